Context: an optimization exercise on an open-source flow, tuned for small area, a short achievable clock period and few clock cycles. The choices shown serve that exercise and are no tape-out recipe.
In this exercise RTL edits were held to simulation tests only and were not proved equivalent to the original.
The runs stand in the order in which they began. Some may have run side by side, so a run need not build on the results above it, and the first need not be the original design.
The series may have gaps, and a smaller design here may also do less where the tests do not look.
Power is estimated from default activity; no workload was simulated.

===== design/flow/flow/run.sh =====
#!/bin/bash
# Standard synthesis and layout; the layout's timing repair aims for a setup
# slack of SETUP_MARGIN ns at the design's clock period (same SDC), so that
# the achieved period is pushed well below the constraint.
set -euo pipefail
SETUP_MARGIN=10
bash standard.sh synth > synth.log 2>&1
bash standard.sh SETUP_SLACK_MARGIN=$SETUP_MARGIN finish > layout.log 2>&1

===== design/flow/standard.sh =====
#!/bin/bash
# synth_recipe.tcl (not shown) runs the flow's synth.tcl, then flattens the netlist and writes it again
# the make line also repeats each setting of config.mk as NAME=value (left out here)
make -C /OpenROAD-flow-scripts/flow DESIGN_CONFIG=/design/flow/config.mk WORK_HOME=/design/flow/orfs CLKGATE_MAP_FILE= SYNTH_SCRIPT=/design/flow/synth_recipe.tcl "${@:-finish}"

===== design/flow/config.mk =====
export PLATFORM = sky130hd
export DESIGN_NAME = riscv_core
export DESIGN_NICKNAME = riscv_core
export VERILOG_FILES = /design/flow/design.v
export SDC_FILE = /design/flow/constraint.sdc
export NUM_CORES = 4
export LEC_CHECK = 0
export CAP_MARGIN = 20
export CELL_PAD_IN_SITES_DETAIL_PLACEMENT = 1
export CELL_PAD_IN_SITES_GLOBAL_PLACEMENT = 1
export CORE_MARGIN = 2
export CORE_UTILIZATION = 35
export PLACE_DENSITY = 0.45
export SLEW_MARGIN = 20

===== design/flow/constraint.sdc =====
create_clock -name core_clock -period 15.0 [get_ports {clk}]
set_input_delay 3.0000 -clock core_clock [delete_from_list [all_inputs] [get_ports {clk}]]
set_output_delay 3.0000 -clock core_clock [all_outputs]
set_load 0.01 [all_outputs]

===== design/flow/design.v =====
module riscv_mult_csa (
  input  logic [32:0] a_i,    
  input  logic [32:0] b_i,    
  output logic [63:0] s_o,    
  output logic [63:0] c_o     
);
  logic [33:0] bx;
  assign bx = {b_i[32], b_i};
  logic [34:0] ax;   
  assign ax = {a_i[32], a_i, 1'b0};
  logic one0, two0, neg0;
  assign one0 = bx[0] ^ 1'b0;
  assign two0 = (bx[1] & ~bx[0] & ~1'b0) | (~bx[1] & bx[0] & 1'b0);
  assign neg0 = bx[1];
  logic [33:0] pp0;
  assign pp0[0] = ((ax[1] & one0) | (ax[0] & two0)) ^ neg0;
  assign pp0[1] = ((ax[2] & one0) | (ax[1] & two0)) ^ neg0;
  assign pp0[2] = ((ax[3] & one0) | (ax[2] & two0)) ^ neg0;
  assign pp0[3] = ((ax[4] & one0) | (ax[3] & two0)) ^ neg0;
  assign pp0[4] = ((ax[5] & one0) | (ax[4] & two0)) ^ neg0;
  assign pp0[5] = ((ax[6] & one0) | (ax[5] & two0)) ^ neg0;
  assign pp0[6] = ((ax[7] & one0) | (ax[6] & two0)) ^ neg0;
  assign pp0[7] = ((ax[8] & one0) | (ax[7] & two0)) ^ neg0;
  assign pp0[8] = ((ax[9] & one0) | (ax[8] & two0)) ^ neg0;
  assign pp0[9] = ((ax[10] & one0) | (ax[9] & two0)) ^ neg0;
  assign pp0[10] = ((ax[11] & one0) | (ax[10] & two0)) ^ neg0;
  assign pp0[11] = ((ax[12] & one0) | (ax[11] & two0)) ^ neg0;
  assign pp0[12] = ((ax[13] & one0) | (ax[12] & two0)) ^ neg0;
  assign pp0[13] = ((ax[14] & one0) | (ax[13] & two0)) ^ neg0;
  assign pp0[14] = ((ax[15] & one0) | (ax[14] & two0)) ^ neg0;
  assign pp0[15] = ((ax[16] & one0) | (ax[15] & two0)) ^ neg0;
  assign pp0[16] = ((ax[17] & one0) | (ax[16] & two0)) ^ neg0;
  assign pp0[17] = ((ax[18] & one0) | (ax[17] & two0)) ^ neg0;
  assign pp0[18] = ((ax[19] & one0) | (ax[18] & two0)) ^ neg0;
  assign pp0[19] = ((ax[20] & one0) | (ax[19] & two0)) ^ neg0;
  assign pp0[20] = ((ax[21] & one0) | (ax[20] & two0)) ^ neg0;
  assign pp0[21] = ((ax[22] & one0) | (ax[21] & two0)) ^ neg0;
  assign pp0[22] = ((ax[23] & one0) | (ax[22] & two0)) ^ neg0;
  assign pp0[23] = ((ax[24] & one0) | (ax[23] & two0)) ^ neg0;
  assign pp0[24] = ((ax[25] & one0) | (ax[24] & two0)) ^ neg0;
  assign pp0[25] = ((ax[26] & one0) | (ax[25] & two0)) ^ neg0;
  assign pp0[26] = ((ax[27] & one0) | (ax[26] & two0)) ^ neg0;
  assign pp0[27] = ((ax[28] & one0) | (ax[27] & two0)) ^ neg0;
  assign pp0[28] = ((ax[29] & one0) | (ax[28] & two0)) ^ neg0;
  assign pp0[29] = ((ax[30] & one0) | (ax[29] & two0)) ^ neg0;
  assign pp0[30] = ((ax[31] & one0) | (ax[30] & two0)) ^ neg0;
  assign pp0[31] = ((ax[32] & one0) | (ax[31] & two0)) ^ neg0;
  assign pp0[32] = ((ax[33] & one0) | (ax[32] & two0)) ^ neg0;
  assign pp0[33] = ((ax[34] & one0) | (ax[33] & two0)) ^ neg0;
  logic one1, two1, neg1;
  assign one1 = bx[2] ^ bx[1];
  assign two1 = (bx[3] & ~bx[2] & ~bx[1]) | (~bx[3] & bx[2] & bx[1]);
  assign neg1 = bx[3];
  logic [33:0] pp1;
  assign pp1[0] = ((ax[1] & one1) | (ax[0] & two1)) ^ neg1;
  assign pp1[1] = ((ax[2] & one1) | (ax[1] & two1)) ^ neg1;
  assign pp1[2] = ((ax[3] & one1) | (ax[2] & two1)) ^ neg1;
  assign pp1[3] = ((ax[4] & one1) | (ax[3] & two1)) ^ neg1;
  assign pp1[4] = ((ax[5] & one1) | (ax[4] & two1)) ^ neg1;
  assign pp1[5] = ((ax[6] & one1) | (ax[5] & two1)) ^ neg1;
  assign pp1[6] = ((ax[7] & one1) | (ax[6] & two1)) ^ neg1;
  assign pp1[7] = ((ax[8] & one1) | (ax[7] & two1)) ^ neg1;
  assign pp1[8] = ((ax[9] & one1) | (ax[8] & two1)) ^ neg1;
  assign pp1[9] = ((ax[10] & one1) | (ax[9] & two1)) ^ neg1;
  assign pp1[10] = ((ax[11] & one1) | (ax[10] & two1)) ^ neg1;
  assign pp1[11] = ((ax[12] & one1) | (ax[11] & two1)) ^ neg1;
  assign pp1[12] = ((ax[13] & one1) | (ax[12] & two1)) ^ neg1;
  assign pp1[13] = ((ax[14] & one1) | (ax[13] & two1)) ^ neg1;
  assign pp1[14] = ((ax[15] & one1) | (ax[14] & two1)) ^ neg1;
  assign pp1[15] = ((ax[16] & one1) | (ax[15] & two1)) ^ neg1;
  assign pp1[16] = ((ax[17] & one1) | (ax[16] & two1)) ^ neg1;
  assign pp1[17] = ((ax[18] & one1) | (ax[17] & two1)) ^ neg1;
  assign pp1[18] = ((ax[19] & one1) | (ax[18] & two1)) ^ neg1;
  assign pp1[19] = ((ax[20] & one1) | (ax[19] & two1)) ^ neg1;
  assign pp1[20] = ((ax[21] & one1) | (ax[20] & two1)) ^ neg1;
  assign pp1[21] = ((ax[22] & one1) | (ax[21] & two1)) ^ neg1;
  assign pp1[22] = ((ax[23] & one1) | (ax[22] & two1)) ^ neg1;
  assign pp1[23] = ((ax[24] & one1) | (ax[23] & two1)) ^ neg1;
  assign pp1[24] = ((ax[25] & one1) | (ax[24] & two1)) ^ neg1;
  assign pp1[25] = ((ax[26] & one1) | (ax[25] & two1)) ^ neg1;
  assign pp1[26] = ((ax[27] & one1) | (ax[26] & two1)) ^ neg1;
  assign pp1[27] = ((ax[28] & one1) | (ax[27] & two1)) ^ neg1;
  assign pp1[28] = ((ax[29] & one1) | (ax[28] & two1)) ^ neg1;
  assign pp1[29] = ((ax[30] & one1) | (ax[29] & two1)) ^ neg1;
  assign pp1[30] = ((ax[31] & one1) | (ax[30] & two1)) ^ neg1;
  assign pp1[31] = ((ax[32] & one1) | (ax[31] & two1)) ^ neg1;
  assign pp1[32] = ((ax[33] & one1) | (ax[32] & two1)) ^ neg1;
  assign pp1[33] = ((ax[34] & one1) | (ax[33] & two1)) ^ neg1;
  logic one2, two2, neg2;
  assign one2 = bx[4] ^ bx[3];
  assign two2 = (bx[5] & ~bx[4] & ~bx[3]) | (~bx[5] & bx[4] & bx[3]);
  assign neg2 = bx[5];
  logic [33:0] pp2;
  assign pp2[0] = ((ax[1] & one2) | (ax[0] & two2)) ^ neg2;
  assign pp2[1] = ((ax[2] & one2) | (ax[1] & two2)) ^ neg2;
  assign pp2[2] = ((ax[3] & one2) | (ax[2] & two2)) ^ neg2;
  assign pp2[3] = ((ax[4] & one2) | (ax[3] & two2)) ^ neg2;
  assign pp2[4] = ((ax[5] & one2) | (ax[4] & two2)) ^ neg2;
  assign pp2[5] = ((ax[6] & one2) | (ax[5] & two2)) ^ neg2;
  assign pp2[6] = ((ax[7] & one2) | (ax[6] & two2)) ^ neg2;
  assign pp2[7] = ((ax[8] & one2) | (ax[7] & two2)) ^ neg2;
  assign pp2[8] = ((ax[9] & one2) | (ax[8] & two2)) ^ neg2;
  assign pp2[9] = ((ax[10] & one2) | (ax[9] & two2)) ^ neg2;
  assign pp2[10] = ((ax[11] & one2) | (ax[10] & two2)) ^ neg2;
  assign pp2[11] = ((ax[12] & one2) | (ax[11] & two2)) ^ neg2;
  assign pp2[12] = ((ax[13] & one2) | (ax[12] & two2)) ^ neg2;
  assign pp2[13] = ((ax[14] & one2) | (ax[13] & two2)) ^ neg2;
  assign pp2[14] = ((ax[15] & one2) | (ax[14] & two2)) ^ neg2;
  assign pp2[15] = ((ax[16] & one2) | (ax[15] & two2)) ^ neg2;
  assign pp2[16] = ((ax[17] & one2) | (ax[16] & two2)) ^ neg2;
  assign pp2[17] = ((ax[18] & one2) | (ax[17] & two2)) ^ neg2;
  assign pp2[18] = ((ax[19] & one2) | (ax[18] & two2)) ^ neg2;
  assign pp2[19] = ((ax[20] & one2) | (ax[19] & two2)) ^ neg2;
  assign pp2[20] = ((ax[21] & one2) | (ax[20] & two2)) ^ neg2;
  assign pp2[21] = ((ax[22] & one2) | (ax[21] & two2)) ^ neg2;
  assign pp2[22] = ((ax[23] & one2) | (ax[22] & two2)) ^ neg2;
  assign pp2[23] = ((ax[24] & one2) | (ax[23] & two2)) ^ neg2;
  assign pp2[24] = ((ax[25] & one2) | (ax[24] & two2)) ^ neg2;
  assign pp2[25] = ((ax[26] & one2) | (ax[25] & two2)) ^ neg2;
  assign pp2[26] = ((ax[27] & one2) | (ax[26] & two2)) ^ neg2;
  assign pp2[27] = ((ax[28] & one2) | (ax[27] & two2)) ^ neg2;
  assign pp2[28] = ((ax[29] & one2) | (ax[28] & two2)) ^ neg2;
  assign pp2[29] = ((ax[30] & one2) | (ax[29] & two2)) ^ neg2;
  assign pp2[30] = ((ax[31] & one2) | (ax[30] & two2)) ^ neg2;
  assign pp2[31] = ((ax[32] & one2) | (ax[31] & two2)) ^ neg2;
  assign pp2[32] = ((ax[33] & one2) | (ax[32] & two2)) ^ neg2;
  assign pp2[33] = ((ax[34] & one2) | (ax[33] & two2)) ^ neg2;
  logic one3, two3, neg3;
  assign one3 = bx[6] ^ bx[5];
  assign two3 = (bx[7] & ~bx[6] & ~bx[5]) | (~bx[7] & bx[6] & bx[5]);
  assign neg3 = bx[7];
  logic [33:0] pp3;
  assign pp3[0] = ((ax[1] & one3) | (ax[0] & two3)) ^ neg3;
  assign pp3[1] = ((ax[2] & one3) | (ax[1] & two3)) ^ neg3;
  assign pp3[2] = ((ax[3] & one3) | (ax[2] & two3)) ^ neg3;
  assign pp3[3] = ((ax[4] & one3) | (ax[3] & two3)) ^ neg3;
  assign pp3[4] = ((ax[5] & one3) | (ax[4] & two3)) ^ neg3;
  assign pp3[5] = ((ax[6] & one3) | (ax[5] & two3)) ^ neg3;
  assign pp3[6] = ((ax[7] & one3) | (ax[6] & two3)) ^ neg3;
  assign pp3[7] = ((ax[8] & one3) | (ax[7] & two3)) ^ neg3;
  assign pp3[8] = ((ax[9] & one3) | (ax[8] & two3)) ^ neg3;
  assign pp3[9] = ((ax[10] & one3) | (ax[9] & two3)) ^ neg3;
  assign pp3[10] = ((ax[11] & one3) | (ax[10] & two3)) ^ neg3;
  assign pp3[11] = ((ax[12] & one3) | (ax[11] & two3)) ^ neg3;
  assign pp3[12] = ((ax[13] & one3) | (ax[12] & two3)) ^ neg3;
  assign pp3[13] = ((ax[14] & one3) | (ax[13] & two3)) ^ neg3;
  assign pp3[14] = ((ax[15] & one3) | (ax[14] & two3)) ^ neg3;
  assign pp3[15] = ((ax[16] & one3) | (ax[15] & two3)) ^ neg3;
  assign pp3[16] = ((ax[17] & one3) | (ax[16] & two3)) ^ neg3;
  assign pp3[17] = ((ax[18] & one3) | (ax[17] & two3)) ^ neg3;
  assign pp3[18] = ((ax[19] & one3) | (ax[18] & two3)) ^ neg3;
  assign pp3[19] = ((ax[20] & one3) | (ax[19] & two3)) ^ neg3;
  assign pp3[20] = ((ax[21] & one3) | (ax[20] & two3)) ^ neg3;
  assign pp3[21] = ((ax[22] & one3) | (ax[21] & two3)) ^ neg3;
  assign pp3[22] = ((ax[23] & one3) | (ax[22] & two3)) ^ neg3;
  assign pp3[23] = ((ax[24] & one3) | (ax[23] & two3)) ^ neg3;
  assign pp3[24] = ((ax[25] & one3) | (ax[24] & two3)) ^ neg3;
  assign pp3[25] = ((ax[26] & one3) | (ax[25] & two3)) ^ neg3;
  assign pp3[26] = ((ax[27] & one3) | (ax[26] & two3)) ^ neg3;
  assign pp3[27] = ((ax[28] & one3) | (ax[27] & two3)) ^ neg3;
  assign pp3[28] = ((ax[29] & one3) | (ax[28] & two3)) ^ neg3;
  assign pp3[29] = ((ax[30] & one3) | (ax[29] & two3)) ^ neg3;
  assign pp3[30] = ((ax[31] & one3) | (ax[30] & two3)) ^ neg3;
  assign pp3[31] = ((ax[32] & one3) | (ax[31] & two3)) ^ neg3;
  assign pp3[32] = ((ax[33] & one3) | (ax[32] & two3)) ^ neg3;
  assign pp3[33] = ((ax[34] & one3) | (ax[33] & two3)) ^ neg3;
  logic one4, two4, neg4;
  assign one4 = bx[8] ^ bx[7];
  assign two4 = (bx[9] & ~bx[8] & ~bx[7]) | (~bx[9] & bx[8] & bx[7]);
  assign neg4 = bx[9];
  logic [33:0] pp4;
  assign pp4[0] = ((ax[1] & one4) | (ax[0] & two4)) ^ neg4;
  assign pp4[1] = ((ax[2] & one4) | (ax[1] & two4)) ^ neg4;
  assign pp4[2] = ((ax[3] & one4) | (ax[2] & two4)) ^ neg4;
  assign pp4[3] = ((ax[4] & one4) | (ax[3] & two4)) ^ neg4;
  assign pp4[4] = ((ax[5] & one4) | (ax[4] & two4)) ^ neg4;
  assign pp4[5] = ((ax[6] & one4) | (ax[5] & two4)) ^ neg4;
  assign pp4[6] = ((ax[7] & one4) | (ax[6] & two4)) ^ neg4;
  assign pp4[7] = ((ax[8] & one4) | (ax[7] & two4)) ^ neg4;
  assign pp4[8] = ((ax[9] & one4) | (ax[8] & two4)) ^ neg4;
  assign pp4[9] = ((ax[10] & one4) | (ax[9] & two4)) ^ neg4;
  assign pp4[10] = ((ax[11] & one4) | (ax[10] & two4)) ^ neg4;
  assign pp4[11] = ((ax[12] & one4) | (ax[11] & two4)) ^ neg4;
  assign pp4[12] = ((ax[13] & one4) | (ax[12] & two4)) ^ neg4;
  assign pp4[13] = ((ax[14] & one4) | (ax[13] & two4)) ^ neg4;
  assign pp4[14] = ((ax[15] & one4) | (ax[14] & two4)) ^ neg4;
  assign pp4[15] = ((ax[16] & one4) | (ax[15] & two4)) ^ neg4;
  assign pp4[16] = ((ax[17] & one4) | (ax[16] & two4)) ^ neg4;
  assign pp4[17] = ((ax[18] & one4) | (ax[17] & two4)) ^ neg4;
  assign pp4[18] = ((ax[19] & one4) | (ax[18] & two4)) ^ neg4;
  assign pp4[19] = ((ax[20] & one4) | (ax[19] & two4)) ^ neg4;
  assign pp4[20] = ((ax[21] & one4) | (ax[20] & two4)) ^ neg4;
  assign pp4[21] = ((ax[22] & one4) | (ax[21] & two4)) ^ neg4;
  assign pp4[22] = ((ax[23] & one4) | (ax[22] & two4)) ^ neg4;
  assign pp4[23] = ((ax[24] & one4) | (ax[23] & two4)) ^ neg4;
  assign pp4[24] = ((ax[25] & one4) | (ax[24] & two4)) ^ neg4;
  assign pp4[25] = ((ax[26] & one4) | (ax[25] & two4)) ^ neg4;
  assign pp4[26] = ((ax[27] & one4) | (ax[26] & two4)) ^ neg4;
  assign pp4[27] = ((ax[28] & one4) | (ax[27] & two4)) ^ neg4;
  assign pp4[28] = ((ax[29] & one4) | (ax[28] & two4)) ^ neg4;
  assign pp4[29] = ((ax[30] & one4) | (ax[29] & two4)) ^ neg4;
  assign pp4[30] = ((ax[31] & one4) | (ax[30] & two4)) ^ neg4;
  assign pp4[31] = ((ax[32] & one4) | (ax[31] & two4)) ^ neg4;
  assign pp4[32] = ((ax[33] & one4) | (ax[32] & two4)) ^ neg4;
  assign pp4[33] = ((ax[34] & one4) | (ax[33] & two4)) ^ neg4;
  logic one5, two5, neg5;
  assign one5 = bx[10] ^ bx[9];
  assign two5 = (bx[11] & ~bx[10] & ~bx[9]) | (~bx[11] & bx[10] & bx[9]);
  assign neg5 = bx[11];
  logic [33:0] pp5;
  assign pp5[0] = ((ax[1] & one5) | (ax[0] & two5)) ^ neg5;
  assign pp5[1] = ((ax[2] & one5) | (ax[1] & two5)) ^ neg5;
  assign pp5[2] = ((ax[3] & one5) | (ax[2] & two5)) ^ neg5;
  assign pp5[3] = ((ax[4] & one5) | (ax[3] & two5)) ^ neg5;
  assign pp5[4] = ((ax[5] & one5) | (ax[4] & two5)) ^ neg5;
  assign pp5[5] = ((ax[6] & one5) | (ax[5] & two5)) ^ neg5;
  assign pp5[6] = ((ax[7] & one5) | (ax[6] & two5)) ^ neg5;
  assign pp5[7] = ((ax[8] & one5) | (ax[7] & two5)) ^ neg5;
  assign pp5[8] = ((ax[9] & one5) | (ax[8] & two5)) ^ neg5;
  assign pp5[9] = ((ax[10] & one5) | (ax[9] & two5)) ^ neg5;
  assign pp5[10] = ((ax[11] & one5) | (ax[10] & two5)) ^ neg5;
  assign pp5[11] = ((ax[12] & one5) | (ax[11] & two5)) ^ neg5;
  assign pp5[12] = ((ax[13] & one5) | (ax[12] & two5)) ^ neg5;
  assign pp5[13] = ((ax[14] & one5) | (ax[13] & two5)) ^ neg5;
  assign pp5[14] = ((ax[15] & one5) | (ax[14] & two5)) ^ neg5;
  assign pp5[15] = ((ax[16] & one5) | (ax[15] & two5)) ^ neg5;
  assign pp5[16] = ((ax[17] & one5) | (ax[16] & two5)) ^ neg5;
  assign pp5[17] = ((ax[18] & one5) | (ax[17] & two5)) ^ neg5;
  assign pp5[18] = ((ax[19] & one5) | (ax[18] & two5)) ^ neg5;
  assign pp5[19] = ((ax[20] & one5) | (ax[19] & two5)) ^ neg5;
  assign pp5[20] = ((ax[21] & one5) | (ax[20] & two5)) ^ neg5;
  assign pp5[21] = ((ax[22] & one5) | (ax[21] & two5)) ^ neg5;
  assign pp5[22] = ((ax[23] & one5) | (ax[22] & two5)) ^ neg5;
  assign pp5[23] = ((ax[24] & one5) | (ax[23] & two5)) ^ neg5;
  assign pp5[24] = ((ax[25] & one5) | (ax[24] & two5)) ^ neg5;
  assign pp5[25] = ((ax[26] & one5) | (ax[25] & two5)) ^ neg5;
  assign pp5[26] = ((ax[27] & one5) | (ax[26] & two5)) ^ neg5;
  assign pp5[27] = ((ax[28] & one5) | (ax[27] & two5)) ^ neg5;
  assign pp5[28] = ((ax[29] & one5) | (ax[28] & two5)) ^ neg5;
  assign pp5[29] = ((ax[30] & one5) | (ax[29] & two5)) ^ neg5;
  assign pp5[30] = ((ax[31] & one5) | (ax[30] & two5)) ^ neg5;
  assign pp5[31] = ((ax[32] & one5) | (ax[31] & two5)) ^ neg5;
  assign pp5[32] = ((ax[33] & one5) | (ax[32] & two5)) ^ neg5;
  assign pp5[33] = ((ax[34] & one5) | (ax[33] & two5)) ^ neg5;
  logic one6, two6, neg6;
  assign one6 = bx[12] ^ bx[11];
  assign two6 = (bx[13] & ~bx[12] & ~bx[11]) | (~bx[13] & bx[12] & bx[11]);
  assign neg6 = bx[13];
  logic [33:0] pp6;
  assign pp6[0] = ((ax[1] & one6) | (ax[0] & two6)) ^ neg6;
  assign pp6[1] = ((ax[2] & one6) | (ax[1] & two6)) ^ neg6;
  assign pp6[2] = ((ax[3] & one6) | (ax[2] & two6)) ^ neg6;
  assign pp6[3] = ((ax[4] & one6) | (ax[3] & two6)) ^ neg6;
  assign pp6[4] = ((ax[5] & one6) | (ax[4] & two6)) ^ neg6;
  assign pp6[5] = ((ax[6] & one6) | (ax[5] & two6)) ^ neg6;
  assign pp6[6] = ((ax[7] & one6) | (ax[6] & two6)) ^ neg6;
  assign pp6[7] = ((ax[8] & one6) | (ax[7] & two6)) ^ neg6;
  assign pp6[8] = ((ax[9] & one6) | (ax[8] & two6)) ^ neg6;
  assign pp6[9] = ((ax[10] & one6) | (ax[9] & two6)) ^ neg6;
  assign pp6[10] = ((ax[11] & one6) | (ax[10] & two6)) ^ neg6;
  assign pp6[11] = ((ax[12] & one6) | (ax[11] & two6)) ^ neg6;
  assign pp6[12] = ((ax[13] & one6) | (ax[12] & two6)) ^ neg6;
  assign pp6[13] = ((ax[14] & one6) | (ax[13] & two6)) ^ neg6;
  assign pp6[14] = ((ax[15] & one6) | (ax[14] & two6)) ^ neg6;
  assign pp6[15] = ((ax[16] & one6) | (ax[15] & two6)) ^ neg6;
  assign pp6[16] = ((ax[17] & one6) | (ax[16] & two6)) ^ neg6;
  assign pp6[17] = ((ax[18] & one6) | (ax[17] & two6)) ^ neg6;
  assign pp6[18] = ((ax[19] & one6) | (ax[18] & two6)) ^ neg6;
  assign pp6[19] = ((ax[20] & one6) | (ax[19] & two6)) ^ neg6;
  assign pp6[20] = ((ax[21] & one6) | (ax[20] & two6)) ^ neg6;
  assign pp6[21] = ((ax[22] & one6) | (ax[21] & two6)) ^ neg6;
  assign pp6[22] = ((ax[23] & one6) | (ax[22] & two6)) ^ neg6;
  assign pp6[23] = ((ax[24] & one6) | (ax[23] & two6)) ^ neg6;
  assign pp6[24] = ((ax[25] & one6) | (ax[24] & two6)) ^ neg6;
  assign pp6[25] = ((ax[26] & one6) | (ax[25] & two6)) ^ neg6;
  assign pp6[26] = ((ax[27] & one6) | (ax[26] & two6)) ^ neg6;
  assign pp6[27] = ((ax[28] & one6) | (ax[27] & two6)) ^ neg6;
  assign pp6[28] = ((ax[29] & one6) | (ax[28] & two6)) ^ neg6;
  assign pp6[29] = ((ax[30] & one6) | (ax[29] & two6)) ^ neg6;
  assign pp6[30] = ((ax[31] & one6) | (ax[30] & two6)) ^ neg6;
  assign pp6[31] = ((ax[32] & one6) | (ax[31] & two6)) ^ neg6;
  assign pp6[32] = ((ax[33] & one6) | (ax[32] & two6)) ^ neg6;
  assign pp6[33] = ((ax[34] & one6) | (ax[33] & two6)) ^ neg6;
  logic one7, two7, neg7;
  assign one7 = bx[14] ^ bx[13];
  assign two7 = (bx[15] & ~bx[14] & ~bx[13]) | (~bx[15] & bx[14] & bx[13]);
  assign neg7 = bx[15];
  logic [33:0] pp7;
  assign pp7[0] = ((ax[1] & one7) | (ax[0] & two7)) ^ neg7;
  assign pp7[1] = ((ax[2] & one7) | (ax[1] & two7)) ^ neg7;
  assign pp7[2] = ((ax[3] & one7) | (ax[2] & two7)) ^ neg7;
  assign pp7[3] = ((ax[4] & one7) | (ax[3] & two7)) ^ neg7;
  assign pp7[4] = ((ax[5] & one7) | (ax[4] & two7)) ^ neg7;
  assign pp7[5] = ((ax[6] & one7) | (ax[5] & two7)) ^ neg7;
  assign pp7[6] = ((ax[7] & one7) | (ax[6] & two7)) ^ neg7;
  assign pp7[7] = ((ax[8] & one7) | (ax[7] & two7)) ^ neg7;
  assign pp7[8] = ((ax[9] & one7) | (ax[8] & two7)) ^ neg7;
  assign pp7[9] = ((ax[10] & one7) | (ax[9] & two7)) ^ neg7;
  assign pp7[10] = ((ax[11] & one7) | (ax[10] & two7)) ^ neg7;
  assign pp7[11] = ((ax[12] & one7) | (ax[11] & two7)) ^ neg7;
  assign pp7[12] = ((ax[13] & one7) | (ax[12] & two7)) ^ neg7;
  assign pp7[13] = ((ax[14] & one7) | (ax[13] & two7)) ^ neg7;
  assign pp7[14] = ((ax[15] & one7) | (ax[14] & two7)) ^ neg7;
  assign pp7[15] = ((ax[16] & one7) | (ax[15] & two7)) ^ neg7;
  assign pp7[16] = ((ax[17] & one7) | (ax[16] & two7)) ^ neg7;
  assign pp7[17] = ((ax[18] & one7) | (ax[17] & two7)) ^ neg7;
  assign pp7[18] = ((ax[19] & one7) | (ax[18] & two7)) ^ neg7;
  assign pp7[19] = ((ax[20] & one7) | (ax[19] & two7)) ^ neg7;
  assign pp7[20] = ((ax[21] & one7) | (ax[20] & two7)) ^ neg7;
  assign pp7[21] = ((ax[22] & one7) | (ax[21] & two7)) ^ neg7;
  assign pp7[22] = ((ax[23] & one7) | (ax[22] & two7)) ^ neg7;
  assign pp7[23] = ((ax[24] & one7) | (ax[23] & two7)) ^ neg7;
  assign pp7[24] = ((ax[25] & one7) | (ax[24] & two7)) ^ neg7;
  assign pp7[25] = ((ax[26] & one7) | (ax[25] & two7)) ^ neg7;
  assign pp7[26] = ((ax[27] & one7) | (ax[26] & two7)) ^ neg7;
  assign pp7[27] = ((ax[28] & one7) | (ax[27] & two7)) ^ neg7;
  assign pp7[28] = ((ax[29] & one7) | (ax[28] & two7)) ^ neg7;
  assign pp7[29] = ((ax[30] & one7) | (ax[29] & two7)) ^ neg7;
  assign pp7[30] = ((ax[31] & one7) | (ax[30] & two7)) ^ neg7;
  assign pp7[31] = ((ax[32] & one7) | (ax[31] & two7)) ^ neg7;
  assign pp7[32] = ((ax[33] & one7) | (ax[32] & two7)) ^ neg7;
  assign pp7[33] = ((ax[34] & one7) | (ax[33] & two7)) ^ neg7;
  logic one8, two8, neg8;
  assign one8 = bx[16] ^ bx[15];
  assign two8 = (bx[17] & ~bx[16] & ~bx[15]) | (~bx[17] & bx[16] & bx[15]);
  assign neg8 = bx[17];
  logic [33:0] pp8;
  assign pp8[0] = ((ax[1] & one8) | (ax[0] & two8)) ^ neg8;
  assign pp8[1] = ((ax[2] & one8) | (ax[1] & two8)) ^ neg8;
  assign pp8[2] = ((ax[3] & one8) | (ax[2] & two8)) ^ neg8;
  assign pp8[3] = ((ax[4] & one8) | (ax[3] & two8)) ^ neg8;
  assign pp8[4] = ((ax[5] & one8) | (ax[4] & two8)) ^ neg8;
  assign pp8[5] = ((ax[6] & one8) | (ax[5] & two8)) ^ neg8;
  assign pp8[6] = ((ax[7] & one8) | (ax[6] & two8)) ^ neg8;
  assign pp8[7] = ((ax[8] & one8) | (ax[7] & two8)) ^ neg8;
  assign pp8[8] = ((ax[9] & one8) | (ax[8] & two8)) ^ neg8;
  assign pp8[9] = ((ax[10] & one8) | (ax[9] & two8)) ^ neg8;
  assign pp8[10] = ((ax[11] & one8) | (ax[10] & two8)) ^ neg8;
  assign pp8[11] = ((ax[12] & one8) | (ax[11] & two8)) ^ neg8;
  assign pp8[12] = ((ax[13] & one8) | (ax[12] & two8)) ^ neg8;
  assign pp8[13] = ((ax[14] & one8) | (ax[13] & two8)) ^ neg8;
  assign pp8[14] = ((ax[15] & one8) | (ax[14] & two8)) ^ neg8;
  assign pp8[15] = ((ax[16] & one8) | (ax[15] & two8)) ^ neg8;
  assign pp8[16] = ((ax[17] & one8) | (ax[16] & two8)) ^ neg8;
  assign pp8[17] = ((ax[18] & one8) | (ax[17] & two8)) ^ neg8;
  assign pp8[18] = ((ax[19] & one8) | (ax[18] & two8)) ^ neg8;
  assign pp8[19] = ((ax[20] & one8) | (ax[19] & two8)) ^ neg8;
  assign pp8[20] = ((ax[21] & one8) | (ax[20] & two8)) ^ neg8;
  assign pp8[21] = ((ax[22] & one8) | (ax[21] & two8)) ^ neg8;
  assign pp8[22] = ((ax[23] & one8) | (ax[22] & two8)) ^ neg8;
  assign pp8[23] = ((ax[24] & one8) | (ax[23] & two8)) ^ neg8;
  assign pp8[24] = ((ax[25] & one8) | (ax[24] & two8)) ^ neg8;
  assign pp8[25] = ((ax[26] & one8) | (ax[25] & two8)) ^ neg8;
  assign pp8[26] = ((ax[27] & one8) | (ax[26] & two8)) ^ neg8;
  assign pp8[27] = ((ax[28] & one8) | (ax[27] & two8)) ^ neg8;
  assign pp8[28] = ((ax[29] & one8) | (ax[28] & two8)) ^ neg8;
  assign pp8[29] = ((ax[30] & one8) | (ax[29] & two8)) ^ neg8;
  assign pp8[30] = ((ax[31] & one8) | (ax[30] & two8)) ^ neg8;
  assign pp8[31] = ((ax[32] & one8) | (ax[31] & two8)) ^ neg8;
  assign pp8[32] = ((ax[33] & one8) | (ax[32] & two8)) ^ neg8;
  assign pp8[33] = ((ax[34] & one8) | (ax[33] & two8)) ^ neg8;
  logic one9, two9, neg9;
  assign one9 = bx[18] ^ bx[17];
  assign two9 = (bx[19] & ~bx[18] & ~bx[17]) | (~bx[19] & bx[18] & bx[17]);
  assign neg9 = bx[19];
  logic [33:0] pp9;
  assign pp9[0] = ((ax[1] & one9) | (ax[0] & two9)) ^ neg9;
  assign pp9[1] = ((ax[2] & one9) | (ax[1] & two9)) ^ neg9;
  assign pp9[2] = ((ax[3] & one9) | (ax[2] & two9)) ^ neg9;
  assign pp9[3] = ((ax[4] & one9) | (ax[3] & two9)) ^ neg9;
  assign pp9[4] = ((ax[5] & one9) | (ax[4] & two9)) ^ neg9;
  assign pp9[5] = ((ax[6] & one9) | (ax[5] & two9)) ^ neg9;
  assign pp9[6] = ((ax[7] & one9) | (ax[6] & two9)) ^ neg9;
  assign pp9[7] = ((ax[8] & one9) | (ax[7] & two9)) ^ neg9;
  assign pp9[8] = ((ax[9] & one9) | (ax[8] & two9)) ^ neg9;
  assign pp9[9] = ((ax[10] & one9) | (ax[9] & two9)) ^ neg9;
  assign pp9[10] = ((ax[11] & one9) | (ax[10] & two9)) ^ neg9;
  assign pp9[11] = ((ax[12] & one9) | (ax[11] & two9)) ^ neg9;
  assign pp9[12] = ((ax[13] & one9) | (ax[12] & two9)) ^ neg9;
  assign pp9[13] = ((ax[14] & one9) | (ax[13] & two9)) ^ neg9;
  assign pp9[14] = ((ax[15] & one9) | (ax[14] & two9)) ^ neg9;
  assign pp9[15] = ((ax[16] & one9) | (ax[15] & two9)) ^ neg9;
  assign pp9[16] = ((ax[17] & one9) | (ax[16] & two9)) ^ neg9;
  assign pp9[17] = ((ax[18] & one9) | (ax[17] & two9)) ^ neg9;
  assign pp9[18] = ((ax[19] & one9) | (ax[18] & two9)) ^ neg9;
  assign pp9[19] = ((ax[20] & one9) | (ax[19] & two9)) ^ neg9;
  assign pp9[20] = ((ax[21] & one9) | (ax[20] & two9)) ^ neg9;
  assign pp9[21] = ((ax[22] & one9) | (ax[21] & two9)) ^ neg9;
  assign pp9[22] = ((ax[23] & one9) | (ax[22] & two9)) ^ neg9;
  assign pp9[23] = ((ax[24] & one9) | (ax[23] & two9)) ^ neg9;
  assign pp9[24] = ((ax[25] & one9) | (ax[24] & two9)) ^ neg9;
  assign pp9[25] = ((ax[26] & one9) | (ax[25] & two9)) ^ neg9;
  assign pp9[26] = ((ax[27] & one9) | (ax[26] & two9)) ^ neg9;
  assign pp9[27] = ((ax[28] & one9) | (ax[27] & two9)) ^ neg9;
  assign pp9[28] = ((ax[29] & one9) | (ax[28] & two9)) ^ neg9;
  assign pp9[29] = ((ax[30] & one9) | (ax[29] & two9)) ^ neg9;
  assign pp9[30] = ((ax[31] & one9) | (ax[30] & two9)) ^ neg9;
  assign pp9[31] = ((ax[32] & one9) | (ax[31] & two9)) ^ neg9;
  assign pp9[32] = ((ax[33] & one9) | (ax[32] & two9)) ^ neg9;
  assign pp9[33] = ((ax[34] & one9) | (ax[33] & two9)) ^ neg9;
  logic one10, two10, neg10;
  assign one10 = bx[20] ^ bx[19];
  assign two10 = (bx[21] & ~bx[20] & ~bx[19]) | (~bx[21] & bx[20] & bx[19]);
  assign neg10 = bx[21];
  logic [33:0] pp10;
  assign pp10[0] = ((ax[1] & one10) | (ax[0] & two10)) ^ neg10;
  assign pp10[1] = ((ax[2] & one10) | (ax[1] & two10)) ^ neg10;
  assign pp10[2] = ((ax[3] & one10) | (ax[2] & two10)) ^ neg10;
  assign pp10[3] = ((ax[4] & one10) | (ax[3] & two10)) ^ neg10;
  assign pp10[4] = ((ax[5] & one10) | (ax[4] & two10)) ^ neg10;
  assign pp10[5] = ((ax[6] & one10) | (ax[5] & two10)) ^ neg10;
  assign pp10[6] = ((ax[7] & one10) | (ax[6] & two10)) ^ neg10;
  assign pp10[7] = ((ax[8] & one10) | (ax[7] & two10)) ^ neg10;
  assign pp10[8] = ((ax[9] & one10) | (ax[8] & two10)) ^ neg10;
  assign pp10[9] = ((ax[10] & one10) | (ax[9] & two10)) ^ neg10;
  assign pp10[10] = ((ax[11] & one10) | (ax[10] & two10)) ^ neg10;
  assign pp10[11] = ((ax[12] & one10) | (ax[11] & two10)) ^ neg10;
  assign pp10[12] = ((ax[13] & one10) | (ax[12] & two10)) ^ neg10;
  assign pp10[13] = ((ax[14] & one10) | (ax[13] & two10)) ^ neg10;
  assign pp10[14] = ((ax[15] & one10) | (ax[14] & two10)) ^ neg10;
  assign pp10[15] = ((ax[16] & one10) | (ax[15] & two10)) ^ neg10;
  assign pp10[16] = ((ax[17] & one10) | (ax[16] & two10)) ^ neg10;
  assign pp10[17] = ((ax[18] & one10) | (ax[17] & two10)) ^ neg10;
  assign pp10[18] = ((ax[19] & one10) | (ax[18] & two10)) ^ neg10;
  assign pp10[19] = ((ax[20] & one10) | (ax[19] & two10)) ^ neg10;
  assign pp10[20] = ((ax[21] & one10) | (ax[20] & two10)) ^ neg10;
  assign pp10[21] = ((ax[22] & one10) | (ax[21] & two10)) ^ neg10;
  assign pp10[22] = ((ax[23] & one10) | (ax[22] & two10)) ^ neg10;
  assign pp10[23] = ((ax[24] & one10) | (ax[23] & two10)) ^ neg10;
  assign pp10[24] = ((ax[25] & one10) | (ax[24] & two10)) ^ neg10;
  assign pp10[25] = ((ax[26] & one10) | (ax[25] & two10)) ^ neg10;
  assign pp10[26] = ((ax[27] & one10) | (ax[26] & two10)) ^ neg10;
  assign pp10[27] = ((ax[28] & one10) | (ax[27] & two10)) ^ neg10;
  assign pp10[28] = ((ax[29] & one10) | (ax[28] & two10)) ^ neg10;
  assign pp10[29] = ((ax[30] & one10) | (ax[29] & two10)) ^ neg10;
  assign pp10[30] = ((ax[31] & one10) | (ax[30] & two10)) ^ neg10;
  assign pp10[31] = ((ax[32] & one10) | (ax[31] & two10)) ^ neg10;
  assign pp10[32] = ((ax[33] & one10) | (ax[32] & two10)) ^ neg10;
  assign pp10[33] = ((ax[34] & one10) | (ax[33] & two10)) ^ neg10;
  logic one11, two11, neg11;
  assign one11 = bx[22] ^ bx[21];
  assign two11 = (bx[23] & ~bx[22] & ~bx[21]) | (~bx[23] & bx[22] & bx[21]);
  assign neg11 = bx[23];
  logic [33:0] pp11;
  assign pp11[0] = ((ax[1] & one11) | (ax[0] & two11)) ^ neg11;
  assign pp11[1] = ((ax[2] & one11) | (ax[1] & two11)) ^ neg11;
  assign pp11[2] = ((ax[3] & one11) | (ax[2] & two11)) ^ neg11;
  assign pp11[3] = ((ax[4] & one11) | (ax[3] & two11)) ^ neg11;
  assign pp11[4] = ((ax[5] & one11) | (ax[4] & two11)) ^ neg11;
  assign pp11[5] = ((ax[6] & one11) | (ax[5] & two11)) ^ neg11;
  assign pp11[6] = ((ax[7] & one11) | (ax[6] & two11)) ^ neg11;
  assign pp11[7] = ((ax[8] & one11) | (ax[7] & two11)) ^ neg11;
  assign pp11[8] = ((ax[9] & one11) | (ax[8] & two11)) ^ neg11;
  assign pp11[9] = ((ax[10] & one11) | (ax[9] & two11)) ^ neg11;
  assign pp11[10] = ((ax[11] & one11) | (ax[10] & two11)) ^ neg11;
  assign pp11[11] = ((ax[12] & one11) | (ax[11] & two11)) ^ neg11;
  assign pp11[12] = ((ax[13] & one11) | (ax[12] & two11)) ^ neg11;
  assign pp11[13] = ((ax[14] & one11) | (ax[13] & two11)) ^ neg11;
  assign pp11[14] = ((ax[15] & one11) | (ax[14] & two11)) ^ neg11;
  assign pp11[15] = ((ax[16] & one11) | (ax[15] & two11)) ^ neg11;
  assign pp11[16] = ((ax[17] & one11) | (ax[16] & two11)) ^ neg11;
  assign pp11[17] = ((ax[18] & one11) | (ax[17] & two11)) ^ neg11;
  assign pp11[18] = ((ax[19] & one11) | (ax[18] & two11)) ^ neg11;
  assign pp11[19] = ((ax[20] & one11) | (ax[19] & two11)) ^ neg11;
  assign pp11[20] = ((ax[21] & one11) | (ax[20] & two11)) ^ neg11;
  assign pp11[21] = ((ax[22] & one11) | (ax[21] & two11)) ^ neg11;
  assign pp11[22] = ((ax[23] & one11) | (ax[22] & two11)) ^ neg11;
  assign pp11[23] = ((ax[24] & one11) | (ax[23] & two11)) ^ neg11;
  assign pp11[24] = ((ax[25] & one11) | (ax[24] & two11)) ^ neg11;
  assign pp11[25] = ((ax[26] & one11) | (ax[25] & two11)) ^ neg11;
  assign pp11[26] = ((ax[27] & one11) | (ax[26] & two11)) ^ neg11;
  assign pp11[27] = ((ax[28] & one11) | (ax[27] & two11)) ^ neg11;
  assign pp11[28] = ((ax[29] & one11) | (ax[28] & two11)) ^ neg11;
  assign pp11[29] = ((ax[30] & one11) | (ax[29] & two11)) ^ neg11;
  assign pp11[30] = ((ax[31] & one11) | (ax[30] & two11)) ^ neg11;
  assign pp11[31] = ((ax[32] & one11) | (ax[31] & two11)) ^ neg11;
  assign pp11[32] = ((ax[33] & one11) | (ax[32] & two11)) ^ neg11;
  assign pp11[33] = ((ax[34] & one11) | (ax[33] & two11)) ^ neg11;
  logic one12, two12, neg12;
  assign one12 = bx[24] ^ bx[23];
  assign two12 = (bx[25] & ~bx[24] & ~bx[23]) | (~bx[25] & bx[24] & bx[23]);
  assign neg12 = bx[25];
  logic [33:0] pp12;
  assign pp12[0] = ((ax[1] & one12) | (ax[0] & two12)) ^ neg12;
  assign pp12[1] = ((ax[2] & one12) | (ax[1] & two12)) ^ neg12;
  assign pp12[2] = ((ax[3] & one12) | (ax[2] & two12)) ^ neg12;
  assign pp12[3] = ((ax[4] & one12) | (ax[3] & two12)) ^ neg12;
  assign pp12[4] = ((ax[5] & one12) | (ax[4] & two12)) ^ neg12;
  assign pp12[5] = ((ax[6] & one12) | (ax[5] & two12)) ^ neg12;
  assign pp12[6] = ((ax[7] & one12) | (ax[6] & two12)) ^ neg12;
  assign pp12[7] = ((ax[8] & one12) | (ax[7] & two12)) ^ neg12;
  assign pp12[8] = ((ax[9] & one12) | (ax[8] & two12)) ^ neg12;
  assign pp12[9] = ((ax[10] & one12) | (ax[9] & two12)) ^ neg12;
  assign pp12[10] = ((ax[11] & one12) | (ax[10] & two12)) ^ neg12;
  assign pp12[11] = ((ax[12] & one12) | (ax[11] & two12)) ^ neg12;
  assign pp12[12] = ((ax[13] & one12) | (ax[12] & two12)) ^ neg12;
  assign pp12[13] = ((ax[14] & one12) | (ax[13] & two12)) ^ neg12;
  assign pp12[14] = ((ax[15] & one12) | (ax[14] & two12)) ^ neg12;
  assign pp12[15] = ((ax[16] & one12) | (ax[15] & two12)) ^ neg12;
  assign pp12[16] = ((ax[17] & one12) | (ax[16] & two12)) ^ neg12;
  assign pp12[17] = ((ax[18] & one12) | (ax[17] & two12)) ^ neg12;
  assign pp12[18] = ((ax[19] & one12) | (ax[18] & two12)) ^ neg12;
  assign pp12[19] = ((ax[20] & one12) | (ax[19] & two12)) ^ neg12;
  assign pp12[20] = ((ax[21] & one12) | (ax[20] & two12)) ^ neg12;
  assign pp12[21] = ((ax[22] & one12) | (ax[21] & two12)) ^ neg12;
  assign pp12[22] = ((ax[23] & one12) | (ax[22] & two12)) ^ neg12;
  assign pp12[23] = ((ax[24] & one12) | (ax[23] & two12)) ^ neg12;
  assign pp12[24] = ((ax[25] & one12) | (ax[24] & two12)) ^ neg12;
  assign pp12[25] = ((ax[26] & one12) | (ax[25] & two12)) ^ neg12;
  assign pp12[26] = ((ax[27] & one12) | (ax[26] & two12)) ^ neg12;
  assign pp12[27] = ((ax[28] & one12) | (ax[27] & two12)) ^ neg12;
  assign pp12[28] = ((ax[29] & one12) | (ax[28] & two12)) ^ neg12;
  assign pp12[29] = ((ax[30] & one12) | (ax[29] & two12)) ^ neg12;
  assign pp12[30] = ((ax[31] & one12) | (ax[30] & two12)) ^ neg12;
  assign pp12[31] = ((ax[32] & one12) | (ax[31] & two12)) ^ neg12;
  assign pp12[32] = ((ax[33] & one12) | (ax[32] & two12)) ^ neg12;
  assign pp12[33] = ((ax[34] & one12) | (ax[33] & two12)) ^ neg12;
  logic one13, two13, neg13;
  assign one13 = bx[26] ^ bx[25];
  assign two13 = (bx[27] & ~bx[26] & ~bx[25]) | (~bx[27] & bx[26] & bx[25]);
  assign neg13 = bx[27];
  logic [33:0] pp13;
  assign pp13[0] = ((ax[1] & one13) | (ax[0] & two13)) ^ neg13;
  assign pp13[1] = ((ax[2] & one13) | (ax[1] & two13)) ^ neg13;
  assign pp13[2] = ((ax[3] & one13) | (ax[2] & two13)) ^ neg13;
  assign pp13[3] = ((ax[4] & one13) | (ax[3] & two13)) ^ neg13;
  assign pp13[4] = ((ax[5] & one13) | (ax[4] & two13)) ^ neg13;
  assign pp13[5] = ((ax[6] & one13) | (ax[5] & two13)) ^ neg13;
  assign pp13[6] = ((ax[7] & one13) | (ax[6] & two13)) ^ neg13;
  assign pp13[7] = ((ax[8] & one13) | (ax[7] & two13)) ^ neg13;
  assign pp13[8] = ((ax[9] & one13) | (ax[8] & two13)) ^ neg13;
  assign pp13[9] = ((ax[10] & one13) | (ax[9] & two13)) ^ neg13;
  assign pp13[10] = ((ax[11] & one13) | (ax[10] & two13)) ^ neg13;
  assign pp13[11] = ((ax[12] & one13) | (ax[11] & two13)) ^ neg13;
  assign pp13[12] = ((ax[13] & one13) | (ax[12] & two13)) ^ neg13;
  assign pp13[13] = ((ax[14] & one13) | (ax[13] & two13)) ^ neg13;
  assign pp13[14] = ((ax[15] & one13) | (ax[14] & two13)) ^ neg13;
  assign pp13[15] = ((ax[16] & one13) | (ax[15] & two13)) ^ neg13;
  assign pp13[16] = ((ax[17] & one13) | (ax[16] & two13)) ^ neg13;
  assign pp13[17] = ((ax[18] & one13) | (ax[17] & two13)) ^ neg13;
  assign pp13[18] = ((ax[19] & one13) | (ax[18] & two13)) ^ neg13;
  assign pp13[19] = ((ax[20] & one13) | (ax[19] & two13)) ^ neg13;
  assign pp13[20] = ((ax[21] & one13) | (ax[20] & two13)) ^ neg13;
  assign pp13[21] = ((ax[22] & one13) | (ax[21] & two13)) ^ neg13;
  assign pp13[22] = ((ax[23] & one13) | (ax[22] & two13)) ^ neg13;
  assign pp13[23] = ((ax[24] & one13) | (ax[23] & two13)) ^ neg13;
  assign pp13[24] = ((ax[25] & one13) | (ax[24] & two13)) ^ neg13;
  assign pp13[25] = ((ax[26] & one13) | (ax[25] & two13)) ^ neg13;
  assign pp13[26] = ((ax[27] & one13) | (ax[26] & two13)) ^ neg13;
  assign pp13[27] = ((ax[28] & one13) | (ax[27] & two13)) ^ neg13;
  assign pp13[28] = ((ax[29] & one13) | (ax[28] & two13)) ^ neg13;
  assign pp13[29] = ((ax[30] & one13) | (ax[29] & two13)) ^ neg13;
  assign pp13[30] = ((ax[31] & one13) | (ax[30] & two13)) ^ neg13;
  assign pp13[31] = ((ax[32] & one13) | (ax[31] & two13)) ^ neg13;
  assign pp13[32] = ((ax[33] & one13) | (ax[32] & two13)) ^ neg13;
  assign pp13[33] = ((ax[34] & one13) | (ax[33] & two13)) ^ neg13;
  logic one14, two14, neg14;
  assign one14 = bx[28] ^ bx[27];
  assign two14 = (bx[29] & ~bx[28] & ~bx[27]) | (~bx[29] & bx[28] & bx[27]);
  assign neg14 = bx[29];
  logic [33:0] pp14;
  assign pp14[0] = ((ax[1] & one14) | (ax[0] & two14)) ^ neg14;
  assign pp14[1] = ((ax[2] & one14) | (ax[1] & two14)) ^ neg14;
  assign pp14[2] = ((ax[3] & one14) | (ax[2] & two14)) ^ neg14;
  assign pp14[3] = ((ax[4] & one14) | (ax[3] & two14)) ^ neg14;
  assign pp14[4] = ((ax[5] & one14) | (ax[4] & two14)) ^ neg14;
  assign pp14[5] = ((ax[6] & one14) | (ax[5] & two14)) ^ neg14;
  assign pp14[6] = ((ax[7] & one14) | (ax[6] & two14)) ^ neg14;
  assign pp14[7] = ((ax[8] & one14) | (ax[7] & two14)) ^ neg14;
  assign pp14[8] = ((ax[9] & one14) | (ax[8] & two14)) ^ neg14;
  assign pp14[9] = ((ax[10] & one14) | (ax[9] & two14)) ^ neg14;
  assign pp14[10] = ((ax[11] & one14) | (ax[10] & two14)) ^ neg14;
  assign pp14[11] = ((ax[12] & one14) | (ax[11] & two14)) ^ neg14;
  assign pp14[12] = ((ax[13] & one14) | (ax[12] & two14)) ^ neg14;
  assign pp14[13] = ((ax[14] & one14) | (ax[13] & two14)) ^ neg14;
  assign pp14[14] = ((ax[15] & one14) | (ax[14] & two14)) ^ neg14;
  assign pp14[15] = ((ax[16] & one14) | (ax[15] & two14)) ^ neg14;
  assign pp14[16] = ((ax[17] & one14) | (ax[16] & two14)) ^ neg14;
  assign pp14[17] = ((ax[18] & one14) | (ax[17] & two14)) ^ neg14;
  assign pp14[18] = ((ax[19] & one14) | (ax[18] & two14)) ^ neg14;
  assign pp14[19] = ((ax[20] & one14) | (ax[19] & two14)) ^ neg14;
  assign pp14[20] = ((ax[21] & one14) | (ax[20] & two14)) ^ neg14;
  assign pp14[21] = ((ax[22] & one14) | (ax[21] & two14)) ^ neg14;
  assign pp14[22] = ((ax[23] & one14) | (ax[22] & two14)) ^ neg14;
  assign pp14[23] = ((ax[24] & one14) | (ax[23] & two14)) ^ neg14;
  assign pp14[24] = ((ax[25] & one14) | (ax[24] & two14)) ^ neg14;
  assign pp14[25] = ((ax[26] & one14) | (ax[25] & two14)) ^ neg14;
  assign pp14[26] = ((ax[27] & one14) | (ax[26] & two14)) ^ neg14;
  assign pp14[27] = ((ax[28] & one14) | (ax[27] & two14)) ^ neg14;
  assign pp14[28] = ((ax[29] & one14) | (ax[28] & two14)) ^ neg14;
  assign pp14[29] = ((ax[30] & one14) | (ax[29] & two14)) ^ neg14;
  assign pp14[30] = ((ax[31] & one14) | (ax[30] & two14)) ^ neg14;
  assign pp14[31] = ((ax[32] & one14) | (ax[31] & two14)) ^ neg14;
  assign pp14[32] = ((ax[33] & one14) | (ax[32] & two14)) ^ neg14;
  assign pp14[33] = ((ax[34] & one14) | (ax[33] & two14)) ^ neg14;
  logic one15, two15, neg15;
  assign one15 = bx[30] ^ bx[29];
  assign two15 = (bx[31] & ~bx[30] & ~bx[29]) | (~bx[31] & bx[30] & bx[29]);
  assign neg15 = bx[31];
  logic [33:0] pp15;
  assign pp15[0] = ((ax[1] & one15) | (ax[0] & two15)) ^ neg15;
  assign pp15[1] = ((ax[2] & one15) | (ax[1] & two15)) ^ neg15;
  assign pp15[2] = ((ax[3] & one15) | (ax[2] & two15)) ^ neg15;
  assign pp15[3] = ((ax[4] & one15) | (ax[3] & two15)) ^ neg15;
  assign pp15[4] = ((ax[5] & one15) | (ax[4] & two15)) ^ neg15;
  assign pp15[5] = ((ax[6] & one15) | (ax[5] & two15)) ^ neg15;
  assign pp15[6] = ((ax[7] & one15) | (ax[6] & two15)) ^ neg15;
  assign pp15[7] = ((ax[8] & one15) | (ax[7] & two15)) ^ neg15;
  assign pp15[8] = ((ax[9] & one15) | (ax[8] & two15)) ^ neg15;
  assign pp15[9] = ((ax[10] & one15) | (ax[9] & two15)) ^ neg15;
  assign pp15[10] = ((ax[11] & one15) | (ax[10] & two15)) ^ neg15;
  assign pp15[11] = ((ax[12] & one15) | (ax[11] & two15)) ^ neg15;
  assign pp15[12] = ((ax[13] & one15) | (ax[12] & two15)) ^ neg15;
  assign pp15[13] = ((ax[14] & one15) | (ax[13] & two15)) ^ neg15;
  assign pp15[14] = ((ax[15] & one15) | (ax[14] & two15)) ^ neg15;
  assign pp15[15] = ((ax[16] & one15) | (ax[15] & two15)) ^ neg15;
  assign pp15[16] = ((ax[17] & one15) | (ax[16] & two15)) ^ neg15;
  assign pp15[17] = ((ax[18] & one15) | (ax[17] & two15)) ^ neg15;
  assign pp15[18] = ((ax[19] & one15) | (ax[18] & two15)) ^ neg15;
  assign pp15[19] = ((ax[20] & one15) | (ax[19] & two15)) ^ neg15;
  assign pp15[20] = ((ax[21] & one15) | (ax[20] & two15)) ^ neg15;
  assign pp15[21] = ((ax[22] & one15) | (ax[21] & two15)) ^ neg15;
  assign pp15[22] = ((ax[23] & one15) | (ax[22] & two15)) ^ neg15;
  assign pp15[23] = ((ax[24] & one15) | (ax[23] & two15)) ^ neg15;
  assign pp15[24] = ((ax[25] & one15) | (ax[24] & two15)) ^ neg15;
  assign pp15[25] = ((ax[26] & one15) | (ax[25] & two15)) ^ neg15;
  assign pp15[26] = ((ax[27] & one15) | (ax[26] & two15)) ^ neg15;
  assign pp15[27] = ((ax[28] & one15) | (ax[27] & two15)) ^ neg15;
  assign pp15[28] = ((ax[29] & one15) | (ax[28] & two15)) ^ neg15;
  assign pp15[29] = ((ax[30] & one15) | (ax[29] & two15)) ^ neg15;
  assign pp15[30] = ((ax[31] & one15) | (ax[30] & two15)) ^ neg15;
  assign pp15[31] = ((ax[32] & one15) | (ax[31] & two15)) ^ neg15;
  assign pp15[32] = ((ax[33] & one15) | (ax[32] & two15)) ^ neg15;
  assign pp15[33] = ((ax[34] & one15) | (ax[33] & two15)) ^ neg15;
  logic one16, two16, neg16;
  assign one16 = bx[32] ^ bx[31];
  assign two16 = (bx[33] & ~bx[32] & ~bx[31]) | (~bx[33] & bx[32] & bx[31]);
  assign neg16 = bx[33];
  logic [33:0] pp16;
  assign pp16[0] = ((ax[1] & one16) | (ax[0] & two16)) ^ neg16;
  assign pp16[1] = ((ax[2] & one16) | (ax[1] & two16)) ^ neg16;
  assign pp16[2] = ((ax[3] & one16) | (ax[2] & two16)) ^ neg16;
  assign pp16[3] = ((ax[4] & one16) | (ax[3] & two16)) ^ neg16;
  assign pp16[4] = ((ax[5] & one16) | (ax[4] & two16)) ^ neg16;
  assign pp16[5] = ((ax[6] & one16) | (ax[5] & two16)) ^ neg16;
  assign pp16[6] = ((ax[7] & one16) | (ax[6] & two16)) ^ neg16;
  assign pp16[7] = ((ax[8] & one16) | (ax[7] & two16)) ^ neg16;
  assign pp16[8] = ((ax[9] & one16) | (ax[8] & two16)) ^ neg16;
  assign pp16[9] = ((ax[10] & one16) | (ax[9] & two16)) ^ neg16;
  assign pp16[10] = ((ax[11] & one16) | (ax[10] & two16)) ^ neg16;
  assign pp16[11] = ((ax[12] & one16) | (ax[11] & two16)) ^ neg16;
  assign pp16[12] = ((ax[13] & one16) | (ax[12] & two16)) ^ neg16;
  assign pp16[13] = ((ax[14] & one16) | (ax[13] & two16)) ^ neg16;
  assign pp16[14] = ((ax[15] & one16) | (ax[14] & two16)) ^ neg16;
  assign pp16[15] = ((ax[16] & one16) | (ax[15] & two16)) ^ neg16;
  assign pp16[16] = ((ax[17] & one16) | (ax[16] & two16)) ^ neg16;
  assign pp16[17] = ((ax[18] & one16) | (ax[17] & two16)) ^ neg16;
  assign pp16[18] = ((ax[19] & one16) | (ax[18] & two16)) ^ neg16;
  assign pp16[19] = ((ax[20] & one16) | (ax[19] & two16)) ^ neg16;
  assign pp16[20] = ((ax[21] & one16) | (ax[20] & two16)) ^ neg16;
  assign pp16[21] = ((ax[22] & one16) | (ax[21] & two16)) ^ neg16;
  assign pp16[22] = ((ax[23] & one16) | (ax[22] & two16)) ^ neg16;
  assign pp16[23] = ((ax[24] & one16) | (ax[23] & two16)) ^ neg16;
  assign pp16[24] = ((ax[25] & one16) | (ax[24] & two16)) ^ neg16;
  assign pp16[25] = ((ax[26] & one16) | (ax[25] & two16)) ^ neg16;
  assign pp16[26] = ((ax[27] & one16) | (ax[26] & two16)) ^ neg16;
  assign pp16[27] = ((ax[28] & one16) | (ax[27] & two16)) ^ neg16;
  assign pp16[28] = ((ax[29] & one16) | (ax[28] & two16)) ^ neg16;
  assign pp16[29] = ((ax[30] & one16) | (ax[29] & two16)) ^ neg16;
  assign pp16[30] = ((ax[31] & one16) | (ax[30] & two16)) ^ neg16;
  assign pp16[31] = ((ax[32] & one16) | (ax[31] & two16)) ^ neg16;
  assign pp16[32] = ((ax[33] & one16) | (ax[32] & two16)) ^ neg16;
  assign pp16[33] = ((ax[34] & one16) | (ax[33] & two16)) ^ neg16;
  logic s1, c2;
  assign s1 = pp0[24] ^ pp1[22];
  assign c2 = pp0[24] & pp1[22];
  logic s3, c4;
  assign s3 = pp0[25] ^ pp1[23];
  assign c4 = pp0[25] & pp1[23];
  logic s5, c6;
  assign s5 = pp0[26] ^ pp1[24] ^ pp2[22];
  assign c6 = (pp0[26] & pp1[24]) | (pp0[26] & pp2[22]) | (pp1[24] & pp2[22]);
  logic s7, c8;
  assign s7 = pp3[20] ^ pp4[18];
  assign c8 = pp3[20] & pp4[18];
  logic s9, c10;
  assign s9 = pp0[27] ^ pp1[25] ^ pp2[23];
  assign c10 = (pp0[27] & pp1[25]) | (pp0[27] & pp2[23]) | (pp1[25] & pp2[23]);
  logic s11, c12;
  assign s11 = pp3[21] ^ pp4[19];
  assign c12 = pp3[21] & pp4[19];
  logic s13, c14;
  assign s13 = pp0[28] ^ pp1[26] ^ pp2[24];
  assign c14 = (pp0[28] & pp1[26]) | (pp0[28] & pp2[24]) | (pp1[26] & pp2[24]);
  logic s15, c16;
  assign s15 = pp3[22] ^ pp4[20] ^ pp5[18];
  assign c16 = (pp3[22] & pp4[20]) | (pp3[22] & pp5[18]) | (pp4[20] & pp5[18]);
  logic s17, c18;
  assign s17 = pp6[16] ^ pp7[14];
  assign c18 = pp6[16] & pp7[14];
  logic s19, c20;
  assign s19 = pp0[29] ^ pp1[27] ^ pp2[25];
  assign c20 = (pp0[29] & pp1[27]) | (pp0[29] & pp2[25]) | (pp1[27] & pp2[25]);
  logic s21, c22;
  assign s21 = pp3[23] ^ pp4[21] ^ pp5[19];
  assign c22 = (pp3[23] & pp4[21]) | (pp3[23] & pp5[19]) | (pp4[21] & pp5[19]);
  logic s23, c24;
  assign s23 = pp6[17] ^ pp7[15];
  assign c24 = pp6[17] & pp7[15];
  logic s25, c26;
  assign s25 = pp0[30] ^ pp1[28] ^ pp2[26];
  assign c26 = (pp0[30] & pp1[28]) | (pp0[30] & pp2[26]) | (pp1[28] & pp2[26]);
  logic s27, c28;
  assign s27 = pp3[24] ^ pp4[22] ^ pp5[20];
  assign c28 = (pp3[24] & pp4[22]) | (pp3[24] & pp5[20]) | (pp4[22] & pp5[20]);
  logic s29, c30;
  assign s29 = pp6[18] ^ pp7[16] ^ pp8[14];
  assign c30 = (pp6[18] & pp7[16]) | (pp6[18] & pp8[14]) | (pp7[16] & pp8[14]);
  logic s31, c32;
  assign s31 = pp9[12] ^ pp10[10];
  assign c32 = pp9[12] & pp10[10];
  logic s33, c34;
  assign s33 = pp0[31] ^ pp1[29] ^ pp2[27];
  assign c34 = (pp0[31] & pp1[29]) | (pp0[31] & pp2[27]) | (pp1[29] & pp2[27]);
  logic s35, c36;
  assign s35 = pp3[25] ^ pp4[23] ^ pp5[21];
  assign c36 = (pp3[25] & pp4[23]) | (pp3[25] & pp5[21]) | (pp4[23] & pp5[21]);
  logic s37, c38;
  assign s37 = pp6[19] ^ pp7[17] ^ pp8[15];
  assign c38 = (pp6[19] & pp7[17]) | (pp6[19] & pp8[15]) | (pp7[17] & pp8[15]);
  logic s39, c40;
  assign s39 = pp9[13] ^ pp10[11];
  assign c40 = pp9[13] & pp10[11];
  logic s41, c42;
  assign s41 = pp0[32] ^ pp1[30] ^ pp2[28];
  assign c42 = (pp0[32] & pp1[30]) | (pp0[32] & pp2[28]) | (pp1[30] & pp2[28]);
  logic s43, c44;
  assign s43 = pp3[26] ^ pp4[24] ^ pp5[22];
  assign c44 = (pp3[26] & pp4[24]) | (pp3[26] & pp5[22]) | (pp4[24] & pp5[22]);
  logic s45, c46;
  assign s45 = pp6[20] ^ pp7[18] ^ pp8[16];
  assign c46 = (pp6[20] & pp7[18]) | (pp6[20] & pp8[16]) | (pp7[18] & pp8[16]);
  logic s47, c48;
  assign s47 = pp9[14] ^ pp10[12] ^ pp11[10];
  assign c48 = (pp9[14] & pp10[12]) | (pp9[14] & pp11[10]) | (pp10[12] & pp11[10]);
  logic s49, c50;
  assign s49 = pp12[8] ^ pp13[6];
  assign c50 = pp12[8] & pp13[6];
  logic s51, c52;
  assign s51 = ~pp0[33] ^ pp1[31] ^ pp2[29];
  assign c52 = (~pp0[33] & pp1[31]) | (~pp0[33] & pp2[29]) | (pp1[31] & pp2[29]);
  logic s53, c54;
  assign s53 = pp3[27] ^ pp4[25] ^ pp5[23];
  assign c54 = (pp3[27] & pp4[25]) | (pp3[27] & pp5[23]) | (pp4[25] & pp5[23]);
  logic s55, c56;
  assign s55 = pp6[21] ^ pp7[19] ^ pp8[17];
  assign c56 = (pp6[21] & pp7[19]) | (pp6[21] & pp8[17]) | (pp7[19] & pp8[17]);
  logic s57, c58;
  assign s57 = pp9[15] ^ pp10[13] ^ pp11[11];
  assign c58 = (pp9[15] & pp10[13]) | (pp9[15] & pp11[11]) | (pp10[13] & pp11[11]);
  logic s59, c60;
  assign s59 = pp12[9] ^ pp13[7] ^ pp14[5];
  assign c60 = (pp12[9] & pp13[7]) | (pp12[9] & pp14[5]) | (pp13[7] & pp14[5]);
  logic s61, c62;
  assign s61 = pp1[32] ^ pp2[30] ^ pp3[28];
  assign c62 = (pp1[32] & pp2[30]) | (pp1[32] & pp3[28]) | (pp2[30] & pp3[28]);
  logic s63, c64;
  assign s63 = pp4[26] ^ pp5[24] ^ pp6[22];
  assign c64 = (pp4[26] & pp5[24]) | (pp4[26] & pp6[22]) | (pp5[24] & pp6[22]);
  logic s65, c66;
  assign s65 = pp7[20] ^ pp8[18] ^ pp9[16];
  assign c66 = (pp7[20] & pp8[18]) | (pp7[20] & pp9[16]) | (pp8[18] & pp9[16]);
  logic s67, c68;
  assign s67 = pp10[14] ^ pp11[12] ^ pp12[10];
  assign c68 = (pp10[14] & pp11[12]) | (pp10[14] & pp12[10]) | (pp11[12] & pp12[10]);
  logic s69, c70;
  assign s69 = pp13[8] ^ pp14[6];
  assign c70 = pp13[8] & pp14[6];
  logic s71, c72;
  assign s71 = ~pp1[33] ^ pp2[31] ^ pp3[29];
  assign c72 = (~pp1[33] & pp2[31]) | (~pp1[33] & pp3[29]) | (pp2[31] & pp3[29]);
  logic s73, c74;
  assign s73 = pp4[27] ^ pp5[25] ^ pp6[23];
  assign c74 = (pp4[27] & pp5[25]) | (pp4[27] & pp6[23]) | (pp5[25] & pp6[23]);
  logic s75, c76;
  assign s75 = pp7[21] ^ pp8[19] ^ pp9[17];
  assign c76 = (pp7[21] & pp8[19]) | (pp7[21] & pp9[17]) | (pp8[19] & pp9[17]);
  logic s77, c78;
  assign s77 = pp10[15] ^ pp11[13] ^ pp12[11];
  assign c78 = (pp10[15] & pp11[13]) | (pp10[15] & pp12[11]) | (pp11[13] & pp12[11]);
  logic s79, c80;
  assign s79 = pp2[32] ^ pp3[30] ^ pp4[28];
  assign c80 = (pp2[32] & pp3[30]) | (pp2[32] & pp4[28]) | (pp3[30] & pp4[28]);
  logic s81, c82;
  assign s81 = pp5[26] ^ pp6[24] ^ pp7[22];
  assign c82 = (pp5[26] & pp6[24]) | (pp5[26] & pp7[22]) | (pp6[24] & pp7[22]);
  logic s83, c84;
  assign s83 = pp8[20] ^ pp9[18] ^ pp10[16];
  assign c84 = (pp8[20] & pp9[18]) | (pp8[20] & pp10[16]) | (pp9[18] & pp10[16]);
  logic s85, c86;
  assign s85 = pp11[14] ^ pp12[12];
  assign c86 = pp11[14] & pp12[12];
  logic s87, c88;
  assign s87 = ~pp2[33] ^ pp3[31] ^ pp4[29];
  assign c88 = (~pp2[33] & pp3[31]) | (~pp2[33] & pp4[29]) | (pp3[31] & pp4[29]);
  logic s89, c90;
  assign s89 = pp5[27] ^ pp6[25] ^ pp7[23];
  assign c90 = (pp5[27] & pp6[25]) | (pp5[27] & pp7[23]) | (pp6[25] & pp7[23]);
  logic s91, c92;
  assign s91 = pp8[21] ^ pp9[19] ^ pp10[17];
  assign c92 = (pp8[21] & pp9[19]) | (pp8[21] & pp10[17]) | (pp9[19] & pp10[17]);
  logic s93, c94;
  assign s93 = pp3[32] ^ pp4[30] ^ pp5[28];
  assign c94 = (pp3[32] & pp4[30]) | (pp3[32] & pp5[28]) | (pp4[30] & pp5[28]);
  logic s95, c96;
  assign s95 = pp6[26] ^ pp7[24] ^ pp8[22];
  assign c96 = (pp6[26] & pp7[24]) | (pp6[26] & pp8[22]) | (pp7[24] & pp8[22]);
  logic s97, c98;
  assign s97 = pp9[20] ^ pp10[18];
  assign c98 = pp9[20] & pp10[18];
  logic s99, c100;
  assign s99 = ~pp3[33] ^ pp4[31] ^ pp5[29];
  assign c100 = (~pp3[33] & pp4[31]) | (~pp3[33] & pp5[29]) | (pp4[31] & pp5[29]);
  logic s101, c102;
  assign s101 = pp6[27] ^ pp7[25] ^ pp8[23];
  assign c102 = (pp6[27] & pp7[25]) | (pp6[27] & pp8[23]) | (pp7[25] & pp8[23]);
  logic s103, c104;
  assign s103 = pp4[32] ^ pp5[30] ^ pp6[28];
  assign c104 = (pp4[32] & pp5[30]) | (pp4[32] & pp6[28]) | (pp5[30] & pp6[28]);
  logic s105, c106;
  assign s105 = pp7[26] ^ pp8[24];
  assign c106 = pp7[26] & pp8[24];
  logic s107, c108;
  assign s107 = ~pp4[33] ^ pp5[31] ^ pp6[29];
  assign c108 = (~pp4[33] & pp5[31]) | (~pp4[33] & pp6[29]) | (pp5[31] & pp6[29]);
  logic s109, c110;
  assign s109 = pp5[32] ^ pp6[30];
  assign c110 = pp5[32] & pp6[30];
  logic s111, c112;
  assign s111 = pp0[16] ^ pp1[14];
  assign c112 = pp0[16] & pp1[14];
  logic s113, c114;
  assign s113 = pp0[17] ^ pp1[15];
  assign c114 = pp0[17] & pp1[15];
  logic s115, c116;
  assign s115 = pp0[18] ^ pp1[16] ^ pp2[14];
  assign c116 = (pp0[18] & pp1[16]) | (pp0[18] & pp2[14]) | (pp1[16] & pp2[14]);
  logic s117, c118;
  assign s117 = pp3[12] ^ pp4[10];
  assign c118 = pp3[12] & pp4[10];
  logic s119, c120;
  assign s119 = pp0[19] ^ pp1[17] ^ pp2[15];
  assign c120 = (pp0[19] & pp1[17]) | (pp0[19] & pp2[15]) | (pp1[17] & pp2[15]);
  logic s121, c122;
  assign s121 = pp3[13] ^ pp4[11];
  assign c122 = pp3[13] & pp4[11];
  logic s123, c124;
  assign s123 = pp0[20] ^ pp1[18] ^ pp2[16];
  assign c124 = (pp0[20] & pp1[18]) | (pp0[20] & pp2[16]) | (pp1[18] & pp2[16]);
  logic s125, c126;
  assign s125 = pp3[14] ^ pp4[12] ^ pp5[10];
  assign c126 = (pp3[14] & pp4[12]) | (pp3[14] & pp5[10]) | (pp4[12] & pp5[10]);
  logic s127, c128;
  assign s127 = pp6[8] ^ pp7[6];
  assign c128 = pp6[8] & pp7[6];
  logic s129, c130;
  assign s129 = pp0[21] ^ pp1[19] ^ pp2[17];
  assign c130 = (pp0[21] & pp1[19]) | (pp0[21] & pp2[17]) | (pp1[19] & pp2[17]);
  logic s131, c132;
  assign s131 = pp3[15] ^ pp4[13] ^ pp5[11];
  assign c132 = (pp3[15] & pp4[13]) | (pp3[15] & pp5[11]) | (pp4[13] & pp5[11]);
  logic s133, c134;
  assign s133 = pp6[9] ^ pp7[7];
  assign c134 = pp6[9] & pp7[7];
  logic s135, c136;
  assign s135 = pp0[22] ^ pp1[20] ^ pp2[18];
  assign c136 = (pp0[22] & pp1[20]) | (pp0[22] & pp2[18]) | (pp1[20] & pp2[18]);
  logic s137, c138;
  assign s137 = pp3[16] ^ pp4[14] ^ pp5[12];
  assign c138 = (pp3[16] & pp4[14]) | (pp3[16] & pp5[12]) | (pp4[14] & pp5[12]);
  logic s139, c140;
  assign s139 = pp6[10] ^ pp7[8] ^ pp8[6];
  assign c140 = (pp6[10] & pp7[8]) | (pp6[10] & pp8[6]) | (pp7[8] & pp8[6]);
  logic s141, c142;
  assign s141 = pp9[4] ^ pp10[2];
  assign c142 = pp9[4] & pp10[2];
  logic s143, c144;
  assign s143 = pp0[23] ^ pp1[21] ^ pp2[19];
  assign c144 = (pp0[23] & pp1[21]) | (pp0[23] & pp2[19]) | (pp1[21] & pp2[19]);
  logic s145, c146;
  assign s145 = pp3[17] ^ pp4[15] ^ pp5[13];
  assign c146 = (pp3[17] & pp4[15]) | (pp3[17] & pp5[13]) | (pp4[15] & pp5[13]);
  logic s147, c148;
  assign s147 = pp6[11] ^ pp7[9] ^ pp8[7];
  assign c148 = (pp6[11] & pp7[9]) | (pp6[11] & pp8[7]) | (pp7[9] & pp8[7]);
  logic s149, c150;
  assign s149 = pp9[5] ^ pp10[3];
  assign c150 = pp9[5] & pp10[3];
  logic s151, c152;
  assign s151 = s1 ^ pp2[20] ^ pp3[18];
  assign c152 = (s1 & pp2[20]) | (s1 & pp3[18]) | (pp2[20] & pp3[18]);
  logic s153, c154;
  assign s153 = pp4[16] ^ pp5[14] ^ pp6[12];
  assign c154 = (pp4[16] & pp5[14]) | (pp4[16] & pp6[12]) | (pp5[14] & pp6[12]);
  logic s155, c156;
  assign s155 = pp7[10] ^ pp8[8] ^ pp9[6];
  assign c156 = (pp7[10] & pp8[8]) | (pp7[10] & pp9[6]) | (pp8[8] & pp9[6]);
  logic s157, c158;
  assign s157 = pp10[4] ^ pp11[2] ^ pp12[0];
  assign c158 = (pp10[4] & pp11[2]) | (pp10[4] & pp12[0]) | (pp11[2] & pp12[0]);
  logic s159, c160;
  assign s159 = s3 ^ pp2[21] ^ pp3[19];
  assign c160 = (s3 & pp2[21]) | (s3 & pp3[19]) | (pp2[21] & pp3[19]);
  logic s161, c162;
  assign s161 = pp4[17] ^ pp5[15] ^ pp6[13];
  assign c162 = (pp4[17] & pp5[15]) | (pp4[17] & pp6[13]) | (pp5[15] & pp6[13]);
  logic s163, c164;
  assign s163 = pp7[11] ^ pp8[9] ^ pp9[7];
  assign c164 = (pp7[11] & pp8[9]) | (pp7[11] & pp9[7]) | (pp8[9] & pp9[7]);
  logic s165, c166;
  assign s165 = pp10[5] ^ pp11[3] ^ pp12[1];
  assign c166 = (pp10[5] & pp11[3]) | (pp10[5] & pp12[1]) | (pp11[3] & pp12[1]);
  logic s167, c168;
  assign s167 = s5 ^ s7 ^ pp5[16];
  assign c168 = (s5 & s7) | (s5 & pp5[16]) | (s7 & pp5[16]);
  logic s169, c170;
  assign s169 = pp6[14] ^ pp7[12] ^ pp8[10];
  assign c170 = (pp6[14] & pp7[12]) | (pp6[14] & pp8[10]) | (pp7[12] & pp8[10]);
  logic s171, c172;
  assign s171 = pp9[8] ^ pp10[6] ^ pp11[4];
  assign c172 = (pp9[8] & pp10[6]) | (pp9[8] & pp11[4]) | (pp10[6] & pp11[4]);
  logic s173, c174;
  assign s173 = pp12[2] ^ pp13[0] ^ neg13;
  assign c174 = (pp12[2] & pp13[0]) | (pp12[2] & neg13) | (pp13[0] & neg13);
  logic s175, c176;
  assign s175 = s9 ^ s11 ^ pp5[17];
  assign c176 = (s9 & s11) | (s9 & pp5[17]) | (s11 & pp5[17]);
  logic s177, c178;
  assign s177 = pp6[15] ^ pp7[13] ^ pp8[11];
  assign c178 = (pp6[15] & pp7[13]) | (pp6[15] & pp8[11]) | (pp7[13] & pp8[11]);
  logic s179, c180;
  assign s179 = pp9[9] ^ pp10[7] ^ pp11[5];
  assign c180 = (pp9[9] & pp10[7]) | (pp9[9] & pp11[5]) | (pp10[7] & pp11[5]);
  logic s181, c182;
  assign s181 = pp12[3] ^ pp13[1] ^ c6;
  assign c182 = (pp12[3] & pp13[1]) | (pp12[3] & c6) | (pp13[1] & c6);
  logic s183, c184;
  assign s183 = s13 ^ s15 ^ s17;
  assign c184 = (s13 & s15) | (s13 & s17) | (s15 & s17);
  logic s185, c186;
  assign s185 = pp8[12] ^ pp9[10] ^ pp10[8];
  assign c186 = (pp8[12] & pp9[10]) | (pp8[12] & pp10[8]) | (pp9[10] & pp10[8]);
  logic s187, c188;
  assign s187 = pp11[6] ^ pp12[4] ^ pp13[2];
  assign c188 = (pp11[6] & pp12[4]) | (pp11[6] & pp13[2]) | (pp12[4] & pp13[2]);
  logic s189, c190;
  assign s189 = pp14[0] ^ neg14 ^ c10;
  assign c190 = (pp14[0] & neg14) | (pp14[0] & c10) | (neg14 & c10);
  logic s191, c192;
  assign s191 = s19 ^ s21 ^ s23;
  assign c192 = (s19 & s21) | (s19 & s23) | (s21 & s23);
  logic s193, c194;
  assign s193 = pp8[13] ^ pp9[11] ^ pp10[9];
  assign c194 = (pp8[13] & pp9[11]) | (pp8[13] & pp10[9]) | (pp9[11] & pp10[9]);
  logic s195, c196;
  assign s195 = pp11[7] ^ pp12[5] ^ pp13[3];
  assign c196 = (pp11[7] & pp12[5]) | (pp11[7] & pp13[3]) | (pp12[5] & pp13[3]);
  logic s197, c198;
  assign s197 = pp14[1] ^ c14 ^ c16;
  assign c198 = (pp14[1] & c14) | (pp14[1] & c16) | (c14 & c16);
  logic s199, c200;
  assign s199 = s25 ^ s27 ^ s29;
  assign c200 = (s25 & s27) | (s25 & s29) | (s27 & s29);
  logic s201, c202;
  assign s201 = s31 ^ pp11[8] ^ pp12[6];
  assign c202 = (s31 & pp11[8]) | (s31 & pp12[6]) | (pp11[8] & pp12[6]);
  logic s203, c204;
  assign s203 = pp13[4] ^ pp14[2] ^ pp15[0];
  assign c204 = (pp13[4] & pp14[2]) | (pp13[4] & pp15[0]) | (pp14[2] & pp15[0]);
  logic s205, c206;
  assign s205 = neg15 ^ c20 ^ c22;
  assign c206 = (neg15 & c20) | (neg15 & c22) | (c20 & c22);
  logic s207, c208;
  assign s207 = s33 ^ s35 ^ s37;
  assign c208 = (s33 & s35) | (s33 & s37) | (s35 & s37);
  logic s209, c210;
  assign s209 = s39 ^ pp11[9] ^ pp12[7];
  assign c210 = (s39 & pp11[9]) | (s39 & pp12[7]) | (pp11[9] & pp12[7]);
  logic s211, c212;
  assign s211 = pp13[5] ^ pp14[3] ^ pp15[1];
  assign c212 = (pp13[5] & pp14[3]) | (pp13[5] & pp15[1]) | (pp14[3] & pp15[1]);
  logic s213, c214;
  assign s213 = c26 ^ c28 ^ c30;
  assign c214 = (c26 & c28) | (c26 & c30) | (c28 & c30);
  logic s215, c216;
  assign s215 = s41 ^ s43 ^ s45;
  assign c216 = (s41 & s43) | (s41 & s45) | (s43 & s45);
  logic s217, c218;
  assign s217 = s47 ^ s49 ^ pp14[4];
  assign c218 = (s47 & s49) | (s47 & pp14[4]) | (s49 & pp14[4]);
  logic s219, c220;
  assign s219 = pp15[2] ^ pp16[0] ^ neg16;
  assign c220 = (pp15[2] & pp16[0]) | (pp15[2] & neg16) | (pp16[0] & neg16);
  logic s221, c222;
  assign s221 = c34 ^ c36 ^ c38;
  assign c222 = (c34 & c36) | (c34 & c38) | (c36 & c38);
  logic s223, c224;
  assign s223 = s51 ^ s53 ^ s55;
  assign c224 = (s51 & s53) | (s51 & s55) | (s53 & s55);
  logic s225, c226;
  assign s225 = s57 ^ s59 ^ pp15[3];
  assign c226 = (s57 & s59) | (s57 & pp15[3]) | (s59 & pp15[3]);
  logic s227, c228;
  assign s227 = pp16[1] ^ 1'b1 ^ c42;
  assign c228 = (pp16[1] & 1'b1) | (pp16[1] & c42) | (1'b1 & c42);
  logic s229, c230;
  assign s229 = c44 ^ c46 ^ c48;
  assign c230 = (c44 & c46) | (c44 & c48) | (c46 & c48);
  logic s231, c232;
  assign s231 = s61 ^ s63 ^ s65;
  assign c232 = (s61 & s63) | (s61 & s65) | (s63 & s65);
  logic s233, c234;
  assign s233 = s67 ^ s69 ^ pp15[4];
  assign c234 = (s67 & s69) | (s67 & pp15[4]) | (s69 & pp15[4]);
  logic s235, c236;
  assign s235 = pp16[2] ^ 1'b1 ^ c52;
  assign c236 = (pp16[2] & 1'b1) | (pp16[2] & c52) | (1'b1 & c52);
  logic s237, c238;
  assign s237 = c54 ^ c56 ^ c58;
  assign c238 = (c54 & c56) | (c54 & c58) | (c56 & c58);
  logic s239, c240;
  assign s239 = s71 ^ s73 ^ s75;
  assign c240 = (s71 & s73) | (s71 & s75) | (s73 & s75);
  logic s241, c242;
  assign s241 = s77 ^ pp13[9] ^ pp14[7];
  assign c242 = (s77 & pp13[9]) | (s77 & pp14[7]) | (pp13[9] & pp14[7]);
  logic s243, c244;
  assign s243 = pp15[5] ^ pp16[3] ^ c62;
  assign c244 = (pp15[5] & pp16[3]) | (pp15[5] & c62) | (pp16[3] & c62);
  logic s245, c246;
  assign s245 = c64 ^ c66 ^ c68;
  assign c246 = (c64 & c66) | (c64 & c68) | (c66 & c68);
  logic s247, c248;
  assign s247 = s79 ^ s81 ^ s83;
  assign c248 = (s79 & s81) | (s79 & s83) | (s81 & s83);
  logic s249, c250;
  assign s249 = s85 ^ pp13[10] ^ pp14[8];
  assign c250 = (s85 & pp13[10]) | (s85 & pp14[8]) | (pp13[10] & pp14[8]);
  logic s251, c252;
  assign s251 = pp15[6] ^ pp16[4] ^ 1'b1;
  assign c252 = (pp15[6] & pp16[4]) | (pp15[6] & 1'b1) | (pp16[4] & 1'b1);
  logic s253, c254;
  assign s253 = c72 ^ c74 ^ c76;
  assign c254 = (c72 & c74) | (c72 & c76) | (c74 & c76);
  logic s255, c256;
  assign s255 = s87 ^ s89 ^ s91;
  assign c256 = (s87 & s89) | (s87 & s91) | (s89 & s91);
  logic s257, c258;
  assign s257 = pp11[15] ^ pp12[13] ^ pp13[11];
  assign c258 = (pp11[15] & pp12[13]) | (pp11[15] & pp13[11]) | (pp12[13] & pp13[11]);
  logic s259, c260;
  assign s259 = pp14[9] ^ pp15[7] ^ pp16[5];
  assign c260 = (pp14[9] & pp15[7]) | (pp14[9] & pp16[5]) | (pp15[7] & pp16[5]);
  logic s261, c262;
  assign s261 = c80 ^ c82 ^ c84;
  assign c262 = (c80 & c82) | (c80 & c84) | (c82 & c84);
  logic s263, c264;
  assign s263 = s93 ^ s95 ^ s97;
  assign c264 = (s93 & s95) | (s93 & s97) | (s95 & s97);
  logic s265, c266;
  assign s265 = pp11[16] ^ pp12[14] ^ pp13[12];
  assign c266 = (pp11[16] & pp12[14]) | (pp11[16] & pp13[12]) | (pp12[14] & pp13[12]);
  logic s267, c268;
  assign s267 = pp14[10] ^ pp15[8] ^ pp16[6];
  assign c268 = (pp14[10] & pp15[8]) | (pp14[10] & pp16[6]) | (pp15[8] & pp16[6]);
  logic s269, c270;
  assign s269 = 1'b1 ^ c88 ^ c90;
  assign c270 = (1'b1 & c88) | (1'b1 & c90) | (c88 & c90);
  logic s271, c272;
  assign s271 = s99 ^ s101 ^ pp9[21];
  assign c272 = (s99 & s101) | (s99 & pp9[21]) | (s101 & pp9[21]);
  logic s273, c274;
  assign s273 = pp10[19] ^ pp11[17] ^ pp12[15];
  assign c274 = (pp10[19] & pp11[17]) | (pp10[19] & pp12[15]) | (pp11[17] & pp12[15]);
  logic s275, c276;
  assign s275 = pp13[13] ^ pp14[11] ^ pp15[9];
  assign c276 = (pp13[13] & pp14[11]) | (pp13[13] & pp15[9]) | (pp14[11] & pp15[9]);
  logic s277, c278;
  assign s277 = pp16[7] ^ c94 ^ c96;
  assign c278 = (pp16[7] & c94) | (pp16[7] & c96) | (c94 & c96);
  logic s279, c280;
  assign s279 = s103 ^ s105 ^ pp9[22];
  assign c280 = (s103 & s105) | (s103 & pp9[22]) | (s105 & pp9[22]);
  logic s281, c282;
  assign s281 = pp10[20] ^ pp11[18] ^ pp12[16];
  assign c282 = (pp10[20] & pp11[18]) | (pp10[20] & pp12[16]) | (pp11[18] & pp12[16]);
  logic s283, c284;
  assign s283 = pp13[14] ^ pp14[12] ^ pp15[10];
  assign c284 = (pp13[14] & pp14[12]) | (pp13[14] & pp15[10]) | (pp14[12] & pp15[10]);
  logic s285, c286;
  assign s285 = pp16[8] ^ 1'b1 ^ c100;
  assign c286 = (pp16[8] & 1'b1) | (pp16[8] & c100) | (1'b1 & c100);
  logic s287, c288;
  assign s287 = s107 ^ pp7[27] ^ pp8[25];
  assign c288 = (s107 & pp7[27]) | (s107 & pp8[25]) | (pp7[27] & pp8[25]);
  logic s289, c290;
  assign s289 = pp9[23] ^ pp10[21] ^ pp11[19];
  assign c290 = (pp9[23] & pp10[21]) | (pp9[23] & pp11[19]) | (pp10[21] & pp11[19]);
  logic s291, c292;
  assign s291 = pp12[17] ^ pp13[15] ^ pp14[13];
  assign c292 = (pp12[17] & pp13[15]) | (pp12[17] & pp14[13]) | (pp13[15] & pp14[13]);
  logic s293, c294;
  assign s293 = pp15[11] ^ pp16[9] ^ c104;
  assign c294 = (pp15[11] & pp16[9]) | (pp15[11] & c104) | (pp16[9] & c104);
  logic s295, c296;
  assign s295 = s109 ^ pp7[28] ^ pp8[26];
  assign c296 = (s109 & pp7[28]) | (s109 & pp8[26]) | (pp7[28] & pp8[26]);
  logic s297, c298;
  assign s297 = pp9[24] ^ pp10[22] ^ pp11[20];
  assign c298 = (pp9[24] & pp10[22]) | (pp9[24] & pp11[20]) | (pp10[22] & pp11[20]);
  logic s299, c300;
  assign s299 = pp12[18] ^ pp13[16] ^ pp14[14];
  assign c300 = (pp12[18] & pp13[16]) | (pp12[18] & pp14[14]) | (pp13[16] & pp14[14]);
  logic s301, c302;
  assign s301 = pp15[12] ^ pp16[10] ^ 1'b1;
  assign c302 = (pp15[12] & pp16[10]) | (pp15[12] & 1'b1) | (pp16[10] & 1'b1);
  logic s303, c304;
  assign s303 = ~pp5[33] ^ pp6[31] ^ pp7[29];
  assign c304 = (~pp5[33] & pp6[31]) | (~pp5[33] & pp7[29]) | (pp6[31] & pp7[29]);
  logic s305, c306;
  assign s305 = pp8[27] ^ pp9[25] ^ pp10[23];
  assign c306 = (pp8[27] & pp9[25]) | (pp8[27] & pp10[23]) | (pp9[25] & pp10[23]);
  logic s307, c308;
  assign s307 = pp11[21] ^ pp12[19] ^ pp13[17];
  assign c308 = (pp11[21] & pp12[19]) | (pp11[21] & pp13[17]) | (pp12[19] & pp13[17]);
  logic s309, c310;
  assign s309 = pp14[15] ^ pp15[13] ^ pp16[11];
  assign c310 = (pp14[15] & pp15[13]) | (pp14[15] & pp16[11]) | (pp15[13] & pp16[11]);
  logic s311, c312;
  assign s311 = pp6[32] ^ pp7[30] ^ pp8[28];
  assign c312 = (pp6[32] & pp7[30]) | (pp6[32] & pp8[28]) | (pp7[30] & pp8[28]);
  logic s313, c314;
  assign s313 = pp9[26] ^ pp10[24] ^ pp11[22];
  assign c314 = (pp9[26] & pp10[24]) | (pp9[26] & pp11[22]) | (pp10[24] & pp11[22]);
  logic s315, c316;
  assign s315 = pp12[20] ^ pp13[18] ^ pp14[16];
  assign c316 = (pp12[20] & pp13[18]) | (pp12[20] & pp14[16]) | (pp13[18] & pp14[16]);
  logic s317, c318;
  assign s317 = pp15[14] ^ pp16[12];
  assign c318 = pp15[14] & pp16[12];
  logic s319, c320;
  assign s319 = ~pp6[33] ^ pp7[31] ^ pp8[29];
  assign c320 = (~pp6[33] & pp7[31]) | (~pp6[33] & pp8[29]) | (pp7[31] & pp8[29]);
  logic s321, c322;
  assign s321 = pp9[27] ^ pp10[25] ^ pp11[23];
  assign c322 = (pp9[27] & pp10[25]) | (pp9[27] & pp11[23]) | (pp10[25] & pp11[23]);
  logic s323, c324;
  assign s323 = pp12[21] ^ pp13[19] ^ pp14[17];
  assign c324 = (pp12[21] & pp13[19]) | (pp12[21] & pp14[17]) | (pp13[19] & pp14[17]);
  logic s325, c326;
  assign s325 = pp7[32] ^ pp8[30] ^ pp9[28];
  assign c326 = (pp7[32] & pp8[30]) | (pp7[32] & pp9[28]) | (pp8[30] & pp9[28]);
  logic s327, c328;
  assign s327 = pp10[26] ^ pp11[24] ^ pp12[22];
  assign c328 = (pp10[26] & pp11[24]) | (pp10[26] & pp12[22]) | (pp11[24] & pp12[22]);
  logic s329, c330;
  assign s329 = pp13[20] ^ pp14[18];
  assign c330 = pp13[20] & pp14[18];
  logic s331, c332;
  assign s331 = ~pp7[33] ^ pp8[31] ^ pp9[29];
  assign c332 = (~pp7[33] & pp8[31]) | (~pp7[33] & pp9[29]) | (pp8[31] & pp9[29]);
  logic s333, c334;
  assign s333 = pp10[27] ^ pp11[25] ^ pp12[23];
  assign c334 = (pp10[27] & pp11[25]) | (pp10[27] & pp12[23]) | (pp11[25] & pp12[23]);
  logic s335, c336;
  assign s335 = pp8[32] ^ pp9[30] ^ pp10[28];
  assign c336 = (pp8[32] & pp9[30]) | (pp8[32] & pp10[28]) | (pp9[30] & pp10[28]);
  logic s337, c338;
  assign s337 = pp11[26] ^ pp12[24];
  assign c338 = pp11[26] & pp12[24];
  logic s339, c340;
  assign s339 = ~pp8[33] ^ pp9[31] ^ pp10[29];
  assign c340 = (~pp8[33] & pp9[31]) | (~pp8[33] & pp10[29]) | (pp9[31] & pp10[29]);
  logic s341, c342;
  assign s341 = pp9[32] ^ pp10[30];
  assign c342 = pp9[32] & pp10[30];
  logic s343, c344;
  assign s343 = pp0[10] ^ pp1[8];
  assign c344 = pp0[10] & pp1[8];
  logic s345, c346;
  assign s345 = pp0[11] ^ pp1[9];
  assign c346 = pp0[11] & pp1[9];
  logic s347, c348;
  assign s347 = pp0[12] ^ pp1[10] ^ pp2[8];
  assign c348 = (pp0[12] & pp1[10]) | (pp0[12] & pp2[8]) | (pp1[10] & pp2[8]);
  logic s349, c350;
  assign s349 = pp3[6] ^ pp4[4];
  assign c350 = pp3[6] & pp4[4];
  logic s351, c352;
  assign s351 = pp0[13] ^ pp1[11] ^ pp2[9];
  assign c352 = (pp0[13] & pp1[11]) | (pp0[13] & pp2[9]) | (pp1[11] & pp2[9]);
  logic s353, c354;
  assign s353 = pp3[7] ^ pp4[5];
  assign c354 = pp3[7] & pp4[5];
  logic s355, c356;
  assign s355 = pp0[14] ^ pp1[12] ^ pp2[10];
  assign c356 = (pp0[14] & pp1[12]) | (pp0[14] & pp2[10]) | (pp1[12] & pp2[10]);
  logic s357, c358;
  assign s357 = pp3[8] ^ pp4[6] ^ pp5[4];
  assign c358 = (pp3[8] & pp4[6]) | (pp3[8] & pp5[4]) | (pp4[6] & pp5[4]);
  logic s359, c360;
  assign s359 = pp6[2] ^ pp7[0];
  assign c360 = pp6[2] & pp7[0];
  logic s361, c362;
  assign s361 = pp0[15] ^ pp1[13] ^ pp2[11];
  assign c362 = (pp0[15] & pp1[13]) | (pp0[15] & pp2[11]) | (pp1[13] & pp2[11]);
  logic s363, c364;
  assign s363 = pp3[9] ^ pp4[7] ^ pp5[5];
  assign c364 = (pp3[9] & pp4[7]) | (pp3[9] & pp5[5]) | (pp4[7] & pp5[5]);
  logic s365, c366;
  assign s365 = pp6[3] ^ pp7[1];
  assign c366 = pp6[3] & pp7[1];
  logic s367, c368;
  assign s367 = s111 ^ pp2[12] ^ pp3[10];
  assign c368 = (s111 & pp2[12]) | (s111 & pp3[10]) | (pp2[12] & pp3[10]);
  logic s369, c370;
  assign s369 = pp4[8] ^ pp5[6] ^ pp6[4];
  assign c370 = (pp4[8] & pp5[6]) | (pp4[8] & pp6[4]) | (pp5[6] & pp6[4]);
  logic s371, c372;
  assign s371 = pp7[2] ^ pp8[0] ^ neg8;
  assign c372 = (pp7[2] & pp8[0]) | (pp7[2] & neg8) | (pp8[0] & neg8);
  logic s373, c374;
  assign s373 = s113 ^ pp2[13] ^ pp3[11];
  assign c374 = (s113 & pp2[13]) | (s113 & pp3[11]) | (pp2[13] & pp3[11]);
  logic s375, c376;
  assign s375 = pp4[9] ^ pp5[7] ^ pp6[5];
  assign c376 = (pp4[9] & pp5[7]) | (pp4[9] & pp6[5]) | (pp5[7] & pp6[5]);
  logic s377, c378;
  assign s377 = pp7[3] ^ pp8[1] ^ c112;
  assign c378 = (pp7[3] & pp8[1]) | (pp7[3] & c112) | (pp8[1] & c112);
  logic s379, c380;
  assign s379 = s115 ^ s117 ^ pp5[8];
  assign c380 = (s115 & s117) | (s115 & pp5[8]) | (s117 & pp5[8]);
  logic s381, c382;
  assign s381 = pp6[6] ^ pp7[4] ^ pp8[2];
  assign c382 = (pp6[6] & pp7[4]) | (pp6[6] & pp8[2]) | (pp7[4] & pp8[2]);
  logic s383, c384;
  assign s383 = pp9[0] ^ neg9 ^ c114;
  assign c384 = (pp9[0] & neg9) | (pp9[0] & c114) | (neg9 & c114);
  logic s385, c386;
  assign s385 = s119 ^ s121 ^ pp5[9];
  assign c386 = (s119 & s121) | (s119 & pp5[9]) | (s121 & pp5[9]);
  logic s387, c388;
  assign s387 = pp6[7] ^ pp7[5] ^ pp8[3];
  assign c388 = (pp6[7] & pp7[5]) | (pp6[7] & pp8[3]) | (pp7[5] & pp8[3]);
  logic s389, c390;
  assign s389 = pp9[1] ^ c116 ^ c118;
  assign c390 = (pp9[1] & c116) | (pp9[1] & c118) | (c116 & c118);
  logic s391, c392;
  assign s391 = s123 ^ s125 ^ s127;
  assign c392 = (s123 & s125) | (s123 & s127) | (s125 & s127);
  logic s393, c394;
  assign s393 = pp8[4] ^ pp9[2] ^ pp10[0];
  assign c394 = (pp8[4] & pp9[2]) | (pp8[4] & pp10[0]) | (pp9[2] & pp10[0]);
  logic s395, c396;
  assign s395 = neg10 ^ c120 ^ c122;
  assign c396 = (neg10 & c120) | (neg10 & c122) | (c120 & c122);
  logic s397, c398;
  assign s397 = s129 ^ s131 ^ s133;
  assign c398 = (s129 & s131) | (s129 & s133) | (s131 & s133);
  logic s399, c400;
  assign s399 = pp8[5] ^ pp9[3] ^ pp10[1];
  assign c400 = (pp8[5] & pp9[3]) | (pp8[5] & pp10[1]) | (pp9[3] & pp10[1]);
  logic s401, c402;
  assign s401 = c124 ^ c126 ^ c128;
  assign c402 = (c124 & c126) | (c124 & c128) | (c126 & c128);
  logic s403, c404;
  assign s403 = s135 ^ s137 ^ s139;
  assign c404 = (s135 & s137) | (s135 & s139) | (s137 & s139);
  logic s405, c406;
  assign s405 = s141 ^ pp11[0] ^ neg11;
  assign c406 = (s141 & pp11[0]) | (s141 & neg11) | (pp11[0] & neg11);
  logic s407, c408;
  assign s407 = c130 ^ c132 ^ c134;
  assign c408 = (c130 & c132) | (c130 & c134) | (c132 & c134);
  logic s409, c410;
  assign s409 = s143 ^ s145 ^ s147;
  assign c410 = (s143 & s145) | (s143 & s147) | (s145 & s147);
  logic s411, c412;
  assign s411 = s149 ^ pp11[1] ^ c136;
  assign c412 = (s149 & pp11[1]) | (s149 & c136) | (pp11[1] & c136);
  logic s413, c414;
  assign s413 = c138 ^ c140 ^ c142;
  assign c414 = (c138 & c140) | (c138 & c142) | (c140 & c142);
  logic s415, c416;
  assign s415 = s151 ^ s153 ^ s155;
  assign c416 = (s151 & s153) | (s151 & s155) | (s153 & s155);
  logic s417, c418;
  assign s417 = s157 ^ neg12 ^ c144;
  assign c418 = (s157 & neg12) | (s157 & c144) | (neg12 & c144);
  logic s419, c420;
  assign s419 = c146 ^ c148 ^ c150;
  assign c420 = (c146 & c148) | (c146 & c150) | (c148 & c150);
  logic s421, c422;
  assign s421 = s159 ^ s161 ^ s163;
  assign c422 = (s159 & s161) | (s159 & s163) | (s161 & s163);
  logic s423, c424;
  assign s423 = s165 ^ c2 ^ c152;
  assign c424 = (s165 & c2) | (s165 & c152) | (c2 & c152);
  logic s425, c426;
  assign s425 = c154 ^ c156 ^ c158;
  assign c426 = (c154 & c156) | (c154 & c158) | (c156 & c158);
  logic s427, c428;
  assign s427 = s167 ^ s169 ^ s171;
  assign c428 = (s167 & s169) | (s167 & s171) | (s169 & s171);
  logic s429, c430;
  assign s429 = s173 ^ c4 ^ c160;
  assign c430 = (s173 & c4) | (s173 & c160) | (c4 & c160);
  logic s431, c432;
  assign s431 = c162 ^ c164 ^ c166;
  assign c432 = (c162 & c164) | (c162 & c166) | (c164 & c166);
  logic s433, c434;
  assign s433 = s175 ^ s177 ^ s179;
  assign c434 = (s175 & s177) | (s175 & s179) | (s177 & s179);
  logic s435, c436;
  assign s435 = s181 ^ c8 ^ c168;
  assign c436 = (s181 & c8) | (s181 & c168) | (c8 & c168);
  logic s437, c438;
  assign s437 = c170 ^ c172 ^ c174;
  assign c438 = (c170 & c172) | (c170 & c174) | (c172 & c174);
  logic s439, c440;
  assign s439 = s183 ^ s185 ^ s187;
  assign c440 = (s183 & s185) | (s183 & s187) | (s185 & s187);
  logic s441, c442;
  assign s441 = s189 ^ c12 ^ c176;
  assign c442 = (s189 & c12) | (s189 & c176) | (c12 & c176);
  logic s443, c444;
  assign s443 = c178 ^ c180 ^ c182;
  assign c444 = (c178 & c180) | (c178 & c182) | (c180 & c182);
  logic s445, c446;
  assign s445 = s191 ^ s193 ^ s195;
  assign c446 = (s191 & s193) | (s191 & s195) | (s193 & s195);
  logic s447, c448;
  assign s447 = s197 ^ c18 ^ c184;
  assign c448 = (s197 & c18) | (s197 & c184) | (c18 & c184);
  logic s449, c450;
  assign s449 = c186 ^ c188 ^ c190;
  assign c450 = (c186 & c188) | (c186 & c190) | (c188 & c190);
  logic s451, c452;
  assign s451 = s199 ^ s201 ^ s203;
  assign c452 = (s199 & s201) | (s199 & s203) | (s201 & s203);
  logic s453, c454;
  assign s453 = s205 ^ c24 ^ c192;
  assign c454 = (s205 & c24) | (s205 & c192) | (c24 & c192);
  logic s455, c456;
  assign s455 = c194 ^ c196 ^ c198;
  assign c456 = (c194 & c196) | (c194 & c198) | (c196 & c198);
  logic s457, c458;
  assign s457 = s207 ^ s209 ^ s211;
  assign c458 = (s207 & s209) | (s207 & s211) | (s209 & s211);
  logic s459, c460;
  assign s459 = s213 ^ c32 ^ c200;
  assign c460 = (s213 & c32) | (s213 & c200) | (c32 & c200);
  logic s461, c462;
  assign s461 = c202 ^ c204 ^ c206;
  assign c462 = (c202 & c204) | (c202 & c206) | (c204 & c206);
  logic s463, c464;
  assign s463 = s215 ^ s217 ^ s219;
  assign c464 = (s215 & s217) | (s215 & s219) | (s217 & s219);
  logic s465, c466;
  assign s465 = s221 ^ c40 ^ c208;
  assign c466 = (s221 & c40) | (s221 & c208) | (c40 & c208);
  logic s467, c468;
  assign s467 = c210 ^ c212 ^ c214;
  assign c468 = (c210 & c212) | (c210 & c214) | (c212 & c214);
  logic s469, c470;
  assign s469 = s223 ^ s225 ^ s227;
  assign c470 = (s223 & s225) | (s223 & s227) | (s225 & s227);
  logic s471, c472;
  assign s471 = s229 ^ c50 ^ c216;
  assign c472 = (s229 & c50) | (s229 & c216) | (c50 & c216);
  logic s473, c474;
  assign s473 = c218 ^ c220 ^ c222;
  assign c474 = (c218 & c220) | (c218 & c222) | (c220 & c222);
  logic s475, c476;
  assign s475 = s231 ^ s233 ^ s235;
  assign c476 = (s231 & s233) | (s231 & s235) | (s233 & s235);
  logic s477, c478;
  assign s477 = s237 ^ c60 ^ c224;
  assign c478 = (s237 & c60) | (s237 & c224) | (c60 & c224);
  logic s479, c480;
  assign s479 = c226 ^ c228 ^ c230;
  assign c480 = (c226 & c228) | (c226 & c230) | (c228 & c230);
  logic s481, c482;
  assign s481 = s239 ^ s241 ^ s243;
  assign c482 = (s239 & s241) | (s239 & s243) | (s241 & s243);
  logic s483, c484;
  assign s483 = s245 ^ c70 ^ c232;
  assign c484 = (s245 & c70) | (s245 & c232) | (c70 & c232);
  logic s485, c486;
  assign s485 = c234 ^ c236 ^ c238;
  assign c486 = (c234 & c236) | (c234 & c238) | (c236 & c238);
  logic s487, c488;
  assign s487 = s247 ^ s249 ^ s251;
  assign c488 = (s247 & s249) | (s247 & s251) | (s249 & s251);
  logic s489, c490;
  assign s489 = s253 ^ c78 ^ c240;
  assign c490 = (s253 & c78) | (s253 & c240) | (c78 & c240);
  logic s491, c492;
  assign s491 = c242 ^ c244 ^ c246;
  assign c492 = (c242 & c244) | (c242 & c246) | (c244 & c246);
  logic s493, c494;
  assign s493 = s255 ^ s257 ^ s259;
  assign c494 = (s255 & s257) | (s255 & s259) | (s257 & s259);
  logic s495, c496;
  assign s495 = s261 ^ c86 ^ c248;
  assign c496 = (s261 & c86) | (s261 & c248) | (c86 & c248);
  logic s497, c498;
  assign s497 = c250 ^ c252 ^ c254;
  assign c498 = (c250 & c252) | (c250 & c254) | (c252 & c254);
  logic s499, c500;
  assign s499 = s263 ^ s265 ^ s267;
  assign c500 = (s263 & s265) | (s263 & s267) | (s265 & s267);
  logic s501, c502;
  assign s501 = s269 ^ c92 ^ c256;
  assign c502 = (s269 & c92) | (s269 & c256) | (c92 & c256);
  logic s503, c504;
  assign s503 = c258 ^ c260 ^ c262;
  assign c504 = (c258 & c260) | (c258 & c262) | (c260 & c262);
  logic s505, c506;
  assign s505 = s271 ^ s273 ^ s275;
  assign c506 = (s271 & s273) | (s271 & s275) | (s273 & s275);
  logic s507, c508;
  assign s507 = s277 ^ c98 ^ c264;
  assign c508 = (s277 & c98) | (s277 & c264) | (c98 & c264);
  logic s509, c510;
  assign s509 = c266 ^ c268 ^ c270;
  assign c510 = (c266 & c268) | (c266 & c270) | (c268 & c270);
  logic s511, c512;
  assign s511 = s279 ^ s281 ^ s283;
  assign c512 = (s279 & s281) | (s279 & s283) | (s281 & s283);
  logic s513, c514;
  assign s513 = s285 ^ c102 ^ c272;
  assign c514 = (s285 & c102) | (s285 & c272) | (c102 & c272);
  logic s515, c516;
  assign s515 = c274 ^ c276 ^ c278;
  assign c516 = (c274 & c276) | (c274 & c278) | (c276 & c278);
  logic s517, c518;
  assign s517 = s287 ^ s289 ^ s291;
  assign c518 = (s287 & s289) | (s287 & s291) | (s289 & s291);
  logic s519, c520;
  assign s519 = s293 ^ c106 ^ c280;
  assign c520 = (s293 & c106) | (s293 & c280) | (c106 & c280);
  logic s521, c522;
  assign s521 = c282 ^ c284 ^ c286;
  assign c522 = (c282 & c284) | (c282 & c286) | (c284 & c286);
  logic s523, c524;
  assign s523 = s295 ^ s297 ^ s299;
  assign c524 = (s295 & s297) | (s295 & s299) | (s297 & s299);
  logic s525, c526;
  assign s525 = s301 ^ c108 ^ c288;
  assign c526 = (s301 & c108) | (s301 & c288) | (c108 & c288);
  logic s527, c528;
  assign s527 = c290 ^ c292 ^ c294;
  assign c528 = (c290 & c292) | (c290 & c294) | (c292 & c294);
  logic s529, c530;
  assign s529 = s303 ^ s305 ^ s307;
  assign c530 = (s303 & s305) | (s303 & s307) | (s305 & s307);
  logic s531, c532;
  assign s531 = s309 ^ c110 ^ c296;
  assign c532 = (s309 & c110) | (s309 & c296) | (c110 & c296);
  logic s533, c534;
  assign s533 = c298 ^ c300 ^ c302;
  assign c534 = (c298 & c300) | (c298 & c302) | (c300 & c302);
  logic s535, c536;
  assign s535 = s311 ^ s313 ^ s315;
  assign c536 = (s311 & s313) | (s311 & s315) | (s313 & s315);
  logic s537, c538;
  assign s537 = s317 ^ 1'b1 ^ c304;
  assign c538 = (s317 & 1'b1) | (s317 & c304) | (1'b1 & c304);
  logic s539, c540;
  assign s539 = c306 ^ c308 ^ c310;
  assign c540 = (c306 & c308) | (c306 & c310) | (c308 & c310);
  logic s541, c542;
  assign s541 = s319 ^ s321 ^ s323;
  assign c542 = (s319 & s321) | (s319 & s323) | (s321 & s323);
  logic s543, c544;
  assign s543 = pp15[15] ^ pp16[13] ^ c312;
  assign c544 = (pp15[15] & pp16[13]) | (pp15[15] & c312) | (pp16[13] & c312);
  logic s545, c546;
  assign s545 = c314 ^ c316 ^ c318;
  assign c546 = (c314 & c316) | (c314 & c318) | (c316 & c318);
  logic s547, c548;
  assign s547 = s325 ^ s327 ^ s329;
  assign c548 = (s325 & s327) | (s325 & s329) | (s327 & s329);
  logic s549, c550;
  assign s549 = pp15[16] ^ pp16[14] ^ 1'b1;
  assign c550 = (pp15[16] & pp16[14]) | (pp15[16] & 1'b1) | (pp16[14] & 1'b1);
  logic s551, c552;
  assign s551 = c320 ^ c322 ^ c324;
  assign c552 = (c320 & c322) | (c320 & c324) | (c322 & c324);
  logic s553, c554;
  assign s553 = s331 ^ s333 ^ pp13[21];
  assign c554 = (s331 & s333) | (s331 & pp13[21]) | (s333 & pp13[21]);
  logic s555, c556;
  assign s555 = pp14[19] ^ pp15[17] ^ pp16[15];
  assign c556 = (pp14[19] & pp15[17]) | (pp14[19] & pp16[15]) | (pp15[17] & pp16[15]);
  logic s557, c558;
  assign s557 = c326 ^ c328 ^ c330;
  assign c558 = (c326 & c328) | (c326 & c330) | (c328 & c330);
  logic s559, c560;
  assign s559 = s335 ^ s337 ^ pp13[22];
  assign c560 = (s335 & s337) | (s335 & pp13[22]) | (s337 & pp13[22]);
  logic s561, c562;
  assign s561 = pp14[20] ^ pp15[18] ^ pp16[16];
  assign c562 = (pp14[20] & pp15[18]) | (pp14[20] & pp16[16]) | (pp15[18] & pp16[16]);
  logic s563, c564;
  assign s563 = 1'b1 ^ c332 ^ c334;
  assign c564 = (1'b1 & c332) | (1'b1 & c334) | (c332 & c334);
  logic s565, c566;
  assign s565 = s339 ^ pp11[27] ^ pp12[25];
  assign c566 = (s339 & pp11[27]) | (s339 & pp12[25]) | (pp11[27] & pp12[25]);
  logic s567, c568;
  assign s567 = pp13[23] ^ pp14[21] ^ pp15[19];
  assign c568 = (pp13[23] & pp14[21]) | (pp13[23] & pp15[19]) | (pp14[21] & pp15[19]);
  logic s569, c570;
  assign s569 = pp16[17] ^ c336 ^ c338;
  assign c570 = (pp16[17] & c336) | (pp16[17] & c338) | (c336 & c338);
  logic s571, c572;
  assign s571 = s341 ^ pp11[28] ^ pp12[26];
  assign c572 = (s341 & pp11[28]) | (s341 & pp12[26]) | (pp11[28] & pp12[26]);
  logic s573, c574;
  assign s573 = pp13[24] ^ pp14[22] ^ pp15[20];
  assign c574 = (pp13[24] & pp14[22]) | (pp13[24] & pp15[20]) | (pp14[22] & pp15[20]);
  logic s575, c576;
  assign s575 = pp16[18] ^ 1'b1 ^ c340;
  assign c576 = (pp16[18] & 1'b1) | (pp16[18] & c340) | (1'b1 & c340);
  logic s577, c578;
  assign s577 = ~pp9[33] ^ pp10[31] ^ pp11[29];
  assign c578 = (~pp9[33] & pp10[31]) | (~pp9[33] & pp11[29]) | (pp10[31] & pp11[29]);
  logic s579, c580;
  assign s579 = pp12[27] ^ pp13[25] ^ pp14[23];
  assign c580 = (pp12[27] & pp13[25]) | (pp12[27] & pp14[23]) | (pp13[25] & pp14[23]);
  logic s581, c582;
  assign s581 = pp15[21] ^ pp16[19] ^ c342;
  assign c582 = (pp15[21] & pp16[19]) | (pp15[21] & c342) | (pp16[19] & c342);
  logic s583, c584;
  assign s583 = pp10[32] ^ pp11[30] ^ pp12[28];
  assign c584 = (pp10[32] & pp11[30]) | (pp10[32] & pp12[28]) | (pp11[30] & pp12[28]);
  logic s585, c586;
  assign s585 = pp13[26] ^ pp14[24] ^ pp15[22];
  assign c586 = (pp13[26] & pp14[24]) | (pp13[26] & pp15[22]) | (pp14[24] & pp15[22]);
  logic s587, c588;
  assign s587 = pp16[20] ^ 1'b1;
  assign c588 = pp16[20] & 1'b1;
  logic s589, c590;
  assign s589 = ~pp10[33] ^ pp11[31] ^ pp12[29];
  assign c590 = (~pp10[33] & pp11[31]) | (~pp10[33] & pp12[29]) | (pp11[31] & pp12[29]);
  logic s591, c592;
  assign s591 = pp13[27] ^ pp14[25] ^ pp15[23];
  assign c592 = (pp13[27] & pp14[25]) | (pp13[27] & pp15[23]) | (pp14[25] & pp15[23]);
  logic s593, c594;
  assign s593 = pp11[32] ^ pp12[30] ^ pp13[28];
  assign c594 = (pp11[32] & pp12[30]) | (pp11[32] & pp13[28]) | (pp12[30] & pp13[28]);
  logic s595, c596;
  assign s595 = pp14[26] ^ pp15[24];
  assign c596 = pp14[26] & pp15[24];
  logic s597, c598;
  assign s597 = ~pp11[33] ^ pp12[31] ^ pp13[29];
  assign c598 = (~pp11[33] & pp12[31]) | (~pp11[33] & pp13[29]) | (pp12[31] & pp13[29]);
  logic s599, c600;
  assign s599 = pp12[32] ^ pp13[30];
  assign c600 = pp12[32] & pp13[30];
  logic s601, c602;
  assign s601 = pp0[6] ^ pp1[4];
  assign c602 = pp0[6] & pp1[4];
  logic s603, c604;
  assign s603 = pp0[7] ^ pp1[5];
  assign c604 = pp0[7] & pp1[5];
  logic s605, c606;
  assign s605 = pp0[8] ^ pp1[6] ^ pp2[4];
  assign c606 = (pp0[8] & pp1[6]) | (pp0[8] & pp2[4]) | (pp1[6] & pp2[4]);
  logic s607, c608;
  assign s607 = pp3[2] ^ pp4[0];
  assign c608 = pp3[2] & pp4[0];
  logic s609, c610;
  assign s609 = pp0[9] ^ pp1[7] ^ pp2[5];
  assign c610 = (pp0[9] & pp1[7]) | (pp0[9] & pp2[5]) | (pp1[7] & pp2[5]);
  logic s611, c612;
  assign s611 = pp3[3] ^ pp4[1];
  assign c612 = pp3[3] & pp4[1];
  logic s613, c614;
  assign s613 = s343 ^ pp2[6] ^ pp3[4];
  assign c614 = (s343 & pp2[6]) | (s343 & pp3[4]) | (pp2[6] & pp3[4]);
  logic s615, c616;
  assign s615 = pp4[2] ^ pp5[0] ^ neg5;
  assign c616 = (pp4[2] & pp5[0]) | (pp4[2] & neg5) | (pp5[0] & neg5);
  logic s617, c618;
  assign s617 = s345 ^ pp2[7] ^ pp3[5];
  assign c618 = (s345 & pp2[7]) | (s345 & pp3[5]) | (pp2[7] & pp3[5]);
  logic s619, c620;
  assign s619 = pp4[3] ^ pp5[1] ^ c344;
  assign c620 = (pp4[3] & pp5[1]) | (pp4[3] & c344) | (pp5[1] & c344);
  logic s621, c622;
  assign s621 = s347 ^ s349 ^ pp5[2];
  assign c622 = (s347 & s349) | (s347 & pp5[2]) | (s349 & pp5[2]);
  logic s623, c624;
  assign s623 = pp6[0] ^ neg6 ^ c346;
  assign c624 = (pp6[0] & neg6) | (pp6[0] & c346) | (neg6 & c346);
  logic s625, c626;
  assign s625 = s351 ^ s353 ^ pp5[3];
  assign c626 = (s351 & s353) | (s351 & pp5[3]) | (s353 & pp5[3]);
  logic s627, c628;
  assign s627 = pp6[1] ^ c348 ^ c350;
  assign c628 = (pp6[1] & c348) | (pp6[1] & c350) | (c348 & c350);
  logic s629, c630;
  assign s629 = s355 ^ s357 ^ s359;
  assign c630 = (s355 & s357) | (s355 & s359) | (s357 & s359);
  logic s631, c632;
  assign s631 = neg7 ^ c352 ^ c354;
  assign c632 = (neg7 & c352) | (neg7 & c354) | (c352 & c354);
  logic s633, c634;
  assign s633 = s361 ^ s363 ^ s365;
  assign c634 = (s361 & s363) | (s361 & s365) | (s363 & s365);
  logic s635, c636;
  assign s635 = c356 ^ c358 ^ c360;
  assign c636 = (c356 & c358) | (c356 & c360) | (c358 & c360);
  logic s637, c638;
  assign s637 = s367 ^ s369 ^ s371;
  assign c638 = (s367 & s369) | (s367 & s371) | (s369 & s371);
  logic s639, c640;
  assign s639 = c362 ^ c364 ^ c366;
  assign c640 = (c362 & c364) | (c362 & c366) | (c364 & c366);
  logic s641, c642;
  assign s641 = s373 ^ s375 ^ s377;
  assign c642 = (s373 & s375) | (s373 & s377) | (s375 & s377);
  logic s643, c644;
  assign s643 = c368 ^ c370 ^ c372;
  assign c644 = (c368 & c370) | (c368 & c372) | (c370 & c372);
  logic s645, c646;
  assign s645 = s379 ^ s381 ^ s383;
  assign c646 = (s379 & s381) | (s379 & s383) | (s381 & s383);
  logic s647, c648;
  assign s647 = c374 ^ c376 ^ c378;
  assign c648 = (c374 & c376) | (c374 & c378) | (c376 & c378);
  logic s649, c650;
  assign s649 = s385 ^ s387 ^ s389;
  assign c650 = (s385 & s387) | (s385 & s389) | (s387 & s389);
  logic s651, c652;
  assign s651 = c380 ^ c382 ^ c384;
  assign c652 = (c380 & c382) | (c380 & c384) | (c382 & c384);
  logic s653, c654;
  assign s653 = s391 ^ s393 ^ s395;
  assign c654 = (s391 & s393) | (s391 & s395) | (s393 & s395);
  logic s655, c656;
  assign s655 = c386 ^ c388 ^ c390;
  assign c656 = (c386 & c388) | (c386 & c390) | (c388 & c390);
  logic s657, c658;
  assign s657 = s397 ^ s399 ^ s401;
  assign c658 = (s397 & s399) | (s397 & s401) | (s399 & s401);
  logic s659, c660;
  assign s659 = c392 ^ c394 ^ c396;
  assign c660 = (c392 & c394) | (c392 & c396) | (c394 & c396);
  logic s661, c662;
  assign s661 = s403 ^ s405 ^ s407;
  assign c662 = (s403 & s405) | (s403 & s407) | (s405 & s407);
  logic s663, c664;
  assign s663 = c398 ^ c400 ^ c402;
  assign c664 = (c398 & c400) | (c398 & c402) | (c400 & c402);
  logic s665, c666;
  assign s665 = s409 ^ s411 ^ s413;
  assign c666 = (s409 & s411) | (s409 & s413) | (s411 & s413);
  logic s667, c668;
  assign s667 = c404 ^ c406 ^ c408;
  assign c668 = (c404 & c406) | (c404 & c408) | (c406 & c408);
  logic s669, c670;
  assign s669 = s415 ^ s417 ^ s419;
  assign c670 = (s415 & s417) | (s415 & s419) | (s417 & s419);
  logic s671, c672;
  assign s671 = c410 ^ c412 ^ c414;
  assign c672 = (c410 & c412) | (c410 & c414) | (c412 & c414);
  logic s673, c674;
  assign s673 = s421 ^ s423 ^ s425;
  assign c674 = (s421 & s423) | (s421 & s425) | (s423 & s425);
  logic s675, c676;
  assign s675 = c416 ^ c418 ^ c420;
  assign c676 = (c416 & c418) | (c416 & c420) | (c418 & c420);
  logic s677, c678;
  assign s677 = s427 ^ s429 ^ s431;
  assign c678 = (s427 & s429) | (s427 & s431) | (s429 & s431);
  logic s679, c680;
  assign s679 = c422 ^ c424 ^ c426;
  assign c680 = (c422 & c424) | (c422 & c426) | (c424 & c426);
  logic s681, c682;
  assign s681 = s433 ^ s435 ^ s437;
  assign c682 = (s433 & s435) | (s433 & s437) | (s435 & s437);
  logic s683, c684;
  assign s683 = c428 ^ c430 ^ c432;
  assign c684 = (c428 & c430) | (c428 & c432) | (c430 & c432);
  logic s685, c686;
  assign s685 = s439 ^ s441 ^ s443;
  assign c686 = (s439 & s441) | (s439 & s443) | (s441 & s443);
  logic s687, c688;
  assign s687 = c434 ^ c436 ^ c438;
  assign c688 = (c434 & c436) | (c434 & c438) | (c436 & c438);
  logic s689, c690;
  assign s689 = s445 ^ s447 ^ s449;
  assign c690 = (s445 & s447) | (s445 & s449) | (s447 & s449);
  logic s691, c692;
  assign s691 = c440 ^ c442 ^ c444;
  assign c692 = (c440 & c442) | (c440 & c444) | (c442 & c444);
  logic s693, c694;
  assign s693 = s451 ^ s453 ^ s455;
  assign c694 = (s451 & s453) | (s451 & s455) | (s453 & s455);
  logic s695, c696;
  assign s695 = c446 ^ c448 ^ c450;
  assign c696 = (c446 & c448) | (c446 & c450) | (c448 & c450);
  logic s697, c698;
  assign s697 = s457 ^ s459 ^ s461;
  assign c698 = (s457 & s459) | (s457 & s461) | (s459 & s461);
  logic s699, c700;
  assign s699 = c452 ^ c454 ^ c456;
  assign c700 = (c452 & c454) | (c452 & c456) | (c454 & c456);
  logic s701, c702;
  assign s701 = s463 ^ s465 ^ s467;
  assign c702 = (s463 & s465) | (s463 & s467) | (s465 & s467);
  logic s703, c704;
  assign s703 = c458 ^ c460 ^ c462;
  assign c704 = (c458 & c460) | (c458 & c462) | (c460 & c462);
  logic s705, c706;
  assign s705 = s469 ^ s471 ^ s473;
  assign c706 = (s469 & s471) | (s469 & s473) | (s471 & s473);
  logic s707, c708;
  assign s707 = c464 ^ c466 ^ c468;
  assign c708 = (c464 & c466) | (c464 & c468) | (c466 & c468);
  logic s709, c710;
  assign s709 = s475 ^ s477 ^ s479;
  assign c710 = (s475 & s477) | (s475 & s479) | (s477 & s479);
  logic s711, c712;
  assign s711 = c470 ^ c472 ^ c474;
  assign c712 = (c470 & c472) | (c470 & c474) | (c472 & c474);
  logic s713, c714;
  assign s713 = s481 ^ s483 ^ s485;
  assign c714 = (s481 & s483) | (s481 & s485) | (s483 & s485);
  logic s715, c716;
  assign s715 = c476 ^ c478 ^ c480;
  assign c716 = (c476 & c478) | (c476 & c480) | (c478 & c480);
  logic s717, c718;
  assign s717 = s487 ^ s489 ^ s491;
  assign c718 = (s487 & s489) | (s487 & s491) | (s489 & s491);
  logic s719, c720;
  assign s719 = c482 ^ c484 ^ c486;
  assign c720 = (c482 & c484) | (c482 & c486) | (c484 & c486);
  logic s721, c722;
  assign s721 = s493 ^ s495 ^ s497;
  assign c722 = (s493 & s495) | (s493 & s497) | (s495 & s497);
  logic s723, c724;
  assign s723 = c488 ^ c490 ^ c492;
  assign c724 = (c488 & c490) | (c488 & c492) | (c490 & c492);
  logic s725, c726;
  assign s725 = s499 ^ s501 ^ s503;
  assign c726 = (s499 & s501) | (s499 & s503) | (s501 & s503);
  logic s727, c728;
  assign s727 = c494 ^ c496 ^ c498;
  assign c728 = (c494 & c496) | (c494 & c498) | (c496 & c498);
  logic s729, c730;
  assign s729 = s505 ^ s507 ^ s509;
  assign c730 = (s505 & s507) | (s505 & s509) | (s507 & s509);
  logic s731, c732;
  assign s731 = c500 ^ c502 ^ c504;
  assign c732 = (c500 & c502) | (c500 & c504) | (c502 & c504);
  logic s733, c734;
  assign s733 = s511 ^ s513 ^ s515;
  assign c734 = (s511 & s513) | (s511 & s515) | (s513 & s515);
  logic s735, c736;
  assign s735 = c506 ^ c508 ^ c510;
  assign c736 = (c506 & c508) | (c506 & c510) | (c508 & c510);
  logic s737, c738;
  assign s737 = s517 ^ s519 ^ s521;
  assign c738 = (s517 & s519) | (s517 & s521) | (s519 & s521);
  logic s739, c740;
  assign s739 = c512 ^ c514 ^ c516;
  assign c740 = (c512 & c514) | (c512 & c516) | (c514 & c516);
  logic s741, c742;
  assign s741 = s523 ^ s525 ^ s527;
  assign c742 = (s523 & s525) | (s523 & s527) | (s525 & s527);
  logic s743, c744;
  assign s743 = c518 ^ c520 ^ c522;
  assign c744 = (c518 & c520) | (c518 & c522) | (c520 & c522);
  logic s745, c746;
  assign s745 = s529 ^ s531 ^ s533;
  assign c746 = (s529 & s531) | (s529 & s533) | (s531 & s533);
  logic s747, c748;
  assign s747 = c524 ^ c526 ^ c528;
  assign c748 = (c524 & c526) | (c524 & c528) | (c526 & c528);
  logic s749, c750;
  assign s749 = s535 ^ s537 ^ s539;
  assign c750 = (s535 & s537) | (s535 & s539) | (s537 & s539);
  logic s751, c752;
  assign s751 = c530 ^ c532 ^ c534;
  assign c752 = (c530 & c532) | (c530 & c534) | (c532 & c534);
  logic s753, c754;
  assign s753 = s541 ^ s543 ^ s545;
  assign c754 = (s541 & s543) | (s541 & s545) | (s543 & s545);
  logic s755, c756;
  assign s755 = c536 ^ c538 ^ c540;
  assign c756 = (c536 & c538) | (c536 & c540) | (c538 & c540);
  logic s757, c758;
  assign s757 = s547 ^ s549 ^ s551;
  assign c758 = (s547 & s549) | (s547 & s551) | (s549 & s551);
  logic s759, c760;
  assign s759 = c542 ^ c544 ^ c546;
  assign c760 = (c542 & c544) | (c542 & c546) | (c544 & c546);
  logic s761, c762;
  assign s761 = s553 ^ s555 ^ s557;
  assign c762 = (s553 & s555) | (s553 & s557) | (s555 & s557);
  logic s763, c764;
  assign s763 = c548 ^ c550 ^ c552;
  assign c764 = (c548 & c550) | (c548 & c552) | (c550 & c552);
  logic s765, c766;
  assign s765 = s559 ^ s561 ^ s563;
  assign c766 = (s559 & s561) | (s559 & s563) | (s561 & s563);
  logic s767, c768;
  assign s767 = c554 ^ c556 ^ c558;
  assign c768 = (c554 & c556) | (c554 & c558) | (c556 & c558);
  logic s769, c770;
  assign s769 = s565 ^ s567 ^ s569;
  assign c770 = (s565 & s567) | (s565 & s569) | (s567 & s569);
  logic s771, c772;
  assign s771 = c560 ^ c562 ^ c564;
  assign c772 = (c560 & c562) | (c560 & c564) | (c562 & c564);
  logic s773, c774;
  assign s773 = s571 ^ s573 ^ s575;
  assign c774 = (s571 & s573) | (s571 & s575) | (s573 & s575);
  logic s775, c776;
  assign s775 = c566 ^ c568 ^ c570;
  assign c776 = (c566 & c568) | (c566 & c570) | (c568 & c570);
  logic s777, c778;
  assign s777 = s577 ^ s579 ^ s581;
  assign c778 = (s577 & s579) | (s577 & s581) | (s579 & s581);
  logic s779, c780;
  assign s779 = c572 ^ c574 ^ c576;
  assign c780 = (c572 & c574) | (c572 & c576) | (c574 & c576);
  logic s781, c782;
  assign s781 = s583 ^ s585 ^ s587;
  assign c782 = (s583 & s585) | (s583 & s587) | (s585 & s587);
  logic s783, c784;
  assign s783 = c578 ^ c580 ^ c582;
  assign c784 = (c578 & c580) | (c578 & c582) | (c580 & c582);
  logic s785, c786;
  assign s785 = s589 ^ s591 ^ pp16[21];
  assign c786 = (s589 & s591) | (s589 & pp16[21]) | (s591 & pp16[21]);
  logic s787, c788;
  assign s787 = c584 ^ c586 ^ c588;
  assign c788 = (c584 & c586) | (c584 & c588) | (c586 & c588);
  logic s789, c790;
  assign s789 = s593 ^ s595 ^ pp16[22];
  assign c790 = (s593 & s595) | (s593 & pp16[22]) | (s595 & pp16[22]);
  logic s791, c792;
  assign s791 = 1'b1 ^ c590 ^ c592;
  assign c792 = (1'b1 & c590) | (1'b1 & c592) | (c590 & c592);
  logic s793, c794;
  assign s793 = s597 ^ pp14[27] ^ pp15[25];
  assign c794 = (s597 & pp14[27]) | (s597 & pp15[25]) | (pp14[27] & pp15[25]);
  logic s795, c796;
  assign s795 = pp16[23] ^ c594 ^ c596;
  assign c796 = (pp16[23] & c594) | (pp16[23] & c596) | (c594 & c596);
  logic s797, c798;
  assign s797 = s599 ^ pp14[28] ^ pp15[26];
  assign c798 = (s599 & pp14[28]) | (s599 & pp15[26]) | (pp14[28] & pp15[26]);
  logic s799, c800;
  assign s799 = pp16[24] ^ 1'b1 ^ c598;
  assign c800 = (pp16[24] & 1'b1) | (pp16[24] & c598) | (1'b1 & c598);
  logic s801, c802;
  assign s801 = ~pp12[33] ^ pp13[31] ^ pp14[29];
  assign c802 = (~pp12[33] & pp13[31]) | (~pp12[33] & pp14[29]) | (pp13[31] & pp14[29]);
  logic s803, c804;
  assign s803 = pp15[27] ^ pp16[25] ^ c600;
  assign c804 = (pp15[27] & pp16[25]) | (pp15[27] & c600) | (pp16[25] & c600);
  logic s805, c806;
  assign s805 = pp13[32] ^ pp14[30] ^ pp15[28];
  assign c806 = (pp13[32] & pp14[30]) | (pp13[32] & pp15[28]) | (pp14[30] & pp15[28]);
  logic s807, c808;
  assign s807 = pp16[26] ^ 1'b1;
  assign c808 = pp16[26] & 1'b1;
  logic s809, c810;
  assign s809 = ~pp13[33] ^ pp14[31] ^ pp15[29];
  assign c810 = (~pp13[33] & pp14[31]) | (~pp13[33] & pp15[29]) | (pp14[31] & pp15[29]);
  logic s811, c812;
  assign s811 = pp14[32] ^ pp15[30];
  assign c812 = pp14[32] & pp15[30];
  logic s813, c814;
  assign s813 = pp0[4] ^ pp1[2];
  assign c814 = pp0[4] & pp1[2];
  logic s815, c816;
  assign s815 = pp0[5] ^ pp1[3];
  assign c816 = pp0[5] & pp1[3];
  logic s817, c818;
  assign s817 = s601 ^ pp2[2] ^ pp3[0];
  assign c818 = (s601 & pp2[2]) | (s601 & pp3[0]) | (pp2[2] & pp3[0]);
  logic s819, c820;
  assign s819 = s603 ^ pp2[3] ^ pp3[1];
  assign c820 = (s603 & pp2[3]) | (s603 & pp3[1]) | (pp2[3] & pp3[1]);
  logic s821, c822;
  assign s821 = s605 ^ s607 ^ neg4;
  assign c822 = (s605 & s607) | (s605 & neg4) | (s607 & neg4);
  logic s823, c824;
  assign s823 = s609 ^ s611 ^ c606;
  assign c824 = (s609 & s611) | (s609 & c606) | (s611 & c606);
  logic s825, c826;
  assign s825 = s613 ^ s615 ^ c610;
  assign c826 = (s613 & s615) | (s613 & c610) | (s615 & c610);
  logic s827, c828;
  assign s827 = s617 ^ s619 ^ c614;
  assign c828 = (s617 & s619) | (s617 & c614) | (s619 & c614);
  logic s829, c830;
  assign s829 = s621 ^ s623 ^ c618;
  assign c830 = (s621 & s623) | (s621 & c618) | (s623 & c618);
  logic s831, c832;
  assign s831 = s625 ^ s627 ^ c622;
  assign c832 = (s625 & s627) | (s625 & c622) | (s627 & c622);
  logic s833, c834;
  assign s833 = s629 ^ s631 ^ c626;
  assign c834 = (s629 & s631) | (s629 & c626) | (s631 & c626);
  logic s835, c836;
  assign s835 = s633 ^ s635 ^ c630;
  assign c836 = (s633 & s635) | (s633 & c630) | (s635 & c630);
  logic s837, c838;
  assign s837 = s637 ^ s639 ^ c634;
  assign c838 = (s637 & s639) | (s637 & c634) | (s639 & c634);
  logic s839, c840;
  assign s839 = s641 ^ s643 ^ c638;
  assign c840 = (s641 & s643) | (s641 & c638) | (s643 & c638);
  logic s841, c842;
  assign s841 = s645 ^ s647 ^ c642;
  assign c842 = (s645 & s647) | (s645 & c642) | (s647 & c642);
  logic s843, c844;
  assign s843 = s649 ^ s651 ^ c646;
  assign c844 = (s649 & s651) | (s649 & c646) | (s651 & c646);
  logic s845, c846;
  assign s845 = s653 ^ s655 ^ c650;
  assign c846 = (s653 & s655) | (s653 & c650) | (s655 & c650);
  logic s847, c848;
  assign s847 = s657 ^ s659 ^ c654;
  assign c848 = (s657 & s659) | (s657 & c654) | (s659 & c654);
  logic s849, c850;
  assign s849 = s661 ^ s663 ^ c658;
  assign c850 = (s661 & s663) | (s661 & c658) | (s663 & c658);
  logic s851, c852;
  assign s851 = s665 ^ s667 ^ c662;
  assign c852 = (s665 & s667) | (s665 & c662) | (s667 & c662);
  logic s853, c854;
  assign s853 = s669 ^ s671 ^ c666;
  assign c854 = (s669 & s671) | (s669 & c666) | (s671 & c666);
  logic s855, c856;
  assign s855 = s673 ^ s675 ^ c670;
  assign c856 = (s673 & s675) | (s673 & c670) | (s675 & c670);
  logic s857, c858;
  assign s857 = s677 ^ s679 ^ c674;
  assign c858 = (s677 & s679) | (s677 & c674) | (s679 & c674);
  logic s859, c860;
  assign s859 = s681 ^ s683 ^ c678;
  assign c860 = (s681 & s683) | (s681 & c678) | (s683 & c678);
  logic s861, c862;
  assign s861 = s685 ^ s687 ^ c682;
  assign c862 = (s685 & s687) | (s685 & c682) | (s687 & c682);
  logic s863, c864;
  assign s863 = s689 ^ s691 ^ c686;
  assign c864 = (s689 & s691) | (s689 & c686) | (s691 & c686);
  logic s865, c866;
  assign s865 = s693 ^ s695 ^ c690;
  assign c866 = (s693 & s695) | (s693 & c690) | (s695 & c690);
  logic s867, c868;
  assign s867 = s697 ^ s699 ^ c694;
  assign c868 = (s697 & s699) | (s697 & c694) | (s699 & c694);
  logic s869, c870;
  assign s869 = s701 ^ s703 ^ c698;
  assign c870 = (s701 & s703) | (s701 & c698) | (s703 & c698);
  logic s871, c872;
  assign s871 = s705 ^ s707 ^ c702;
  assign c872 = (s705 & s707) | (s705 & c702) | (s707 & c702);
  logic s873, c874;
  assign s873 = s709 ^ s711 ^ c706;
  assign c874 = (s709 & s711) | (s709 & c706) | (s711 & c706);
  logic s875, c876;
  assign s875 = s713 ^ s715 ^ c710;
  assign c876 = (s713 & s715) | (s713 & c710) | (s715 & c710);
  logic s877, c878;
  assign s877 = s717 ^ s719 ^ c714;
  assign c878 = (s717 & s719) | (s717 & c714) | (s719 & c714);
  logic s879, c880;
  assign s879 = s721 ^ s723 ^ c718;
  assign c880 = (s721 & s723) | (s721 & c718) | (s723 & c718);
  logic s881, c882;
  assign s881 = s725 ^ s727 ^ c722;
  assign c882 = (s725 & s727) | (s725 & c722) | (s727 & c722);
  logic s883, c884;
  assign s883 = s729 ^ s731 ^ c726;
  assign c884 = (s729 & s731) | (s729 & c726) | (s731 & c726);
  logic s885, c886;
  assign s885 = s733 ^ s735 ^ c730;
  assign c886 = (s733 & s735) | (s733 & c730) | (s735 & c730);
  logic s887, c888;
  assign s887 = s737 ^ s739 ^ c734;
  assign c888 = (s737 & s739) | (s737 & c734) | (s739 & c734);
  logic s889, c890;
  assign s889 = s741 ^ s743 ^ c738;
  assign c890 = (s741 & s743) | (s741 & c738) | (s743 & c738);
  logic s891, c892;
  assign s891 = s745 ^ s747 ^ c742;
  assign c892 = (s745 & s747) | (s745 & c742) | (s747 & c742);
  logic s893, c894;
  assign s893 = s749 ^ s751 ^ c746;
  assign c894 = (s749 & s751) | (s749 & c746) | (s751 & c746);
  logic s895, c896;
  assign s895 = s753 ^ s755 ^ c750;
  assign c896 = (s753 & s755) | (s753 & c750) | (s755 & c750);
  logic s897, c898;
  assign s897 = s757 ^ s759 ^ c754;
  assign c898 = (s757 & s759) | (s757 & c754) | (s759 & c754);
  logic s899, c900;
  assign s899 = s761 ^ s763 ^ c758;
  assign c900 = (s761 & s763) | (s761 & c758) | (s763 & c758);
  logic s901, c902;
  assign s901 = s765 ^ s767 ^ c762;
  assign c902 = (s765 & s767) | (s765 & c762) | (s767 & c762);
  logic s903, c904;
  assign s903 = s769 ^ s771 ^ c766;
  assign c904 = (s769 & s771) | (s769 & c766) | (s771 & c766);
  logic s905, c906;
  assign s905 = s773 ^ s775 ^ c770;
  assign c906 = (s773 & s775) | (s773 & c770) | (s775 & c770);
  logic s907, c908;
  assign s907 = s777 ^ s779 ^ c774;
  assign c908 = (s777 & s779) | (s777 & c774) | (s779 & c774);
  logic s909, c910;
  assign s909 = s781 ^ s783 ^ c778;
  assign c910 = (s781 & s783) | (s781 & c778) | (s783 & c778);
  logic s911, c912;
  assign s911 = s785 ^ s787 ^ c782;
  assign c912 = (s785 & s787) | (s785 & c782) | (s787 & c782);
  logic s913, c914;
  assign s913 = s789 ^ s791 ^ c786;
  assign c914 = (s789 & s791) | (s789 & c786) | (s791 & c786);
  logic s915, c916;
  assign s915 = s793 ^ s795 ^ c790;
  assign c916 = (s793 & s795) | (s793 & c790) | (s795 & c790);
  logic s917, c918;
  assign s917 = s797 ^ s799 ^ c794;
  assign c918 = (s797 & s799) | (s797 & c794) | (s799 & c794);
  logic s919, c920;
  assign s919 = s801 ^ s803 ^ c798;
  assign c920 = (s801 & s803) | (s801 & c798) | (s803 & c798);
  logic s921, c922;
  assign s921 = s805 ^ s807 ^ c802;
  assign c922 = (s805 & s807) | (s805 & c802) | (s807 & c802);
  logic s923, c924;
  assign s923 = s809 ^ pp16[27] ^ c806;
  assign c924 = (s809 & pp16[27]) | (s809 & c806) | (pp16[27] & c806);
  logic s925, c926;
  assign s925 = s811 ^ pp16[28] ^ 1'b1;
  assign c926 = (s811 & pp16[28]) | (s811 & 1'b1) | (pp16[28] & 1'b1);
  logic s927, c928;
  assign s927 = ~pp14[33] ^ pp15[31] ^ pp16[29];
  assign c928 = (~pp14[33] & pp15[31]) | (~pp14[33] & pp16[29]) | (pp15[31] & pp16[29]);
  logic s929, c930;
  assign s929 = pp15[32] ^ pp16[30];
  assign c930 = pp15[32] & pp16[30];
  logic s931, c932;
  assign s931 = pp0[2] ^ pp1[0];
  assign c932 = pp0[2] & pp1[0];
  logic s933, c934;
  assign s933 = pp0[3] ^ pp1[1];
  assign c934 = pp0[3] & pp1[1];
  logic s935, c936;
  assign s935 = s813 ^ pp2[0] ^ neg2;
  assign c936 = (s813 & pp2[0]) | (s813 & neg2) | (pp2[0] & neg2);
  logic s937, c938;
  assign s937 = s815 ^ pp2[1] ^ c814;
  assign c938 = (s815 & pp2[1]) | (s815 & c814) | (pp2[1] & c814);
  logic s939, c940;
  assign s939 = s817 ^ neg3 ^ c816;
  assign c940 = (s817 & neg3) | (s817 & c816) | (neg3 & c816);
  logic s941, c942;
  assign s941 = s819 ^ c602 ^ c818;
  assign c942 = (s819 & c602) | (s819 & c818) | (c602 & c818);
  logic s943, c944;
  assign s943 = s821 ^ c604 ^ c820;
  assign c944 = (s821 & c604) | (s821 & c820) | (c604 & c820);
  logic s945, c946;
  assign s945 = s823 ^ c608 ^ c822;
  assign c946 = (s823 & c608) | (s823 & c822) | (c608 & c822);
  logic s947, c948;
  assign s947 = s825 ^ c612 ^ c824;
  assign c948 = (s825 & c612) | (s825 & c824) | (c612 & c824);
  logic s949, c950;
  assign s949 = s827 ^ c616 ^ c826;
  assign c950 = (s827 & c616) | (s827 & c826) | (c616 & c826);
  logic s951, c952;
  assign s951 = s829 ^ c620 ^ c828;
  assign c952 = (s829 & c620) | (s829 & c828) | (c620 & c828);
  logic s953, c954;
  assign s953 = s831 ^ c624 ^ c830;
  assign c954 = (s831 & c624) | (s831 & c830) | (c624 & c830);
  logic s955, c956;
  assign s955 = s833 ^ c628 ^ c832;
  assign c956 = (s833 & c628) | (s833 & c832) | (c628 & c832);
  logic s957, c958;
  assign s957 = s835 ^ c632 ^ c834;
  assign c958 = (s835 & c632) | (s835 & c834) | (c632 & c834);
  logic s959, c960;
  assign s959 = s837 ^ c636 ^ c836;
  assign c960 = (s837 & c636) | (s837 & c836) | (c636 & c836);
  logic s961, c962;
  assign s961 = s839 ^ c640 ^ c838;
  assign c962 = (s839 & c640) | (s839 & c838) | (c640 & c838);
  logic s963, c964;
  assign s963 = s841 ^ c644 ^ c840;
  assign c964 = (s841 & c644) | (s841 & c840) | (c644 & c840);
  logic s965, c966;
  assign s965 = s843 ^ c648 ^ c842;
  assign c966 = (s843 & c648) | (s843 & c842) | (c648 & c842);
  logic s967, c968;
  assign s967 = s845 ^ c652 ^ c844;
  assign c968 = (s845 & c652) | (s845 & c844) | (c652 & c844);
  logic s969, c970;
  assign s969 = s847 ^ c656 ^ c846;
  assign c970 = (s847 & c656) | (s847 & c846) | (c656 & c846);
  logic s971, c972;
  assign s971 = s849 ^ c660 ^ c848;
  assign c972 = (s849 & c660) | (s849 & c848) | (c660 & c848);
  logic s973, c974;
  assign s973 = s851 ^ c664 ^ c850;
  assign c974 = (s851 & c664) | (s851 & c850) | (c664 & c850);
  logic s975, c976;
  assign s975 = s853 ^ c668 ^ c852;
  assign c976 = (s853 & c668) | (s853 & c852) | (c668 & c852);
  logic s977, c978;
  assign s977 = s855 ^ c672 ^ c854;
  assign c978 = (s855 & c672) | (s855 & c854) | (c672 & c854);
  logic s979, c980;
  assign s979 = s857 ^ c676 ^ c856;
  assign c980 = (s857 & c676) | (s857 & c856) | (c676 & c856);
  logic s981, c982;
  assign s981 = s859 ^ c680 ^ c858;
  assign c982 = (s859 & c680) | (s859 & c858) | (c680 & c858);
  logic s983, c984;
  assign s983 = s861 ^ c684 ^ c860;
  assign c984 = (s861 & c684) | (s861 & c860) | (c684 & c860);
  logic s985, c986;
  assign s985 = s863 ^ c688 ^ c862;
  assign c986 = (s863 & c688) | (s863 & c862) | (c688 & c862);
  logic s987, c988;
  assign s987 = s865 ^ c692 ^ c864;
  assign c988 = (s865 & c692) | (s865 & c864) | (c692 & c864);
  logic s989, c990;
  assign s989 = s867 ^ c696 ^ c866;
  assign c990 = (s867 & c696) | (s867 & c866) | (c696 & c866);
  logic s991, c992;
  assign s991 = s869 ^ c700 ^ c868;
  assign c992 = (s869 & c700) | (s869 & c868) | (c700 & c868);
  logic s993, c994;
  assign s993 = s871 ^ c704 ^ c870;
  assign c994 = (s871 & c704) | (s871 & c870) | (c704 & c870);
  logic s995, c996;
  assign s995 = s873 ^ c708 ^ c872;
  assign c996 = (s873 & c708) | (s873 & c872) | (c708 & c872);
  logic s997, c998;
  assign s997 = s875 ^ c712 ^ c874;
  assign c998 = (s875 & c712) | (s875 & c874) | (c712 & c874);
  logic s999, c1000;
  assign s999 = s877 ^ c716 ^ c876;
  assign c1000 = (s877 & c716) | (s877 & c876) | (c716 & c876);
  logic s1001, c1002;
  assign s1001 = s879 ^ c720 ^ c878;
  assign c1002 = (s879 & c720) | (s879 & c878) | (c720 & c878);
  logic s1003, c1004;
  assign s1003 = s881 ^ c724 ^ c880;
  assign c1004 = (s881 & c724) | (s881 & c880) | (c724 & c880);
  logic s1005, c1006;
  assign s1005 = s883 ^ c728 ^ c882;
  assign c1006 = (s883 & c728) | (s883 & c882) | (c728 & c882);
  logic s1007, c1008;
  assign s1007 = s885 ^ c732 ^ c884;
  assign c1008 = (s885 & c732) | (s885 & c884) | (c732 & c884);
  logic s1009, c1010;
  assign s1009 = s887 ^ c736 ^ c886;
  assign c1010 = (s887 & c736) | (s887 & c886) | (c736 & c886);
  logic s1011, c1012;
  assign s1011 = s889 ^ c740 ^ c888;
  assign c1012 = (s889 & c740) | (s889 & c888) | (c740 & c888);
  logic s1013, c1014;
  assign s1013 = s891 ^ c744 ^ c890;
  assign c1014 = (s891 & c744) | (s891 & c890) | (c744 & c890);
  logic s1015, c1016;
  assign s1015 = s893 ^ c748 ^ c892;
  assign c1016 = (s893 & c748) | (s893 & c892) | (c748 & c892);
  logic s1017, c1018;
  assign s1017 = s895 ^ c752 ^ c894;
  assign c1018 = (s895 & c752) | (s895 & c894) | (c752 & c894);
  logic s1019, c1020;
  assign s1019 = s897 ^ c756 ^ c896;
  assign c1020 = (s897 & c756) | (s897 & c896) | (c756 & c896);
  logic s1021, c1022;
  assign s1021 = s899 ^ c760 ^ c898;
  assign c1022 = (s899 & c760) | (s899 & c898) | (c760 & c898);
  logic s1023, c1024;
  assign s1023 = s901 ^ c764 ^ c900;
  assign c1024 = (s901 & c764) | (s901 & c900) | (c764 & c900);
  logic s1025, c1026;
  assign s1025 = s903 ^ c768 ^ c902;
  assign c1026 = (s903 & c768) | (s903 & c902) | (c768 & c902);
  logic s1027, c1028;
  assign s1027 = s905 ^ c772 ^ c904;
  assign c1028 = (s905 & c772) | (s905 & c904) | (c772 & c904);
  logic s1029, c1030;
  assign s1029 = s907 ^ c776 ^ c906;
  assign c1030 = (s907 & c776) | (s907 & c906) | (c776 & c906);
  logic s1031, c1032;
  assign s1031 = s909 ^ c780 ^ c908;
  assign c1032 = (s909 & c780) | (s909 & c908) | (c780 & c908);
  logic s1033, c1034;
  assign s1033 = s911 ^ c784 ^ c910;
  assign c1034 = (s911 & c784) | (s911 & c910) | (c784 & c910);
  logic s1035, c1036;
  assign s1035 = s913 ^ c788 ^ c912;
  assign c1036 = (s913 & c788) | (s913 & c912) | (c788 & c912);
  logic s1037, c1038;
  assign s1037 = s915 ^ c792 ^ c914;
  assign c1038 = (s915 & c792) | (s915 & c914) | (c792 & c914);
  logic s1039, c1040;
  assign s1039 = s917 ^ c796 ^ c916;
  assign c1040 = (s917 & c796) | (s917 & c916) | (c796 & c916);
  logic s1041, c1042;
  assign s1041 = s919 ^ c800 ^ c918;
  assign c1042 = (s919 & c800) | (s919 & c918) | (c800 & c918);
  logic s1043, c1044;
  assign s1043 = s921 ^ c804 ^ c920;
  assign c1044 = (s921 & c804) | (s921 & c920) | (c804 & c920);
  logic s1045, c1046;
  assign s1045 = s923 ^ c808 ^ c922;
  assign c1046 = (s923 & c808) | (s923 & c922) | (c808 & c922);
  logic s1047, c1048;
  assign s1047 = s925 ^ c810 ^ c924;
  assign c1048 = (s925 & c810) | (s925 & c924) | (c810 & c924);
  logic s1049, c1050;
  assign s1049 = s927 ^ c812 ^ c926;
  assign c1050 = (s927 & c812) | (s927 & c926) | (c812 & c926);
  logic s1051, c1052;
  assign s1051 = s929 ^ 1'b1 ^ c928;
  assign c1052 = (s929 & 1'b1) | (s929 & c928) | (1'b1 & c928);
  logic s1053, c1054;
  assign s1053 = ~pp15[33] ^ pp16[31] ^ c930;
  assign c1054 = (~pp15[33] & pp16[31]) | (~pp15[33] & c930) | (pp16[31] & c930);
  assign s_o[0] = pp0[0];
  assign c_o[0] = neg0;
  assign s_o[1] = pp0[1];
  assign c_o[1] = 1'b0;
  assign s_o[2] = s931;
  assign c_o[2] = neg1;
  assign s_o[3] = s933;
  assign c_o[3] = c932;
  assign s_o[4] = s935;
  assign c_o[4] = c934;
  assign s_o[5] = s937;
  assign c_o[5] = c936;
  assign s_o[6] = s939;
  assign c_o[6] = c938;
  assign s_o[7] = s941;
  assign c_o[7] = c940;
  assign s_o[8] = s943;
  assign c_o[8] = c942;
  assign s_o[9] = s945;
  assign c_o[9] = c944;
  assign s_o[10] = s947;
  assign c_o[10] = c946;
  assign s_o[11] = s949;
  assign c_o[11] = c948;
  assign s_o[12] = s951;
  assign c_o[12] = c950;
  assign s_o[13] = s953;
  assign c_o[13] = c952;
  assign s_o[14] = s955;
  assign c_o[14] = c954;
  assign s_o[15] = s957;
  assign c_o[15] = c956;
  assign s_o[16] = s959;
  assign c_o[16] = c958;
  assign s_o[17] = s961;
  assign c_o[17] = c960;
  assign s_o[18] = s963;
  assign c_o[18] = c962;
  assign s_o[19] = s965;
  assign c_o[19] = c964;
  assign s_o[20] = s967;
  assign c_o[20] = c966;
  assign s_o[21] = s969;
  assign c_o[21] = c968;
  assign s_o[22] = s971;
  assign c_o[22] = c970;
  assign s_o[23] = s973;
  assign c_o[23] = c972;
  assign s_o[24] = s975;
  assign c_o[24] = c974;
  assign s_o[25] = s977;
  assign c_o[25] = c976;
  assign s_o[26] = s979;
  assign c_o[26] = c978;
  assign s_o[27] = s981;
  assign c_o[27] = c980;
  assign s_o[28] = s983;
  assign c_o[28] = c982;
  assign s_o[29] = s985;
  assign c_o[29] = c984;
  assign s_o[30] = s987;
  assign c_o[30] = c986;
  assign s_o[31] = s989;
  assign c_o[31] = c988;
  assign s_o[32] = s991;
  assign c_o[32] = c990;
  assign s_o[33] = s993;
  assign c_o[33] = c992;
  assign s_o[34] = s995;
  assign c_o[34] = c994;
  assign s_o[35] = s997;
  assign c_o[35] = c996;
  assign s_o[36] = s999;
  assign c_o[36] = c998;
  assign s_o[37] = s1001;
  assign c_o[37] = c1000;
  assign s_o[38] = s1003;
  assign c_o[38] = c1002;
  assign s_o[39] = s1005;
  assign c_o[39] = c1004;
  assign s_o[40] = s1007;
  assign c_o[40] = c1006;
  assign s_o[41] = s1009;
  assign c_o[41] = c1008;
  assign s_o[42] = s1011;
  assign c_o[42] = c1010;
  assign s_o[43] = s1013;
  assign c_o[43] = c1012;
  assign s_o[44] = s1015;
  assign c_o[44] = c1014;
  assign s_o[45] = s1017;
  assign c_o[45] = c1016;
  assign s_o[46] = s1019;
  assign c_o[46] = c1018;
  assign s_o[47] = s1021;
  assign c_o[47] = c1020;
  assign s_o[48] = s1023;
  assign c_o[48] = c1022;
  assign s_o[49] = s1025;
  assign c_o[49] = c1024;
  assign s_o[50] = s1027;
  assign c_o[50] = c1026;
  assign s_o[51] = s1029;
  assign c_o[51] = c1028;
  assign s_o[52] = s1031;
  assign c_o[52] = c1030;
  assign s_o[53] = s1033;
  assign c_o[53] = c1032;
  assign s_o[54] = s1035;
  assign c_o[54] = c1034;
  assign s_o[55] = s1037;
  assign c_o[55] = c1036;
  assign s_o[56] = s1039;
  assign c_o[56] = c1038;
  assign s_o[57] = s1041;
  assign c_o[57] = c1040;
  assign s_o[58] = s1043;
  assign c_o[58] = c1042;
  assign s_o[59] = s1045;
  assign c_o[59] = c1044;
  assign s_o[60] = s1047;
  assign c_o[60] = c1046;
  assign s_o[61] = s1049;
  assign c_o[61] = c1048;
  assign s_o[62] = s1051;
  assign c_o[62] = c1050;
  assign s_o[63] = s1053;
  assign c_o[63] = c1052;
endmodule
module riscv_regfile (
  input  logic        clk,
  input  logic [4:0]  raddr_a,
  output logic [31:0] rdata_a,
  input  logic [4:0]  raddr_b,
  output logic [31:0] rdata_b,
  input  logic        we,
  input  logic [4:0]  waddr,
  input  logic [31:0] wdata
);
  logic [31:0] rf [1:31];
  genvar i;
  generate
    for (i = 1; i < 32; i++) begin : g_reg
      always_ff @(posedge clk) begin
        if (we && waddr == i) rf[i] <= wdata;
      end
    end
  endgenerate
  assign rdata_a = (raddr_a == 5'd0) ? 32'b0 : rf[raddr_a];
  assign rdata_b = (raddr_b == 5'd0) ? 32'b0 : rf[raddr_b];
endmodule
module riscv_core
(
  input  logic            clk,
  input  logic            rst_n,
  input  logic            fetch_enable_i,
  output logic            ctrl_busy_o,
  output logic            instr_req_o,
  output logic [31:0]     instr_addr_o,
  input  logic            instr_rvalid_i,
  input  logic [31:0]     instr_rdata_i,
  output logic            data_req_o,
  output logic [31:0]     data_addr_o,
  output logic [31:0]     data_wdata_o,
  output logic            data_we_o,
  output logic [3:0]      data_be_o,
  input  logic            data_rvalid_i,
  input  logic [31:0]     data_rdata_i
);
  logic        started_q;
  logic [31:1] pc_f_q;           
  logic [31:1] pc_d_q;           
  logic        vd_q;             
  logic        pred_d_q;         
  logic        btb_v_q;
  logic [31:1] btb_pc_q, btb_tgt_q;
  logic        e_v_q;
  logic [31:1] e_pc_q;
  logic [31:0] e_a_q, e_b_q;
  logic [31:1] e_tgt_q;          
  logic [4:0]  e_rd_q;
  logic        e_we_q;
  logic        e_sub_q, e_r_add_q, e_r_slt_q, e_slt_u_q, e_r_xor_q, e_r_or_q, e_r_and_q;
  logic        e_r_sh_q, e_sh_left_q, e_sh_arith_q, e_r_link_q, e_r_csr_q;
  logic        e_load_q, e_store_q;
  logic [1:0]  e_size_q;
  logic        e_lsign_q;
  logic        e_branch_q, e_jal_q, e_jalr_q;
  logic [2:0]  e_bf3_q;
  logic        e_off4_q, e_off8_q, e_back_q;
  logic        e_mul_q, e_mulhi_q;
  logic [32:0] e_ma_q, e_mb_q;   
  logic        e_btbp_q;         
  logic        e_csr_q;
  logic [1:0]  e_csr_op_q;       
  logic        e_c_mscratch_q, e_c_mepc_q, e_c_mcause_q, e_c_mstatus_q, e_c_misa_q;
  logic        e_c_mtvec_q, e_c_mvendorid_q, e_c_marchid_q;
  logic        e_trap_q;
  logic [1:0]  e_cause_q;        
  logic        e_mret_q;
  logic        e_pred_q;
  logic        m_v_q;
  logic [4:0]  m_rd_q;
  logic        m_we_q;
  logic        m_load_q;
  logic        m_mul_q, m_mulhi_q;
  logic [1:0]  m_size_q;
  logic        m_lsign_q;
  logic [31:0] m_res_q;          
  logic [63:0] m_cs_q, m_cc_q;   
  logic        m_req_q, m_dwe_q;
  logic [3:0]  m_be_q;
  logic [31:0] m_wdata_q;
  logic        w_v_q;
  logic [4:0]  w_rd_q;
  logic        w_we_q;
  logic        w_load_q;
  logic [1:0]  w_size_q;
  logic        w_lsign_q;
  logic [1:0]  w_alo_q;
  logic [31:0] w_res_q;
  logic [31:0] mscratch_q;
  logic [31:1] mepc_q;
  logic [1:0]  mcause_q;         
  logic        mpie_q, mie_q;
  assign ctrl_busy_o  = started_q;
  assign instr_req_o  = 1'b1;
  assign instr_addr_o = {pc_f_q, 1'b0};
  assign data_req_o   = m_req_q;
  assign data_we_o    = m_dwe_q;
  assign data_addr_o  = m_res_q;
  assign data_be_o    = m_be_q;
  assign data_wdata_o = m_wdata_q;
  logic [31:0] ir;
  assign ir = instr_rdata_i;
  logic [6:0] opc;
  logic [2:0] f3;
  logic [6:0] f7;
  logic [4:0] rs1, rs2, rd;
  assign opc = ir[6:0];
  assign f3  = ir[14:12];
  assign f7  = ir[31:25];
  assign rs1 = ir[19:15];
  assign rs2 = ir[24:20];
  assign rd  = ir[11:7];
  logic [31:0] imm_i, imm_s, imm_u, imm_j;
  logic [12:1] imm_b;
  assign imm_i = {{20{ir[31]}}, ir[31:20]};
  assign imm_s = {{20{ir[31]}}, ir[31:25], ir[11:7]};
  assign imm_u = {ir[31:12], 12'b0};
  assign imm_j = {{12{ir[31]}}, ir[19:12], ir[20], ir[30:21], 1'b0};
  assign imm_b = {ir[31], ir[7], ir[30:25], ir[11:8]};
  logic op_lui, op_auipc, op_jal, op_jalr, op_br, op_ld, op_st, op_imm, op_op, op_fence, op_sys;
  assign op_lui   = (opc == 7'b0110111);
  assign op_auipc = (opc == 7'b0010111);
  assign op_jal   = (opc == 7'b1101111);
  assign op_jalr  = (opc == 7'b1100111);
  assign op_br    = (opc == 7'b1100011);
  assign op_ld    = (opc == 7'b0000011);
  assign op_st    = (opc == 7'b0100011);
  assign op_imm   = (opc == 7'b0010011);
  assign op_op    = (opc == 7'b0110011);
  assign op_fence = (opc == 7'b0001111);
  assign op_sys   = (opc == 7'b1110011);
  logic is_mul, sys_priv, sys_csr, is_ecall, is_ebreak, is_mret, sys_nop;
  assign is_mul    = op_op & (f7 == 7'b0000001) & ~f3[2];
  assign sys_priv  = op_sys & (f3 == 3'b000) & (rs1 == 5'd0) & (rd == 5'd0);
  assign is_ecall  = sys_priv & (ir[31:20] == 12'h000);
  assign is_ebreak = sys_priv & (ir[31:20] == 12'h001);
  assign is_mret   = sys_priv & (ir[31:20] == 12'h302);
  assign sys_nop   = sys_priv & ((ir[31:20] == 12'h7b2) | (ir[31:20] == 12'h105) | (ir[31:20] == 12'h8c0));
  assign sys_csr   = op_sys & (f3[1:0] != 2'b00);
  logic legal;
  always_comb begin
    legal = 1'b0;
    if (op_lui | op_auipc | op_jal | op_ld) legal = 1'b1;
    if (op_jalr & (f3 == 3'b000)) legal = 1'b1;
    if (op_br & (f3[2:1] != 2'b01)) legal = 1'b1;
    if (op_st & (f3[2] == 1'b0) & (f3[1:0] != 2'b11)) legal = 1'b1;
    if (op_imm) begin
      if (f3 == 3'b001)      legal = (f7 == 7'b0);
      else if (f3 == 3'b101) legal = (f7 == 7'b0) | (f7 == 7'b0100000);
      else                   legal = 1'b1;
    end
    if (op_op) legal = (f7 == 7'b0) | ((f7 == 7'b0100000) & ((f3 == 3'b000) | (f3 == 3'b101))) | is_mul;
    if (op_fence & (f3[2:1] == 2'b00)) legal = 1'b1;
    if (is_ecall | is_ebreak | is_mret | sys_nop | sys_csr) legal = 1'b1;
  end
  logic trap_d;
  assign trap_d = ~legal | is_ecall | is_ebreak;
  logic use1, use2;
  assign use1 = op_jalr | op_br | op_ld | op_st | op_imm | op_op | (sys_csr & ~f3[2]);
  assign use2 = op_br | op_st | op_op;
  logic wr_d;
  assign wr_d = legal & (op_lui | op_auipc | op_jal | op_jalr | op_ld | op_imm | op_op | sys_csr) & (rd != 5'd0);
  logic        w_wen;
  logic [31:0] w_data;
  logic [31:0] rf_a, rf_b;
  riscv_regfile regfile_i (
    .clk     ( clk     ),
    .raddr_a ( rs1     ),
    .rdata_a ( rf_a    ),
    .raddr_b ( rs2     ),
    .rdata_b ( rf_b    ),
    .we      ( w_wen   ),
    .waddr   ( w_rd_q  ),
    .wdata   ( w_data  )
  );
  logic [31:0] alu_out;    
  logic [31:0] m_result;   
  logic e_fw_ok, m_fw_ok, w_fw_ok;
  assign e_fw_ok = e_v_q & e_we_q;
  assign m_fw_ok = m_v_q & m_we_q;
  assign w_fw_ok = w_v_q & w_we_q;
  logic        hit1_e, hit1_m, hit1_w, hit2_e, hit2_m, hit2_w;
  assign hit1_e = e_fw_ok & (e_rd_q == rs1);
  assign hit1_m = m_fw_ok & (m_rd_q == rs1);
  assign hit1_w = w_fw_ok & (w_rd_q == rs1);
  assign hit2_e = e_fw_ok & (e_rd_q == rs2);
  assign hit2_m = m_fw_ok & (m_rd_q == rs2);
  assign hit2_w = w_fw_ok & (w_rd_q == rs2);
  logic [31:0] fw1, fw2;
  assign fw1 = hit1_e ? alu_out : hit1_m ? m_result : w_data;
  assign fw2 = hit2_e ? alu_out : hit2_m ? m_result : w_data;
  logic rf1_sel, rf2_sel;
  assign rf1_sel = ~(hit1_e | hit1_m | hit1_w);
  assign rf2_sel = ~(hit2_e | hit2_m | hit2_w);
  logic [31:0] rs1_v, rs2_v;
  assign rs1_v = rf1_sel ? rf_a : fw1;
  assign rs2_v = rf2_sel ? rf_b : fw2;
  logic        a_nreg, b_nreg;
  logic [31:0] a_alt, b_alt;
  assign a_nreg = op_lui | op_auipc | op_jal | (sys_csr & f3[2]);
  assign a_alt  = (op_auipc | op_jal) ? {pc_d_q, 1'b0} : (sys_csr & f3[2]) ? {27'b0, rs1} : 32'b0;
  assign b_nreg = ~(op_op | op_br);
  assign b_alt  = op_st ? imm_s : (op_lui | op_auipc) ? imm_u : op_jal ? imm_j : imm_i;
  logic [31:0] a_early, b_early;
  assign a_early = a_nreg ? a_alt : fw1;
  assign b_early = b_nreg ? b_alt : fw2;
  logic [31:0] a_next, b_next;
  assign a_next = (rf1_sel & ~a_nreg) ? rf_a : a_early;
  assign b_next = (rf2_sel & ~b_nreg) ? rf_b : b_early;
  logic e_late, m_late;
  assign e_late = e_fw_ok & (e_load_q | e_mul_q);
  assign m_late = m_fw_ok & m_load_q;
  logic hazard;
  assign hazard = (use1 & (rs1 != 5'd0) & ((e_late & (e_rd_q == rs1)) | (m_late & (m_rd_q == rs1)))) |
                  (use2 & (rs2 != 5'd0) & ((e_late & (e_rd_q == rs2)) | (m_late & (m_rd_q == rs2))));
  logic [32:0] sum33;
  logic [31:0] b_inv;
  assign b_inv = e_sub_q ? ~e_b_q : e_b_q;
  assign sum33 = {1'b0, e_a_q} + {1'b0, b_inv} + {32'b0, e_sub_q};
  logic ltu, lts, eq;
  assign ltu = ~sum33[32];
  assign lts = (e_a_q[31] ^ e_b_q[31]) ? e_a_q[31] : sum33[31];
  assign eq  = (e_a_q == e_b_q);
  logic [31:0] sh_in, sh_rev, sh_res;
  logic [32:0] sh_ext;
  always_comb begin
    for (int i = 0; i < 32; i++) sh_rev[i] = e_a_q[31 - i];
  end
  assign sh_in  = e_sh_left_q ? sh_rev : e_a_q;
  assign sh_ext = $signed({e_sh_arith_q & e_a_q[31], sh_in}) >>> e_b_q[4:0];
  always_comb begin
    for (int i = 0; i < 32; i++) sh_res[i] = e_sh_left_q ? sh_ext[31 - i] : sh_ext[i];
  end
  logic [31:1] link;
  assign link = e_pc_q + 31'd2;
  logic [31:0] csr_rdata;
  logic [31:0] mcause_val;
  always_comb begin
    case (mcause_q)
      2'd1:    mcause_val = 32'd2;
      2'd2:    mcause_val = 32'd3;
      2'd3:    mcause_val = 32'd11;
      default: mcause_val = 32'd0;
    endcase
  end
  assign csr_rdata = ({32{e_c_mscratch_q}}  & mscratch_q) |
                     ({32{e_c_mepc_q}}      & {mepc_q, 1'b0}) |
                     ({32{e_c_mcause_q}}    & mcause_val) |
                     ({32{e_c_mstatus_q}}   & {19'b0, 2'b11, 3'b0, mpie_q, 3'b0, mie_q, 3'b0}) |
                     ({32{e_c_misa_q}}      & 32'h4000_1100) |
                     ({32{e_c_mtvec_q}}     & 32'h0000_0001) |
                     ({32{e_c_mvendorid_q}} & 32'h0000_0602) |
                     ({32{e_c_marchid_q}}   & 32'h0000_0004);
  assign alu_out = ({32{e_r_add_q}}  & sum33[31:0]) |
                   ({32{e_r_slt_q}}  & {31'b0, e_slt_u_q ? ltu : lts}) |
                   ({32{e_r_xor_q}}  & (e_a_q ^ e_b_q)) |
                   ({32{e_r_or_q}}   & (e_a_q | e_b_q)) |
                   ({32{e_r_and_q}}  & (e_a_q & e_b_q)) |
                   ({32{e_r_sh_q}}   & sh_res) |
                   ({32{e_r_link_q}} & {link, 1'b0}) |
                   ({32{e_r_csr_q}}  & csr_rdata);
  logic cond;
  always_comb begin
    case (e_bf3_q[2:1])
      2'b00:   cond = eq;
      2'b10:   cond = lts;
      default: cond = ltu;
    endcase
    cond = cond ^ e_bf3_q[0];
  end
  logic [31:1] br_tgt;
  assign br_tgt = e_tgt_q;
  logic br_taken, jmp_taken;
  assign br_taken  = e_v_q & e_branch_q & cond;
  assign jmp_taken = e_v_q & (e_jal_q | br_taken);
  logic        redirect;       
  logic        skip8;          
  logic [31:1] tgt;
  always_comb begin
    redirect = 1'b0;
    skip8    = 1'b0;
    tgt      = link;
    if (e_v_q) begin
      if (e_trap_q) begin
        redirect = 1'b1;
        tgt      = 31'h2c;             
      end else if (e_mret_q) begin
        redirect = 1'b1;
        tgt      = mepc_q;
      end else if (e_jalr_q) begin
        redirect = 1'b1;
        tgt      = sum33[31:1];
      end else if (jmp_taken) begin
        tgt = br_tgt;
        if (e_pred_q)      ;
        else if (e_off4_q) ;
        else if (e_off8_q & ~pred_d_q) skip8 = 1'b1;
        else redirect = 1'b1;
      end else if (e_pred_q) begin
        redirect = 1'b1;               
        tgt      = link;
      end
    end
  end
  logic dv;         
  logic replay;
  assign dv     = vd_q & ~redirect & ~skip8;
  assign replay = dv & hazard;
  logic issue;      
  assign issue = dv & ~hazard;
  logic        dpred;
  logic [31:1] dtgt;
  assign dpred = issue & ~pred_d_q & ((op_jal & (imm_j != 32'd4)) | (op_br & (f3[2:1] != 2'b01) & ir[31]));
  assign dtgt  = pc_d_q + (op_jal ? imm_j[31:1] : {{19{imm_b[12]}}, imm_b});   
  logic btb_hit;
  assign btb_hit = btb_v_q & (btb_pc_q == pc_f_q);
  logic go;
  assign go = started_q | fetch_enable_i;
  logic [31:1] pc_f_early;
  always_comb begin
    if (redirect)     pc_f_early = tgt;
    else if (dpred)   pc_f_early = dtgt;
    else if (!go)     pc_f_early = pc_f_q;
    else if (btb_hit) pc_f_early = btb_tgt_q;
    else              pc_f_early = pc_f_q + 31'd2;
  end
  always_ff @(posedge clk, negedge rst_n) begin
    if (!rst_n) begin
      started_q <= 1'b0;
      pc_f_q    <= 31'h40;                
      vd_q      <= 1'b0;
      pred_d_q  <= 1'b0;
      btb_v_q   <= 1'b0;
    end else begin
      if (fetch_enable_i) started_q <= 1'b1;
      pc_f_q <= replay ? pc_d_q : pc_f_early;
      vd_q     <= go & ~redirect & ~replay & ~dpred;
      pred_d_q <= btb_hit;
      if (br_taken & e_back_q & ~e_btbp_q) btb_v_q <= 1'b1;
    end
  end
  always_ff @(posedge clk) begin
    pc_d_q <= pc_f_q;
    if (br_taken & e_back_q & ~e_btbp_q) begin
      btb_pc_q  <= e_pc_q;
      btb_tgt_q <= br_tgt;
    end
  end
  always_ff @(posedge clk, negedge rst_n) begin
    if (!rst_n) e_v_q <= 1'b0;
    else        e_v_q <= issue;
  end
  always_ff @(posedge clk) begin
    e_pc_q   <= pc_d_q;
    e_pred_q <= pred_d_q | dpred;
    e_btbp_q <= pred_d_q;
    e_rd_q   <= rd;
    e_we_q   <= wr_d;
    e_a_q    <= a_next;
    e_b_q    <= b_next;
    e_tgt_q  <= dtgt;
    e_sub_q      <= op_br | (op_op & ~f7[0] & (f3 == 3'b000) & f7[5]) | ((op_op & ~f7[0] | op_imm) & (f3[2:1] == 2'b01));
    e_r_add_q    <= op_lui | op_auipc | op_ld | op_st | ((op_op & ~f7[0] | op_imm) & (f3 == 3'b000));
    e_r_slt_q    <= (op_op & ~f7[0] | op_imm) & (f3[2:1] == 2'b01);
    e_slt_u_q    <= f3[0];
    e_r_xor_q    <= (op_op & ~f7[0] | op_imm) & (f3 == 3'b100);
    e_r_or_q     <= (op_op & ~f7[0] | op_imm) & (f3 == 3'b110);
    e_r_and_q    <= (op_op & ~f7[0] | op_imm) & (f3 == 3'b111);
    e_r_sh_q     <= (op_op & ~f7[0] | op_imm) & (f3[1:0] == 2'b01);
    e_sh_left_q  <= ~f3[2];
    e_sh_arith_q <= f7[5];
    e_r_link_q   <= op_jal | op_jalr;
    e_r_csr_q    <= sys_csr;
    e_load_q   <= op_ld;
    e_store_q  <= op_st & legal;
    e_size_q   <= f3[1:0];
    e_lsign_q  <= ~f3[2];
    e_branch_q <= op_br & legal;
    e_jal_q    <= op_jal;
    e_jalr_q   <= op_jalr & legal;
    e_bf3_q    <= f3;
    e_off4_q   <= op_jal ? (imm_j == 32'd4) : (imm_b == 12'd2);
    e_off8_q   <= op_jal ? (imm_j == 32'd8) : (imm_b == 12'd4);
    e_back_q   <= ir[31];
    e_mul_q    <= is_mul;
    e_mulhi_q  <= (f3[1:0] != 2'b00);
    e_ma_q     <= {(f3[1:0] != 2'b11) & rs1_v[31], rs1_v};
    e_mb_q     <= {(f3[1:0] == 2'b01) & rs2_v[31], rs2_v};
    e_csr_q          <= sys_csr;
    e_csr_op_q       <= (f3[1:0] == 2'b01 || rs1 != 5'd0) ? f3[1:0] : 2'b00;
    e_c_mscratch_q   <= (ir[31:20] == 12'h340);
    e_c_mepc_q       <= (ir[31:20] == 12'h341);
    e_c_mcause_q     <= (ir[31:20] == 12'h342);
    e_c_mstatus_q    <= (ir[31:20] == 12'h300);
    e_c_misa_q       <= (ir[31:20] == 12'h301);
    e_c_mtvec_q      <= (ir[31:20] == 12'h305);
    e_c_mvendorid_q  <= (ir[31:20] == 12'hf11);
    e_c_marchid_q    <= (ir[31:20] == 12'hf12);
    e_trap_q  <= trap_d;
    e_cause_q <= ~legal ? 2'd1 : is_ebreak ? 2'd2 : 2'd3;
    e_mret_q  <= is_mret;
  end
  logic [63:0] mul_s, mul_c;
  riscv_mult_csa mult_i (
    .a_i ( e_ma_q ),
    .b_i ( e_mb_q ),
    .s_o ( mul_s ),
    .c_o ( mul_c )
  );
  logic [31:0] csr_wval;
  always_comb begin
    case (e_csr_op_q)
      2'b10:   csr_wval = csr_rdata | e_a_q;
      2'b11:   csr_wval = csr_rdata & ~e_a_q;
      default: csr_wval = e_a_q;
    endcase
  end
  logic csr_we;
  assign csr_we = e_v_q & e_csr_q & ~e_trap_q & (e_csr_op_q != 2'b00);
  always_ff @(posedge clk, negedge rst_n) begin
    if (!rst_n) begin
      mscratch_q <= 32'b0;
      mepc_q     <= 31'b0;
      mcause_q   <= 2'b0;
      mpie_q     <= 1'b0;
      mie_q      <= 1'b0;
    end else begin
      if (e_v_q & e_trap_q) begin
        mepc_q   <= e_pc_q;
        mcause_q <= e_cause_q;
        mpie_q   <= mie_q;
        mie_q    <= 1'b0;
      end else begin
        if (csr_we & e_c_mscratch_q) mscratch_q <= csr_wval;
        if (csr_we & e_c_mepc_q)     mepc_q     <= csr_wval[31:1];
        if (e_v_q & e_mret_q) begin
          mpie_q <= 1'b1;
          mie_q  <= mpie_q;
        end
      end
    end
  end
  logic [3:0] be;
  always_comb begin
    case (e_size_q)
      2'b00:   be = 4'b0001 << sum33[1:0];
      2'b01:   be = sum33[1] ? 4'b1100 : 4'b0011;
      default: be = 4'b1111;
    endcase
  end
  always_ff @(posedge clk, negedge rst_n) begin
    if (!rst_n) begin
      m_v_q   <= 1'b0;
      m_req_q <= 1'b0;
    end else begin
      m_v_q   <= e_v_q & ~e_trap_q;
      m_req_q <= e_v_q & ~e_trap_q & (e_load_q | e_store_q);
    end
  end
  always_ff @(posedge clk) begin
    m_rd_q    <= e_rd_q;
    m_we_q    <= e_we_q & ~e_trap_q;
    m_load_q  <= e_load_q;
    m_mul_q   <= e_mul_q;
    m_mulhi_q <= e_mulhi_q;
    m_size_q  <= e_size_q;
    m_lsign_q <= e_lsign_q;
    m_res_q   <= alu_out;
    m_cs_q    <= mul_s;
    m_cc_q    <= mul_c;
    m_dwe_q   <= e_store_q;
    m_be_q    <= be;
    case (e_size_q)
      2'b00:   m_wdata_q <= {4{e_mb_q[7:0]}};
      2'b01:   m_wdata_q <= {2{e_mb_q[15:0]}};
      default: m_wdata_q <= e_mb_q[31:0];
    endcase
  end
  logic [63:0] prod;
  assign prod = m_cs_q + m_cc_q;
  assign m_result = m_mul_q ? (m_mulhi_q ? prod[63:32] : prod[31:0]) : m_res_q;
  always_ff @(posedge clk, negedge rst_n) begin
    if (!rst_n) w_v_q <= 1'b0;
    else        w_v_q <= m_v_q;
  end
  always_ff @(posedge clk) begin
    w_rd_q    <= m_rd_q;
    w_we_q    <= m_we_q;
    w_load_q  <= m_load_q;
    w_size_q  <= m_size_q;
    w_lsign_q <= m_lsign_q;
    w_alo_q   <= m_res_q[1:0];
    w_res_q   <= m_result;
  end
  logic [31:0] ld_sh;
  logic [31:0] ld_val;
  assign ld_sh = data_rdata_i >> {w_alo_q, 3'b000};
  always_comb begin
    case (w_size_q)
      2'b00:   ld_val = {{24{w_lsign_q & ld_sh[7]}}, ld_sh[7:0]};
      2'b01:   ld_val = {{16{w_lsign_q & ld_sh[15]}}, ld_sh[15:0]};
      default: ld_val = data_rdata_i;
    endcase
  end
  assign w_data = w_load_q ? ld_val : w_res_q;
  assign w_wen  = w_v_q & w_we_q;
endmodule

==> results of run 1 <==
[cells in the mapped netlist, drive strengths merged, types with 59 or more instances]
library cell | instances | area share
a211oi | 148 | 0.0099
a21o | 98 | 0.0065
a21oi | 960 | 0.042
a221oi | 291 | 0.023
a222oi | 70 | 0.0062
a22o | 268 | 0.021
a22oi | 677 | 0.045
a31oi | 59 | 0.0033
and2 | 59 | 0.0033
and3 | 82 | 0.0045
buf | 228 | 0.0082
clkbuf | 957 | 0.032
dfrtp | 105 | 0.023
dfxtp | 519 | 0.092
edfxtp | 1054 | 0.28
fa | 459 | 0.081
ha | 248 | 0.027
inv | 618 | 0.020
maj3 | 127 | 0.011
mux2i | 141 | 0.012
nand2 | 1215 | 0.040
nand3 | 177 | 0.0078
nand4 | 209 | 0.012
nor2 | 1012 | 0.034
nor2b | 78 | 0.0043
nor3 | 165 | 0.0074
o211ai | 199 | 0.013
o21ai | 1017 | 0.045
o221ai | 71 | 0.0055
o22ai | 123 | 0.0068
xnor2 | 155 | 0.012
xor2 | 142 | 0.011
[metrics by stage]
| stage | util | setup WS, ns | total power (W) | hold WS (ns) |
|---|---|---|---|---|
| floorplan | - | 8.56 | 0.0152 | 0.310 |
| global placement | 0.373 | 6.58 | 0.0231 | 0.316 |
| detailed placement | 0.374 | 6.61 | 0.0228 | 0.315 |
| CTS | 0.429 | 9.37 | 0.0289 | 0.328 |
| global route | 0.446 | 9.11 | 0.0309 | 0.322 |
| finish | 0.446 | 9.21 | 0.0292 | 0.327 |
[timing repair]
item	CTS	global route
resized for setup	1242	568
cloned	67	28
pin swaps	278	369
endpoints found under the setup margin	785	289
setup buffers	497	242
[layout make-up]
class,instances,share of cell area
clock inverters,124,0.00944
multi-input cells,8925,0.467
well taps,4325,0.0375
repair inverters,1,0.0000347
repair buffers,1419,0.120
diodes,31,0.000537
clock buffers,249,0.0376
inverters,625,0.0168
flip-flops and latches,1679,0.312
[registers in the layout, summed over array words and instances (netlist names), 3 cells and up]
signal        count
btb_pc_q         31
e_tgt_q          31
e_bf3_q           3
m_rd_q            5
m_be_q            4
regfile_i.rf    992
mscratch_q       32
btb_tgt_q        31
e_ma_q           33
e_pc_q           31
e_mb_q           33
m_res_q          32
e_a_q            32
w_res_q          32
m_cc_q           61
w_rd_q            5
pc_f_q           31
e_b_q            32
m_wdata_q        32
mepc_q           31
m_cs_q           64
pc_d_q           31
e_rd_q            5
[worst min path at each step]
stage	start	to	slack, ns
4_1_cts	m_size_q[0]	w_size_q[0]	0.33
2_1_floorplan	e_mulhi_q	m_mulhi_q	0.31
3_5_place_dp	m_size_q[0]	w_size_q[0]	0.31
5_1_grt	m_size_q[0]	w_size_q[0]	0.32
6_report	m_size_q[0]	w_size_q[0]	0.33
3_3_place_gp	m_size_q[1]	w_size_q[1]	0.32
[kinds of logic after synthesis]
family / count (synthesis) / synth area share
compound gates: 4295 / 0.251
xor+xnor: 297 / 0.0229
fa+ha+maj: 834 / 0.120
buf+inv: 1810 / 0.0605
flops: 1679 / 0.394
mux: 226 / 0.0248
other cells: 2 / 0.0000662
simple gates: 3248 / 0.128
[power by group]
group          switching (W)  total [W]  internal (W)  leakage, nW
Clock                0.00228    0.00522       0.00294         3.30
Combinational         0.0111     0.0179       0.00679         35.4
Sequential          0.000494    0.00606       0.00557         15.3
[critical path: stages]
cell,delay [ns]
buf_6,0.10
buf_12,0.13
buf_12,0.14
nand3b_1,0.11
buf_4,0.14
buf_6,0.10
nor2_4,0.04
buf_12,0.15
buf_4,0.16
buf_16,0.15
a22oi_1,0.21
nand4_1,0.21
nor4_4,1.11
nor3_4,0.14
a21oi_2,0.21
a31oi_4,0.11
buf_12,0.17
buf_12,0.13
[metal layers]
metal | track usage | share of wire | routed length [µm] | vias to the layer above
met5 | 0 | 0.00034 | 251 | -
met4 | 0.286 | 0.086 | 63700 | 38
met2 | 0.639 | 0.43 | 317000 | 8013
met1 | 0.534 | 0.37 | 275000 | 60200
met3 | 0.0991 | 0.11 | 81300 | 2203
li1 | - | - | - | 46800
==> results.sh, run 1 <==
export IMPL_status="complete, no violations"
export IMPL_ys_seq_area_frac=0.394
export IMPL_finalHoldViolations=0
export IMPL_globalplace_congestion=0.981
export IMPL_nFillCells=35400
export IMPL_crit_path_end="e_ma_q[11]"
export IMPL_place_area_mm2=0.121
export IMPL_insertion_delay_ns=1.01
export IMPL_synthArstFlopShare=0.0631
export IMPL_syn_avg_cell_area_um2=9.16
export IMPL_hp_class="register to register"
export IMPL_grt_pass1_vias=112000
export IMPL_drive_above_1_share=0.204
export IMPL_required_ns=15.76
export IMPL_worstReg2RegStart="e_a_q[31]"
export IMPL_critical_path_startpoint="instr_rdata_i[19]"
export IMPL_htree_num_levels=4
export IMPL_crit_path_max_fanout=6
export IMPL_vdd_drop_max_mv=0.350
export IMPL_cts_sinks=1679
export IMPL_rrSetupSlack_ns=9.83
export IMPL_die_w_um=573
export IMPL_wirelength_um=737000
export IMPL_synth_edf_count=1054
export IMPL_dp_hpwl_um=447000
export IMPL_power_density_mw_per_mm2=202
export IMPL_placed_cells=16100
export IMPL_drc_errors=0
export IMPL_drtIter0Drc=17700
export IMPL_period_minus_slack_ns=5.79
export IMPL_netlist_instances=12400
export IMPL_max_freq_ghz=0.173
export IMPL_path_class="primary input to register"
export IMPL_vias=117000
export IMPL_setup_worst_path_end_class="register"
export IMPL_min_period_over_period=0.386
export IMPL_rsz0062_at_grt="yes"
export IMPL_postRouteAntennaNets=0
export IMPL_synth_ff_latch_count=1679
export IMPL_most_common_layout_cells="nand2_1, edfxtp_1, o21ai_0"
export IMPL_core_mm2=0.323
export IMPL_areaGrowthSynthToFinish_pct=27.2
export IMPL_synth_fp_nets=13200
export IMPL_clockBufferDepth=4
export IMPL_instances_no_fill=17400
export IMPL_finalSetupViolCount=0
export IMPL_p_leak_nw=54.0
export IMPL_dieArea_mm2=0.329
export IMPL_maxCapViolCount=0
export IMPL_min_path_cells=0
export IMPL_grt_max_degree=86
export IMPL_regToRegEndpoint="pc_f_q[30]"
export IMPL_synth_ff_type="edfxtp_1"
export IMPL_vias_per_cell=6.75
export IMPL_numCtsBuffers=201
export IMPL_drv_slew=0
export IMPL_clock_skew_ns=0.150
export IMPL_antenna_found_initial=74
export IMPL_hold_buffers=0
export IMPL_worst_pin_slew_ns=1.33
export IMPL_yosysUniqueCellTypes=105
export IMPL_reg2regPathDepth=15
export IMPL_ys_warn_count=35
export IMPL_initial_core_util=0.351
export IMPL_die_y_um=573
export IMPL_final_area_mm2=0.144
export IMPL_grt_usage=0.422
export IMPL_startpoint_type="primary input"
export IMPL_cp_arrival_ns=6.55
export IMPL_tns_ns=0
export IMPL_io_pins=173
export IMPL_slew_headroom=0.114
export IMPL_io_buffers=168
export IMPL_regArea_mm2=0.0450
export IMPL_cts_tree="yes"
export IMPL_rows=209
export IMPL_clockRootBuffer="clkbuf_16"
export IMPL_firstDrtPassIters=9
export IMPL_final_common_cell="nand2_1"
export IMPL_wl_per_cell_um=42.4
export IMPL_clkTransAtPathRegs_ns=0.06
export IMPL_multiInputGateArea_mm2=0.0674
export IMPL_finalNetCount=13600
export IMPL_grt_pass1_wl_um=968000
export IMPL_synth_area_mm2=0.113
export IMPL_grt_overflow=0
Testbench counts, summed over its fixed seeds: cycles 29,761.
==> run 2: changes to the inputs <==
--- a/design/flow/design.v
+++ b/design/flow/design.v
@@ -2,6 +2,7 @@
   input  logic [32:0] a_i,    
   input  logic [32:0] b_i,    
-  output logic [63:0] s_o,    
-  output logic [63:0] c_o     
+  output logic [63:0] r0_o,
+  output logic [63:0] r1_o,
+  output logic [63:0] r2_o
 );
   logic [33:0] bx;
@@ -2067,318 +2068,196 @@
   assign s929 = pp15[32] ^ pp16[30];
   assign c930 = pp15[32] & pp16[30];
-  logic s931, c932;
-  assign s931 = pp0[2] ^ pp1[0];
-  assign c932 = pp0[2] & pp1[0];
-  logic s933, c934;
-  assign s933 = pp0[3] ^ pp1[1];
-  assign c934 = pp0[3] & pp1[1];
-  logic s935, c936;
-  assign s935 = s813 ^ pp2[0] ^ neg2;
-  assign c936 = (s813 & pp2[0]) | (s813 & neg2) | (pp2[0] & neg2);
-  logic s937, c938;
-  assign s937 = s815 ^ pp2[1] ^ c814;
-  assign c938 = (s815 & pp2[1]) | (s815 & c814) | (pp2[1] & c814);
-  logic s939, c940;
-  assign s939 = s817 ^ neg3 ^ c816;
-  assign c940 = (s817 & neg3) | (s817 & c816) | (neg3 & c816);
-  logic s941, c942;
-  assign s941 = s819 ^ c602 ^ c818;
-  assign c942 = (s819 & c602) | (s819 & c818) | (c602 & c818);
-  logic s943, c944;
-  assign s943 = s821 ^ c604 ^ c820;
-  assign c944 = (s821 & c604) | (s821 & c820) | (c604 & c820);
-  logic s945, c946;
-  assign s945 = s823 ^ c608 ^ c822;
-  assign c946 = (s823 & c608) | (s823 & c822) | (c608 & c822);
-  logic s947, c948;
-  assign s947 = s825 ^ c612 ^ c824;
-  assign c948 = (s825 & c612) | (s825 & c824) | (c612 & c824);
-  logic s949, c950;
-  assign s949 = s827 ^ c616 ^ c826;
-  assign c950 = (s827 & c616) | (s827 & c826) | (c616 & c826);
-  logic s951, c952;
-  assign s951 = s829 ^ c620 ^ c828;
-  assign c952 = (s829 & c620) | (s829 & c828) | (c620 & c828);
-  logic s953, c954;
-  assign s953 = s831 ^ c624 ^ c830;
-  assign c954 = (s831 & c624) | (s831 & c830) | (c624 & c830);
-  logic s955, c956;
-  assign s955 = s833 ^ c628 ^ c832;
-  assign c956 = (s833 & c628) | (s833 & c832) | (c628 & c832);
-  logic s957, c958;
-  assign s957 = s835 ^ c632 ^ c834;
-  assign c958 = (s835 & c632) | (s835 & c834) | (c632 & c834);
-  logic s959, c960;
-  assign s959 = s837 ^ c636 ^ c836;
-  assign c960 = (s837 & c636) | (s837 & c836) | (c636 & c836);
-  logic s961, c962;
-  assign s961 = s839 ^ c640 ^ c838;
-  assign c962 = (s839 & c640) | (s839 & c838) | (c640 & c838);
-  logic s963, c964;
-  assign s963 = s841 ^ c644 ^ c840;
-  assign c964 = (s841 & c644) | (s841 & c840) | (c644 & c840);
-  logic s965, c966;
-  assign s965 = s843 ^ c648 ^ c842;
-  assign c966 = (s843 & c648) | (s843 & c842) | (c648 & c842);
-  logic s967, c968;
-  assign s967 = s845 ^ c652 ^ c844;
-  assign c968 = (s845 & c652) | (s845 & c844) | (c652 & c844);
-  logic s969, c970;
-  assign s969 = s847 ^ c656 ^ c846;
-  assign c970 = (s847 & c656) | (s847 & c846) | (c656 & c846);
-  logic s971, c972;
-  assign s971 = s849 ^ c660 ^ c848;
-  assign c972 = (s849 & c660) | (s849 & c848) | (c660 & c848);
-  logic s973, c974;
-  assign s973 = s851 ^ c664 ^ c850;
-  assign c974 = (s851 & c664) | (s851 & c850) | (c664 & c850);
-  logic s975, c976;
-  assign s975 = s853 ^ c668 ^ c852;
-  assign c976 = (s853 & c668) | (s853 & c852) | (c668 & c852);
-  logic s977, c978;
-  assign s977 = s855 ^ c672 ^ c854;
-  assign c978 = (s855 & c672) | (s855 & c854) | (c672 & c854);
-  logic s979, c980;
-  assign s979 = s857 ^ c676 ^ c856;
-  assign c980 = (s857 & c676) | (s857 & c856) | (c676 & c856);
-  logic s981, c982;
-  assign s981 = s859 ^ c680 ^ c858;
-  assign c982 = (s859 & c680) | (s859 & c858) | (c680 & c858);
-  logic s983, c984;
-  assign s983 = s861 ^ c684 ^ c860;
-  assign c984 = (s861 & c684) | (s861 & c860) | (c684 & c860);
-  logic s985, c986;
-  assign s985 = s863 ^ c688 ^ c862;
-  assign c986 = (s863 & c688) | (s863 & c862) | (c688 & c862);
-  logic s987, c988;
-  assign s987 = s865 ^ c692 ^ c864;
-  assign c988 = (s865 & c692) | (s865 & c864) | (c692 & c864);
-  logic s989, c990;
-  assign s989 = s867 ^ c696 ^ c866;
-  assign c990 = (s867 & c696) | (s867 & c866) | (c696 & c866);
-  logic s991, c992;
-  assign s991 = s869 ^ c700 ^ c868;
-  assign c992 = (s869 & c700) | (s869 & c868) | (c700 & c868);
-  logic s993, c994;
-  assign s993 = s871 ^ c704 ^ c870;
-  assign c994 = (s871 & c704) | (s871 & c870) | (c704 & c870);
-  logic s995, c996;
-  assign s995 = s873 ^ c708 ^ c872;
-  assign c996 = (s873 & c708) | (s873 & c872) | (c708 & c872);
-  logic s997, c998;
-  assign s997 = s875 ^ c712 ^ c874;
-  assign c998 = (s875 & c712) | (s875 & c874) | (c712 & c874);
-  logic s999, c1000;
-  assign s999 = s877 ^ c716 ^ c876;
-  assign c1000 = (s877 & c716) | (s877 & c876) | (c716 & c876);
-  logic s1001, c1002;
-  assign s1001 = s879 ^ c720 ^ c878;
-  assign c1002 = (s879 & c720) | (s879 & c878) | (c720 & c878);
-  logic s1003, c1004;
-  assign s1003 = s881 ^ c724 ^ c880;
-  assign c1004 = (s881 & c724) | (s881 & c880) | (c724 & c880);
-  logic s1005, c1006;
-  assign s1005 = s883 ^ c728 ^ c882;
-  assign c1006 = (s883 & c728) | (s883 & c882) | (c728 & c882);
-  logic s1007, c1008;
-  assign s1007 = s885 ^ c732 ^ c884;
-  assign c1008 = (s885 & c732) | (s885 & c884) | (c732 & c884);
-  logic s1009, c1010;
-  assign s1009 = s887 ^ c736 ^ c886;
-  assign c1010 = (s887 & c736) | (s887 & c886) | (c736 & c886);
-  logic s1011, c1012;
-  assign s1011 = s889 ^ c740 ^ c888;
-  assign c1012 = (s889 & c740) | (s889 & c888) | (c740 & c888);
-  logic s1013, c1014;
-  assign s1013 = s891 ^ c744 ^ c890;
-  assign c1014 = (s891 & c744) | (s891 & c890) | (c744 & c890);
-  logic s1015, c1016;
-  assign s1015 = s893 ^ c748 ^ c892;
-  assign c1016 = (s893 & c748) | (s893 & c892) | (c748 & c892);
-  logic s1017, c1018;
-  assign s1017 = s895 ^ c752 ^ c894;
-  assign c1018 = (s895 & c752) | (s895 & c894) | (c752 & c894);
-  logic s1019, c1020;
-  assign s1019 = s897 ^ c756 ^ c896;
-  assign c1020 = (s897 & c756) | (s897 & c896) | (c756 & c896);
-  logic s1021, c1022;
-  assign s1021 = s899 ^ c760 ^ c898;
-  assign c1022 = (s899 & c760) | (s899 & c898) | (c760 & c898);
-  logic s1023, c1024;
-  assign s1023 = s901 ^ c764 ^ c900;
-  assign c1024 = (s901 & c764) | (s901 & c900) | (c764 & c900);
-  logic s1025, c1026;
-  assign s1025 = s903 ^ c768 ^ c902;
-  assign c1026 = (s903 & c768) | (s903 & c902) | (c768 & c902);
-  logic s1027, c1028;
-  assign s1027 = s905 ^ c772 ^ c904;
-  assign c1028 = (s905 & c772) | (s905 & c904) | (c772 & c904);
-  logic s1029, c1030;
-  assign s1029 = s907 ^ c776 ^ c906;
-  assign c1030 = (s907 & c776) | (s907 & c906) | (c776 & c906);
-  logic s1031, c1032;
-  assign s1031 = s909 ^ c780 ^ c908;
-  assign c1032 = (s909 & c780) | (s909 & c908) | (c780 & c908);
-  logic s1033, c1034;
-  assign s1033 = s911 ^ c784 ^ c910;
-  assign c1034 = (s911 & c784) | (s911 & c910) | (c784 & c910);
-  logic s1035, c1036;
-  assign s1035 = s913 ^ c788 ^ c912;
-  assign c1036 = (s913 & c788) | (s913 & c912) | (c788 & c912);
-  logic s1037, c1038;
-  assign s1037 = s915 ^ c792 ^ c914;
-  assign c1038 = (s915 & c792) | (s915 & c914) | (c792 & c914);
-  logic s1039, c1040;
-  assign s1039 = s917 ^ c796 ^ c916;
-  assign c1040 = (s917 & c796) | (s917 & c916) | (c796 & c916);
-  logic s1041, c1042;
-  assign s1041 = s919 ^ c800 ^ c918;
-  assign c1042 = (s919 & c800) | (s919 & c918) | (c800 & c918);
-  logic s1043, c1044;
-  assign s1043 = s921 ^ c804 ^ c920;
-  assign c1044 = (s921 & c804) | (s921 & c920) | (c804 & c920);
-  logic s1045, c1046;
-  assign s1045 = s923 ^ c808 ^ c922;
-  assign c1046 = (s923 & c808) | (s923 & c922) | (c808 & c922);
-  logic s1047, c1048;
-  assign s1047 = s925 ^ c810 ^ c924;
-  assign c1048 = (s925 & c810) | (s925 & c924) | (c810 & c924);
-  logic s1049, c1050;
-  assign s1049 = s927 ^ c812 ^ c926;
-  assign c1050 = (s927 & c812) | (s927 & c926) | (c812 & c926);
-  logic s1051, c1052;
-  assign s1051 = s929 ^ 1'b1 ^ c928;
-  assign c1052 = (s929 & 1'b1) | (s929 & c928) | (1'b1 & c928);
-  logic s1053, c1054;
-  assign s1053 = ~pp15[33] ^ pp16[31] ^ c930;
-  assign c1054 = (~pp15[33] & pp16[31]) | (~pp15[33] & c930) | (pp16[31] & c930);
-  assign s_o[0] = pp0[0];
-  assign c_o[0] = neg0;
-  assign s_o[1] = pp0[1];
-  assign c_o[1] = 1'b0;
-  assign s_o[2] = s931;
-  assign c_o[2] = neg1;
-  assign s_o[3] = s933;
-  assign c_o[3] = c932;
-  assign s_o[4] = s935;
-  assign c_o[4] = c934;
-  assign s_o[5] = s937;
-  assign c_o[5] = c936;
-  assign s_o[6] = s939;
-  assign c_o[6] = c938;
-  assign s_o[7] = s941;
-  assign c_o[7] = c940;
-  assign s_o[8] = s943;
-  assign c_o[8] = c942;
-  assign s_o[9] = s945;
-  assign c_o[9] = c944;
-  assign s_o[10] = s947;
-  assign c_o[10] = c946;
-  assign s_o[11] = s949;
-  assign c_o[11] = c948;
-  assign s_o[12] = s951;
-  assign c_o[12] = c950;
-  assign s_o[13] = s953;
-  assign c_o[13] = c952;
-  assign s_o[14] = s955;
-  assign c_o[14] = c954;
-  assign s_o[15] = s957;
-  assign c_o[15] = c956;
-  assign s_o[16] = s959;
-  assign c_o[16] = c958;
-  assign s_o[17] = s961;
-  assign c_o[17] = c960;
-  assign s_o[18] = s963;
-  assign c_o[18] = c962;
-  assign s_o[19] = s965;
-  assign c_o[19] = c964;
-  assign s_o[20] = s967;
-  assign c_o[20] = c966;
-  assign s_o[21] = s969;
-  assign c_o[21] = c968;
-  assign s_o[22] = s971;
-  assign c_o[22] = c970;
-  assign s_o[23] = s973;
-  assign c_o[23] = c972;
-  assign s_o[24] = s975;
-  assign c_o[24] = c974;
-  assign s_o[25] = s977;
-  assign c_o[25] = c976;
-  assign s_o[26] = s979;
-  assign c_o[26] = c978;
-  assign s_o[27] = s981;
-  assign c_o[27] = c980;
-  assign s_o[28] = s983;
-  assign c_o[28] = c982;
-  assign s_o[29] = s985;
-  assign c_o[29] = c984;
-  assign s_o[30] = s987;
-  assign c_o[30] = c986;
-  assign s_o[31] = s989;
-  assign c_o[31] = c988;
-  assign s_o[32] = s991;
-  assign c_o[32] = c990;
-  assign s_o[33] = s993;
-  assign c_o[33] = c992;
-  assign s_o[34] = s995;
-  assign c_o[34] = c994;
-  assign s_o[35] = s997;
-  assign c_o[35] = c996;
-  assign s_o[36] = s999;
-  assign c_o[36] = c998;
-  assign s_o[37] = s1001;
-  assign c_o[37] = c1000;
-  assign s_o[38] = s1003;
-  assign c_o[38] = c1002;
-  assign s_o[39] = s1005;
-  assign c_o[39] = c1004;
-  assign s_o[40] = s1007;
-  assign c_o[40] = c1006;
-  assign s_o[41] = s1009;
-  assign c_o[41] = c1008;
-  assign s_o[42] = s1011;
-  assign c_o[42] = c1010;
-  assign s_o[43] = s1013;
-  assign c_o[43] = c1012;
-  assign s_o[44] = s1015;
-  assign c_o[44] = c1014;
-  assign s_o[45] = s1017;
-  assign c_o[45] = c1016;
-  assign s_o[46] = s1019;
-  assign c_o[46] = c1018;
-  assign s_o[47] = s1021;
-  assign c_o[47] = c1020;
-  assign s_o[48] = s1023;
-  assign c_o[48] = c1022;
-  assign s_o[49] = s1025;
-  assign c_o[49] = c1024;
-  assign s_o[50] = s1027;
-  assign c_o[50] = c1026;
-  assign s_o[51] = s1029;
-  assign c_o[51] = c1028;
-  assign s_o[52] = s1031;
-  assign c_o[52] = c1030;
-  assign s_o[53] = s1033;
-  assign c_o[53] = c1032;
-  assign s_o[54] = s1035;
-  assign c_o[54] = c1034;
-  assign s_o[55] = s1037;
-  assign c_o[55] = c1036;
-  assign s_o[56] = s1039;
-  assign c_o[56] = c1038;
-  assign s_o[57] = s1041;
-  assign c_o[57] = c1040;
-  assign s_o[58] = s1043;
-  assign c_o[58] = c1042;
-  assign s_o[59] = s1045;
-  assign c_o[59] = c1044;
-  assign s_o[60] = s1047;
-  assign c_o[60] = c1046;
-  assign s_o[61] = s1049;
-  assign c_o[61] = c1048;
-  assign s_o[62] = s1051;
-  assign c_o[62] = c1050;
-  assign s_o[63] = s1053;
-  assign c_o[63] = c1052;
+  assign r0_o[0] = pp0[0];
+  assign r1_o[0] = neg0;
+  assign r2_o[0] = 1'b0;
+  assign r0_o[1] = pp0[1];
+  assign r1_o[1] = 1'b0;
+  assign r2_o[1] = 1'b0;
+  assign r0_o[2] = pp0[2];
+  assign r1_o[2] = pp1[0];
+  assign r2_o[2] = neg1;
+  assign r0_o[3] = pp0[3];
+  assign r1_o[3] = pp1[1];
+  assign r2_o[3] = 1'b0;
+  assign r0_o[4] = s813;
+  assign r1_o[4] = pp2[0];
+  assign r2_o[4] = neg2;
+  assign r0_o[5] = s815;
+  assign r1_o[5] = pp2[1];
+  assign r2_o[5] = c814;
+  assign r0_o[6] = s817;
+  assign r1_o[6] = neg3;
+  assign r2_o[6] = c816;
+  assign r0_o[7] = s819;
+  assign r1_o[7] = c602;
+  assign r2_o[7] = c818;
+  assign r0_o[8] = s821;
+  assign r1_o[8] = c604;
+  assign r2_o[8] = c820;
+  assign r0_o[9] = s823;
+  assign r1_o[9] = c608;
+  assign r2_o[9] = c822;
+  assign r0_o[10] = s825;
+  assign r1_o[10] = c612;
+  assign r2_o[10] = c824;
+  assign r0_o[11] = s827;
+  assign r1_o[11] = c616;
+  assign r2_o[11] = c826;
+  assign r0_o[12] = s829;
+  assign r1_o[12] = c620;
+  assign r2_o[12] = c828;
+  assign r0_o[13] = s831;
+  assign r1_o[13] = c624;
+  assign r2_o[13] = c830;
+  assign r0_o[14] = s833;
+  assign r1_o[14] = c628;
+  assign r2_o[14] = c832;
+  assign r0_o[15] = s835;
+  assign r1_o[15] = c632;
+  assign r2_o[15] = c834;
+  assign r0_o[16] = s837;
+  assign r1_o[16] = c636;
+  assign r2_o[16] = c836;
+  assign r0_o[17] = s839;
+  assign r1_o[17] = c640;
+  assign r2_o[17] = c838;
+  assign r0_o[18] = s841;
+  assign r1_o[18] = c644;
+  assign r2_o[18] = c840;
+  assign r0_o[19] = s843;
+  assign r1_o[19] = c648;
+  assign r2_o[19] = c842;
+  assign r0_o[20] = s845;
+  assign r1_o[20] = c652;
+  assign r2_o[20] = c844;
+  assign r0_o[21] = s847;
+  assign r1_o[21] = c656;
+  assign r2_o[21] = c846;
+  assign r0_o[22] = s849;
+  assign r1_o[22] = c660;
+  assign r2_o[22] = c848;
+  assign r0_o[23] = s851;
+  assign r1_o[23] = c664;
+  assign r2_o[23] = c850;
+  assign r0_o[24] = s853;
+  assign r1_o[24] = c668;
+  assign r2_o[24] = c852;
+  assign r0_o[25] = s855;
+  assign r1_o[25] = c672;
+  assign r2_o[25] = c854;
+  assign r0_o[26] = s857;
+  assign r1_o[26] = c676;
+  assign r2_o[26] = c856;
+  assign r0_o[27] = s859;
+  assign r1_o[27] = c680;
+  assign r2_o[27] = c858;
+  assign r0_o[28] = s861;
+  assign r1_o[28] = c684;
+  assign r2_o[28] = c860;
+  assign r0_o[29] = s863;
+  assign r1_o[29] = c688;
+  assign r2_o[29] = c862;
+  assign r0_o[30] = s865;
+  assign r1_o[30] = c692;
+  assign r2_o[30] = c864;
+  assign r0_o[31] = s867;
+  assign r1_o[31] = c696;
+  assign r2_o[31] = c866;
+  assign r0_o[32] = s869;
+  assign r1_o[32] = c700;
+  assign r2_o[32] = c868;
+  assign r0_o[33] = s871;
+  assign r1_o[33] = c704;
+  assign r2_o[33] = c870;
+  assign r0_o[34] = s873;
+  assign r1_o[34] = c708;
+  assign r2_o[34] = c872;
+  assign r0_o[35] = s875;
+  assign r1_o[35] = c712;
+  assign r2_o[35] = c874;
+  assign r0_o[36] = s877;
+  assign r1_o[36] = c716;
+  assign r2_o[36] = c876;
+  assign r0_o[37] = s879;
+  assign r1_o[37] = c720;
+  assign r2_o[37] = c878;
+  assign r0_o[38] = s881;
+  assign r1_o[38] = c724;
+  assign r2_o[38] = c880;
+  assign r0_o[39] = s883;
+  assign r1_o[39] = c728;
+  assign r2_o[39] = c882;
+  assign r0_o[40] = s885;
+  assign r1_o[40] = c732;
+  assign r2_o[40] = c884;
+  assign r0_o[41] = s887;
+  assign r1_o[41] = c736;
+  assign r2_o[41] = c886;
+  assign r0_o[42] = s889;
+  assign r1_o[42] = c740;
+  assign r2_o[42] = c888;
+  assign r0_o[43] = s891;
+  assign r1_o[43] = c744;
+  assign r2_o[43] = c890;
+  assign r0_o[44] = s893;
+  assign r1_o[44] = c748;
+  assign r2_o[44] = c892;
+  assign r0_o[45] = s895;
+  assign r1_o[45] = c752;
+  assign r2_o[45] = c894;
+  assign r0_o[46] = s897;
+  assign r1_o[46] = c756;
+  assign r2_o[46] = c896;
+  assign r0_o[47] = s899;
+  assign r1_o[47] = c760;
+  assign r2_o[47] = c898;
+  assign r0_o[48] = s901;
+  assign r1_o[48] = c764;
+  assign r2_o[48] = c900;
+  assign r0_o[49] = s903;
+  assign r1_o[49] = c768;
+  assign r2_o[49] = c902;
+  assign r0_o[50] = s905;
+  assign r1_o[50] = c772;
+  assign r2_o[50] = c904;
+  assign r0_o[51] = s907;
+  assign r1_o[51] = c776;
+  assign r2_o[51] = c906;
+  assign r0_o[52] = s909;
+  assign r1_o[52] = c780;
+  assign r2_o[52] = c908;
+  assign r0_o[53] = s911;
+  assign r1_o[53] = c784;
+  assign r2_o[53] = c910;
+  assign r0_o[54] = s913;
+  assign r1_o[54] = c788;
+  assign r2_o[54] = c912;
+  assign r0_o[55] = s915;
+  assign r1_o[55] = c792;
+  assign r2_o[55] = c914;
+  assign r0_o[56] = s917;
+  assign r1_o[56] = c796;
+  assign r2_o[56] = c916;
+  assign r0_o[57] = s919;
+  assign r1_o[57] = c800;
+  assign r2_o[57] = c918;
+  assign r0_o[58] = s921;
+  assign r1_o[58] = c804;
+  assign r2_o[58] = c920;
+  assign r0_o[59] = s923;
+  assign r1_o[59] = c808;
+  assign r2_o[59] = c922;
+  assign r0_o[60] = s925;
+  assign r1_o[60] = c810;
+  assign r2_o[60] = c924;
+  assign r0_o[61] = s927;
+  assign r1_o[61] = c812;
+  assign r2_o[61] = c926;
+  assign r0_o[62] = s929;
+  assign r1_o[62] = 1'b1;
+  assign r2_o[62] = c928;
+  assign r0_o[63] = ~pp15[33];
+  assign r1_o[63] = pp16[31];
+  assign r2_o[63] = c930;
 endmodule
 module riscv_regfile (
@@ -2424,4 +2303,5 @@
   logic        started_q;
   logic [31:1] pc_f_q;           
+  logic [31:1] pc_o_q;           
   logic [31:1] pc_d_q;           
   logic        vd_q;             
@@ -2431,6 +2311,9 @@
   logic        e_v_q;
   logic [31:1] e_pc_q;
-  logic [31:0] e_a_q, e_b_q;
-  logic [31:1] e_tgt_q;          
+  logic [31:0] e_ra_q, e_rb_q;    
+  logic [31:0] e_imm_q;          
+  logic        e_f1a_q, e_f2a_q, e_f3a_q, e_f1b_q, e_f2b_q, e_f3b_q;   
+  logic        e_a_pc_q, e_a_zero_q, e_b_imm_q, e_csr_imm_q;
+  logic [12:1] e_immb_q;          
   logic [4:0]  e_rd_q;
   logic        e_we_q;
@@ -2443,6 +2326,6 @@
   logic [2:0]  e_bf3_q;
   logic        e_off4_q, e_off8_q, e_back_q;
-  logic        e_mul_q, e_mulhi_q;
-  logic [32:0] e_ma_q, e_mb_q;   
+  logic        e_mul_q, e_mulhi_q, e_mulhsu_q;
+  logic        e_msa_q, e_msb_q;  
   logic        e_btbp_q;         
   logic        e_csr_q;
@@ -2458,9 +2341,11 @@
   logic        m_we_q;
   logic        m_load_q;
-  logic        m_mul_q, m_mulhi_q;
+  logic        m_mul_q, m_mulhi_q, m_mulhsu_q;
+  logic [15:0] m_ahi_q, m_bhi_q;   
   logic [1:0]  m_size_q;
   logic        m_lsign_q;
   logic [31:0] m_res_q;          
-  logic [63:0] m_cs_q, m_cc_q;   
+  logic [31:0] m_addr_q;         
+  logic [63:0] m_r0_q, m_r1_q, m_r2_q;   
   logic        m_req_q, m_dwe_q;
   logic [3:0]  m_be_q;
@@ -2474,4 +2359,7 @@
   logic [1:0]  w_alo_q;
   logic [31:0] w_res_q;
+  logic        w_mulhsu_q;
+  logic [16:0] w_y17_q;          
+  logic [31:0] x_res_q;          
   logic [31:0] mscratch_q;
   logic [31:1] mepc_q;
@@ -2480,8 +2368,8 @@
   assign ctrl_busy_o  = started_q;
   assign instr_req_o  = 1'b1;
-  assign instr_addr_o = {pc_f_q, 1'b0};
+  assign instr_addr_o = {pc_o_q, 1'b0};
   assign data_req_o   = m_req_q;
   assign data_we_o    = m_dwe_q;
-  assign data_addr_o  = m_res_q;
+  assign data_addr_o  = m_addr_q;
   assign data_be_o    = m_be_q;
   assign data_wdata_o = m_wdata_q;
@@ -2574,46 +2462,38 @@
   assign hit2_m = m_fw_ok & (m_rd_q == rs2);
   assign hit2_w = w_fw_ok & (w_rd_q == rs2);
-  logic [31:0] fw1, fw2;
-  assign fw1 = hit1_e ? alu_out : hit1_m ? m_result : w_data;
-  assign fw2 = hit2_e ? alu_out : hit2_m ? m_result : w_data;
-  logic rf1_sel, rf2_sel;
-  assign rf1_sel = ~(hit1_e | hit1_m | hit1_w);
-  assign rf2_sel = ~(hit2_e | hit2_m | hit2_w);
-  logic [31:0] rs1_v, rs2_v;
-  assign rs1_v = rf1_sel ? rf_a : fw1;
-  assign rs2_v = rf2_sel ? rf_b : fw2;
-  logic        a_nreg, b_nreg;
-  logic [31:0] a_alt, b_alt;
-  assign a_nreg = op_lui | op_auipc | op_jal | (sys_csr & f3[2]);
-  assign a_alt  = (op_auipc | op_jal) ? {pc_d_q, 1'b0} : (sys_csr & f3[2]) ? {27'b0, rs1} : 32'b0;
-  assign b_nreg = ~(op_op | op_br);
-  assign b_alt  = op_st ? imm_s : (op_lui | op_auipc) ? imm_u : op_jal ? imm_j : imm_i;
-  logic [31:0] a_early, b_early;
-  assign a_early = a_nreg ? a_alt : fw1;
-  assign b_early = b_nreg ? b_alt : fw2;
-  logic [31:0] a_next, b_next;
-  assign a_next = (rf1_sel & ~a_nreg) ? rf_a : a_early;
-  assign b_next = (rf2_sel & ~b_nreg) ? rf_b : b_early;
+  logic [31:0] imm_d;
+  always_comb begin
+    if (op_st)                      imm_d = imm_s;
+    else if (op_lui | op_auipc)     imm_d = imm_u;
+    else if (op_jal)                imm_d = imm_j;
+    else if (sys_csr & f3[2])       imm_d = {27'b0, rs1};
+    else                            imm_d = imm_i;
+  end
   logic e_late, m_late;
   assign e_late = e_fw_ok & (e_load_q | e_mul_q);
-  assign m_late = m_fw_ok & m_load_q;
+  assign m_late = m_fw_ok & (m_load_q | (m_mul_q & m_mulhsu_q));
   logic hazard;
   assign hazard = (use1 & (rs1 != 5'd0) & ((e_late & (e_rd_q == rs1)) | (m_late & (m_rd_q == rs1)))) |
                   (use2 & (rs2 != 5'd0) & ((e_late & (e_rd_q == rs2)) | (m_late & (m_rd_q == rs2))));
+  logic [31:0] ra, rb, opa, opb;
+  assign ra  = e_f1a_q ? m_res_q : e_f2a_q ? w_res_q : e_f3a_q ? x_res_q : e_ra_q;
+  assign rb  = e_f1b_q ? m_res_q : e_f2b_q ? w_res_q : e_f3b_q ? x_res_q : e_rb_q;
+  assign opa = e_a_pc_q ? {e_pc_q, 1'b0} : e_a_zero_q ? 32'b0 : ra;
+  assign opb = e_b_imm_q ? e_imm_q : rb;
   logic [32:0] sum33;
   logic [31:0] b_inv;
-  assign b_inv = e_sub_q ? ~e_b_q : e_b_q;
-  assign sum33 = {1'b0, e_a_q} + {1'b0, b_inv} + {32'b0, e_sub_q};
+  assign b_inv = e_sub_q ? ~opb : opb;
+  assign sum33 = {1'b0, opa} + {1'b0, b_inv} + {32'b0, e_sub_q};
   logic ltu, lts, eq;
   assign ltu = ~sum33[32];
-  assign lts = (e_a_q[31] ^ e_b_q[31]) ? e_a_q[31] : sum33[31];
-  assign eq  = (e_a_q == e_b_q);
+  assign lts = (opa[31] ^ opb[31]) ? opa[31] : sum33[31];
+  assign eq  = (opa == opb);
   logic [31:0] sh_in, sh_rev, sh_res;
   logic [32:0] sh_ext;
   always_comb begin
-    for (int i = 0; i < 32; i++) sh_rev[i] = e_a_q[31 - i];
+    for (int i = 0; i < 32; i++) sh_rev[i] = opa[31 - i];
   end
-  assign sh_in  = e_sh_left_q ? sh_rev : e_a_q;
-  assign sh_ext = $signed({e_sh_arith_q & e_a_q[31], sh_in}) >>> e_b_q[4:0];
+  assign sh_in  = e_sh_left_q ? sh_rev : opa;
+  assign sh_ext = $signed({e_sh_arith_q & opa[31], sh_in}) >>> opb[4:0];
   always_comb begin
     for (int i = 0; i < 32; i++) sh_res[i] = e_sh_left_q ? sh_ext[31 - i] : sh_ext[i];
@@ -2641,7 +2521,7 @@
   assign alu_out = ({32{e_r_add_q}}  & sum33[31:0]) |
                    ({32{e_r_slt_q}}  & {31'b0, e_slt_u_q ? ltu : lts}) |
-                   ({32{e_r_xor_q}}  & (e_a_q ^ e_b_q)) |
-                   ({32{e_r_or_q}}   & (e_a_q | e_b_q)) |
-                   ({32{e_r_and_q}}  & (e_a_q & e_b_q)) |
+                   ({32{e_r_xor_q}}  & (opa ^ opb)) |
+                   ({32{e_r_or_q}}   & (opa | opb)) |
+                   ({32{e_r_and_q}}  & (opa & opb)) |
                    ({32{e_r_sh_q}}   & sh_res) |
                    ({32{e_r_link_q}} & {link, 1'b0}) |
@@ -2657,5 +2537,5 @@
   end
   logic [31:1] br_tgt;
-  assign br_tgt = e_tgt_q;
+  assign br_tgt = e_pc_q + {{19{e_immb_q[12]}}, e_immb_q};
   logic br_taken, jmp_taken;
   assign br_taken  = e_v_q & e_branch_q & cond;
@@ -2679,5 +2559,5 @@
         tgt      = sum33[31:1];
       end else if (jmp_taken) begin
-        tgt = br_tgt;
+        tgt = e_jal_q ? sum33[31:1] : br_tgt;
         if (e_pred_q)      ;
         else if (e_off4_q) ;
@@ -2696,8 +2576,4 @@
   logic issue;      
   assign issue = dv & ~hazard;
-  logic        dpred;
-  logic [31:1] dtgt;
-  assign dpred = issue & ~pred_d_q & ((op_jal & (imm_j != 32'd4)) | (op_br & (f3[2:1] != 2'b01) & ir[31]));
-  assign dtgt  = pc_d_q + (op_jal ? imm_j[31:1] : {{19{imm_b[12]}}, imm_b});   
   logic btb_hit;
   assign btb_hit = btb_v_q & (btb_pc_q == pc_f_q);
@@ -2707,5 +2583,4 @@
   always_comb begin
     if (redirect)     pc_f_early = tgt;
-    else if (dpred)   pc_f_early = dtgt;
     else if (!go)     pc_f_early = pc_f_q;
     else if (btb_hit) pc_f_early = btb_tgt_q;
@@ -2722,5 +2597,5 @@
       if (fetch_enable_i) started_q <= 1'b1;
       pc_f_q <= replay ? pc_d_q : pc_f_early;
-      vd_q     <= go & ~redirect & ~replay & ~dpred;
+      vd_q     <= go & ~redirect & ~replay;
       pred_d_q <= btb_hit;
       if (br_taken & e_back_q & ~e_btbp_q) btb_v_q <= 1'b1;
@@ -2728,4 +2603,8 @@
   end
   always_ff @(posedge clk) begin
+    if (!rst_n) pc_o_q <= 31'h40;
+    else        pc_o_q <= replay ? pc_d_q : pc_f_early;
+  end
+  always_ff @(posedge clk) begin
     pc_d_q <= pc_f_q;
     if (br_taken & e_back_q & ~e_btbp_q) begin
@@ -2740,11 +2619,22 @@
   always_ff @(posedge clk) begin
     e_pc_q   <= pc_d_q;
-    e_pred_q <= pred_d_q | dpred;
+    e_pred_q <= pred_d_q;
     e_btbp_q <= pred_d_q;
     e_rd_q   <= rd;
     e_we_q   <= wr_d;
-    e_a_q    <= a_next;
-    e_b_q    <= b_next;
-    e_tgt_q  <= dtgt;
+    e_ra_q      <= rf_a;
+    e_rb_q      <= rf_b;
+    e_imm_q     <= imm_d;
+    e_f1a_q     <= hit1_e;
+    e_f2a_q     <= hit1_m;
+    e_f3a_q     <= hit1_w;
+    e_f1b_q     <= hit2_e;
+    e_f2b_q     <= hit2_m;
+    e_f3b_q     <= hit2_w;
+    e_a_pc_q    <= op_auipc | op_jal;
+    e_a_zero_q  <= op_lui;
+    e_b_imm_q   <= ~(op_op | op_br);
+    e_csr_imm_q <= sys_csr & f3[2];
+    e_immb_q <= imm_b;
     e_sub_q      <= op_br | (op_op & ~f7[0] & (f3 == 3'b000) & f7[5]) | ((op_op & ~f7[0] | op_imm) & (f3[2:1] == 2'b01));
     e_r_add_q    <= op_lui | op_auipc | op_ld | op_st | ((op_op & ~f7[0] | op_imm) & (f3 == 3'b000));
@@ -2772,6 +2662,7 @@
     e_mul_q    <= is_mul;
     e_mulhi_q  <= (f3[1:0] != 2'b00);
-    e_ma_q     <= {(f3[1:0] != 2'b11) & rs1_v[31], rs1_v};
-    e_mb_q     <= {(f3[1:0] == 2'b01) & rs2_v[31], rs2_v};
+    e_mulhsu_q <= (f3[1:0] == 2'b10);
+    e_msa_q    <= (f3[1:0] != 2'b11);
+    e_msb_q    <= (f3[1:0] == 2'b01);
     e_csr_q          <= sys_csr;
     e_csr_op_q       <= (f3[1:0] == 2'b01 || rs1 != 5'd0) ? f3[1:0] : 2'b00;
@@ -2788,17 +2679,19 @@
     e_mret_q  <= is_mret;
   end
-  logic [63:0] mul_s, mul_c;
+  logic [63:0] mul_r0, mul_r1, mul_r2;
   riscv_mult_csa mult_i (
-    .a_i ( e_ma_q ),
-    .b_i ( e_mb_q ),
-    .s_o ( mul_s ),
-    .c_o ( mul_c )
+    .a_i  ( {e_msa_q & ra[31], ra} ),
+    .b_i  ( {e_msb_q & rb[31], rb} ),
+    .r0_o ( mul_r0 ),
+    .r1_o ( mul_r1 ),
+    .r2_o ( mul_r2 )
   );
-  logic [31:0] csr_wval;
+  logic [31:0] csr_src, csr_wval;
+  assign csr_src = e_csr_imm_q ? e_imm_q : ra;
   always_comb begin
     case (e_csr_op_q)
-      2'b10:   csr_wval = csr_rdata | e_a_q;
-      2'b11:   csr_wval = csr_rdata & ~e_a_q;
-      default: csr_wval = e_a_q;
+      2'b10:   csr_wval = csr_rdata | csr_src;
+      2'b11:   csr_wval = csr_rdata & ~csr_src;
+      default: csr_wval = csr_src;
     endcase
   end
@@ -2851,20 +2744,29 @@
     m_mul_q   <= e_mul_q;
     m_mulhi_q <= e_mulhi_q;
+    m_mulhsu_q <= e_mulhsu_q;
+    m_ahi_q   <= ra[31:16];
+    m_bhi_q   <= rb[31:16];
     m_size_q  <= e_size_q;
     m_lsign_q <= e_lsign_q;
     m_res_q   <= alu_out;
-    m_cs_q    <= mul_s;
-    m_cc_q    <= mul_c;
+    if (e_load_q | e_store_q) m_addr_q <= alu_out;
+    m_r0_q    <= mul_r0;
+    m_r1_q    <= mul_r1;
+    m_r2_q    <= mul_r2;
     m_dwe_q   <= e_store_q;
     m_be_q    <= be;
     case (e_size_q)
-      2'b00:   m_wdata_q <= {4{e_mb_q[7:0]}};
-      2'b01:   m_wdata_q <= {2{e_mb_q[15:0]}};
-      default: m_wdata_q <= e_mb_q[31:0];
+      2'b00:   m_wdata_q <= {4{rb[7:0]}};
+      2'b01:   m_wdata_q <= {2{rb[15:0]}};
+      default: m_wdata_q <= rb;
     endcase
   end
-  logic [63:0] prod;
-  assign prod = m_cs_q + m_cc_q;
+  logic [63:0] prod, csa_s, csa_c;
+  assign csa_s = m_r0_q ^ m_r1_q ^ m_r2_q;
+  assign csa_c = {(m_r0_q[62:0] & m_r1_q[62:0]) | (m_r0_q[62:0] & m_r2_q[62:0]) | (m_r1_q[62:0] & m_r2_q[62:0]), 1'b0};
+  assign prod  = csa_s + csa_c;
   assign m_result = m_mul_q ? (m_mulhi_q ? prod[63:32] : prod[31:0]) : m_res_q;
+  logic [16:0] y17;
+  assign y17 = 17'(m_ahi_q * m_bhi_q) ^ {m_ahi_q[15] & m_bhi_q[0], 16'b0};
   always_ff @(posedge clk, negedge rst_n) begin
     if (!rst_n) w_v_q <= 1'b0;
@@ -2879,4 +2781,7 @@
     w_alo_q   <= m_res_q[1:0];
     w_res_q   <= m_result;
+    w_mulhsu_q <= m_mul_q & m_mulhsu_q;
+    w_y17_q   <= y17;
+    x_res_q   <= w_data;
   end
   logic [31:0] ld_sh;
@@ -2890,5 +2795,11 @@
     endcase
   end
-  assign w_data = w_load_q ? ld_val : w_res_q;
+  logic [16:0] hsu_r;
+  logic        hsu_k;
+  logic [31:0] w_mres;
+  assign hsu_r  = w_res_q[16:0] - w_y17_q;
+  assign hsu_k  = w_mulhsu_q & hsu_r[16] & ~hsu_r[15];
+  assign w_mres = hsu_k ? {w_res_q[31:17] - 15'd1, w_res_q[16:0]} : w_res_q;
+  assign w_data = w_load_q ? ld_val : w_mres;
   assign w_wen  = w_v_q & w_we_q;
 endmodule
--- a/design/flow/flow/run.sh
+++ b/design/flow/flow/run.sh
@@ -4,5 +4,5 @@
 # the achieved period is pushed well below the constraint.
 set -euo pipefail
-SETUP_MARGIN=10
+SETUP_MARGIN=9.8
 bash standard.sh synth > synth.log 2>&1
 bash standard.sh SETUP_SLACK_MARGIN=$SETUP_MARGIN finish > layout.log 2>&1
--- a/design/flow/config.mk
+++ b/design/flow/config.mk
@@ -10,5 +10,5 @@
 export CELL_PAD_IN_SITES_GLOBAL_PLACEMENT = 1
 export CORE_MARGIN = 2
-export CORE_UTILIZATION = 35
-export PLACE_DENSITY = 0.45
+export CORE_UTILIZATION = 40
+export PLACE_DENSITY = 0.55
 export SLEW_MARGIN = 20
==> run 2 against run 1 <==
Now fails the layout checks on capacitance limit, slew limit. Sequential cell count is 156 higher. Core utilization is 5.3 points higher. Total power is 5.0% higher. First-iteration DRC count is 16% higher. Critical endpoint is now pc_o_q[22]. Largest cell class unchanged.
==> results.sh, run 2 <==
export IMPL_status="complete, but fails checks"
export IMPL_check_failures="capacitance limit, slew limit"
export IMPL_critPathSlowestCell="dfxtp_4"
export IMPL_core_mm2=0.289
export IMPL_startpoint_type="register"
export IMPL_numCtsBuffers=208
export IMPL_yosys_area_top_type="edfxtp_1"
export IMPL_path_buf_inv=6
export IMPL_synth_area_mm2=0.116
export IMPL_nFillCells=30500
export IMPL_drtIter0Drc=20500
export IMPL_drc_errors=0
export IMPL_place_area_mm2=0.124
export IMPL_required_ns=15.77
export IMPL_antenna_found_initial=86
export IMPL_synth_edf_count=1086
export IMPL_vdd_drop_max_mv=0.257
export IMPL_htree_num_levels=4
export IMPL_synthArstFlopShare=0.0578
export IMPL_syn_avg_cell_area_um2=9.80
export IMPL_ys_seq_area_frac=0.414
export IMPL_cp_arrival_ns=6.58
export IMPL_synth_ff_latch_count=1835
export IMPL_clock_skew_ns=0.0881
export IMPL_crit_path_max_fanout=15
export IMPL_reg_top3="regfile_i.rf: 992 flops, m_r0_q: 64 flops, m_r1_q: 60 flops"
export IMPL_finalHoldViolations=0
export IMPL_wl_per_cell_um=45.8
export IMPL_path_cells="bufbuf_16 -> nor2b_1 -> a211oi_4 -> o31a_4 -> clkinv_1 -> a22o_1 -> inv_1 -> ha_1 -> nor4_1 -> nand4_1 -> nor4_2 -> a32o_1 -> o31ai_1 -> a31o_4 -> buf_4 -> nor3_4 -> buf_6 -> o21ai_2 -> clkdlybuf4s15_2 -> a21oi_1 -> o32ai_4 -> o211a_1"
export IMPL_grt_pass1_wl_um=986000
export IMPL_grt_pass1_vias=116000
export IMPL_initial_core_util=0.403
export IMPL_grt_overflow=0
export IMPL_drive_above_1_share=0.191
export IMPL_path_class="register to register"
export IMPL_vias=119000
export IMPL_power_density_mw_per_mm2=213
export IMPL_final_area_mm2=0.144
export IMPL_tns_ns=0
export IMPL_grt_usage=0.483
export IMPL_clkTransAtPathRegs_ns=0.06
export IMPL_fin_ws_ns=9.19
export IMPL_synth_top_area_share=0.280
export IMPL_max_freq_ghz=0.172
export IMPL_vias_per_cell=7.34
export IMPL_netlist_top_cells_count="edfxtp_1, a21oi_1, clkbuf_1"
export IMPL_synth_area_leaders="edfxtp_1, dfxtp_1, fa_1"
export IMPL_die_w_um=543
export IMPL_synth_fp_nets=12800
export IMPL_ys_warn_count=35
export IMPL_drv_slew=6
export IMPL_insertion_delay_ns=0.95
export IMPL_wirelength_um=741000
export IMPL_finalNetCount=13000
export IMPL_io_buffers=168
export IMPL_instances_no_fill=16200
export IMPL_post_place_ws_ns=6.71
export IMPL_firstDrtPassIters=9
export IMPL_dp_hpwl_um=455000
export IMPL_globalplace_congestion=1.03
export IMPL_areaGrowthSynthToFinish_pct=23.8
export IMPL_cts_sinks=1835
export IMPL_largest_reg_flops=992
export IMPL_maxCapViolCount=2
export IMPL_postRouteAntennaNets=0
export IMPL_period_minus_slack_ns=5.81
export IMPL_placed_cells=15300
export IMPL_dieArea_mm2=0.295
export IMPL_io_pins=173
export IMPL_die_y_um=543
export IMPL_clockRootBuffer="clkbuf_16"
export IMPL_cpPeakStageDelay_ns=0.46
export IMPL_grt_max_degree=77
export IMPL_synth_ff_type="edfxtp_1"
export IMPL_p_leak_nw=53.5
export IMPL_setup_worst_path_end_class="register"
export IMPL_slew_headroom=-0.176
export IMPL_netlist_instances=11900
export IMPL_worst_pin_slew_ns=1.75
export IMPL_synthMostInstantiatedCell="edfxtp_1"
export IMPL_regMostFlops="regfile_i.rf"
export IMPL_clockBufferDepth=4
export IMPL_yosysUniqueCellTypes=99
export IMPL_rsz0062_at_grt="yes"
export IMPL_fin_hold_ws_ns=0.329
export IMPL_rows=197
export IMPL_critPathTopFamily="compound AO/OA/AOI/OAI gates"
export IMPL_finalSetupViolCount=0
export IMPL_most_common_layout_cells="edfxtp_1, a21oi_1, o21ai_0"
export IMPL_hp_class="register to register"
export IMPL_cts_tree="yes"
export IMPL_min_period_over_period=0.388
export IMPL_final_common_cell="edfxtp_1"
==> run 2: what timing repair did <==
action | CTS | global route
hold buffers | 0 | 0
gates cloned | 65 | 24
pin swaps | 206 | 140
setup endpoints to repair | 881 | 669
resized for setup | 1132 | 433
setup buffers | 285 | 127
==> run 2: stage by stage <==
stage,utilization,power (W)
2_1_floorplan,-,0.0160
3_3_place_gp,0.428,0.0222
3_5_place_dp,0.429,0.0226
4_1_cts,0.486,0.0293
5_1_grt,0.499,0.0320
6_report,0.499,0.0306
==> run 2: cell families (layout without fill, tap and decap cells) <==
kind of cell / after synthesis / count (layout) / synth area share
AOI/OAI and AO/OA: 4446 / 4458 / 0.255
buffers and inverters: 1838 / 2228 / 0.0600
muxes: 260 / 264 / 0.0263
and+or+nand+nor: 2306 / 2313 / 0.0922
xor gates and xnor gates: 311 / 311 / 0.0234
adders and majority gates: 868 / 868 / 0.129
other: 2 / 34 / 0.0000646
DFF: 1835 / 1835 / 0.414
==> run 2: path summary, 6_finish.rpt <==
path | slack [ns] | startpoint | cells past startpoint | end
worst min-delay path | 0.33 | m_size_q[1] | 0 | w_size_q[1]
min in group asynchronous | 2.08 | rst_n | 1 | w_v_q
max in group asynchronous | 11.16 | rst_n | 3 | pc_f_q[14]
worst min register to register | 0.33 | m_size_q[1] | 0 | w_size_q[1]
worst max register to register | 9.19 | e_f3a_q | 22 | pc_o_q[22]
worst max-delay path | 9.19 | e_f3a_q | 22 | pc_o_q[22]
==> run 2: report_power, final <==
part | total, W | internal (W) | switching [W]
sequential | 0.00632 | 0.00596 | 0.000365
combinational | 0.0187 | 0.00689 | 0.0118
clock | 0.00562 | 0.00328 | 0.00234
total | 0.0306 | 0.0161 | 0.0145
==> run 2: final cells by class <==
type | instances | area (µm²) | share of cell area
well taps | 3880 | 4850 | 0.0337
diodes | 32 | 80.1 | 0.000556
repair inverters | 1 | 8.76 | 0.0000608
inverters | 725 | 2960 | 0.0206
clock inverters | 114 | 1530 | 0.0106
clock buffers | 272 | 5820 | 0.0404
multi-input cells | 8216 | 67500 | 0.469
flip-flops and latches | 1835 | 48200 | 0.335
repair buffers | 1116 | 13000 | 0.0904
==> run 2: layer usage <==
layer,vias to the layer above,track usage,routed length [µm]
li1,45100,-,-
met1,60000,0.595,264000
met3,3256,0.166,102000
met5,-,0,479
met4,52,0.381,74200
met2,10400,0.689,301000
Testbench counts for the RTL of run 2, summed over its fixed seeds: cycles 30,452.
==> run 3: changes to the inputs <==
--- a/design/flow/design.v
+++ b/design/flow/design.v
@@ -2,7 +2,6 @@
   input  logic [32:0] a_i,    
   input  logic [32:0] b_i,    
-  output logic [63:0] r0_o,
-  output logic [63:0] r1_o,
-  output logic [63:0] r2_o
+  output logic [63:0] s_o,    
+  output logic [63:0] c_o     
 );
   logic [33:0] bx;
@@ -2068,196 +2067,318 @@
   assign s929 = pp15[32] ^ pp16[30];
   assign c930 = pp15[32] & pp16[30];
-  assign r0_o[0] = pp0[0];
-  assign r1_o[0] = neg0;
-  assign r2_o[0] = 1'b0;
-  assign r0_o[1] = pp0[1];
-  assign r1_o[1] = 1'b0;
-  assign r2_o[1] = 1'b0;
-  assign r0_o[2] = pp0[2];
-  assign r1_o[2] = pp1[0];
-  assign r2_o[2] = neg1;
-  assign r0_o[3] = pp0[3];
-  assign r1_o[3] = pp1[1];
-  assign r2_o[3] = 1'b0;
-  assign r0_o[4] = s813;
-  assign r1_o[4] = pp2[0];
-  assign r2_o[4] = neg2;
-  assign r0_o[5] = s815;
-  assign r1_o[5] = pp2[1];
-  assign r2_o[5] = c814;
-  assign r0_o[6] = s817;
-  assign r1_o[6] = neg3;
-  assign r2_o[6] = c816;
-  assign r0_o[7] = s819;
-  assign r1_o[7] = c602;
-  assign r2_o[7] = c818;
-  assign r0_o[8] = s821;
-  assign r1_o[8] = c604;
-  assign r2_o[8] = c820;
-  assign r0_o[9] = s823;
-  assign r1_o[9] = c608;
-  assign r2_o[9] = c822;
-  assign r0_o[10] = s825;
-  assign r1_o[10] = c612;
-  assign r2_o[10] = c824;
-  assign r0_o[11] = s827;
-  assign r1_o[11] = c616;
-  assign r2_o[11] = c826;
-  assign r0_o[12] = s829;
-  assign r1_o[12] = c620;
-  assign r2_o[12] = c828;
-  assign r0_o[13] = s831;
-  assign r1_o[13] = c624;
-  assign r2_o[13] = c830;
-  assign r0_o[14] = s833;
-  assign r1_o[14] = c628;
-  assign r2_o[14] = c832;
-  assign r0_o[15] = s835;
-  assign r1_o[15] = c632;
-  assign r2_o[15] = c834;
-  assign r0_o[16] = s837;
-  assign r1_o[16] = c636;
-  assign r2_o[16] = c836;
-  assign r0_o[17] = s839;
-  assign r1_o[17] = c640;
-  assign r2_o[17] = c838;
-  assign r0_o[18] = s841;
-  assign r1_o[18] = c644;
-  assign r2_o[18] = c840;
-  assign r0_o[19] = s843;
-  assign r1_o[19] = c648;
-  assign r2_o[19] = c842;
-  assign r0_o[20] = s845;
-  assign r1_o[20] = c652;
-  assign r2_o[20] = c844;
-  assign r0_o[21] = s847;
-  assign r1_o[21] = c656;
-  assign r2_o[21] = c846;
-  assign r0_o[22] = s849;
-  assign r1_o[22] = c660;
-  assign r2_o[22] = c848;
-  assign r0_o[23] = s851;
-  assign r1_o[23] = c664;
-  assign r2_o[23] = c850;
-  assign r0_o[24] = s853;
-  assign r1_o[24] = c668;
-  assign r2_o[24] = c852;
-  assign r0_o[25] = s855;
-  assign r1_o[25] = c672;
-  assign r2_o[25] = c854;
-  assign r0_o[26] = s857;
-  assign r1_o[26] = c676;
-  assign r2_o[26] = c856;
-  assign r0_o[27] = s859;
-  assign r1_o[27] = c680;
-  assign r2_o[27] = c858;
-  assign r0_o[28] = s861;
-  assign r1_o[28] = c684;
-  assign r2_o[28] = c860;
-  assign r0_o[29] = s863;
-  assign r1_o[29] = c688;
-  assign r2_o[29] = c862;
-  assign r0_o[30] = s865;
-  assign r1_o[30] = c692;
-  assign r2_o[30] = c864;
-  assign r0_o[31] = s867;
-  assign r1_o[31] = c696;
-  assign r2_o[31] = c866;
-  assign r0_o[32] = s869;
-  assign r1_o[32] = c700;
-  assign r2_o[32] = c868;
-  assign r0_o[33] = s871;
-  assign r1_o[33] = c704;
-  assign r2_o[33] = c870;
-  assign r0_o[34] = s873;
-  assign r1_o[34] = c708;
-  assign r2_o[34] = c872;
-  assign r0_o[35] = s875;
-  assign r1_o[35] = c712;
-  assign r2_o[35] = c874;
-  assign r0_o[36] = s877;
-  assign r1_o[36] = c716;
-  assign r2_o[36] = c876;
-  assign r0_o[37] = s879;
-  assign r1_o[37] = c720;
-  assign r2_o[37] = c878;
-  assign r0_o[38] = s881;
-  assign r1_o[38] = c724;
-  assign r2_o[38] = c880;
-  assign r0_o[39] = s883;
-  assign r1_o[39] = c728;
-  assign r2_o[39] = c882;
-  assign r0_o[40] = s885;
-  assign r1_o[40] = c732;
-  assign r2_o[40] = c884;
-  assign r0_o[41] = s887;
-  assign r1_o[41] = c736;
-  assign r2_o[41] = c886;
-  assign r0_o[42] = s889;
-  assign r1_o[42] = c740;
-  assign r2_o[42] = c888;
-  assign r0_o[43] = s891;
-  assign r1_o[43] = c744;
-  assign r2_o[43] = c890;
-  assign r0_o[44] = s893;
-  assign r1_o[44] = c748;
-  assign r2_o[44] = c892;
-  assign r0_o[45] = s895;
-  assign r1_o[45] = c752;
-  assign r2_o[45] = c894;
-  assign r0_o[46] = s897;
-  assign r1_o[46] = c756;
-  assign r2_o[46] = c896;
-  assign r0_o[47] = s899;
-  assign r1_o[47] = c760;
-  assign r2_o[47] = c898;
-  assign r0_o[48] = s901;
-  assign r1_o[48] = c764;
-  assign r2_o[48] = c900;
-  assign r0_o[49] = s903;
-  assign r1_o[49] = c768;
-  assign r2_o[49] = c902;
-  assign r0_o[50] = s905;
-  assign r1_o[50] = c772;
-  assign r2_o[50] = c904;
-  assign r0_o[51] = s907;
-  assign r1_o[51] = c776;
-  assign r2_o[51] = c906;
-  assign r0_o[52] = s909;
-  assign r1_o[52] = c780;
-  assign r2_o[52] = c908;
-  assign r0_o[53] = s911;
-  assign r1_o[53] = c784;
-  assign r2_o[53] = c910;
-  assign r0_o[54] = s913;
-  assign r1_o[54] = c788;
-  assign r2_o[54] = c912;
-  assign r0_o[55] = s915;
-  assign r1_o[55] = c792;
-  assign r2_o[55] = c914;
-  assign r0_o[56] = s917;
-  assign r1_o[56] = c796;
-  assign r2_o[56] = c916;
-  assign r0_o[57] = s919;
-  assign r1_o[57] = c800;
-  assign r2_o[57] = c918;
-  assign r0_o[58] = s921;
-  assign r1_o[58] = c804;
-  assign r2_o[58] = c920;
-  assign r0_o[59] = s923;
-  assign r1_o[59] = c808;
-  assign r2_o[59] = c922;
-  assign r0_o[60] = s925;
-  assign r1_o[60] = c810;
-  assign r2_o[60] = c924;
-  assign r0_o[61] = s927;
-  assign r1_o[61] = c812;
-  assign r2_o[61] = c926;
-  assign r0_o[62] = s929;
-  assign r1_o[62] = 1'b1;
-  assign r2_o[62] = c928;
-  assign r0_o[63] = ~pp15[33];
-  assign r1_o[63] = pp16[31];
-  assign r2_o[63] = c930;
+  logic s931, c932;
+  assign s931 = pp0[2] ^ pp1[0];
+  assign c932 = pp0[2] & pp1[0];
+  logic s933, c934;
+  assign s933 = pp0[3] ^ pp1[1];
+  assign c934 = pp0[3] & pp1[1];
+  logic s935, c936;
+  assign s935 = s813 ^ pp2[0] ^ neg2;
+  assign c936 = (s813 & pp2[0]) | (s813 & neg2) | (pp2[0] & neg2);
+  logic s937, c938;
+  assign s937 = s815 ^ pp2[1] ^ c814;
+  assign c938 = (s815 & pp2[1]) | (s815 & c814) | (pp2[1] & c814);
+  logic s939, c940;
+  assign s939 = s817 ^ neg3 ^ c816;
+  assign c940 = (s817 & neg3) | (s817 & c816) | (neg3 & c816);
+  logic s941, c942;
+  assign s941 = s819 ^ c602 ^ c818;
+  assign c942 = (s819 & c602) | (s819 & c818) | (c602 & c818);
+  logic s943, c944;
+  assign s943 = s821 ^ c604 ^ c820;
+  assign c944 = (s821 & c604) | (s821 & c820) | (c604 & c820);
+  logic s945, c946;
+  assign s945 = s823 ^ c608 ^ c822;
+  assign c946 = (s823 & c608) | (s823 & c822) | (c608 & c822);
+  logic s947, c948;
+  assign s947 = s825 ^ c612 ^ c824;
+  assign c948 = (s825 & c612) | (s825 & c824) | (c612 & c824);
+  logic s949, c950;
+  assign s949 = s827 ^ c616 ^ c826;
+  assign c950 = (s827 & c616) | (s827 & c826) | (c616 & c826);
+  logic s951, c952;
+  assign s951 = s829 ^ c620 ^ c828;
+  assign c952 = (s829 & c620) | (s829 & c828) | (c620 & c828);
+  logic s953, c954;
+  assign s953 = s831 ^ c624 ^ c830;
+  assign c954 = (s831 & c624) | (s831 & c830) | (c624 & c830);
+  logic s955, c956;
+  assign s955 = s833 ^ c628 ^ c832;
+  assign c956 = (s833 & c628) | (s833 & c832) | (c628 & c832);
+  logic s957, c958;
+  assign s957 = s835 ^ c632 ^ c834;
+  assign c958 = (s835 & c632) | (s835 & c834) | (c632 & c834);
+  logic s959, c960;
+  assign s959 = s837 ^ c636 ^ c836;
+  assign c960 = (s837 & c636) | (s837 & c836) | (c636 & c836);
+  logic s961, c962;
+  assign s961 = s839 ^ c640 ^ c838;
+  assign c962 = (s839 & c640) | (s839 & c838) | (c640 & c838);
+  logic s963, c964;
+  assign s963 = s841 ^ c644 ^ c840;
+  assign c964 = (s841 & c644) | (s841 & c840) | (c644 & c840);
+  logic s965, c966;
+  assign s965 = s843 ^ c648 ^ c842;
+  assign c966 = (s843 & c648) | (s843 & c842) | (c648 & c842);
+  logic s967, c968;
+  assign s967 = s845 ^ c652 ^ c844;
+  assign c968 = (s845 & c652) | (s845 & c844) | (c652 & c844);
+  logic s969, c970;
+  assign s969 = s847 ^ c656 ^ c846;
+  assign c970 = (s847 & c656) | (s847 & c846) | (c656 & c846);
+  logic s971, c972;
+  assign s971 = s849 ^ c660 ^ c848;
+  assign c972 = (s849 & c660) | (s849 & c848) | (c660 & c848);
+  logic s973, c974;
+  assign s973 = s851 ^ c664 ^ c850;
+  assign c974 = (s851 & c664) | (s851 & c850) | (c664 & c850);
+  logic s975, c976;
+  assign s975 = s853 ^ c668 ^ c852;
+  assign c976 = (s853 & c668) | (s853 & c852) | (c668 & c852);
+  logic s977, c978;
+  assign s977 = s855 ^ c672 ^ c854;
+  assign c978 = (s855 & c672) | (s855 & c854) | (c672 & c854);
+  logic s979, c980;
+  assign s979 = s857 ^ c676 ^ c856;
+  assign c980 = (s857 & c676) | (s857 & c856) | (c676 & c856);
+  logic s981, c982;
+  assign s981 = s859 ^ c680 ^ c858;
+  assign c982 = (s859 & c680) | (s859 & c858) | (c680 & c858);
+  logic s983, c984;
+  assign s983 = s861 ^ c684 ^ c860;
+  assign c984 = (s861 & c684) | (s861 & c860) | (c684 & c860);
+  logic s985, c986;
+  assign s985 = s863 ^ c688 ^ c862;
+  assign c986 = (s863 & c688) | (s863 & c862) | (c688 & c862);
+  logic s987, c988;
+  assign s987 = s865 ^ c692 ^ c864;
+  assign c988 = (s865 & c692) | (s865 & c864) | (c692 & c864);
+  logic s989, c990;
+  assign s989 = s867 ^ c696 ^ c866;
+  assign c990 = (s867 & c696) | (s867 & c866) | (c696 & c866);
+  logic s991, c992;
+  assign s991 = s869 ^ c700 ^ c868;
+  assign c992 = (s869 & c700) | (s869 & c868) | (c700 & c868);
+  logic s993, c994;
+  assign s993 = s871 ^ c704 ^ c870;
+  assign c994 = (s871 & c704) | (s871 & c870) | (c704 & c870);
+  logic s995, c996;
+  assign s995 = s873 ^ c708 ^ c872;
+  assign c996 = (s873 & c708) | (s873 & c872) | (c708 & c872);
+  logic s997, c998;
+  assign s997 = s875 ^ c712 ^ c874;
+  assign c998 = (s875 & c712) | (s875 & c874) | (c712 & c874);
+  logic s999, c1000;
+  assign s999 = s877 ^ c716 ^ c876;
+  assign c1000 = (s877 & c716) | (s877 & c876) | (c716 & c876);
+  logic s1001, c1002;
+  assign s1001 = s879 ^ c720 ^ c878;
+  assign c1002 = (s879 & c720) | (s879 & c878) | (c720 & c878);
+  logic s1003, c1004;
+  assign s1003 = s881 ^ c724 ^ c880;
+  assign c1004 = (s881 & c724) | (s881 & c880) | (c724 & c880);
+  logic s1005, c1006;
+  assign s1005 = s883 ^ c728 ^ c882;
+  assign c1006 = (s883 & c728) | (s883 & c882) | (c728 & c882);
+  logic s1007, c1008;
+  assign s1007 = s885 ^ c732 ^ c884;
+  assign c1008 = (s885 & c732) | (s885 & c884) | (c732 & c884);
+  logic s1009, c1010;
+  assign s1009 = s887 ^ c736 ^ c886;
+  assign c1010 = (s887 & c736) | (s887 & c886) | (c736 & c886);
+  logic s1011, c1012;
+  assign s1011 = s889 ^ c740 ^ c888;
+  assign c1012 = (s889 & c740) | (s889 & c888) | (c740 & c888);
+  logic s1013, c1014;
+  assign s1013 = s891 ^ c744 ^ c890;
+  assign c1014 = (s891 & c744) | (s891 & c890) | (c744 & c890);
+  logic s1015, c1016;
+  assign s1015 = s893 ^ c748 ^ c892;
+  assign c1016 = (s893 & c748) | (s893 & c892) | (c748 & c892);
+  logic s1017, c1018;
+  assign s1017 = s895 ^ c752 ^ c894;
+  assign c1018 = (s895 & c752) | (s895 & c894) | (c752 & c894);
+  logic s1019, c1020;
+  assign s1019 = s897 ^ c756 ^ c896;
+  assign c1020 = (s897 & c756) | (s897 & c896) | (c756 & c896);
+  logic s1021, c1022;
+  assign s1021 = s899 ^ c760 ^ c898;
+  assign c1022 = (s899 & c760) | (s899 & c898) | (c760 & c898);
+  logic s1023, c1024;
+  assign s1023 = s901 ^ c764 ^ c900;
+  assign c1024 = (s901 & c764) | (s901 & c900) | (c764 & c900);
+  logic s1025, c1026;
+  assign s1025 = s903 ^ c768 ^ c902;
+  assign c1026 = (s903 & c768) | (s903 & c902) | (c768 & c902);
+  logic s1027, c1028;
+  assign s1027 = s905 ^ c772 ^ c904;
+  assign c1028 = (s905 & c772) | (s905 & c904) | (c772 & c904);
+  logic s1029, c1030;
+  assign s1029 = s907 ^ c776 ^ c906;
+  assign c1030 = (s907 & c776) | (s907 & c906) | (c776 & c906);
+  logic s1031, c1032;
+  assign s1031 = s909 ^ c780 ^ c908;
+  assign c1032 = (s909 & c780) | (s909 & c908) | (c780 & c908);
+  logic s1033, c1034;
+  assign s1033 = s911 ^ c784 ^ c910;
+  assign c1034 = (s911 & c784) | (s911 & c910) | (c784 & c910);
+  logic s1035, c1036;
+  assign s1035 = s913 ^ c788 ^ c912;
+  assign c1036 = (s913 & c788) | (s913 & c912) | (c788 & c912);
+  logic s1037, c1038;
+  assign s1037 = s915 ^ c792 ^ c914;
+  assign c1038 = (s915 & c792) | (s915 & c914) | (c792 & c914);
+  logic s1039, c1040;
+  assign s1039 = s917 ^ c796 ^ c916;
+  assign c1040 = (s917 & c796) | (s917 & c916) | (c796 & c916);
+  logic s1041, c1042;
+  assign s1041 = s919 ^ c800 ^ c918;
+  assign c1042 = (s919 & c800) | (s919 & c918) | (c800 & c918);
+  logic s1043, c1044;
+  assign s1043 = s921 ^ c804 ^ c920;
+  assign c1044 = (s921 & c804) | (s921 & c920) | (c804 & c920);
+  logic s1045, c1046;
+  assign s1045 = s923 ^ c808 ^ c922;
+  assign c1046 = (s923 & c808) | (s923 & c922) | (c808 & c922);
+  logic s1047, c1048;
+  assign s1047 = s925 ^ c810 ^ c924;
+  assign c1048 = (s925 & c810) | (s925 & c924) | (c810 & c924);
+  logic s1049, c1050;
+  assign s1049 = s927 ^ c812 ^ c926;
+  assign c1050 = (s927 & c812) | (s927 & c926) | (c812 & c926);
+  logic s1051, c1052;
+  assign s1051 = s929 ^ 1'b1 ^ c928;
+  assign c1052 = (s929 & 1'b1) | (s929 & c928) | (1'b1 & c928);
+  logic s1053, c1054;
+  assign s1053 = ~pp15[33] ^ pp16[31] ^ c930;
+  assign c1054 = (~pp15[33] & pp16[31]) | (~pp15[33] & c930) | (pp16[31] & c930);
+  assign s_o[0] = pp0[0];
+  assign c_o[0] = neg0;
+  assign s_o[1] = pp0[1];
+  assign c_o[1] = 1'b0;
+  assign s_o[2] = s931;
+  assign c_o[2] = neg1;
+  assign s_o[3] = s933;
+  assign c_o[3] = c932;
+  assign s_o[4] = s935;
+  assign c_o[4] = c934;
+  assign s_o[5] = s937;
+  assign c_o[5] = c936;
+  assign s_o[6] = s939;
+  assign c_o[6] = c938;
+  assign s_o[7] = s941;
+  assign c_o[7] = c940;
+  assign s_o[8] = s943;
+  assign c_o[8] = c942;
+  assign s_o[9] = s945;
+  assign c_o[9] = c944;
+  assign s_o[10] = s947;
+  assign c_o[10] = c946;
+  assign s_o[11] = s949;
+  assign c_o[11] = c948;
+  assign s_o[12] = s951;
+  assign c_o[12] = c950;
+  assign s_o[13] = s953;
+  assign c_o[13] = c952;
+  assign s_o[14] = s955;
+  assign c_o[14] = c954;
+  assign s_o[15] = s957;
+  assign c_o[15] = c956;
+  assign s_o[16] = s959;
+  assign c_o[16] = c958;
+  assign s_o[17] = s961;
+  assign c_o[17] = c960;
+  assign s_o[18] = s963;
+  assign c_o[18] = c962;
+  assign s_o[19] = s965;
+  assign c_o[19] = c964;
+  assign s_o[20] = s967;
+  assign c_o[20] = c966;
+  assign s_o[21] = s969;
+  assign c_o[21] = c968;
+  assign s_o[22] = s971;
+  assign c_o[22] = c970;
+  assign s_o[23] = s973;
+  assign c_o[23] = c972;
+  assign s_o[24] = s975;
+  assign c_o[24] = c974;
+  assign s_o[25] = s977;
+  assign c_o[25] = c976;
+  assign s_o[26] = s979;
+  assign c_o[26] = c978;
+  assign s_o[27] = s981;
+  assign c_o[27] = c980;
+  assign s_o[28] = s983;
+  assign c_o[28] = c982;
+  assign s_o[29] = s985;
+  assign c_o[29] = c984;
+  assign s_o[30] = s987;
+  assign c_o[30] = c986;
+  assign s_o[31] = s989;
+  assign c_o[31] = c988;
+  assign s_o[32] = s991;
+  assign c_o[32] = c990;
+  assign s_o[33] = s993;
+  assign c_o[33] = c992;
+  assign s_o[34] = s995;
+  assign c_o[34] = c994;
+  assign s_o[35] = s997;
+  assign c_o[35] = c996;
+  assign s_o[36] = s999;
+  assign c_o[36] = c998;
+  assign s_o[37] = s1001;
+  assign c_o[37] = c1000;
+  assign s_o[38] = s1003;
+  assign c_o[38] = c1002;
+  assign s_o[39] = s1005;
+  assign c_o[39] = c1004;
+  assign s_o[40] = s1007;
+  assign c_o[40] = c1006;
+  assign s_o[41] = s1009;
+  assign c_o[41] = c1008;
+  assign s_o[42] = s1011;
+  assign c_o[42] = c1010;
+  assign s_o[43] = s1013;
+  assign c_o[43] = c1012;
+  assign s_o[44] = s1015;
+  assign c_o[44] = c1014;
+  assign s_o[45] = s1017;
+  assign c_o[45] = c1016;
+  assign s_o[46] = s1019;
+  assign c_o[46] = c1018;
+  assign s_o[47] = s1021;
+  assign c_o[47] = c1020;
+  assign s_o[48] = s1023;
+  assign c_o[48] = c1022;
+  assign s_o[49] = s1025;
+  assign c_o[49] = c1024;
+  assign s_o[50] = s1027;
+  assign c_o[50] = c1026;
+  assign s_o[51] = s1029;
+  assign c_o[51] = c1028;
+  assign s_o[52] = s1031;
+  assign c_o[52] = c1030;
+  assign s_o[53] = s1033;
+  assign c_o[53] = c1032;
+  assign s_o[54] = s1035;
+  assign c_o[54] = c1034;
+  assign s_o[55] = s1037;
+  assign c_o[55] = c1036;
+  assign s_o[56] = s1039;
+  assign c_o[56] = c1038;
+  assign s_o[57] = s1041;
+  assign c_o[57] = c1040;
+  assign s_o[58] = s1043;
+  assign c_o[58] = c1042;
+  assign s_o[59] = s1045;
+  assign c_o[59] = c1044;
+  assign s_o[60] = s1047;
+  assign c_o[60] = c1046;
+  assign s_o[61] = s1049;
+  assign c_o[61] = c1048;
+  assign s_o[62] = s1051;
+  assign c_o[62] = c1050;
+  assign s_o[63] = s1053;
+  assign c_o[63] = c1052;
 endmodule
 module riscv_regfile (
@@ -2311,9 +2432,6 @@
   logic        e_v_q;
   logic [31:1] e_pc_q;
-  logic [31:0] e_ra_q, e_rb_q;    
-  logic [31:0] e_imm_q;          
-  logic        e_f1a_q, e_f2a_q, e_f3a_q, e_f1b_q, e_f2b_q, e_f3b_q;   
-  logic        e_a_pc_q, e_a_zero_q, e_b_imm_q, e_csr_imm_q;
-  logic [12:1] e_immb_q;          
+  logic [31:0] e_a_q, e_b_q;
+  logic [31:1] e_tgt_q;          
   logic [4:0]  e_rd_q;
   logic        e_we_q;
@@ -2327,5 +2445,5 @@
   logic        e_off4_q, e_off8_q, e_back_q;
   logic        e_mul_q, e_mulhi_q, e_mulhsu_q;
-  logic        e_msa_q, e_msb_q;  
+  logic [32:0] e_ma_q, e_mb_q;   
   logic        e_btbp_q;         
   logic        e_csr_q;
@@ -2347,5 +2465,5 @@
   logic [31:0] m_res_q;          
   logic [31:0] m_addr_q;         
-  logic [63:0] m_r0_q, m_r1_q, m_r2_q;   
+  logic [63:0] m_cs_q, m_cc_q;   
   logic        m_req_q, m_dwe_q;
   logic [3:0]  m_be_q;
@@ -2361,5 +2479,4 @@
   logic        w_mulhsu_q;
   logic [16:0] w_y17_q;          
-  logic [31:0] x_res_q;          
   logic [31:0] mscratch_q;
   logic [31:1] mepc_q;
@@ -2462,12 +2579,25 @@
   assign hit2_m = m_fw_ok & (m_rd_q == rs2);
   assign hit2_w = w_fw_ok & (w_rd_q == rs2);
-  logic [31:0] imm_d;
-  always_comb begin
-    if (op_st)                      imm_d = imm_s;
-    else if (op_lui | op_auipc)     imm_d = imm_u;
-    else if (op_jal)                imm_d = imm_j;
-    else if (sys_csr & f3[2])       imm_d = {27'b0, rs1};
-    else                            imm_d = imm_i;
-  end
+  logic [31:0] fw1, fw2;
+  assign fw1 = hit1_e ? alu_out : hit1_m ? m_result : w_data;
+  assign fw2 = hit2_e ? alu_out : hit2_m ? m_result : w_data;
+  logic rf1_sel, rf2_sel;
+  assign rf1_sel = ~(hit1_e | hit1_m | hit1_w);
+  assign rf2_sel = ~(hit2_e | hit2_m | hit2_w);
+  logic [31:0] rs1_v, rs2_v;
+  assign rs1_v = rf1_sel ? rf_a : fw1;
+  assign rs2_v = rf2_sel ? rf_b : fw2;
+  logic        a_nreg, b_nreg;
+  logic [31:0] a_alt, b_alt;
+  assign a_nreg = op_lui | op_auipc | op_jal | (sys_csr & f3[2]);
+  assign a_alt  = (op_auipc | op_jal) ? {pc_d_q, 1'b0} : (sys_csr & f3[2]) ? {27'b0, rs1} : 32'b0;
+  assign b_nreg = ~(op_op | op_br);
+  assign b_alt  = op_st ? imm_s : (op_lui | op_auipc) ? imm_u : op_jal ? imm_j : imm_i;
+  logic [31:0] a_early, b_early;
+  assign a_early = a_nreg ? a_alt : fw1;
+  assign b_early = b_nreg ? b_alt : fw2;
+  logic [31:0] a_next, b_next;
+  assign a_next = (rf1_sel & ~a_nreg) ? rf_a : a_early;
+  assign b_next = (rf2_sel & ~b_nreg) ? rf_b : b_early;
   logic e_late, m_late;
   assign e_late = e_fw_ok & (e_load_q | e_mul_q);
@@ -2476,24 +2606,19 @@
   assign hazard = (use1 & (rs1 != 5'd0) & ((e_late & (e_rd_q == rs1)) | (m_late & (m_rd_q == rs1)))) |
                   (use2 & (rs2 != 5'd0) & ((e_late & (e_rd_q == rs2)) | (m_late & (m_rd_q == rs2))));
-  logic [31:0] ra, rb, opa, opb;
-  assign ra  = e_f1a_q ? m_res_q : e_f2a_q ? w_res_q : e_f3a_q ? x_res_q : e_ra_q;
-  assign rb  = e_f1b_q ? m_res_q : e_f2b_q ? w_res_q : e_f3b_q ? x_res_q : e_rb_q;
-  assign opa = e_a_pc_q ? {e_pc_q, 1'b0} : e_a_zero_q ? 32'b0 : ra;
-  assign opb = e_b_imm_q ? e_imm_q : rb;
   logic [32:0] sum33;
   logic [31:0] b_inv;
-  assign b_inv = e_sub_q ? ~opb : opb;
-  assign sum33 = {1'b0, opa} + {1'b0, b_inv} + {32'b0, e_sub_q};
+  assign b_inv = e_sub_q ? ~e_b_q : e_b_q;
+  assign sum33 = {1'b0, e_a_q} + {1'b0, b_inv} + {32'b0, e_sub_q};
   logic ltu, lts, eq;
   assign ltu = ~sum33[32];
-  assign lts = (opa[31] ^ opb[31]) ? opa[31] : sum33[31];
-  assign eq  = (opa == opb);
+  assign lts = (e_a_q[31] ^ e_b_q[31]) ? e_a_q[31] : sum33[31];
+  assign eq  = (e_a_q == e_b_q);
   logic [31:0] sh_in, sh_rev, sh_res;
   logic [32:0] sh_ext;
   always_comb begin
-    for (int i = 0; i < 32; i++) sh_rev[i] = opa[31 - i];
+    for (int i = 0; i < 32; i++) sh_rev[i] = e_a_q[31 - i];
   end
-  assign sh_in  = e_sh_left_q ? sh_rev : opa;
-  assign sh_ext = $signed({e_sh_arith_q & opa[31], sh_in}) >>> opb[4:0];
+  assign sh_in  = e_sh_left_q ? sh_rev : e_a_q;
+  assign sh_ext = $signed({e_sh_arith_q & e_a_q[31], sh_in}) >>> e_b_q[4:0];
   always_comb begin
     for (int i = 0; i < 32; i++) sh_res[i] = e_sh_left_q ? sh_ext[31 - i] : sh_ext[i];
@@ -2521,7 +2646,7 @@
   assign alu_out = ({32{e_r_add_q}}  & sum33[31:0]) |
                    ({32{e_r_slt_q}}  & {31'b0, e_slt_u_q ? ltu : lts}) |
-                   ({32{e_r_xor_q}}  & (opa ^ opb)) |
-                   ({32{e_r_or_q}}   & (opa | opb)) |
-                   ({32{e_r_and_q}}  & (opa & opb)) |
+                   ({32{e_r_xor_q}}  & (e_a_q ^ e_b_q)) |
+                   ({32{e_r_or_q}}   & (e_a_q | e_b_q)) |
+                   ({32{e_r_and_q}}  & (e_a_q & e_b_q)) |
                    ({32{e_r_sh_q}}   & sh_res) |
                    ({32{e_r_link_q}} & {link, 1'b0}) |
@@ -2537,5 +2662,5 @@
   end
   logic [31:1] br_tgt;
-  assign br_tgt = e_pc_q + {{19{e_immb_q[12]}}, e_immb_q};
+  assign br_tgt = e_tgt_q;
   logic br_taken, jmp_taken;
   assign br_taken  = e_v_q & e_branch_q & cond;
@@ -2576,4 +2701,8 @@
   logic issue;      
   assign issue = dv & ~hazard;
+  logic        dpred;
+  logic [31:1] dtgt;
+  assign dpred = issue & ~pred_d_q & op_br & (f3[2:1] != 2'b01) & ir[31];
+  assign dtgt  = pc_d_q + {{19{imm_b[12]}}, imm_b};   
   logic btb_hit;
   assign btb_hit = btb_v_q & (btb_pc_q == pc_f_q);
@@ -2583,4 +2712,5 @@
   always_comb begin
     if (redirect)     pc_f_early = tgt;
+    else if (dpred)   pc_f_early = dtgt;
     else if (!go)     pc_f_early = pc_f_q;
     else if (btb_hit) pc_f_early = btb_tgt_q;
@@ -2597,5 +2727,5 @@
       if (fetch_enable_i) started_q <= 1'b1;
       pc_f_q <= replay ? pc_d_q : pc_f_early;
-      vd_q     <= go & ~redirect & ~replay;
+      vd_q     <= go & ~redirect & ~replay & ~dpred;
       pred_d_q <= btb_hit;
       if (br_taken & e_back_q & ~e_btbp_q) btb_v_q <= 1'b1;
@@ -2619,22 +2749,11 @@
   always_ff @(posedge clk) begin
     e_pc_q   <= pc_d_q;
-    e_pred_q <= pred_d_q;
+    e_pred_q <= pred_d_q | dpred;
     e_btbp_q <= pred_d_q;
     e_rd_q   <= rd;
     e_we_q   <= wr_d;
-    e_ra_q      <= rf_a;
-    e_rb_q      <= rf_b;
-    e_imm_q     <= imm_d;
-    e_f1a_q     <= hit1_e;
-    e_f2a_q     <= hit1_m;
-    e_f3a_q     <= hit1_w;
-    e_f1b_q     <= hit2_e;
-    e_f2b_q     <= hit2_m;
-    e_f3b_q     <= hit2_w;
-    e_a_pc_q    <= op_auipc | op_jal;
-    e_a_zero_q  <= op_lui;
-    e_b_imm_q   <= ~(op_op | op_br);
-    e_csr_imm_q <= sys_csr & f3[2];
-    e_immb_q <= imm_b;
+    e_a_q    <= a_next;
+    e_b_q    <= b_next;
+    e_tgt_q  <= dtgt;
     e_sub_q      <= op_br | (op_op & ~f7[0] & (f3 == 3'b000) & f7[5]) | ((op_op & ~f7[0] | op_imm) & (f3[2:1] == 2'b01));
     e_r_add_q    <= op_lui | op_auipc | op_ld | op_st | ((op_op & ~f7[0] | op_imm) & (f3 == 3'b000));
@@ -2663,6 +2782,6 @@
     e_mulhi_q  <= (f3[1:0] != 2'b00);
     e_mulhsu_q <= (f3[1:0] == 2'b10);
-    e_msa_q    <= (f3[1:0] != 2'b11);
-    e_msb_q    <= (f3[1:0] == 2'b01);
+    e_ma_q     <= {(f3[1:0] != 2'b11) & rs1_v[31], rs1_v};
+    e_mb_q     <= {(f3[1:0] == 2'b01) & rs2_v[31], rs2_v};
     e_csr_q          <= sys_csr;
     e_csr_op_q       <= (f3[1:0] == 2'b01 || rs1 != 5'd0) ? f3[1:0] : 2'b00;
@@ -2679,19 +2798,17 @@
     e_mret_q  <= is_mret;
   end
-  logic [63:0] mul_r0, mul_r1, mul_r2;
+  logic [63:0] mul_s, mul_c;
   riscv_mult_csa mult_i (
-    .a_i  ( {e_msa_q & ra[31], ra} ),
-    .b_i  ( {e_msb_q & rb[31], rb} ),
-    .r0_o ( mul_r0 ),
-    .r1_o ( mul_r1 ),
-    .r2_o ( mul_r2 )
+    .a_i ( e_ma_q ),
+    .b_i ( e_mb_q ),
+    .s_o ( mul_s ),
+    .c_o ( mul_c )
   );
-  logic [31:0] csr_src, csr_wval;
-  assign csr_src = e_csr_imm_q ? e_imm_q : ra;
+  logic [31:0] csr_wval;
   always_comb begin
     case (e_csr_op_q)
-      2'b10:   csr_wval = csr_rdata | csr_src;
-      2'b11:   csr_wval = csr_rdata & ~csr_src;
-      default: csr_wval = csr_src;
+      2'b10:   csr_wval = csr_rdata | e_a_q;
+      2'b11:   csr_wval = csr_rdata & ~e_a_q;
+      default: csr_wval = e_a_q;
     endcase
   end
@@ -2745,25 +2862,22 @@
     m_mulhi_q <= e_mulhi_q;
     m_mulhsu_q <= e_mulhsu_q;
-    m_ahi_q   <= ra[31:16];
-    m_bhi_q   <= rb[31:16];
+    m_ahi_q   <= e_ma_q[31:16];
+    m_bhi_q   <= e_mb_q[31:16];
     m_size_q  <= e_size_q;
     m_lsign_q <= e_lsign_q;
     m_res_q   <= alu_out;
     if (e_load_q | e_store_q) m_addr_q <= alu_out;
-    m_r0_q    <= mul_r0;
-    m_r1_q    <= mul_r1;
-    m_r2_q    <= mul_r2;
+    m_cs_q    <= mul_s;
+    m_cc_q    <= mul_c;
     m_dwe_q   <= e_store_q;
     m_be_q    <= be;
     case (e_size_q)
-      2'b00:   m_wdata_q <= {4{rb[7:0]}};
-      2'b01:   m_wdata_q <= {2{rb[15:0]}};
-      default: m_wdata_q <= rb;
+      2'b00:   m_wdata_q <= {4{e_mb_q[7:0]}};
+      2'b01:   m_wdata_q <= {2{e_mb_q[15:0]}};
+      default: m_wdata_q <= e_mb_q[31:0];
     endcase
   end
-  logic [63:0] prod, csa_s, csa_c;
-  assign csa_s = m_r0_q ^ m_r1_q ^ m_r2_q;
-  assign csa_c = {(m_r0_q[62:0] & m_r1_q[62:0]) | (m_r0_q[62:0] & m_r2_q[62:0]) | (m_r1_q[62:0] & m_r2_q[62:0]), 1'b0};
-  assign prod  = csa_s + csa_c;
+  logic [63:0] prod;
+  assign prod = m_cs_q + m_cc_q;
   assign m_result = m_mul_q ? (m_mulhi_q ? prod[63:32] : prod[31:0]) : m_res_q;
   logic [16:0] y17;
@@ -2783,5 +2897,4 @@
     w_mulhsu_q <= m_mul_q & m_mulhsu_q;
     w_y17_q   <= y17;
-    x_res_q   <= w_data;
   end
   logic [31:0] ld_sh;
--- a/design/flow/config.mk
+++ b/design/flow/config.mk
@@ -10,5 +10,6 @@
 export CELL_PAD_IN_SITES_GLOBAL_PLACEMENT = 1
 export CORE_MARGIN = 2
-export CORE_UTILIZATION = 40
-export PLACE_DENSITY = 0.55
+export CORE_UTILIZATION = 38
+export PLACE_DENSITY = 0.5
 export SLEW_MARGIN = 20
+export TNS_END_PERCENT = 10
==> run 3 against run 2 <==
Now clean on timing, DRC and antenna. Combinational power grew 5%. Hold slack worse by 0.00050 ns. Via count decreased by 0.40%. Clock skew is 0.025 ns higher. Critical path depth down 10. Die area up 9.5%. Sequential power rose by 4.4%.
==> results.sh, run 3 <==
export IMPL_status="complete, no violations"
export IMPL_required_ns=15.82
export IMPL_switching_power_w=0.0152
export IMPL_setup_worst_path_end_class="register"
export IMPL_cts_tree="yes"
export IMPL_finalHoldViolations=0
export IMPL_reg_top3="regfile_i.rf: 992 flops, m_cs_q: 64 flops, m_cc_q: 61 flops"
export IMPL_slew_headroom=0.177
export IMPL_dp_hpwl_um=456000
export IMPL_io_pins=173
export IMPL_power_frac_clock=0.169
export IMPL_die_y_um=568
export IMPL_fin_ws_ns=9.32
export IMPL_clock_skew_ns=0.113
export IMPL_maxCapViolCount=0
export IMPL_clockRootBuffer="clkbuf_16"
export IMPL_numCtsBuffers=207
export IMPL_synthMostInstantiatedCell="nand2_1"
export IMPL_grt_max_degree=93
export IMPL_dieArea_mm2=0.323
export IMPL_synthArstFlopShare=0.0591
export IMPL_initial_core_util=0.381
export IMPL_synth_area_mm2=0.121
export IMPL_yosysUniqueCellTypes=120
export IMPL_ys_warn_count=35
export IMPL_htree_num_levels=4
export IMPL_vdd_drop_max_mv=0.444
export IMPL_grt_pass1_vias=114000
export IMPL_io_buffers=168
export IMPL_antenna_found_initial=75
export IMPL_vias=118000
export IMPL_core_mm2=0.318
export IMPL_post_place_ws_ns=6.45
export IMPL_grt_pass1_wl_um=930000
export IMPL_netlist_top_cells_count="nand2_1, nor2_1, edfxtp_1"
export IMPL_drc_errors=0
export IMPL_ys_seq_area_frac=0.391
export IMPL_swShare=0.480
export IMPL_synth_ff_latch_count=1794
export IMPL_insertion_delay_ns=0.98
export IMPL_wirelength_um=694000
export IMPL_largest_reg_flops=992
export IMPL_nFillCells=35200
export IMPL_combinationalPowerShare=0.623
export IMPL_period_minus_slack_ns=5.68
export IMPL_wl_per_cell_um=39.8
export IMPL_rows=207
export IMPL_drv_slew=0
export IMPL_most_common_layout_cells="nand2_1, edfxtp_1, nor2_1"
export IMPL_yosys_area_top_type="edfxtp_1"
export IMPL_final_common_cell="nand2_1"
export IMPL_finalNetCount=14000
export IMPL_synth_edf_count=1086
export IMPL_grt_overflow=0
export IMPL_vias_per_cell=6.80
export IMPL_max_freq_ghz=0.176
export IMPL_crit_path_max_fanout=21
export IMPL_synth_ff_type="edfxtp_1"
export IMPL_regMostFlops="regfile_i.rf"
export IMPL_clockBufferDepth=4
export IMPL_synth_area_leaders="edfxtp_1, dfxtp_1, fa_1"
export IMPL_worst_pin_slew_ns=1.22
export IMPL_synth_top_area_share=0.269
export IMPL_rsz0062_at_grt="yes"
export IMPL_p_int_w=0.0165
export IMPL_power_density_mw_per_mm2=224
export IMPL_min_period_over_period=0.379
export IMPL_synth_fp_nets=14100
export IMPL_globalplace_congestion=0.988
export IMPL_syn_avg_cell_area_um2=9.22
export IMPL_startpoint_type="primary input"
export IMPL_p_leak_nw=52.6
export IMPL_die_w_um=568
export IMPL_firstDrtPassIters=9
export IMPL_finalSetupViolCount=0
export IMPL_cp_arrival_ns=6.49
export IMPL_drtIter0Drc=18100
export IMPL_netlist_instances=13100
export IMPL_p_seq_frac=0.208
export IMPL_grt_usage=0.407
export IMPL_power_w=0.0317
export IMPL_path_class="primary input to register"
export IMPL_cts_sinks=1794
export IMPL_hp_class="register to register"
export IMPL_postRouteAntennaNets=0
export IMPL_clkTransAtPathRegs_ns=0.06
export IMPL_areaGrowthSynthToFinish_pct=16.8
export IMPL_tns_ns=0
export IMPL_drive_above_1_share=0.130
-- run 3: logic make-up (layout without fill, tap and decap cells) --
logic type	Yosys count	after routing	synth area share
AO/OA/AOI/OAI	4371	4371	0.240
XOR/XNOR	345	345	0.0250
adder cells (fa/ha/maj)	1004	1004	0.135
buffers and inverters	1953	2023	0.0620
flip-flops	1794	1794	0.391
multiplexers	185	185	0.0198
other	2	42	0.0000621
AND/OR/NAND/NOR	3471	3472	0.127
-- run 3: layout make-up --
type / instances / area [µm²] / share of cell area
Tap cell: 4180 / 5230 / 0.0370
Inverter: 755 / 2890 / 0.0205
Multi-Input combinational cell: 9379 / 68800 / 0.487
Antenna cell: 40 / 100 / 0.000708
Timing Repair inverter: 4 / 22.5 / 0.000159
Sequential cell: 1794 / 47600 / 0.337
Clock buffer: 258 / 5590 / 0.0395
Timing Repair Buffer: 883 / 9690 / 0.0686
Clock inverter: 123 / 1390 / 0.00986
-- run 3: power groups by stage --
stage	sequential [W]	clock (W)	combinational, W
finish	0.00660	0.00535	0.0197
CTS	0.00664	0.00536	0.0189
floorplan	0.00621	0	0.0109
global placement	0.00674	0	0.0183
global route	0.00661	0.00555	0.0214
detailed placement	0.00674	0	0.0186
-- run 3: worst paths after layout --
kind	cells after the start	to	slack [ns]	from
hold / removal	0	w_size_q[1]	0.33	m_size_q[1]
setup / recovery	12	e_a_q[0]	9.32	instr_rdata_i[18]
max in group asynchronous	2	mscratch_q[6]	11.55	rst_n
hold reg to reg	0	w_size_q[1]	0.33	m_size_q[1]
min in group asynchronous	1	started_q	1.98	rst_n
setup reg to reg	15	e_b_q[27]	9.52	e_sub_q
-- run 3: repair_timing --
action | in CTS | in global routing
hold buffers | 0 | 0
pin swaps | 89 | 45
resized for setup | 672 | 253
cloned | 18 | 9
setup buffers | 181 | 90
setup endpoints to repair | 512 | 341
-- run 3: critical path, cell delays in order --
cell and delay [ns]:
buf_6 0.19, nand3b_1 0.24, buf_4 0.18, nor2_4 0.03
buf_4 0.23, buf_4 0.40, a22o_1 0.32, a221oi_1 0.24
nand4_1 0.36, o221ai_1 0.43, o221ai_2 0.43, a22o_1 0.36
-- run 3: per-stage QoR --
stage / std cells / instance area (µm²) / hold slack [ns] / util
after floorplan: 13100 / 121000 / 0.310 / -
after global placement: 16700 / 128000 / 0.314 / 0.402
after detailed placement: 16700 / 128000 / 0.316 / 0.402
after CTS: 17300 / 139000 / 0.329 / 0.438
after global routing: 17400 / 141000 / 0.340 / 0.445
final: 17400 / 141000 / 0.328 / 0.445
-- run 3: per-layer routing --
layer,global-route usage,vias to the layer above,part of all wire,routed length [µm]
li1,-,47800,-,-
met1,0.551,60700,0.40,279000
met2,0.587,7916,0.41,286000
met3,0.114,1921,0.12,82900
met4,0.218,36,0.067,46500
met5,0,-,0.00038,265
Testbench counts for the RTL of run 3, summed over its fixed seeds: cycles 30,000.
==> run 4: changes to the inputs <==
==> design/flow/config.mk (replaced) <==
export PLATFORM = sky130hd
export DESIGN_NAME = riscv_core
export DESIGN_NICKNAME = riscv_core
export VERILOG_FILES = /design/flow/design.v
export SDC_FILE = /design/flow/constraint.sdc
export NUM_CORES = 4
export LEC_CHECK = 0
export CAP_MARGIN = 20
export CORE_MARGIN = 2
export CORE_UTILIZATION = 45
export PLACE_DENSITY = 0.6
export SLEW_MARGIN = 20
export TNS_END_PERCENT = 10
==> run 4 against run 3 <==
Via count decreased by 1.7%. First-iteration DRC count increased by 19%. Hold slack got worse by 0.0042 ns. Total power decreased by 0.17%. Clock skew increased by 0.0026 ns. Worst setup slack got worse by 0.030 ns. Critical endpoint is now e_b_q[1]. Largest cell class unchanged.
==> results.sh, run 4 <==
export IMPL_crit_path_max_fanout=27
export IMPL_synth_edf_count=1086
export IMPL_vias_per_cell=7.01
export IMPL_path_class="primary input to register"
export IMPL_synth_area_leaders="edfxtp_1, dfxtp_1, fa_1"
export IMPL_synthArstFlopShare=0.0591
export IMPL_io_pins=173
export IMPL_multiInputGateArea_mm2=0.0688
export IMPL_syn_avg_cell_area_um2=9.22
export IMPL_maxCapViolCount=0
export IMPL_insertion_delay_ns=0.94
export IMPL_startpoint_type="primary input"
export IMPL_max_freq_ghz=0.175
export IMPL_tns_ns=0
export IMPL_wl_per_cell_um=35.2
export IMPL_wirelength_um=585000
export IMPL_grt_pass1_wl_um=798000
export IMPL_clockRootBuffer="clkbuf_16"
export IMPL_vias=116000
export IMPL_finalNetCount=13800
export IMPL_worst_pin_slew_ns=1.27
export IMPL_power_w=0.0316
export IMPL_p_leak_nw=51.4
export IMPL_drv_slew=0
export IMPL_hp_class="register to register"
export IMPL_status="complete, no violations"
export IMPL_netlist_instances=13100
export IMPL_clockBufferDepth=4
export IMPL_ys_warn_count=35
export IMPL_yosys_area_top_type="edfxtp_1"
export IMPL_final_area_mm2=0.138
export IMPL_die_y_um=523
export IMPL_cp_arrival_ns=6.54
export IMPL_die_w_um=523
export IMPL_netlist_top_cells_count="nand2_1, nor2_1, edfxtp_1"
export IMPL_globalplace_congestion=1.08
export IMPL_dieArea_mm2=0.273
export IMPL_finalSetupViolCount=0
export IMPL_synth_area_mm2=0.121
export IMPL_rsz0062_at_grt="yes"
export IMPL_rows=190
export IMPL_synth_ff_latch_count=1794
export IMPL_clock_skew_ns=0.115
export IMPL_antenna_found_initial=59
export IMPL_areaGrowthSynthToFinish_pct=14.2
export IMPL_power_density_mw_per_mm2=229
export IMPL_grt_max_degree=139
export IMPL_slew_headroom=0.154
export IMPL_ys_seq_area_frac=0.391
export IMPL_synth_top_area_share=0.269
export IMPL_drive_above_1_share=0.119
export IMPL_most_common_layout_cells="nand2_1, edfxtp_1, nor2_1"
export IMPL_regArea_mm2=0.0475
export IMPL_initial_core_util=0.452
export IMPL_nFillCells=24100
export IMPL_postRouteAntennaNets=0
export IMPL_dp_hpwl_um=376000
export IMPL_clkTransAtPathRegs_ns=0.07
export IMPL_hold_buffers=0
export IMPL_m1WireLength_um=207000
export IMPL_grt_overflow=0
export IMPL_min_period_over_period=0.381
export IMPL_grt_pass1_vias=105000
export IMPL_yosysUniqueCellTypes=120
export IMPL_vdd_drop_max_mv=0.916
export IMPL_io_buffers=168
export IMPL_regMostFlops="regfile_i.rf"
export IMPL_synth_ff_type="edfxtp_1"
export IMPL_core_mm2=0.268
export IMPL_topRoutingLayerUsed="met5"
export IMPL_fin_ws_ns=9.29
export IMPL_firstDrtPassIters=13
export IMPL_required_ns=15.84
export IMPL_final_util=0.516
export IMPL_drc_errors=0
export IMPL_finalHoldViolations=0
export IMPL_period_minus_slack_ns=5.71
export IMPL_wl_met3_um=88300
export IMPL_grt_usage=0.407
export IMPL_drtIter0Drc=21700
export IMPL_wl_met2_um=238000
export IMPL_final_common_cell="nand2_1"
export IMPL_place_area_mm2=0.126
export IMPL_htree_num_levels=4
export IMPL_numCtsBuffers=195
export IMPL_post_place_ws_ns=6.46
export IMPL_cts_tree="yes"
export IMPL_synth_fp_nets=14100
export IMPL_largest_reg_flops=992
export IMPL_setup_worst_path_end_class="register"
export IMPL_cts_sinks=1794
export IMPL_reg_top3="regfile_i.rf: 992 flops, m_cs_q: 64 flops, m_cc_q: 61 flops"
export IMPL_synthMostInstantiatedCell="nand2_1"
-- run 4: cell counts after synthesis --
No cell type changed its count.
-- run 4: layout make-up --
cell class              instances  area share
multi-input cells            9382       0.498
flip-flops and latches       1794       0.344
repair buffers                731      0.0535
clock buffers                 232      0.0378
well taps                    3552      0.0322
inverters                     755      0.0209
clock inverters               120      0.0133
diodes                         31    0.000561
repair inverters                2    0.000109
-- run 4: layer usage --
metal | global-route usage | vias to the layer above
met2 | 0.583 | 10000
li1 | - | 47500
met3 | 0.149 | 2606
met1 | 0.518 | 56100
met4 | 0.256 | 45
met5 | 0.00386 | -
-- run 4: critical path, stage by stage --
cell and delay (ns):
buf_6 0.20, nor2b_2 0.44, nand2_2 0.24, nor2_4 0.44
buf_6 0.54, a22o_1 0.25, a221oi_1 0.06, nand4_1 0.15
nor3_1 0.07, buf_4 0.19, nor2_1 0.27, a21oi_1 0.07
o21ai_0 0.30, nor2_1 0.08, a31oi_1 0.18
-- run 4: logic make-up (layout without fill, tap and decap cells) --
group	after synthesis	after routing	share of synthesized area
flip-flops	1794	1794	0.391
other	2	33	0.0000621
adder cells (fa/ha/maj)	1004	1004	0.135
multiplexers	185	185	0.0198
buffers and inverters	1953	1840	0.0620
AO/OA/AOI/OAI	4371	4374	0.240
AND/OR/NAND/NOR	3471	3472	0.127
XOR/XNOR	345	345	0.0250
-- run 4: worst paths after layout --
check,startpoint,end,slack [ns],depth (start not counted)
setup / recovery,instr_rdata_i[23],e_b_q[1],9.29,15
setup reg to reg,e_sub_q,e_mb_q[30],9.42,15
hold / removal,e_mulhsu_q,m_mulhsu_q,0.32,0
max in group asynchronous,rst_n,pc_f_q[13],11.76,2
min in group asynchronous,rst_n,started_q,2.09,1
hold reg to reg,e_mulhsu_q,m_mulhsu_q,0.32,0
-- run 4: repair_timing --
| item | 4_1_cts | 5_1_grt |
|---|---|---|
| endpoints found under the setup margin | 692 | 358 |
| pin swaps | 72 | 49 |
| setup buffers | 120 | 69 |
| resized for setup | 546 | 264 |
| gates cloned | 8 | 8 |
-- run 4: power by group --
group | internal, W | total (W) | switching [W]
clock | 0.00321 | 0.00543 | 0.00222
sequential | 0.00597 | 0.00650 | 0.000531
combinational | 0.00766 | 0.0197 | 0.0120
-- run 4: metrics by stage --
stage	std cells	hold WS (ns)
floorplan	13100	0.310
global placement	16000	0.312
detailed placement	16000	0.315
CTS	16500	0.310
global route	16600	0.325
finish	16600	0.324

what the ideal ports hide:
Ports are ideal in the flow. The routed layouts listed here were re-timed in OpenROAD. Step 1 assumes that a clkbuf_16 drives the clock port and a buf_2 every other input. Step 2 adds t to the input delays and takes it off the output delays; t is the mean of the earliest and latest rising clock arrival at the registers after step 1. Input paths then give back, and output paths get back, about the clock's delay inside the block. Slacks: ideal ports / drivers / drivers and shift; pairs: ideal ports / drivers.
run	t (ns)	setup slack, ns	worst setup path at the end	latest minus earliest clock arrival (ns)	worst slew at a driven data input, ns
run 1	1.042	9.210 / 9.232 / 8.190	input to register	0.159 / 0.159	0.20
run 2	1.014	9.186 / 9.186 / 8.433	input to register	0.090 / 0.090	0.10
run 3	1.028	9.321 / 9.382 / 8.354	input to register	0.123 / 0.122	0.26
run 4	0.984	9.291 / 9.149 / 8.165	input to register	0.124 / 0.124	0.25
The setup slack of run 4, which loses most, moves by -0.142 ns with the drivers and by -1.126 ns with both steps.
